This is an optimization exercise on Yosys and OpenROAD, whose aim is small area, a short achievable clock period and few clock cycles per item, not a production implementation. Function was checked by simulation only, so behaviour that the tests miss may differ from the original. Order is by start time. A run may have started before the one above it ended, and the first run may already hold edits. Not every run is shown, and edits may drop behaviour that the tests do not exercise. No activity file was given, so power comes from the tool's default toggle rates.

==> flow/design.v <==
module bram_18_6_P ( clk, wr_en, wr_addr, rd_addr, wr_din, wr_dout, rd_dout );
  input                   clk;
  input                   wr_en;
  input       [  5 : 0]   wr_addr;
  input       [  5 : 0]   rd_addr;
  input       [ 17 : 0]   wr_din;
  output      [ 17 : 0]   wr_dout;
  output      [ 17 : 0]   rd_dout;
  reg         [ 17 : 0]   ram [63:0];
  reg         [  5 : 0]   reg_wra;
  reg         [  5 : 0]   reg_rda;
  always @ (posedge clk) begin
    if(wr_en) begin
      ram[wr_addr] <= wr_din;
    end
    reg_wra <= wr_addr;
    reg_rda <= rd_addr;
  end
  assign wr_dout = ram[reg_wra];
  assign rd_dout = ram[reg_rda];
endmodule
module modmul163841s (
  input                     clk,
  input                     rst,
  input signed      [34:0]  inZ,
  output reg signed [17:0]  outZ
) ;
  wire signed       [34:0]  mZ;
  wire              [3:0]   mZptoken;
  wire              [3:0]   mZntoken;
  wire              [3:0]   mZpuu;
  wire              [5:0]   mZpu;
  wire              [5:0]   mZnu;
  wire              [13:0]  mZpl_p0;
  wire              [11:0]  mZnl_p00;
  wire              [4:0]   mZnl_p01;
  wire              [11:0]  mZnl_p0;
  wire              [14:0]  mZnl_p1;
  reg               [13:0]  mZpl;
  reg               [14:0]  mZnl;
  reg               [6:0]   mZpnu;
  reg                       mZ33_1;
  wire              [2:0]   mZn2u;
  wire              [4:0]   mZpn2u;
  wire              [14:0]  mZn2l;
  wire              [13:0]  mZp2l_33T;
  wire              [4:0]   mZp3u;
  wire              [13:0]  mZp2l_33F;
  reg               [17:0]  mZp_33T;
  reg               [17:0]  mZn_33T;
  reg               [17:0]  mZp_33F;
  reg               [14:0]  mZn_33F;
  reg                       mZ33_2;
  wire signed       [18:0]  mZpn_33T;
  wire signed       [17:0]  mZpn_33T_pQ;
  wire signed       [17:0]  mZpn_33T_nQ;
  wire                      mZpn_33T_G;
  wire signed       [18:0]  mZpn_33F;
  wire signed       [17:0]  mZpn_33F_nQ;
  wire                      mZpn_33F_G;
  wire signed       [17:0]  outZ_33T;
  wire signed       [17:0]  outZ_33F;
  assign mZ = inZ;
  assign mZptoken = ( { 2'b0, mZ[20:19] } + { 2'b0, mZ[24:23] } ) + ( { 2'b0, mZ[28:27] } + { 2'b0, mZ[32:31] } ) ;
  assign mZntoken = ( { 2'b0, mZ[18:17] } + { 2'b0, mZ[22:21] } ) + ( { 2'b0, mZ[26:25] } + { 2'b0, mZ[30:29] } ) ;
  assign mZpuu    = mZptoken + { 2'b0, mZ[16:15] };
  assign mZpu     = { mZpuu, mZ[14:13] };
  assign mZnu     = { mZntoken, mZ[32], mZ[32] };
  assign mZpl_p0  = { 1'b0, mZ[12:0] } + { 1'b0, mZ[34], mZ[34], 2'b0, mZ[34], mZ[34], 2'b0, mZ[34], mZ[34], 2'b0, mZ[34] };
  assign mZnl_p00 = { 1'b0, mZ[31:21] } + { 4'b0, mZ[32:25] };
  assign mZnl_p01 = { 1'b0, mZ[32:29] } + { 3'b0, mZptoken[3:2] };
  assign mZnl_p0  = mZnl_p00 + { 7'b0, mZnl_p01 };
  assign mZnl_p1  = { mZnl_p0, mZptoken[1:0], 1'b0 } + { 1'b0, mZnl_p0, mZptoken[1:0] };
  always @ ( posedge clk ) begin
    if(rst) begin
      mZpl   <= 'd0;
      mZnl   <= 'd0;
      mZpnu  <= 'd0;
      mZ33_1 <= 'b0;
    end else begin
      mZpl   <= mZpl_p0;
      mZnl   <= mZnl_p1 + mZntoken;
      mZpnu  <= { 1'b0, mZpu } - { 1'b0, mZnu };
      mZ33_1 <= mZ[33];
    end
  end
  assign mZn2u     = { 1'b0, mZpnu[5:4] } + { 2'b0, mZpnu[6] };
  assign mZpn2u    = { 1'b0, mZpnu[3:0] } - { mZn2u, 2'b0 };
  assign mZn2l     = mZnl + { 13'b0, mZpnu[5:4] };
  assign mZp2l_33T = mZpl + { 12'b0, mZpnu[6], mZpnu[6] };
  assign mZp3u     = { 1'b0, mZpn2u[3:0] } + { 2'b0, mZpn2u[4], 2'b0 };
  assign mZp2l_33F = mZp2l_33T + { 13'b0, mZpn2u[4] };
  always @ ( posedge clk ) begin
    if(rst) begin
      mZp_33T <= 'd0;
      mZn_33T <= 'd0;
      mZp_33F <= 'd0;
      mZn_33F <= 'd0;
      mZ33_2  <= 'b0;
    end else begin
      mZp_33T <= { 1'b0, mZpn2u[3:0], 13'b0 } + { 4'b0, mZp2l_33T } ;
      mZn_33T <= { mZpn2u[4], 2'b0, mZn2l } ;
      mZp_33F <= { mZp3u, 13'b0 } + { 4'b0, mZp2l_33F } ;
      mZn_33F <= mZn2l;
      mZ33_2  <= mZ33_1;
    end
  end
  assign mZpn_33T    = { 1'b0, mZp_33T } - { 1'b0, mZn_33T } ;
  assign mZpn_33T_pQ = mZpn_33T + 'sd78644;
  assign mZpn_33T_nQ = mZpn_33T - 'sd85197;
  assign mZpn_33T_G  = (mZpn_33T > 'sd3276);
  assign outZ_33T    = mZpn_33T_G ? mZpn_33T_nQ : mZpn_33T_pQ ;
  assign mZpn_33F    = { 1'b0, mZp_33F } - { 4'b0, mZn_33F } ;
  assign mZpn_33F_nQ = mZpn_33F - 'sd163841;
  assign mZpn_33F_G  = (mZpn_33F > 'sd81920);
  assign outZ_33F    = mZpn_33F_G ? mZpn_33F_nQ : mZpn_33F[17:0] ;
  always @ ( posedge clk ) begin
    outZ <= mZ33_2 ? outZ_33T : outZ_33F;
  end
endmodule
module ntt32_163841 ( clk, rst, start, input_fg, addr, din, dout, valid );
  localparam Q0 = 163841;
  localparam ST_IDLE   = 0;
  localparam ST_NTT    = 1;
  localparam ST_PMUL   = 2;
  localparam ST_RELOAD = 3;
  localparam ST_INTT   = 4;
  localparam ST_CRT    = 5;   
  localparam ST_REDUCE = 6;
  localparam ST_FINISH = 7;
  input                      clk;
  input                      rst;
  input                      start;
  input                      input_fg;
  input             [5 : 0] addr;
  input signed      [17 : 0] din;
  output reg signed [17 : 0] dout;
  output reg                 valid;
  reg            wr_en   [0 : 1];
  reg   [5  : 0] wr_addr [0 : 1];
  reg   [5  : 0] rd_addr [0 : 1];
  reg   [17 : 0] wr_din  [0 : 1];
  wire  [17 : 0] rd_dout [0 : 1];
  wire  [17 : 0] wr_dout [0 : 1];
  wire         bank_index_rd [0 : 1];
  wire         bank_index_wr [0 : 1];
  wire [4 : 0] data_index_rd [0 : 1];
  wire [4 : 0] data_index_wr [0 : 1];
  reg  bank_index_wr_0_shift_1, bank_index_wr_0_shift_2;
  reg  fg_shift_1, fg_shift_2, fg_shift_3;
  reg  [4  : 0] stage_bit;
  wire [4  : 0] w_addr;
  reg                  ntt_state; 
  reg  signed [17: 0] in_a  ;
  reg  signed [17: 0] in_b  ;
  reg  signed [17: 0] in_w  ;
  wire signed [35: 0] bw    ;
  wire signed [17: 0] out_a ;
  wire signed [17: 0] out_b ;
  reg  [2 : 0] state, next_state;
  reg  [3 : 0] stage, stage_wr;
  wire [3 : 0] stage_rdM, stage_wrM;
  reg  [6 : 0] ctr;
  reg  [6 : 0] ctr_shift_7, ctr_shift_8, ctr_shift_9, ctr_shift_1, ctr_shift_2;
  reg          ctr_MSB_masked;
  reg          poly_select;
  reg          ctr_msb_shift_1;
  wire         ctr_half_end, ctr_full_end, ctr_shift_7_end, stage_rd_end, stage_rd_2, stage_wr_end, ntt_end, point_proc_end, reduce_end;
  reg         [5 : 0] w_addr_in;
  wire signed [17: 0] w_dout ;
  reg          bank_index_rd_shift_1, bank_index_rd_shift_2;
  reg [5 : 0] wr_ctr [0 : 1];
  reg [17: 0] din_shift_1, din_shift_2, din_shift_3;
  reg [5 : 0] w_addr_in_shift_1;
  bram_18_6_P bank_0
  (clk, wr_en[0], wr_addr[0], rd_addr[0], wr_din[0], wr_dout[0], rd_dout[0]);
  bram_18_6_P bank_1
  (clk, wr_en[1], wr_addr[1], rd_addr[1], wr_din[1], wr_dout[1], rd_dout[1]);
  addr_gen addr_rd_0 (clk, stage_rdM, {ctr_MSB_masked, ctr[4:0]}, bank_index_rd[0], data_index_rd[0]);
  addr_gen addr_rd_1 (clk, stage_rdM, {1'b1, ctr[4:0]}, bank_index_rd[1], data_index_rd[1]);
  addr_gen addr_wr_0 (clk, stage_wrM, {wr_ctr[0]}, bank_index_wr[0], data_index_wr[0]);
  addr_gen addr_wr_1 (clk, stage_wrM, {wr_ctr[1]}, bank_index_wr[1], data_index_wr[1]);
  w_addr_gen w_addr_gen_0 (clk, stage_bit, ctr[4:0], w_addr);
  bfu_163841 bfu_inst (clk, ntt_state, in_a, in_b, in_w, bw, out_a, out_b);
  w_163841 rom_w_inst (clk, w_addr_in_shift_1, w_dout);
  assign ctr_half_end         = (ctr[4:0] == 31) ? 1 : 0;
  assign ctr_full_end         = (ctr[5:0] == 63) ? 1 : 0;
  assign stage_rd_end         = (stage == 6) ? 1 : 0;
  assign stage_rd_2           = (stage == 2) ? 1 : 0;
  assign ntt_end         = (stage_rd_end && ctr[4 : 0] == 10) ? 1 : 0;
  assign crt_end         = (stage_rd_2 && ctr[4 : 0] == 10) ? 1 : 0;
  assign point_proc_end   = (ctr == 74) ? 1 : 0;
  assign reload_end      = (stage != 0 && ctr[4:0] == 4) ? 1 : 0;
  assign reduce_end      = (ctr == 68);
  always @ ( posedge clk ) begin
    fg_shift_1 <= input_fg;
    fg_shift_2 <= fg_shift_1;
    fg_shift_3 <= fg_shift_2;
  end
  always @ ( posedge clk ) begin
    if (state == ST_FINISH) begin
      if (bank_index_wr_0_shift_2) begin
        dout <= wr_dout[1][17:0];
      end else begin
        dout <= wr_dout[0][17:0];
      end
    end else begin
      dout <= 'sd0;
    end
  end
  always @ ( posedge clk ) begin
    bank_index_wr_0_shift_1 <= bank_index_wr[0];
    bank_index_wr_0_shift_2 <= bank_index_wr_0_shift_1;
  end
  always @ ( posedge clk ) begin
    if (state == ST_NTT || state == ST_INTT) begin
      if (ntt_end) begin
        poly_select <= ~poly_select;
      end else begin
        poly_select <= poly_select;
      end    
    end else if (state == ST_RELOAD) begin
      poly_select <= 1;
    end else begin
      poly_select <= 0;
    end
  end
  always @ ( posedge clk ) begin
    w_addr_in_shift_1 <= w_addr_in;
  end
  always @ ( posedge clk ) begin
    din_shift_1 <= din;
    din_shift_2 <= din_shift_1;
    din_shift_3 <= din_shift_2;
  end
  always @(posedge clk ) begin
    if ( state == ST_NTT || state == ST_INTT ) begin
      if (poly_select ^ bank_index_rd[0]) begin
        rd_addr[0][4:0] <= data_index_rd[1];
        rd_addr[1][4:0] <= data_index_rd[0];
      end else begin
        rd_addr[0][4:0] <= data_index_rd[0];
        rd_addr[1][4:0] <= data_index_rd[1];
      end
    end else begin
      rd_addr[0][4:0] <= data_index_rd[0];
      rd_addr[1][4:0] <= data_index_rd[0];
    end
    if (state == ST_NTT)  begin
      rd_addr[0][5] <= poly_select;
      rd_addr[1][5] <= poly_select;
    end else if (state == ST_PMUL) begin
      rd_addr[0][5] <=  bank_index_rd[0];
      rd_addr[1][5] <= ~bank_index_rd[0];
    end else if (state == ST_RELOAD) begin
      rd_addr[0][5] <= 0;
      rd_addr[1][5] <= 0;
    end else begin
      rd_addr[0][5] <= 1;
      rd_addr[1][5] <= 1;
    end
  end
  always @ ( posedge clk ) begin
    if (state == ST_NTT || state == ST_INTT) begin
      if (stage == 0 && ctr < 11) begin
        wr_en[0] <= 0;
        wr_en[1] <= 0;
      end else begin
        wr_en[0] <= 1;
        wr_en[1] <= 1;
      end
    end else if (state == ST_IDLE) begin
      if (fg_shift_3 ^ bank_index_wr[0]) begin
        wr_en[0] <= 0;
        wr_en[1] <= 1;
      end else begin
        wr_en[0] <= 1;
        wr_en[1] <= 0;
      end
    end else if (state == ST_PMUL) begin
      if (stage == 0 && ctr < 11) begin
        wr_en[0] <= 0;
        wr_en[1] <= 0;
      end else begin
        wr_en[0] <= ~bank_index_wr[0];
        wr_en[1] <=  bank_index_wr[0];
      end
    end else if (state == ST_REDUCE) begin
      if (stage == 0 && ctr < 4) begin
        wr_en[0] <= 0;
        wr_en[1] <= 0;
      end else begin
        wr_en[0] <= ~bank_index_wr[0];
        wr_en[1] <=  bank_index_wr[0];
      end
    end else if (state == ST_CRT) begin
      if (stage == 0 && ctr < 11) begin
        wr_en[0] <= 0;
        wr_en[1] <= 0;
      end else begin
        wr_en[0] <=  bank_index_wr[0];
        wr_en[1] <= ~bank_index_wr[0];
      end
    end else if (state == ST_RELOAD) begin
      if (stage == 0 && ctr < 4) begin
        wr_en[0] <= 0;
        wr_en[1] <= 0;
      end else begin
        wr_en[0] <=  bank_index_wr[0];
        wr_en[1] <= ~bank_index_wr[0];
      end
    end else begin
      wr_en[0] <= 0;
      wr_en[1] <= 0;
    end
  end
  always @(posedge clk ) begin
    if ( state == ST_NTT || state == ST_INTT ) begin
      if (poly_select ^ bank_index_wr[0]) begin
        wr_addr[0][4:0] <= data_index_wr[1];
        wr_addr[1][4:0] <= data_index_wr[0];
      end else begin
        wr_addr[0][4:0] <= data_index_wr[0];
        wr_addr[1][4:0] <= data_index_wr[1];
      end
    end else begin
      wr_addr[0][4:0] <= data_index_wr[0];
      wr_addr[1][4:0] <= data_index_wr[0];
    end  
    if (state == ST_IDLE) begin
      wr_addr[0][5] <= fg_shift_3;
      wr_addr[1][5] <= fg_shift_3;
    end else if(state == ST_NTT || state == ST_INTT) begin
      wr_addr[0][5] <= poly_select;
      wr_addr[1][5] <= poly_select;
    end else if (state == ST_PMUL || state == ST_REDUCE || state == ST_FINISH) begin
      wr_addr[0][5] <= 0;
      wr_addr[1][5] <= 0;
    end else begin
      wr_addr[0][5] <= 1;
      wr_addr[1][5] <= 1;
    end     
  end
  always @ ( posedge clk ) begin
    if (state == ST_IDLE) begin
      wr_din[0][17:0] <= { din_shift_3 };
      wr_din[1][17:0] <= { din_shift_3 };
    end else if (state == ST_NTT || state == ST_INTT) begin
      if (poly_select ^ bank_index_wr[0]) begin
        wr_din[0][17:0] <= out_b;
        wr_din[1][17:0] <= out_a;
      end else begin
        wr_din[0][17:0] <= out_a;
        wr_din[1][17:0] <= out_b;
      end
    end else if (state == ST_RELOAD) begin
      if (bank_index_rd_shift_2) begin
        wr_din[0][17:0] <= rd_dout[1][17:0];
        wr_din[1][17:0] <= rd_dout[1][17:0];
      end else begin
        wr_din[0][17:0] <= rd_dout[0][17:0];
        wr_din[1][17:0] <= rd_dout[0][17:0];
      end
    end else if (state == ST_REDUCE) begin
      if (bank_index_rd_shift_2) begin
        wr_din[0][17:0] <= rd_dout[0][17:0];
        wr_din[1][17:0] <= rd_dout[0][17:0];
      end else begin
        wr_din[0][17:0] <= rd_dout[1][17:0];
        wr_din[1][17:0] <= rd_dout[1][17:0];
      end
    end else begin
      wr_din[0][17:0] <= out_a;
      wr_din[1][17:0] <= out_a;
    end
  end
  always @ ( posedge clk ) begin
    bank_index_rd_shift_1 <= bank_index_rd[0];
    bank_index_rd_shift_2 <= bank_index_rd_shift_1;
  end
  always @ ( posedge clk ) begin
    if (state == ST_INTT) begin
      ntt_state <= 1;
    end else begin
      ntt_state <= 0;
    end
  end
  always @ ( posedge clk ) begin
    if (state == ST_NTT || state == ST_INTT) begin
      if (poly_select ^ bank_index_rd_shift_2) begin
        in_b <= $signed(rd_dout[0]);
      end else begin
        in_b <= $signed(rd_dout[1]);
      end
    end else if (state == ST_CRT) begin
      if (bank_index_rd_shift_2) begin
        in_b <= $signed(rd_dout[0]);
      end else begin
        in_b <= $signed(rd_dout[1]);
      end
    end else begin  
      in_b <= $signed(rd_dout[1]);
    end
    if (state == ST_NTT || state == ST_INTT) begin
      if (poly_select ^ bank_index_rd_shift_2) begin
        in_a <= $signed(rd_dout[1]);
      end else begin
        in_a <= $signed(rd_dout[0]);
      end
    end else begin  
      in_a <= 'sd0;
    end
  end
  always @ ( posedge clk ) begin
    if (state == ST_NTT) begin
      w_addr_in <= {1'b0, w_addr};
    end else begin
      w_addr_in <= 64 - w_addr;
    end
    if (state == ST_PMUL) begin
        in_w <= rd_dout[0];
    end else begin
      in_w <= w_dout;
    end
  end
  always @ ( posedge clk ) begin
    if (state == ST_IDLE || state == ST_FINISH) begin
      wr_ctr[0] <= addr[5:0];
    end else if (state == ST_RELOAD || state == ST_REDUCE) begin
      wr_ctr[0] <= {ctr_shift_1[0], ctr_shift_1[1], ctr_shift_1[2], ctr_shift_1[3], ctr_shift_1[4], ctr_shift_1[5]};
    end else if (state == ST_NTT || state == ST_INTT) begin
      wr_ctr[0] <= {1'b0, ctr_shift_7[4:0]};
    end else begin
      wr_ctr[0] <= ctr_shift_7[5:0];
    end
    wr_ctr[1] <= {1'b1, ctr_shift_7[4:0]};
  end
  always @ (*) begin
    if (state == ST_NTT || state == ST_INTT) begin
      ctr_MSB_masked = 0;
    end else begin
      ctr_MSB_masked = ctr[5];
    end
  end
  always @ ( posedge clk ) begin
    if (state == ST_NTT || state == ST_INTT) begin
      if (ntt_end) begin
        ctr <= 0;
      end else begin
        ctr <= ctr + 1;
      end
    end else if (state == ST_PMUL) begin
      if (point_proc_end) begin
        ctr <= 0;
      end else begin
        ctr <= ctr + 1;
      end
    end else if (state == ST_CRT) begin
      if (crt_end || ctr_full_end) begin
        ctr <= 0;
      end else begin
        ctr <= ctr + 1;
      end
    end else if (state == ST_RELOAD) begin
      if (reload_end) begin
        ctr <= 0;
      end else begin
        ctr <= ctr + 1;
      end
    end else if (state == ST_REDUCE) begin
      if (reduce_end) begin
        ctr <= 0;
      end else begin
        ctr <= ctr + 1;
      end
    end else begin
      ctr <= 0;
    end
    ctr_shift_7 <= ctr - 7;
    ctr_shift_8 <= ctr_shift_7;
    ctr_shift_9 <= ctr_shift_8;
    ctr_shift_1 <= ctr;
    ctr_shift_2 <= ctr_shift_1;
  end
  always @ ( posedge clk ) begin
    if (state == ST_NTT || state == ST_INTT) begin
      if (ntt_end) begin
        stage <= 0;
      end else if (ctr_half_end) begin
        stage <= stage + 1;
      end else begin
        stage <= stage;
      end
    end else if (state == ST_RELOAD) begin
      if (reload_end) begin
        stage <= 0;
      end else if (ctr_full_end) begin
        stage <= stage + 1;
      end else begin
        stage <= stage;
      end
    end else if (state == ST_CRT) begin
      if (crt_end) begin
        stage <= 0;
      end else if (ctr_full_end) begin
        stage <= stage + 1;
      end else begin
        stage <= stage;
      end
    end else begin
      stage <= 0;
    end
    if (state == ST_NTT || state == ST_INTT) begin
      if (ntt_end) begin
        stage_wr <= 0;
      end else if (ctr_shift_7[4:0] == 0 && stage != 0) begin
        stage_wr <= stage_wr + 1;
      end else begin
        stage_wr <= stage_wr;
      end
    end else if (state == ST_RELOAD) begin
      if (reload_end) begin
        stage_wr <= 0;
      end else if (ctr_shift_7[5:0] == 0 && stage != 0) begin
        stage_wr <= stage_wr + 1;
      end else begin
        stage_wr <= stage_wr;
      end
    end else if (state == ST_CRT) begin
      if (crt_end) begin
        stage_wr <= 0;
      end else if (ctr_shift_9[5:0] == 0 && stage != 0) begin
        stage_wr <= stage_wr + 1;
      end else begin
        stage_wr <= stage_wr;
      end
    end else begin
      stage_wr <= 0;
    end        
  end
  assign stage_rdM = (state == ST_NTT || state == ST_INTT) ? stage : 0;
  assign stage_wrM = (state == ST_NTT || state == ST_INTT) ? stage_wr : 0;
  always @ ( posedge clk ) begin
    if (state == ST_NTT || state == ST_INTT) begin
      if (ntt_end) begin
        stage_bit <= 0;
      end else if (ctr_half_end) begin
        stage_bit[0] <= 1'b1;
        stage_bit[4 : 1] <= stage_bit[3 : 0];
      end else begin
        stage_bit <= stage_bit;
      end
    end else begin
      stage_bit <= 'b0;
    end
  end
  always @ (*) begin
      if (state == ST_FINISH) begin
          valid = 1;
      end else begin
          valid = 0;
      end
  end
  always @ ( posedge clk ) begin
    if(rst) begin
            state <= 0;
        end else begin
            state <= next_state;
        end
  end
  always @(*) begin
    case(state)
    ST_IDLE: begin
      if(start)
        next_state = ST_NTT;
      else
        next_state = ST_IDLE;
    end
    ST_NTT: begin
      if(ntt_end && poly_select == 1)
        next_state = ST_PMUL;
      else
        next_state = ST_NTT;
    end
    ST_PMUL: begin
      if (point_proc_end)
        next_state = ST_RELOAD;
      else
        next_state = ST_PMUL;
    end
    ST_RELOAD: begin
      if (reload_end) begin
        next_state = ST_INTT;
      end else begin
        next_state = ST_RELOAD;
      end
    end
    ST_INTT: begin
      if(ntt_end)
        next_state = ST_REDUCE;
      else
        next_state = ST_INTT;
      end
    ST_REDUCE: begin
      if(reduce_end)
        next_state = ST_FINISH;
      else
        next_state = ST_REDUCE;
    end
    ST_FINISH: begin
      if(!start)
        next_state = ST_FINISH;
      else
        next_state = ST_IDLE;
    end
    default: next_state = ST_IDLE;
    endcase
  end
endmodule
module w_addr_gen ( clk, stage_bit, ctr, w_addr );
  input              clk;
  input      [ 4: 0] stage_bit;
  input      [ 4: 0] ctr;
  output reg [ 4: 0] w_addr;
  wire [ 4: 0] w;
  assign w[ 0] = (stage_bit[ 0]) ? ctr[ 0] : 0;
  assign w[ 1] = (stage_bit[ 1]) ? ctr[ 1] : 0;
  assign w[ 2] = (stage_bit[ 2]) ? ctr[ 2] : 0;
  assign w[ 3] = (stage_bit[ 3]) ? ctr[ 3] : 0;
  assign w[ 4] = (stage_bit[ 4]) ? ctr[ 4] : 0;
  always @ ( posedge clk ) begin
    w_addr <= {w[0], w[1], w[2], w[3], w[4]};
  end
endmodule
module addr_gen ( clk, stage, ctr, bank_index, data_index );
  input              clk;
  input      [2 : 0] stage;
  input      [5 : 0] ctr;
  output reg         bank_index;
  output reg [4 : 0] data_index;
  wire       [5 : 0] bs_out;
  barrel_shifter bs ( clk, ctr, stage, bs_out );
    always @( posedge clk ) begin
        bank_index <= ^bs_out;
    end
    always @( posedge clk ) begin
        data_index <= bs_out[5:1];
    end
endmodule
module barrel_shifter ( clk, in, shift, out );
  input              clk;
  input      [5 : 0] in;
  input      [2 : 0] shift;
  output reg [5 : 0] out;
  reg        [5 : 0] in_s [0:3];
  always @ (*) begin
    in_s[0] = in;
  end
  always @ (*) begin
    if(shift[0]) begin
      in_s[1] = { in_s[0][0], in_s[0][5:1] };
    end else begin
      in_s[1] = in_s[0];
    end
  end
  always @ (*) begin
    if(shift[1]) begin
      in_s[2] = { in_s[1][1:0], in_s[1][5:2] };
    end else begin
      in_s[2] = in_s[1];
    end
  end
  always @ (*) begin
    if(shift[2]) begin
      in_s[3] = { in_s[2][3:0], in_s[2][5:4] };
    end else begin
      in_s[3] = in_s[2];
    end
  end
  always @ ( posedge clk ) begin
    out <= in_s[3];
  end
endmodule
module bfu_163841 ( clk, state, in_a, in_b, w, bw, out_a, out_b );
  input                      clk;
  input                      state;
  input      signed [17 : 0] in_a;
  input      signed [17 : 0] in_b;
  input      signed [17 : 0] w;
  output reg signed [34 : 0] bw;
  output reg signed [17 : 0] out_a;
  output reg signed [17 : 0] out_b;
  wire signed       [17 : 0] mod_bw;
  reg signed        [18 : 0] a, b;
  reg signed        [17 : 0] in_a_s1, in_a_s2, in_a_s3, in_a_s4, in_a_s5;
  reg signed        [34 : 0] bwQ_0, bwQ_1, bwQ_2;
  wire signed       [18 : 0] a_add_q, a_sub_q, b_add_q, b_sub_q;
  modmul163841s mod163841s_inst ( clk, 1'b0, bw, mod_bw );
  assign a_add_q = a + 'sd163841;
  assign a_sub_q = a - 'sd163841;
  assign b_add_q = b + 'sd163841;
  assign b_sub_q = b - 'sd163841;
  always @(posedge clk ) begin
    in_a_s1 <= in_a;
    in_a_s2 <= in_a_s1;
    in_a_s3 <= in_a_s2;
    in_a_s4 <= in_a_s3;
    in_a_s5 <= in_a_s4;
  end
  always @ ( posedge clk ) begin
    bw <= in_b * w;
  end
  always @ ( posedge clk ) begin
    a <= in_a_s4 + mod_bw;
    b <= in_a_s4 - mod_bw;
    if (state == 0) begin
      if (a > 'sd81920) begin
        out_a <= a_sub_q;
      end else if (a < -'sd81920) begin
        out_a <= a_add_q;
      end else begin
        out_a <= a;
      end
    end else begin
      if (a[0] == 0) begin
        out_a <= a[18:1];
      end else if (a[18] == 0) begin  
        out_a <= a_sub_q[18:1];
      end else begin                  
        out_a <= a_add_q[18:1];
      end
    end
    if (state == 0) begin
      if (b > 'sd81920) begin
        out_b <= b_sub_q;
      end else if (b < -'sd81920) begin
        out_b <= b_add_q;
      end else begin
        out_b <= b;
      end
    end else begin
      if (b[0] == 0) begin
        out_b <= b[18:1];
      end else if (b[18] == 0) begin  
        out_b <= b_sub_q[18:1];
      end else begin                  
        out_b <= b_add_q[18:1];
      end
    end
  end
endmodule
module w_163841 ( clk, addr, dout );
  input                       clk;
  input             [ 5 : 0]  addr;
  output signed     [17 : 0]  dout;
  wire signed       [17 : 0]  dout_p;
  wire signed       [17 : 0]  dout_n;
  reg               [ 5 : 0]  addr_reg;
  reg signed [17:0] dout_p_r;
  assign dout_p = dout_p_r;
  assign dout_n = -dout_p;
  assign dout   = addr_reg[5] ? dout_n : dout_p;
  always @ ( posedge clk ) begin
    addr_reg <= addr;
  end
  always @ (*) begin
    case (addr_reg[4:0])
      5'd0 : dout_p_r = 'sd1;
      5'd1 : dout_p_r = 'sd8386;
      5'd2 : dout_p_r = 'sd37207;
      5'd3 : dout_p_r = 'sd64638;
      5'd4 : dout_p_r = 'sd68240;
      5'd5 : dout_p_r = -'sd35973;
      5'd6 : dout_p_r = -'sd38297;
      5'd7 : dout_p_r = -'sd30282;
      5'd8 : dout_p_r = 'sd8698;
      5'd9 : dout_p_r = 'sd32183;
      5'd10: dout_p_r = 'sd40511;
      5'd11: dout_p_r = -'sd80988;
      5'd12: dout_p_r = -'sd44423;
      5'd13: dout_p_r = 'sd43156;
      5'd14: dout_p_r = -'sd18553;
      5'd15: dout_p_r = 'sd63492;
      5'd16: dout_p_r = -'sd39338;
      5'd17: dout_p_r = -'sd76535;
      5'd18: dout_p_r = -'sd57313;
      5'd19: dout_p_r = -'sd81165;
      5'd20: dout_p_r = -'sd54176;
      5'd21: dout_p_r = 'sd11157;
      5'd22: dout_p_r = 'sd9391;
      5'd23: dout_p_r = -'sd54595;
      5'd24: dout_p_r = -'sd61916;
      5'd25: dout_p_r = -'sd15447;
      5'd26: dout_p_r = 'sd59689;
      5'd27: dout_p_r = 'sd17699;
      5'd28: dout_p_r = -'sd16132;
      5'd29: dout_p_r = 'sd49714;
      5'd30: dout_p_r = -'sd73741;
      5'd31: dout_p_r = -'sd56092;
      default: dout_p_r = 'sd0;
    endcase
  end
endmodule
==> flow/run.sh <==
#!/bin/bash
# synth_recipe.tcl (not shown) runs the flow's synth.tcl, then flattens the netlist and writes it again
# the make line also repeats each setting of config.mk as NAME=value (left out here)
make -C /OpenROAD-flow-scripts/flow DESIGN_CONFIG=/design/flow/config.mk WORK_HOME=/design/flow/orfs CLKGATE_MAP_FILE= SYNTH_SCRIPT=/design/flow/synth_recipe.tcl finish
==> flow/config.mk <==
export PLATFORM = sky130hd
export DESIGN_NAME = ntt32_163841
export DESIGN_NICKNAME = ntt32_163841
export VERILOG_FILES = /design/flow/design.v
export SDC_FILE = /design/flow/constraint.sdc
export NUM_CORES = 4
export LEC_CHECK = 0
export CAP_MARGIN = 20
export CORE_MARGIN = 2
export CORE_UTILIZATION = 45
export SLEW_MARGIN = 20
==> flow/constraint.sdc <==
create_clock -name core_clock -period 8.0 [get_ports {clk}]
set_input_delay 1.6000 -clock core_clock [delete_from_list [all_inputs] [get_ports {clk}]]
set_output_delay 1.6000 -clock core_clock [all_outputs]
set_load 0.01 [all_outputs]
==> results.yml, run 1 <==
worst_setup_path:
  path_cells: "nand2_1 -> fa_1 -> fa_1 -> fa_1 -> inv_1 -> fa_1 -> fa_1 -> inv_1 -> fa_1 -> inv_1 -> ha_1 -> and2_1 -> a221o_1 -> a21oi_1 -> a2bb2oi_1 -> a31oi_1 -> o41ai_1 -> o21ai_0 -> nand3_1 -> and2_1 -> o21ai_0 -> xor2_1"
  timing.rr.start: "in_b[11]"
  cp_max_fo: 18
  cp.arrival_ns: 8.15
  critPathMostFrequentCell: "fa_1"
  startpoint: "in_b[11]"
  setup.worst_path.end_class: "flop"
  start_kind: "flop"
  slowest_delay_ns: 0.80
  cp.required_ns: 8.76
  worstSetupPathType: "reg -> reg"
  cp_slowest_cell: "dfxtp_1"
global_routing:
  grt_overflow: 0
  grt_pass1_wl_mm: 621.2
  grt_pass1_vias: 87070
  antenna_found_initial: 45
  grt_util_all_layers: 0.2606
  grt_max_degree: 139
power:
  power.switching_uw: 23780
  seqPwrFrac: 0.339
  max-vdd-ir-drop_uv: 1214
  power_density_nw_per_um2: 386.8
  leakagePower_uw: 0.05454
  switching_share: 0.3754
  power.internal_uw: 39570
  combPwrFrac: 0.423
  p_clk_frac: 0.237
sta:
  setup-violations-final: 0
  fin_skew_ns: 0.06405
  worstMarginPinSlew_ns: 1.207
  post-route-period-util: 0.9230
  fin_setup_tns_ns: 0
  hold_violations: 0
  setup_slack_ns: 0.6163
  timing.fmax_mhz: 135.4
  rsz0062_at_grt: "no"
  relSlewSlack: 0.1946
  maxSlewViolCount: 0
  fin_hold_ws_ns: 0.2900
  min_period_ns: 7.384
finish:
  syn2layout_area_growth_pct: 11.49
  nets: 9647
  final_cells: 13610
  drive_gt1_frac: 0.2684
  largest_registers: "bank_0.ram (1152), bank_1.ram (1152), wr_din (36)"
  nFillCells: 26280
  post-route-util: 0.5047
clocking:
  tritoncts_num_sinks: 2943
  cts_buffers: 325
  postCtsHoldBufs: 0
  cts_tree: "yes"
  clk_latency_ns: 0.94
  postCtsSetupRepairBufs: 0
  cts_resized: 0
  root_buffer: "clkbuf_16"
  htreeDepth: 5
  clockBufferDepth: 4
  clk_pin_slew_ns: 0.06
yosys:
  avgSynthCellArea_sq_um: 16.39
  synth_top_family_by_area: "multiplexers"
  synth-seq-area-share: 0.5586
  async_flop_share: 0
  synth_cell_types: 82
  yosys_warnings: 28
  synthesis.nets: 9601
  synth_common_cells: "edfxtp_1 (2312), mux4_2 (1507), dfxtp_1 (631)"
  synth-compound-area-share: 0.03781
  synthXorXnorAreaFrac: 0.01765
  synth_simple_gate_area_frac: 0.04657
  yosys.area.top_type: "edfxtp_1"
  ys_ff_latch: 2943
  synth_edf_count: 2312
  yosys-top-cells-area: "edfxtp_1 (47%), mux4_2 (23%), dfxtp_1 (8.6%)"
  yosys-mux-area-fraction: 0.2399
  post_synth_fa_ha_maj_area_fraction: 0.06976
  synth_area_sq_um: 146900
  synth.most_common_cell: "edfxtp_1"
  synth_top_area_frac: 0.4726
  syn_inst: 8964
  synth_flop_cell: "edfxtp_1"
drt:
  ant_nets: 0
  drt_wl_total_mm: 432.9
  wire_per_inst_um: 31.81
  drc_errors: 0
  detail_route.vias_per_cell: 6.308
  first_pass_iters: 7
  first_iter_violations: 11090
  via_count: 85850
placement:
  io_buffers: 46
  dp_slack_ns: 0.7174
  place_inst: 13010
  dp_hpwl_mm: 271.3
  place.gp.congestion: 0.8856
floorplan:
  dieArea_sq_um: 331000
  core-area_sq_um: 324500
  fp.dieH_um: 575.3
  ios: 47
  die_w_um: 575.3
  start_util: 0.4526
  std_cell_rows: 209
status:
  outcome: "timing/DRC/antenna clean"
run:
  maxCapViolations: 0
hold_path:
  hold_class: "reg -> reg"
  hold_start: "addr_wr_1.bs.out[2]"
[layout make-up]
type,instances,area [sq um],area share
flip-flops and latches,2943,82220,0.5020
multi-input cells,4907,60970,0.3723
clock buffers,419,8977,0.05482
well taps,4325,5411,0.03304
repair buffers,270,2434,0.01486
inverters,563,2113,0.01290
clock inverters,164,1600,0.009771
diodes,20,50.05,0.0003056
[cell usage in the layout (no fill, tap or decap), drive strengths merged, types with 77 or more instances in the layout]
master  netlist  routed
xor2         97      97
mux2i        77      77
nand3        77      77
nor2        450     450
clkbuf      378     419
and2        151     151
clkinv        3     109
inv         560     579
dfxtp       631     631
a21oi       260     260
fa          350     350
ha          259     259
o21ai       234     234
edfxtp     2312    2312
nand2       511     511
mux4       1507    1507
xnor2       199     199
buf         173     224
[layer usage]
layer	share of wire	routed length (um)	vias up	track usage
li1	-	-	35250	-
met1	0.40	172800	45530	0.3705
met2	0.46	197100	4281	0.3963
met3	0.10	45180	770	0.05625
met4	0.041	17700	24	0.09655
met5	0.00039	167	-	0
[power by group through the flow]
stage               clock network (uW)  logic (uW)  registers, uW
floorplan                            0       19300          20700
global placement                     0       26500          21700
detailed placement                   0       26700          21800
CTS                              15200       26900          21500
global route                     15800       29200          21700
finish                           15000       26800          21500
[kinds of logic (layout without fill, tap and decap cells)]
family,count (synthesis),in the layout
flops,2943,2943
mux,1631,1631
simple gates,1491,1491
buf+inv,1114,1416
compound gates,880,880
fa+ha+maj,609,609
xor+xnor,296,296
other cells,0,20
[worst max-delay path: cells and delay by family (launching register included)]
kind / cells / cell delay [ns]
buffers and inverters: 3 / 0.16
AOI/OAI and AO/OA: 7 / 2.02
adders and majority gates: 7 / 3.41
and+or+nand+nor: 4 / 0.69
DFF: 1 / 0.80
xor gates and xnor gates: 1 / 0.16
[stage by stage]
step	total power, uW	instance area (sq um)
6_report	63350	163800
5_1_grt	66790	163700
4_1_cts	63620	163700
3_5_place_dp	48490	153100
3_3_place_gp	48230	153000
2_1_floorplan	39960	146900
[final timing paths]
check,depth (start not counted),to,slack [ns]
setup / recovery,22,bfu_inst.bw[32],0.62
hold / removal,0,addr_wr_1.data_index[1],0.29
setup reg to reg,22,bfu_inst.bw[32],0.62
hold reg to reg,0,addr_wr_1.data_index[1],0.29
Testbench counts, summed over its fixed seeds: cycles 98,120, txns 96.
==> run 2: changes to the inputs <==
==> flow/design.v (replaced) <==
module ntt_bank (
  input             clk,
  input             we,
  input      [4:0]  wa,
  input      [17:0] wd,
  input      [4:0]  ra,
  output     [17:0] rd
);
  reg [17:0] mem [0:31];
  always @(posedge clk) begin
    if (we) mem[wa] <= wd;
  end
  assign rd = mem[ra];
endmodule
module kmul (
  input                     clk,
  input      signed [17:0]  a,
  input      signed [17:0]  b,
  output reg signed [17:0]  x,
  output     signed [18:0]  r2
);
  reg signed [27:0] pl;
  reg signed [26:0] ph;
  always @(posedge clk) begin
    pl <= a * $signed({1'b0, b[8:0]});
    ph <= a * $signed(b[17:9]);
  end
  wire signed [35:0] p  = pl + $signed({ph, 9'd0});
  wire        [14:0] pL = p[14:0];
  wire signed [20:0] pH = p[35:15];
  wire        [17:0] f5 = {pL, 2'b00} + {3'b000, pL};
  wire signed [21:0] r1w = $signed({4'b0000, f5}) - pH;
  reg  signed [19:0] r1;
  always @(posedge clk) r1 <= r1w[19:0];
  wire        [14:0] rL = r1[14:0];
  wire signed [4:0]  rH = r1[19:15];
  wire        [17:0] g5 = {rL, 2'b00} + {3'b000, rL};
  assign r2 = $signed({1'b0, g5}) - rH;
  wire signed [18:0] r2m = r2 - 19'sd163841;
  always @(posedge clk) x <= (r2 > 19'sd81920) ? r2m[17:0] : r2[17:0];
endmodule
module jmul (
  input                     clk,
  input      signed [18:0]  s,
  output reg signed [17:0]  t
);
  wire signed [35:0] se = s;
  reg  signed [35:0] jp;
  always @(posedge clk)
    jp <= (se <<< 16) + (se <<< 13) - (se <<< 8) - (se <<< 6) - (se <<< 2);
  wire        [14:0] pL = jp[14:0];
  wire signed [20:0] pH = jp[35:15];
  wire        [17:0] f5 = {pL, 2'b00} + {3'b000, pL};
  wire signed [21:0] jrw = $signed({4'b0000, f5}) - pH;
  reg  signed [20:0] jr;
  always @(posedge clk) jr <= jrw[20:0];
  wire        [14:0] rl = jr[14:0];
  wire signed [5:0]  rh = jr[20:15];
  reg  signed [17:0] tj;
  always @(*) begin
    case (rh)
      -6'sd12: tj = -18'sd65534;
      -6'sd11: tj = -18'sd32766;
      -6'sd10: tj =  18'sd2;
      -6'sd9 : tj =  18'sd32770;
      -6'sd8 : tj =  18'sd65538;
      -6'sd7 : tj = -18'sd65535;
      -6'sd6 : tj = -18'sd32767;
      -6'sd5 : tj =  18'sd1;
      -6'sd4 : tj =  18'sd32769;
      -6'sd3 : tj =  18'sd65537;
      -6'sd2 : tj = -18'sd65536;
      -6'sd1 : tj = -18'sd32768;
       6'sd0 : tj =  18'sd0;
       6'sd1 : tj =  18'sd32768;
       6'sd2 : tj =  18'sd65536;
       6'sd3 : tj = -18'sd65537;
       6'sd4 : tj = -18'sd32769;
       6'sd5 : tj = -18'sd1;
       6'sd6 : tj =  18'sd32767;
       6'sd7 : tj =  18'sd65535;
       6'sd8 : tj = -18'sd65538;
       6'sd9 : tj = -18'sd32770;
       6'sd10: tj = -18'sd2;
       6'sd11: tj =  18'sd32766;
       6'sd12: tj =  18'sd65534;
       6'sd13: tj = -18'sd65539;
       6'sd14: tj = -18'sd32771;
       6'sd15: tj = -18'sd3;
       6'sd16: tj =  18'sd32765;
      default: tj = 18'sd0;
    endcase
  end
  wire signed [18:0] v  = $signed({4'b0000, rl}) + tj;
  wire signed [18:0] vm = v - 19'sd163841;
  always @(posedge clk) t <= (v > 19'sd81920) ? vm[17:0] : v[17:0];
endmodule
module ntt32_163841 ( clk, rst, start, input_fg, addr, din, dout, valid );
  input                      clk;
  input                      rst;
  input                      start;
  input                      input_fg;
  input             [5 : 0]  addr;
  input  signed     [17 : 0] din;
  output reg signed [17 : 0] dout;
  output                     valid;
  localparam signed [18:0] Q = 19'sd163841;
  localparam signed [17:0] C_OUT = 18'sd9171;    
  localparam ST_IDLE = 2'd0, ST_COMP = 2'd1, ST_VALID = 2'd2;
  localparam [7:0] PW0  = 8'd96;     
  localparam [7:0] IV0  = 8'd128;    
  localparam [7:0] IV1  = 8'd144;    
  localparam [7:0] IV2  = 8'd165;    
  localparam [7:0] IEND = 8'd181;
  localparam [7:0] WLAT = 8'd8;      
  localparam [7:0] DONE = 8'd188;    
  function [15:0] seq;
    input [7:0] c;
    reg       act, pl;
    reg [1:0] md, vd, a2, a1, a0;
    reg [3:0] e, g;
    reg [7:0] cc;
    begin
      act = 1'b1; md = 2'd0; pl = 1'b0; vd = 2'd0;
      a2 = 2'd0; a1 = 2'd0; a0 = 2'd0; e = 4'd0;
      g = c[3:0];
      cc = c - IV2;
      if (c < PW0) begin
        pl = c[4];
        case (c[6:5])
          2'd0:    begin vd = 2'd2; a1 = g[3:2]; a0 = g[1:0]; end
          2'd1:    begin vd = 2'd1; a2 = g[3:2]; a0 = g[1:0]; e = {g[3:2], 2'b00}; end
          default: begin vd = 2'd0; a2 = g[3:2]; a1 = g[1:0]; e = {g[1:0], g[3:2]}; end
        endcase
      end else if (c < IV0) begin
        md = 2'd1; a2 = c[4:3]; a1 = c[2:1]; a0 = {1'b0, c[0]};
      end else if (c < IV1) begin
        md = 2'd2; vd = 2'd0; a2 = g[3:2]; a1 = g[1:0];
      end else if (c < IV1 + 8'd16) begin
        md = 2'd2; vd = 2'd1; a2 = g[3:2]; a0 = g[1:0]; e = {g[1:0], 2'b00};
      end else if (c >= IV2 && c < IEND) begin
        md = 2'd2; vd = 2'd2; a0 = cc[3:2]; a1 = cc[1:0]; e = {cc[1:0], cc[3:2]};
      end else begin
        act = 1'b0;
      end
      seq = {act, md, pl, vd, a2, a1, a0, e};
    end
  endfunction
  function [4:0] laddr;
    input [1:0] md;
    input       pl;
    input [1:0] vd, a2, a1, base, b;
    reg   [1:0] t;
    begin
      t = b - base;
      if (md == 2'd1) laddr = {t[0], a2, a1};
      else case (vd)
        2'd2:    laddr = {pl, t, a1};
        2'd1:    laddr = {pl, a2, t};
        default: laddr = {pl, a2, a1};
      endcase
    end
  endfunction
  function signed [17:0] addmod;
    input signed [18:0] v;
    reg   signed [18:0] r;
    begin
      if (v > 19'sd81920)       r = v - Q;
      else if (v < -19'sd81920) r = v + Q;
      else                      r = v;
      addmod = r[17:0];
    end
  endfunction
  function signed [17:0] tw1;
    input [4:0] ie;
    begin
      case (ie)
        5'd0: tw1 = -18'sd72090;
        5'd1: tw1 = -18'sd76400;
        5'd2: tw1 = -18'sd3604;
        5'd3: tw1 = 18'sd24226;
        5'd4: tw1 = -18'sd12462;
        5'd5: tw1 = -18'sd72798;
        5'd6: tw1 = 18'sd23827;
        5'd7: tw1 = 18'sd53047;
        5'd8: tw1 = -18'sd4077;
        5'd9: tw1 = 18'sd34952;
        5'd10: tw1 = 18'sd6178;
        5'd11: tw1 = 18'sd12661;
        5'd12: tw1 = -18'sd69923;
        5'd13: tw1 = 18'sd68783;
        5'd14: tw1 = 18'sd48168;
        5'd15: tw1 = -18'sd62475;
        5'd16: tw1 = -18'sd72090;
        5'd17: tw1 = 18'sd26550;
        5'd18: tw1 = -18'sd11619;
        5'd19: tw1 = 18'sd48461;
        5'd20: tw1 = 18'sd68266;
        5'd21: tw1 = 18'sd18222;
        5'd22: tw1 = -18'sd53961;
        5'd23: tw1 = 18'sd11896;
        5'd24: tw1 = -18'sd19313;
        5'd25: tw1 = 18'sd79931;
        5'd26: tw1 = 18'sd27835;
        5'd27: tw1 = -18'sd49115;
        5'd28: tw1 = 18'sd17884;
        5'd29: tw1 = 18'sd60709;
        5'd30: tw1 = 18'sd51687;
        5'd31: tw1 = -18'sd76104;
        default: tw1 = 18'sd0;
      endcase
    end
  endfunction
  function signed [17:0] tw2;
    input [4:0] ie;
    begin
      case (ie)
        5'd0: tw2 = -18'sd72090;
        5'd1: tw2 = -18'sd3604;
        5'd2: tw2 = -18'sd12462;
        5'd3: tw2 = 18'sd23827;
        5'd4: tw2 = -18'sd4077;
        5'd5: tw2 = 18'sd6178;
        5'd6: tw2 = -18'sd69923;
        5'd7: tw2 = 18'sd48168;
        5'd8: tw2 = 18'sd47449;
        5'd9: tw2 = -18'sd51687;
        5'd10: tw2 = -18'sd17884;
        5'd11: tw2 = -18'sd27835;
        5'd12: tw2 = 18'sd19313;
        5'd13: tw2 = 18'sd53961;
        5'd14: tw2 = -18'sd68266;
        5'd15: tw2 = 18'sd11619;
        5'd16: tw2 = -18'sd72090;
        5'd17: tw2 = -18'sd11619;
        5'd18: tw2 = 18'sd68266;
        5'd19: tw2 = -18'sd53961;
        5'd20: tw2 = -18'sd19313;
        5'd21: tw2 = 18'sd27835;
        5'd22: tw2 = 18'sd17884;
        5'd23: tw2 = 18'sd51687;
        5'd24: tw2 = -18'sd47449;
        5'd25: tw2 = -18'sd48168;
        5'd26: tw2 = 18'sd69923;
        5'd27: tw2 = -18'sd6178;
        5'd28: tw2 = 18'sd4077;
        5'd29: tw2 = -18'sd23827;
        5'd30: tw2 = 18'sd12462;
        5'd31: tw2 = 18'sd3604;
        default: tw2 = 18'sd0;
      endcase
    end
  endfunction
  function signed [17:0] tw3;
    input [4:0] ie;
    begin
      case (ie)
        5'd0: tw3 = -18'sd72090;
        5'd1: tw3 = 18'sd24226;
        5'd2: tw3 = 18'sd23827;
        5'd3: tw3 = 18'sd34952;
        5'd4: tw3 = -18'sd69923;
        5'd5: tw3 = -18'sd62475;
        5'd6: tw3 = -18'sd51687;
        5'd7: tw3 = 18'sd49115;
        5'd8: tw3 = 18'sd19313;
        5'd9: tw3 = -18'sd18222;
        5'd10: tw3 = 18'sd11619;
        5'd11: tw3 = 18'sd76400;
        5'd12: tw3 = 18'sd12462;
        5'd13: tw3 = -18'sd53047;
        5'd14: tw3 = -18'sd6178;
        5'd15: tw3 = -18'sd68783;
        5'd16: tw3 = -18'sd72090;
        5'd17: tw3 = 18'sd48461;
        5'd18: tw3 = -18'sd53961;
        5'd19: tw3 = 18'sd79931;
        5'd20: tw3 = 18'sd17884;
        5'd21: tw3 = -18'sd76104;
        5'd22: tw3 = -18'sd48168;
        5'd23: tw3 = -18'sd12661;
        5'd24: tw3 = 18'sd4077;
        5'd25: tw3 = 18'sd72798;
        5'd26: tw3 = 18'sd3604;
        5'd27: tw3 = -18'sd26550;
        5'd28: tw3 = -18'sd68266;
        5'd29: tw3 = -18'sd11896;
        5'd30: tw3 = -18'sd27835;
        5'd31: tw3 = -18'sd60709;
        default: tw3 = 18'sd0;
      endcase
    end
  endfunction
  reg [1:0] state;
  reg [7:0] cnt;
  always @(posedge clk) begin
    if (rst) begin
      state <= ST_IDLE;
      cnt   <= 8'd0;
    end else begin
      case (state)
        ST_IDLE:  begin
          cnt <= 8'd0;
          if (start) state <= ST_COMP;
        end
        ST_COMP:  begin
          cnt <= cnt + 8'd1;
          if (cnt == DONE) state <= ST_VALID;
        end
        default:  begin
          cnt <= 8'd0;
          if (start) state <= ST_IDLE;
        end
      endcase
    end
  end
  assign valid = (state == ST_VALID);
  wire comp = (state == ST_COMP);
  wire [15:0] rs = seq(cnt);
  wire        rs_act = rs[15] & comp;
  wire [1:0]  rs_md  = rs[14:13];
  wire        rs_pl  = rs[12];
  wire [1:0]  rs_vd  = rs[11:10];
  wire [1:0]  rs_a2  = rs[9:8];
  wire [1:0]  rs_a1  = rs[7:6];
  wire [1:0]  rs_a0  = rs[5:4];
  wire [3:0]  rs_e   = rs[3:0];
  wire [1:0]  rs_base = rs_a2 + rs_a1 + rs_a0 + {1'b0, rs_pl};
  wire [15:0] ws = seq(cnt - WLAT);
  wire        ws_act = ws[15] & comp & ~rst;
  wire [1:0]  ws_md  = ws[14:13];
  wire        ws_pl  = ws[12];
  wire [1:0]  ws_vd  = ws[11:10];
  wire [1:0]  ws_a2  = ws[9:8];
  wire [1:0]  ws_a1  = ws[7:6];
  wire [1:0]  ws_a0  = ws[5:4];
  wire [1:0]  ws_base = ws_a2 + ws_a1 + ws_a0 + {1'b0, ws_pl};
  reg [4:0] ra [0:3];
  reg [1:0] rbase;
  reg       rpw, rout, rinv;
  reg [3:0] re;
  wire [1:0] addr_bank = addr[5:4] + addr[3:2] + addr[1:0];
  integer i;
  always @(posedge clk) begin
    if (comp) begin
      for (i = 0; i < 4; i = i + 1)
        ra[i] <= laddr(rs_md, rs_pl, rs_vd, rs_a2, rs_a1, rs_base, i[1:0]);
      rbase <= rs_base;
      rpw   <= rs_act & (rs_md == 2'd1);
      rinv  <= (rs_md == 2'd2);
      rout  <= 1'b0;
      re    <= rs_e;
    end else begin
      for (i = 0; i < 4; i = i + 1)
        ra[i] <= {1'b0, addr[5:2]};
      rbase <= addr_bank - 2'd1;     
      rpw   <= 1'b0;
      rinv  <= 1'b0;
      rout  <= 1'b1;
      re    <= 4'd0;
    end
  end
  wire [17:0] rd [0:3];
  reg         bwe [0:3];
  reg  [4:0]  bwa [0:3];
  reg  [17:0] bwd [0:3];
  ntt_bank bank0 (.clk(clk), .we(bwe[0]), .wa(bwa[0]), .wd(bwd[0]), .ra(ra[0]), .rd(rd[0]));
  ntt_bank bank1 (.clk(clk), .we(bwe[1]), .wa(bwa[1]), .wd(bwd[1]), .ra(ra[1]), .rd(rd[1]));
  ntt_bank bank2 (.clk(clk), .we(bwe[2]), .wa(bwa[2]), .wd(bwd[2]), .ra(ra[2]), .rd(rd[2]));
  ntt_bank bank3 (.clk(clk), .we(bwe[3]), .wa(bwa[3]), .wd(bwd[3]), .ra(ra[3]), .rd(rd[3]));
  wire [17:0] xc0 = rd[rbase];
  wire [17:0] xc1 = rd[rbase + 2'd1];
  wire [17:0] xc2 = rd[rbase + 2'd2];
  wire [17:0] xc3 = rd[rbase + 2'd3];
  reg  signed [17:0] x0, x1, x2, x3, w1, w2, w3;
  always @(posedge clk) begin
    x0 <= xc0;
    x1 <= xc1;
    x2 <= xc2;
    x3 <= xc3;
    w1 <= rpw ? xc0 : (rout ? C_OUT : tw1({rinv, re}));
    w2 <= rpw ? xc3 : tw2({rinv, re});
    w3 <= rpw ? 18'sd0 : tw3({rinv, re});
  end
  reg [8:1] pwp;
  always @(posedge clk) pwp <= {pwp[7:1], rpw};
  wire signed [17:0] X1, X2, X3;
  wire signed [18:0] r21, r22, r23;
  kmul m1 (.clk(clk), .a(x1), .b(w1), .x(X1), .r2(r21));
  kmul m2 (.clk(clk), .a(x2), .b(w2), .x(X2), .r2(r22));
  kmul m3 (.clk(clk), .a(x3), .b(w3), .x(X3), .r2(r23));
  reg signed [17:0] x0d1, x0d2, X0;
  reg signed [18:0] s3;
  always @(posedge clk) begin
    x0d1 <= x0;
    x0d2 <= x0d1;
    X0   <= pwp[3] ? 18'sd0 : x0d2;
    s3   <= r21 - r23;
    dout <= X1;
  end
  wire signed [18:0] a02p = X0 + X2;
  wire signed [18:0] a02m = X0 - X2;
  wire signed [18:0] a13p = X1 + X3;
  reg  signed [17:0] s0, s1, s2, s0d, s1d, s2d, s0e, s1e, s2e;
  always @(posedge clk) begin
    s0  <= addmod(a02p);
    s1  <= addmod(a02m);
    s2  <= addmod(a13p);
    s0d <= s0;  s1d <= s1;  s2d <= s2;
    s0e <= s0d; s1e <= s1d; s2e <= s2d;
  end
  wire signed [17:0] t3;
  jmul mj (.clk(clk), .s(s3), .t(t3));
  wire signed [18:0] b0 = s0e + s2e;
  wire signed [18:0] b2 = s0e - s2e;
  wire signed [18:0] b1 = s1e + t3;
  wire signed [18:0] b3 = s1e - t3;
  reg  signed [17:0] y [0:3];
  always @(posedge clk) begin
    y[0] <= pwp[7] ? s2e : addmod(b0);
    y[2] <= pwp[7] ? s0e : addmod(b2);
    y[1] <= addmod(b1);
    y[3] <= addmod(b3);
  end
  reg       wwe [0:3];
  reg [4:0] wwa [0:3];
  reg [1:0] wsel [0:3];
  always @(posedge clk) begin
    for (i = 0; i < 4; i = i + 1) begin
      wwe[i]  <= ws_act & ((ws_md != 2'd1) | ~(i[0] ^ ws_base[0]));
      wwa[i]  <= laddr(ws_md, ws_pl, ws_vd, ws_a2, ws_a1, ws_base, i[1:0]);
      wsel[i] <= (ws_md == 2'd2) ? (ws_base - i[1:0]) : (i[1:0] - ws_base);
    end
  end
  reg        ldv, ld_fg;
  reg [5:0]  ld_addr;
  reg [17:0] din_r;
  always @(posedge clk) begin
    ldv     <= (state == ST_IDLE);
    ld_fg   <= input_fg;
    ld_addr <= addr;
    din_r   <= din;
  end
  wire [1:0] ld_bank = ld_addr[5:4] + ld_addr[3:2] + ld_addr[1:0] + {1'b0, ld_fg};
  always @(*) begin
    for (i = 0; i < 4; i = i + 1) begin
      if (ldv) begin
        bwe[i] = (ld_bank == i[1:0]);
        bwa[i] = {ld_fg, ld_addr[5:2]};
        bwd[i] = din_r;
      end else begin
        bwe[i] = wwe[i];
        bwa[i] = wwa[i];
        bwd[i] = y[wsel[i]];
      end
    end
  end
endmodule
==> results.yml, run 2 <==
clocking:
  clk_latency_ns: 0.98
  cts_tree: "yes"
  postCtsSetupRepairBufs: 0
  postCtsHoldBufs: 0
  cts_resized: 0
  tritoncts_num_sinks: 3228
  clockBufferDepth: 4
  root_buffer: "clkbuf_16"
  clk_pin_slew_ns: 0.06
  cts_buffers: 342
  htreeDepth: 5
drt:
  drt_wl_total_mm: 469.9
  wire_per_inst_um: 23.99
  ant_nets: 0
  first_iter_violations: 10720
  detail_route.vias_per_cell: 5.647
  first_pass_iters: 6
  drc_errors: 0
  via_count: 110600
yosys:
  synth_top_family_by_area: "adder cells"
  post_synth_fa_ha_maj_area_fraction: 0.1603
  synth_top_area_frac: 0.3866
  synth_simple_gate_area_frac: 0.08572
  ys_ff_latch: 3228
  synth_area_sq_um: 179000
  synthesis.nets: 15730
  async_flop_share: 0
  syn_inst: 13930
  yosys.area.top_type: "edfxtp_1"
  yosys-mux-area-fraction: 0.1103
  synth.most_common_cell: "edfxtp_1"
  synth_edf_count: 2304
  synth-compound-area-share: 0.07578
  synth_cell_types: 116
  synth_common_cells: "edfxtp_1 (2304), inv_1 (1410), nand2_1 (979)"
  synth_flop_cell: "edfxtp_1"
  synth-seq-area-share: 0.4899
  avgSynthCellArea_sq_um: 12.85
  yosys-top-cells-area: "edfxtp_1 (39%), dfxtp_1 (10%), mux4_2 (10%)"
  yosys_warnings: 20
  synthXorXnorAreaFrac: 0.03685
finish:
  syn2layout_area_growth_pct: 10.69
  most-common-layout-cells: "edfxtp_1 (2304), inv_1 (1410), nand2_1 (979)"
  nets: 15850
  drive_gt1_frac: 0.1373
  nFillCells: 34070
  final_common_cell: "edfxtp_1"
worst_setup_path:
  r2r_slack_ns: 1.57
  crit_end: "m2.ph[25]"
  timing.rr.start: "w2[9]"
  start_kind: "flop"
  reg2reg_depth: 23
  startpoint: "w2[9]"
  cp.arrival_ns: 7.23
  r2r-end: "m2.ph[25]"
  cp_max_fo: 18
  cp.required_ns: 8.80
  worstSetupPathType: "reg -> reg"
  setup.worst_path.end_class: "flop"
floorplan:
  dieArea_sq_um: 402800
  std_cell_rows: 231
  die_w_um: 634.7
  fp.dieH_um: 634.7
  start_util: 0.4520
  ios: 47
  core-area_sq_um: 396000
global_routing:
  grt_util_all_layers: 0.2324
  grt_pass1_wl_mm: 702.1
  grt_overflow: 0
  grt_max_degree: 116
  antenna_found_initial: 26
  grt_pass1_vias: 108600
sta:
  setup-violations-final: 0
  min_period_ns: 6.433
  post-route-period-util: 0.8041
  relSlewSlack: 0.1464
  fin_skew_ns: 0.09013
  maxSlewViolCount: 0
  worstMarginPinSlew_ns: 1.245
  fin_setup_tns_ns: 0
  rsz0062_at_grt: "no"
  timing.fmax_mhz: 155.5
  fin_hold_ws_ns: 0.3124
  hold_violations: 0
run:
  maxCapViolations: 0
hold_path:
  hold_class: "reg -> reg"
  hold_depth: 0
placement:
  place.gp.congestion: 0.8978
  io_buffers: 46
  dp_hpwl_mm: 329.9
status:
  outcome: "timing/DRC/antenna clean"
-- run 2: cell types whose count changed in the layout (fill, tap and decap cells not counted), sizes merged, moves of 255 or more --
cell	previous run	this run
xnor2	199	526
inv	579	1425
nand2	511	979
dfxtp	631	924
and2	151	530
ha	259	898
o21ai	234	564
fa	350	871
mux4	1507	792
a21oi	260	531
nor2	450	705
-- run 2: cell families after synthesis --
family / after synthesis
DFF: 3228
xor gates and xnor gates: 753
and+or+nand+nor: 3162
buffers and inverters: 1942
AOI/OAI and AO/OA: 2104
adders and majority gates: 1771
muxes: 973
-- run 2: routing by layer --
layer	global-route usage	routed length [um]	up-vias
met2	0.3710	218600	3437
met3	0.03423	31200	664
li1	-	-	50230
met4	0.07197	15770	4
met1	0.3288	204400	56260
met5	0	27	-
-- run 2: final cells by class --
class,count,area [sq um],share of cell area
Sequential cell,3228,87740,0.4429
Multi-Input combinational cell,8763,84860,0.4284
Inverter,1416,5315,0.02683
Tap cell,5242,6559,0.03311
Timing Repair Buffer,305,2551,0.01288
Clock inverter,169,1785,0.009012
Antenna cell,15,37.54,0.0001895
Clock buffer,447,9264,0.04676
-- run 2: worst min path at each step --
| stage | slack [ns] | startpoint | to |
|---|---|---|---|
| detailed placement | 0.31 | s1d[16] | s1e[16] |
| finish | 0.31 | s1d[4] | s1e[4] |
| global route | 0.32 | x0d1[13] | x0d2[13] |
| CTS | 0.31 | s1d[4] | s1e[4] |
| floorplan | 0.31 | pwp[0] | pwp[1] |
| global placement | 0.31 | s0[1] | s0d[1] |
-- run 2: metrics by stage --
stage	util	cell area [sq um]	cells	setup slack (ns)
6_report	0.5003	198100	19590	1.567
5_1_grt	0.5002	198100	19570	1.123
4_1_cts	0.5001	198000	19570	1.600
3_5_place_dp	0.4722	187000	18950	1.609
3_3_place_gp	0.4718	186800	18950	1.734
2_1_floorplan	-	179000	13930	2.063
-- run 2: critical path: stages (launching register included) --
cell and delay [ns]:
dfxtp_1 0.74, nand2_1 0.17, fa_1 0.53, fa_1 0.52
inv_1 0.04, ha_1 0.27, inv_1 0.05, fa_1 0.47
inv_1 0.04, ha_1 0.27, ha_1 0.22, fa_1 0.46
a21o_1 0.18, a21oi_1 0.23, o21bai_1 0.09, a21oi_1 0.23
o21bai_1 0.09, a21oi_1 0.31, o2111ai_1 0.17, a21oi_1 0.31
o21ai_0 0.18, a41o_1 0.30, o41a_1 0.32, xnor2_1 0.13
Testbench counts for the RTL of run 2, summed over its fixed seeds: cycles 37,352, txns 96.
Power of run 2 is not shown: default switching activity piles up to over one toggle a cycle in this logic, so the estimate is an artifact.
==> run 3: changes to the inputs <==
--- a/flow/design.v
+++ b/flow/design.v
@@ -11,5 +11,843 @@
     if (we) mem[wa] <= wd;
   end
-  assign rd = mem[ra];
+  reg [17:0] r;
+  integer k;
+  always @(*) begin
+    r = 18'd0;
+    for (k = 0; k < 32; k = k + 1)
+      r = r | (mem[k] & {18{ra == k[4:0]}});
+  end
+  assign rd = r;
+endmodule
+module bmul (
+  input  [17:0] a,
+  input  [17:0] b,
+  output [35:0] S,
+  output [35:0] C
+);
+  wire one0 = b[0] ^ 1'b0;
+  wire two0 = (b[1] & ~b[0] & ~1'b0) | (~b[1] & b[0] & 1'b0);
+  wire neg0 = b[1];
+  wire pp0_0 = ((one0 & a[0]) | (two0 & 1'b0)) ^ neg0;
+  wire pp0_1 = ((one0 & a[1]) | (two0 & a[0])) ^ neg0;
+  wire pp0_2 = ((one0 & a[2]) | (two0 & a[1])) ^ neg0;
+  wire pp0_3 = ((one0 & a[3]) | (two0 & a[2])) ^ neg0;
+  wire pp0_4 = ((one0 & a[4]) | (two0 & a[3])) ^ neg0;
+  wire pp0_5 = ((one0 & a[5]) | (two0 & a[4])) ^ neg0;
+  wire pp0_6 = ((one0 & a[6]) | (two0 & a[5])) ^ neg0;
+  wire pp0_7 = ((one0 & a[7]) | (two0 & a[6])) ^ neg0;
+  wire pp0_8 = ((one0 & a[8]) | (two0 & a[7])) ^ neg0;
+  wire pp0_9 = ((one0 & a[9]) | (two0 & a[8])) ^ neg0;
+  wire pp0_10 = ((one0 & a[10]) | (two0 & a[9])) ^ neg0;
+  wire pp0_11 = ((one0 & a[11]) | (two0 & a[10])) ^ neg0;
+  wire pp0_12 = ((one0 & a[12]) | (two0 & a[11])) ^ neg0;
+  wire pp0_13 = ((one0 & a[13]) | (two0 & a[12])) ^ neg0;
+  wire pp0_14 = ((one0 & a[14]) | (two0 & a[13])) ^ neg0;
+  wire pp0_15 = ((one0 & a[15]) | (two0 & a[14])) ^ neg0;
+  wire pp0_16 = ((one0 & a[16]) | (two0 & a[15])) ^ neg0;
+  wire pp0_17 = ((one0 & a[17]) | (two0 & a[16])) ^ neg0;
+  wire pp0_18 = ((one0 & a[17]) | (two0 & a[17])) ^ neg0;
+  wire pp0_19 = ((one0 & a[17]) | (two0 & a[17])) ^ neg0;
+  wire one1 = b[2] ^ b[1];
+  wire two1 = (b[3] & ~b[2] & ~b[1]) | (~b[3] & b[2] & b[1]);
+  wire neg1 = b[3];
+  wire pp1_0 = ((one1 & a[0]) | (two1 & 1'b0)) ^ neg1;
+  wire pp1_1 = ((one1 & a[1]) | (two1 & a[0])) ^ neg1;
+  wire pp1_2 = ((one1 & a[2]) | (two1 & a[1])) ^ neg1;
+  wire pp1_3 = ((one1 & a[3]) | (two1 & a[2])) ^ neg1;
+  wire pp1_4 = ((one1 & a[4]) | (two1 & a[3])) ^ neg1;
+  wire pp1_5 = ((one1 & a[5]) | (two1 & a[4])) ^ neg1;
+  wire pp1_6 = ((one1 & a[6]) | (two1 & a[5])) ^ neg1;
+  wire pp1_7 = ((one1 & a[7]) | (two1 & a[6])) ^ neg1;
+  wire pp1_8 = ((one1 & a[8]) | (two1 & a[7])) ^ neg1;
+  wire pp1_9 = ((one1 & a[9]) | (two1 & a[8])) ^ neg1;
+  wire pp1_10 = ((one1 & a[10]) | (two1 & a[9])) ^ neg1;
+  wire pp1_11 = ((one1 & a[11]) | (two1 & a[10])) ^ neg1;
+  wire pp1_12 = ((one1 & a[12]) | (two1 & a[11])) ^ neg1;
+  wire pp1_13 = ((one1 & a[13]) | (two1 & a[12])) ^ neg1;
+  wire pp1_14 = ((one1 & a[14]) | (two1 & a[13])) ^ neg1;
+  wire pp1_15 = ((one1 & a[15]) | (two1 & a[14])) ^ neg1;
+  wire pp1_16 = ((one1 & a[16]) | (two1 & a[15])) ^ neg1;
+  wire pp1_17 = ((one1 & a[17]) | (two1 & a[16])) ^ neg1;
+  wire pp1_18 = ((one1 & a[17]) | (two1 & a[17])) ^ neg1;
+  wire pp1_19 = ((one1 & a[17]) | (two1 & a[17])) ^ neg1;
+  wire one2 = b[4] ^ b[3];
+  wire two2 = (b[5] & ~b[4] & ~b[3]) | (~b[5] & b[4] & b[3]);
+  wire neg2 = b[5];
+  wire pp2_0 = ((one2 & a[0]) | (two2 & 1'b0)) ^ neg2;
+  wire pp2_1 = ((one2 & a[1]) | (two2 & a[0])) ^ neg2;
+  wire pp2_2 = ((one2 & a[2]) | (two2 & a[1])) ^ neg2;
+  wire pp2_3 = ((one2 & a[3]) | (two2 & a[2])) ^ neg2;
+  wire pp2_4 = ((one2 & a[4]) | (two2 & a[3])) ^ neg2;
+  wire pp2_5 = ((one2 & a[5]) | (two2 & a[4])) ^ neg2;
+  wire pp2_6 = ((one2 & a[6]) | (two2 & a[5])) ^ neg2;
+  wire pp2_7 = ((one2 & a[7]) | (two2 & a[6])) ^ neg2;
+  wire pp2_8 = ((one2 & a[8]) | (two2 & a[7])) ^ neg2;
+  wire pp2_9 = ((one2 & a[9]) | (two2 & a[8])) ^ neg2;
+  wire pp2_10 = ((one2 & a[10]) | (two2 & a[9])) ^ neg2;
+  wire pp2_11 = ((one2 & a[11]) | (two2 & a[10])) ^ neg2;
+  wire pp2_12 = ((one2 & a[12]) | (two2 & a[11])) ^ neg2;
+  wire pp2_13 = ((one2 & a[13]) | (two2 & a[12])) ^ neg2;
+  wire pp2_14 = ((one2 & a[14]) | (two2 & a[13])) ^ neg2;
+  wire pp2_15 = ((one2 & a[15]) | (two2 & a[14])) ^ neg2;
+  wire pp2_16 = ((one2 & a[16]) | (two2 & a[15])) ^ neg2;
+  wire pp2_17 = ((one2 & a[17]) | (two2 & a[16])) ^ neg2;
+  wire pp2_18 = ((one2 & a[17]) | (two2 & a[17])) ^ neg2;
+  wire pp2_19 = ((one2 & a[17]) | (two2 & a[17])) ^ neg2;
+  wire one3 = b[6] ^ b[5];
+  wire two3 = (b[7] & ~b[6] & ~b[5]) | (~b[7] & b[6] & b[5]);
+  wire neg3 = b[7];
+  wire pp3_0 = ((one3 & a[0]) | (two3 & 1'b0)) ^ neg3;
+  wire pp3_1 = ((one3 & a[1]) | (two3 & a[0])) ^ neg3;
+  wire pp3_2 = ((one3 & a[2]) | (two3 & a[1])) ^ neg3;
+  wire pp3_3 = ((one3 & a[3]) | (two3 & a[2])) ^ neg3;
+  wire pp3_4 = ((one3 & a[4]) | (two3 & a[3])) ^ neg3;
+  wire pp3_5 = ((one3 & a[5]) | (two3 & a[4])) ^ neg3;
+  wire pp3_6 = ((one3 & a[6]) | (two3 & a[5])) ^ neg3;
+  wire pp3_7 = ((one3 & a[7]) | (two3 & a[6])) ^ neg3;
+  wire pp3_8 = ((one3 & a[8]) | (two3 & a[7])) ^ neg3;
+  wire pp3_9 = ((one3 & a[9]) | (two3 & a[8])) ^ neg3;
+  wire pp3_10 = ((one3 & a[10]) | (two3 & a[9])) ^ neg3;
+  wire pp3_11 = ((one3 & a[11]) | (two3 & a[10])) ^ neg3;
+  wire pp3_12 = ((one3 & a[12]) | (two3 & a[11])) ^ neg3;
+  wire pp3_13 = ((one3 & a[13]) | (two3 & a[12])) ^ neg3;
+  wire pp3_14 = ((one3 & a[14]) | (two3 & a[13])) ^ neg3;
+  wire pp3_15 = ((one3 & a[15]) | (two3 & a[14])) ^ neg3;
+  wire pp3_16 = ((one3 & a[16]) | (two3 & a[15])) ^ neg3;
+  wire pp3_17 = ((one3 & a[17]) | (two3 & a[16])) ^ neg3;
+  wire pp3_18 = ((one3 & a[17]) | (two3 & a[17])) ^ neg3;
+  wire pp3_19 = ((one3 & a[17]) | (two3 & a[17])) ^ neg3;
+  wire one4 = b[8] ^ b[7];
+  wire two4 = (b[9] & ~b[8] & ~b[7]) | (~b[9] & b[8] & b[7]);
+  wire neg4 = b[9];
+  wire pp4_0 = ((one4 & a[0]) | (two4 & 1'b0)) ^ neg4;
+  wire pp4_1 = ((one4 & a[1]) | (two4 & a[0])) ^ neg4;
+  wire pp4_2 = ((one4 & a[2]) | (two4 & a[1])) ^ neg4;
+  wire pp4_3 = ((one4 & a[3]) | (two4 & a[2])) ^ neg4;
+  wire pp4_4 = ((one4 & a[4]) | (two4 & a[3])) ^ neg4;
+  wire pp4_5 = ((one4 & a[5]) | (two4 & a[4])) ^ neg4;
+  wire pp4_6 = ((one4 & a[6]) | (two4 & a[5])) ^ neg4;
+  wire pp4_7 = ((one4 & a[7]) | (two4 & a[6])) ^ neg4;
+  wire pp4_8 = ((one4 & a[8]) | (two4 & a[7])) ^ neg4;
+  wire pp4_9 = ((one4 & a[9]) | (two4 & a[8])) ^ neg4;
+  wire pp4_10 = ((one4 & a[10]) | (two4 & a[9])) ^ neg4;
+  wire pp4_11 = ((one4 & a[11]) | (two4 & a[10])) ^ neg4;
+  wire pp4_12 = ((one4 & a[12]) | (two4 & a[11])) ^ neg4;
+  wire pp4_13 = ((one4 & a[13]) | (two4 & a[12])) ^ neg4;
+  wire pp4_14 = ((one4 & a[14]) | (two4 & a[13])) ^ neg4;
+  wire pp4_15 = ((one4 & a[15]) | (two4 & a[14])) ^ neg4;
+  wire pp4_16 = ((one4 & a[16]) | (two4 & a[15])) ^ neg4;
+  wire pp4_17 = ((one4 & a[17]) | (two4 & a[16])) ^ neg4;
+  wire pp4_18 = ((one4 & a[17]) | (two4 & a[17])) ^ neg4;
+  wire pp4_19 = ((one4 & a[17]) | (two4 & a[17])) ^ neg4;
+  wire one5 = b[10] ^ b[9];
+  wire two5 = (b[11] & ~b[10] & ~b[9]) | (~b[11] & b[10] & b[9]);
+  wire neg5 = b[11];
+  wire pp5_0 = ((one5 & a[0]) | (two5 & 1'b0)) ^ neg5;
+  wire pp5_1 = ((one5 & a[1]) | (two5 & a[0])) ^ neg5;
+  wire pp5_2 = ((one5 & a[2]) | (two5 & a[1])) ^ neg5;
+  wire pp5_3 = ((one5 & a[3]) | (two5 & a[2])) ^ neg5;
+  wire pp5_4 = ((one5 & a[4]) | (two5 & a[3])) ^ neg5;
+  wire pp5_5 = ((one5 & a[5]) | (two5 & a[4])) ^ neg5;
+  wire pp5_6 = ((one5 & a[6]) | (two5 & a[5])) ^ neg5;
+  wire pp5_7 = ((one5 & a[7]) | (two5 & a[6])) ^ neg5;
+  wire pp5_8 = ((one5 & a[8]) | (two5 & a[7])) ^ neg5;
+  wire pp5_9 = ((one5 & a[9]) | (two5 & a[8])) ^ neg5;
+  wire pp5_10 = ((one5 & a[10]) | (two5 & a[9])) ^ neg5;
+  wire pp5_11 = ((one5 & a[11]) | (two5 & a[10])) ^ neg5;
+  wire pp5_12 = ((one5 & a[12]) | (two5 & a[11])) ^ neg5;
+  wire pp5_13 = ((one5 & a[13]) | (two5 & a[12])) ^ neg5;
+  wire pp5_14 = ((one5 & a[14]) | (two5 & a[13])) ^ neg5;
+  wire pp5_15 = ((one5 & a[15]) | (two5 & a[14])) ^ neg5;
+  wire pp5_16 = ((one5 & a[16]) | (two5 & a[15])) ^ neg5;
+  wire pp5_17 = ((one5 & a[17]) | (two5 & a[16])) ^ neg5;
+  wire pp5_18 = ((one5 & a[17]) | (two5 & a[17])) ^ neg5;
+  wire pp5_19 = ((one5 & a[17]) | (two5 & a[17])) ^ neg5;
+  wire one6 = b[12] ^ b[11];
+  wire two6 = (b[13] & ~b[12] & ~b[11]) | (~b[13] & b[12] & b[11]);
+  wire neg6 = b[13];
+  wire pp6_0 = ((one6 & a[0]) | (two6 & 1'b0)) ^ neg6;
+  wire pp6_1 = ((one6 & a[1]) | (two6 & a[0])) ^ neg6;
+  wire pp6_2 = ((one6 & a[2]) | (two6 & a[1])) ^ neg6;
+  wire pp6_3 = ((one6 & a[3]) | (two6 & a[2])) ^ neg6;
+  wire pp6_4 = ((one6 & a[4]) | (two6 & a[3])) ^ neg6;
+  wire pp6_5 = ((one6 & a[5]) | (two6 & a[4])) ^ neg6;
+  wire pp6_6 = ((one6 & a[6]) | (two6 & a[5])) ^ neg6;
+  wire pp6_7 = ((one6 & a[7]) | (two6 & a[6])) ^ neg6;
+  wire pp6_8 = ((one6 & a[8]) | (two6 & a[7])) ^ neg6;
+  wire pp6_9 = ((one6 & a[9]) | (two6 & a[8])) ^ neg6;
+  wire pp6_10 = ((one6 & a[10]) | (two6 & a[9])) ^ neg6;
+  wire pp6_11 = ((one6 & a[11]) | (two6 & a[10])) ^ neg6;
+  wire pp6_12 = ((one6 & a[12]) | (two6 & a[11])) ^ neg6;
+  wire pp6_13 = ((one6 & a[13]) | (two6 & a[12])) ^ neg6;
+  wire pp6_14 = ((one6 & a[14]) | (two6 & a[13])) ^ neg6;
+  wire pp6_15 = ((one6 & a[15]) | (two6 & a[14])) ^ neg6;
+  wire pp6_16 = ((one6 & a[16]) | (two6 & a[15])) ^ neg6;
+  wire pp6_17 = ((one6 & a[17]) | (two6 & a[16])) ^ neg6;
+  wire pp6_18 = ((one6 & a[17]) | (two6 & a[17])) ^ neg6;
+  wire pp6_19 = ((one6 & a[17]) | (two6 & a[17])) ^ neg6;
+  wire one7 = b[14] ^ b[13];
+  wire two7 = (b[15] & ~b[14] & ~b[13]) | (~b[15] & b[14] & b[13]);
+  wire neg7 = b[15];
+  wire pp7_0 = ((one7 & a[0]) | (two7 & 1'b0)) ^ neg7;
+  wire pp7_1 = ((one7 & a[1]) | (two7 & a[0])) ^ neg7;
+  wire pp7_2 = ((one7 & a[2]) | (two7 & a[1])) ^ neg7;
+  wire pp7_3 = ((one7 & a[3]) | (two7 & a[2])) ^ neg7;
+  wire pp7_4 = ((one7 & a[4]) | (two7 & a[3])) ^ neg7;
+  wire pp7_5 = ((one7 & a[5]) | (two7 & a[4])) ^ neg7;
+  wire pp7_6 = ((one7 & a[6]) | (two7 & a[5])) ^ neg7;
+  wire pp7_7 = ((one7 & a[7]) | (two7 & a[6])) ^ neg7;
+  wire pp7_8 = ((one7 & a[8]) | (two7 & a[7])) ^ neg7;
+  wire pp7_9 = ((one7 & a[9]) | (two7 & a[8])) ^ neg7;
+  wire pp7_10 = ((one7 & a[10]) | (two7 & a[9])) ^ neg7;
+  wire pp7_11 = ((one7 & a[11]) | (two7 & a[10])) ^ neg7;
+  wire pp7_12 = ((one7 & a[12]) | (two7 & a[11])) ^ neg7;
+  wire pp7_13 = ((one7 & a[13]) | (two7 & a[12])) ^ neg7;
+  wire pp7_14 = ((one7 & a[14]) | (two7 & a[13])) ^ neg7;
+  wire pp7_15 = ((one7 & a[15]) | (two7 & a[14])) ^ neg7;
+  wire pp7_16 = ((one7 & a[16]) | (two7 & a[15])) ^ neg7;
+  wire pp7_17 = ((one7 & a[17]) | (two7 & a[16])) ^ neg7;
+  wire pp7_18 = ((one7 & a[17]) | (two7 & a[17])) ^ neg7;
+  wire pp7_19 = ((one7 & a[17]) | (two7 & a[17])) ^ neg7;
+  wire one8 = b[16] ^ b[15];
+  wire two8 = (b[17] & ~b[16] & ~b[15]) | (~b[17] & b[16] & b[15]);
+  wire neg8 = b[17];
+  wire pp8_0 = ((one8 & a[0]) | (two8 & 1'b0)) ^ neg8;
+  wire pp8_1 = ((one8 & a[1]) | (two8 & a[0])) ^ neg8;
+  wire pp8_2 = ((one8 & a[2]) | (two8 & a[1])) ^ neg8;
+  wire pp8_3 = ((one8 & a[3]) | (two8 & a[2])) ^ neg8;
+  wire pp8_4 = ((one8 & a[4]) | (two8 & a[3])) ^ neg8;
+  wire pp8_5 = ((one8 & a[5]) | (two8 & a[4])) ^ neg8;
+  wire pp8_6 = ((one8 & a[6]) | (two8 & a[5])) ^ neg8;
+  wire pp8_7 = ((one8 & a[7]) | (two8 & a[6])) ^ neg8;
+  wire pp8_8 = ((one8 & a[8]) | (two8 & a[7])) ^ neg8;
+  wire pp8_9 = ((one8 & a[9]) | (two8 & a[8])) ^ neg8;
+  wire pp8_10 = ((one8 & a[10]) | (two8 & a[9])) ^ neg8;
+  wire pp8_11 = ((one8 & a[11]) | (two8 & a[10])) ^ neg8;
+  wire pp8_12 = ((one8 & a[12]) | (two8 & a[11])) ^ neg8;
+  wire pp8_13 = ((one8 & a[13]) | (two8 & a[12])) ^ neg8;
+  wire pp8_14 = ((one8 & a[14]) | (two8 & a[13])) ^ neg8;
+  wire pp8_15 = ((one8 & a[15]) | (two8 & a[14])) ^ neg8;
+  wire pp8_16 = ((one8 & a[16]) | (two8 & a[15])) ^ neg8;
+  wire pp8_17 = ((one8 & a[17]) | (two8 & a[16])) ^ neg8;
+  wire pp8_18 = ((one8 & a[17]) | (two8 & a[17])) ^ neg8;
+  wire pp8_19 = ((one8 & a[17]) | (two8 & a[17])) ^ neg8;
+  wire s1;
+  wire c2;
+  assign s1 = pp0_16 ^ pp1_14;
+  assign c2 = pp0_16 & pp1_14;
+  wire s3;
+  wire c4;
+  assign s3 = pp0_17 ^ pp1_15;
+  assign c4 = pp0_17 & pp1_15;
+  wire s5;
+  wire c6;
+  assign s5 = pp0_18 ^ pp1_16;
+  assign c6 = pp0_18 & pp1_16;
+  wire s7;
+  wire c8;
+  assign s7 = ~pp0_19 ^ pp1_17 ^ pp2_15;
+  assign c8 = (~pp0_19 & pp1_17) | (~pp0_19 & pp2_15) | (pp1_17 & pp2_15);
+  wire s9;
+  wire c10;
+  assign s9 = pp1_18 ^ pp2_16;
+  assign c10 = pp1_18 & pp2_16;
+  wire s11;
+  wire c12;
+  assign s11 = pp0_10 ^ pp1_8;
+  assign c12 = pp0_10 & pp1_8;
+  wire s13;
+  wire c14;
+  assign s13 = pp0_11 ^ pp1_9;
+  assign c14 = pp0_11 & pp1_9;
+  wire s15;
+  wire c16;
+  assign s15 = pp0_12 ^ pp1_10 ^ pp2_8;
+  assign c16 = (pp0_12 & pp1_10) | (pp0_12 & pp2_8) | (pp1_10 & pp2_8);
+  wire s17;
+  wire c18;
+  assign s17 = pp3_6 ^ pp4_4;
+  assign c18 = pp3_6 & pp4_4;
+  wire s19;
+  wire c20;
+  assign s19 = pp0_13 ^ pp1_11 ^ pp2_9;
+  assign c20 = (pp0_13 & pp1_11) | (pp0_13 & pp2_9) | (pp1_11 & pp2_9);
+  wire s21;
+  wire c22;
+  assign s21 = pp3_7 ^ pp4_5;
+  assign c22 = pp3_7 & pp4_5;
+  wire s23;
+  wire c24;
+  assign s23 = pp0_14 ^ pp1_12 ^ pp2_10;
+  assign c24 = (pp0_14 & pp1_12) | (pp0_14 & pp2_10) | (pp1_12 & pp2_10);
+  wire s25;
+  wire c26;
+  assign s25 = pp3_8 ^ pp4_6 ^ pp5_4;
+  assign c26 = (pp3_8 & pp4_6) | (pp3_8 & pp5_4) | (pp4_6 & pp5_4);
+  wire s27;
+  wire c28;
+  assign s27 = pp6_2 ^ pp7_0;
+  assign c28 = pp6_2 & pp7_0;
+  wire s29;
+  wire c30;
+  assign s29 = pp0_15 ^ pp1_13 ^ pp2_11;
+  assign c30 = (pp0_15 & pp1_13) | (pp0_15 & pp2_11) | (pp1_13 & pp2_11);
+  wire s31;
+  wire c32;
+  assign s31 = pp3_9 ^ pp4_7 ^ pp5_5;
+  assign c32 = (pp3_9 & pp4_7) | (pp3_9 & pp5_5) | (pp4_7 & pp5_5);
+  wire s33;
+  wire c34;
+  assign s33 = pp6_3 ^ pp7_1;
+  assign c34 = pp6_3 & pp7_1;
+  wire s35;
+  wire c36;
+  assign s35 = pp2_12 ^ pp3_10 ^ pp4_8;
+  assign c36 = (pp2_12 & pp3_10) | (pp2_12 & pp4_8) | (pp3_10 & pp4_8);
+  wire s37;
+  wire c38;
+  assign s37 = pp5_6 ^ pp6_4 ^ pp7_2;
+  assign c38 = (pp5_6 & pp6_4) | (pp5_6 & pp7_2) | (pp6_4 & pp7_2);
+  wire s39;
+  wire c40;
+  assign s39 = pp8_0 ^ neg8 ^ s1;
+  assign c40 = (pp8_0 & neg8) | (pp8_0 & s1) | (neg8 & s1);
+  wire s41;
+  wire c42;
+  assign s41 = pp2_13 ^ pp3_11 ^ pp4_9;
+  assign c42 = (pp2_13 & pp3_11) | (pp2_13 & pp4_9) | (pp3_11 & pp4_9);
+  wire s43;
+  wire c44;
+  assign s43 = pp5_7 ^ pp6_5 ^ pp7_3;
+  assign c44 = (pp5_7 & pp6_5) | (pp5_7 & pp7_3) | (pp6_5 & pp7_3);
+  wire s45;
+  wire c46;
+  assign s45 = pp8_1 ^ c2 ^ s3;
+  assign c46 = (pp8_1 & c2) | (pp8_1 & s3) | (c2 & s3);
+  wire s47;
+  wire c48;
+  assign s47 = pp2_14 ^ pp3_12 ^ pp4_10;
+  assign c48 = (pp2_14 & pp3_12) | (pp2_14 & pp4_10) | (pp3_12 & pp4_10);
+  wire s49;
+  wire c50;
+  assign s49 = pp5_8 ^ pp6_6 ^ pp7_4;
+  assign c50 = (pp5_8 & pp6_6) | (pp5_8 & pp7_4) | (pp6_6 & pp7_4);
+  wire s51;
+  wire c52;
+  assign s51 = pp8_2 ^ c4 ^ s5;
+  assign c52 = (pp8_2 & c4) | (pp8_2 & s5) | (c4 & s5);
+  wire s53;
+  wire c54;
+  assign s53 = pp3_13 ^ pp4_11 ^ pp5_9;
+  assign c54 = (pp3_13 & pp4_11) | (pp3_13 & pp5_9) | (pp4_11 & pp5_9);
+  wire s55;
+  wire c56;
+  assign s55 = pp6_7 ^ pp7_5 ^ pp8_3;
+  assign c56 = (pp6_7 & pp7_5) | (pp6_7 & pp8_3) | (pp7_5 & pp8_3);
+  wire s57;
+  wire c58;
+  assign s57 = 1'b1 ^ c6 ^ s7;
+  assign c58 = (1'b1 & c6) | (1'b1 & s7) | (c6 & s7);
+  wire s59;
+  wire c60;
+  assign s59 = pp3_14 ^ pp4_12 ^ pp5_10;
+  assign c60 = (pp3_14 & pp4_12) | (pp3_14 & pp5_10) | (pp4_12 & pp5_10);
+  wire s61;
+  wire c62;
+  assign s61 = pp6_8 ^ pp7_6 ^ pp8_4;
+  assign c62 = (pp6_8 & pp7_6) | (pp6_8 & pp8_4) | (pp7_6 & pp8_4);
+  wire s63;
+  wire c64;
+  assign s63 = 1'b1 ^ c8 ^ s9;
+  assign c64 = (1'b1 & c8) | (1'b1 & s9) | (c8 & s9);
+  wire s65;
+  wire c66;
+  assign s65 = ~pp1_19 ^ pp2_17 ^ pp3_15;
+  assign c66 = (~pp1_19 & pp2_17) | (~pp1_19 & pp3_15) | (pp2_17 & pp3_15);
+  wire s67;
+  wire c68;
+  assign s67 = pp4_13 ^ pp5_11 ^ pp6_9;
+  assign c68 = (pp4_13 & pp5_11) | (pp4_13 & pp6_9) | (pp5_11 & pp6_9);
+  wire s69;
+  wire c70;
+  assign s69 = pp7_7 ^ pp8_5 ^ c10;
+  assign c70 = (pp7_7 & pp8_5) | (pp7_7 & c10) | (pp8_5 & c10);
+  wire s71;
+  wire c72;
+  assign s71 = pp2_18 ^ pp3_16 ^ pp4_14;
+  assign c72 = (pp2_18 & pp3_16) | (pp2_18 & pp4_14) | (pp3_16 & pp4_14);
+  wire s73;
+  wire c74;
+  assign s73 = pp5_12 ^ pp6_10 ^ pp7_8;
+  assign c74 = (pp5_12 & pp6_10) | (pp5_12 & pp7_8) | (pp6_10 & pp7_8);
+  wire s75;
+  wire c76;
+  assign s75 = pp8_6 ^ 1'b1;
+  assign c76 = pp8_6 & 1'b1;
+  wire s77;
+  wire c78;
+  assign s77 = ~pp2_19 ^ pp3_17 ^ pp4_15;
+  assign c78 = (~pp2_19 & pp3_17) | (~pp2_19 & pp4_15) | (pp3_17 & pp4_15);
+  wire s79;
+  wire c80;
+  assign s79 = pp5_13 ^ pp6_11 ^ pp7_9;
+  assign c80 = (pp5_13 & pp6_11) | (pp5_13 & pp7_9) | (pp6_11 & pp7_9);
+  wire s81;
+  wire c82;
+  assign s81 = pp3_18 ^ pp4_16 ^ pp5_14;
+  assign c82 = (pp3_18 & pp4_16) | (pp3_18 & pp5_14) | (pp4_16 & pp5_14);
+  wire s83;
+  wire c84;
+  assign s83 = pp6_12 ^ pp7_10;
+  assign c84 = pp6_12 & pp7_10;
+  wire s85;
+  wire c86;
+  assign s85 = ~pp3_19 ^ pp4_17 ^ pp5_15;
+  assign c86 = (~pp3_19 & pp4_17) | (~pp3_19 & pp5_15) | (pp4_17 & pp5_15);
+  wire s87;
+  wire c88;
+  assign s87 = pp4_18 ^ pp5_16;
+  assign c88 = pp4_18 & pp5_16;
+  wire s89;
+  wire c90;
+  assign s89 = pp0_6 ^ pp1_4;
+  assign c90 = pp0_6 & pp1_4;
+  wire s91;
+  wire c92;
+  assign s91 = pp0_7 ^ pp1_5;
+  assign c92 = pp0_7 & pp1_5;
+  wire s93;
+  wire c94;
+  assign s93 = pp0_8 ^ pp1_6 ^ pp2_4;
+  assign c94 = (pp0_8 & pp1_6) | (pp0_8 & pp2_4) | (pp1_6 & pp2_4);
+  wire s95;
+  wire c96;
+  assign s95 = pp3_2 ^ pp4_0;
+  assign c96 = pp3_2 & pp4_0;
+  wire s97;
+  wire c98;
+  assign s97 = pp0_9 ^ pp1_7 ^ pp2_5;
+  assign c98 = (pp0_9 & pp1_7) | (pp0_9 & pp2_5) | (pp1_7 & pp2_5);
+  wire s99;
+  wire c100;
+  assign s99 = pp3_3 ^ pp4_1;
+  assign c100 = pp3_3 & pp4_1;
+  wire s101;
+  wire c102;
+  assign s101 = pp2_6 ^ pp3_4 ^ pp4_2;
+  assign c102 = (pp2_6 & pp3_4) | (pp2_6 & pp4_2) | (pp3_4 & pp4_2);
+  wire s103;
+  wire c104;
+  assign s103 = pp5_0 ^ neg5 ^ s11;
+  assign c104 = (pp5_0 & neg5) | (pp5_0 & s11) | (neg5 & s11);
+  wire s105;
+  wire c106;
+  assign s105 = pp2_7 ^ pp3_5 ^ pp4_3;
+  assign c106 = (pp2_7 & pp3_5) | (pp2_7 & pp4_3) | (pp3_5 & pp4_3);
+  wire s107;
+  wire c108;
+  assign s107 = pp5_1 ^ c12 ^ s13;
+  assign c108 = (pp5_1 & c12) | (pp5_1 & s13) | (c12 & s13);
+  wire s109;
+  wire c110;
+  assign s109 = pp5_2 ^ pp6_0 ^ neg6;
+  assign c110 = (pp5_2 & pp6_0) | (pp5_2 & neg6) | (pp6_0 & neg6);
+  wire s111;
+  wire c112;
+  assign s111 = c14 ^ s15 ^ s17;
+  assign c112 = (c14 & s15) | (c14 & s17) | (s15 & s17);
+  wire s113;
+  wire c114;
+  assign s113 = pp5_3 ^ pp6_1 ^ c16;
+  assign c114 = (pp5_3 & pp6_1) | (pp5_3 & c16) | (pp6_1 & c16);
+  wire s115;
+  wire c116;
+  assign s115 = c18 ^ s19 ^ s21;
+  assign c116 = (c18 & s19) | (c18 & s21) | (s19 & s21);
+  wire s117;
+  wire c118;
+  assign s117 = neg7 ^ c20 ^ c22;
+  assign c118 = (neg7 & c20) | (neg7 & c22) | (c20 & c22);
+  wire s119;
+  wire c120;
+  assign s119 = s23 ^ s25 ^ s27;
+  assign c120 = (s23 & s25) | (s23 & s27) | (s25 & s27);
+  wire s121;
+  wire c122;
+  assign s121 = c24 ^ c26 ^ c28;
+  assign c122 = (c24 & c26) | (c24 & c28) | (c26 & c28);
+  wire s123;
+  wire c124;
+  assign s123 = s29 ^ s31 ^ s33;
+  assign c124 = (s29 & s31) | (s29 & s33) | (s31 & s33);
+  wire s125;
+  wire c126;
+  assign s125 = c30 ^ c32 ^ c34;
+  assign c126 = (c30 & c32) | (c30 & c34) | (c32 & c34);
+  wire s127;
+  wire c128;
+  assign s127 = s35 ^ s37 ^ s39;
+  assign c128 = (s35 & s37) | (s35 & s39) | (s37 & s39);
+  wire s129;
+  wire c130;
+  assign s129 = c36 ^ c38 ^ c40;
+  assign c130 = (c36 & c38) | (c36 & c40) | (c38 & c40);
+  wire s131;
+  wire c132;
+  assign s131 = s41 ^ s43 ^ s45;
+  assign c132 = (s41 & s43) | (s41 & s45) | (s43 & s45);
+  wire s133;
+  wire c134;
+  assign s133 = c42 ^ c44 ^ c46;
+  assign c134 = (c42 & c44) | (c42 & c46) | (c44 & c46);
+  wire s135;
+  wire c136;
+  assign s135 = s47 ^ s49 ^ s51;
+  assign c136 = (s47 & s49) | (s47 & s51) | (s49 & s51);
+  wire s137;
+  wire c138;
+  assign s137 = c48 ^ c50 ^ c52;
+  assign c138 = (c48 & c50) | (c48 & c52) | (c50 & c52);
+  wire s139;
+  wire c140;
+  assign s139 = s53 ^ s55 ^ s57;
+  assign c140 = (s53 & s55) | (s53 & s57) | (s55 & s57);
+  wire s141;
+  wire c142;
+  assign s141 = c54 ^ c56 ^ c58;
+  assign c142 = (c54 & c56) | (c54 & c58) | (c56 & c58);
+  wire s143;
+  wire c144;
+  assign s143 = s59 ^ s61 ^ s63;
+  assign c144 = (s59 & s61) | (s59 & s63) | (s61 & s63);
+  wire s145;
+  wire c146;
+  assign s145 = c60 ^ c62 ^ c64;
+  assign c146 = (c60 & c62) | (c60 & c64) | (c62 & c64);
+  wire s147;
+  wire c148;
+  assign s147 = s65 ^ s67 ^ s69;
+  assign c148 = (s65 & s67) | (s65 & s69) | (s67 & s69);
+  wire s149;
+  wire c150;
+  assign s149 = c66 ^ c68 ^ c70;
+  assign c150 = (c66 & c68) | (c66 & c70) | (c68 & c70);
+  wire s151;
+  wire c152;
+  assign s151 = s71 ^ s73 ^ s75;
+  assign c152 = (s71 & s73) | (s71 & s75) | (s73 & s75);
+  wire s153;
+  wire c154;
+  assign s153 = pp8_7 ^ c72 ^ c74;
+  assign c154 = (pp8_7 & c72) | (pp8_7 & c74) | (c72 & c74);
+  wire s155;
+  wire c156;
+  assign s155 = c76 ^ s77 ^ s79;
+  assign c156 = (c76 & s77) | (c76 & s79) | (s77 & s79);
+  wire s157;
+  wire c158;
+  assign s157 = pp8_8 ^ 1'b1 ^ c78;
+  assign c158 = (pp8_8 & 1'b1) | (pp8_8 & c78) | (1'b1 & c78);
+  wire s159;
+  wire c160;
+  assign s159 = c80 ^ s81 ^ s83;
+  assign c160 = (c80 & s81) | (c80 & s83) | (s81 & s83);
+  wire s161;
+  wire c162;
+  assign s161 = pp6_13 ^ pp7_11 ^ pp8_9;
+  assign c162 = (pp6_13 & pp7_11) | (pp6_13 & pp8_9) | (pp7_11 & pp8_9);
+  wire s163;
+  wire c164;
+  assign s163 = c82 ^ c84 ^ s85;
+  assign c164 = (c82 & c84) | (c82 & s85) | (c84 & s85);
+  wire s165;
+  wire c166;
+  assign s165 = pp6_14 ^ pp7_12 ^ pp8_10;
+  assign c166 = (pp6_14 & pp7_12) | (pp6_14 & pp8_10) | (pp7_12 & pp8_10);
+  wire s167;
+  wire c168;
+  assign s167 = 1'b1 ^ c86 ^ s87;
+  assign c168 = (1'b1 & c86) | (1'b1 & s87) | (c86 & s87);
+  wire s169;
+  wire c170;
+  assign s169 = ~pp4_19 ^ pp5_17 ^ pp6_15;
+  assign c170 = (~pp4_19 & pp5_17) | (~pp4_19 & pp6_15) | (pp5_17 & pp6_15);
+  wire s171;
+  wire c172;
+  assign s171 = pp7_13 ^ pp8_11 ^ c88;
+  assign c172 = (pp7_13 & pp8_11) | (pp7_13 & c88) | (pp8_11 & c88);
+  wire s173;
+  wire c174;
+  assign s173 = pp5_18 ^ pp6_16 ^ pp7_14;
+  assign c174 = (pp5_18 & pp6_16) | (pp5_18 & pp7_14) | (pp6_16 & pp7_14);
+  wire s175;
+  wire c176;
+  assign s175 = pp8_12 ^ 1'b1;
+  assign c176 = pp8_12 & 1'b1;
+  wire s177;
+  wire c178;
+  assign s177 = ~pp5_19 ^ pp6_17 ^ pp7_15;
+  assign c178 = (~pp5_19 & pp6_17) | (~pp5_19 & pp7_15) | (pp6_17 & pp7_15);
+  wire s179;
+  wire c180;
+  assign s179 = pp6_18 ^ pp7_16;
+  assign c180 = pp6_18 & pp7_16;
+  wire s181;
+  wire c182;
+  assign s181 = pp0_4 ^ pp1_2;
+  assign c182 = pp0_4 & pp1_2;
+  wire s183;
+  wire c184;
+  assign s183 = pp0_5 ^ pp1_3;
+  assign c184 = pp0_5 & pp1_3;
+  wire s185;
+  wire c186;
+  assign s185 = pp2_2 ^ pp3_0 ^ neg3;
+  assign c186 = (pp2_2 & pp3_0) | (pp2_2 & neg3) | (pp3_0 & neg3);
+  wire s187;
+  wire c188;
+  assign s187 = pp2_3 ^ pp3_1 ^ c90;
+  assign c188 = (pp2_3 & pp3_1) | (pp2_3 & c90) | (pp3_1 & c90);
+  wire s189;
+  wire c190;
+  assign s189 = neg4 ^ c92 ^ s93;
+  assign c190 = (neg4 & c92) | (neg4 & s93) | (c92 & s93);
+  wire s191;
+  wire c192;
+  assign s191 = c94 ^ c96 ^ s97;
+  assign c192 = (c94 & c96) | (c94 & s97) | (c96 & s97);
+  wire s193;
+  wire c194;
+  assign s193 = c98 ^ c100 ^ s101;
+  assign c194 = (c98 & c100) | (c98 & s101) | (c100 & s101);
+  wire s195;
+  wire c196;
+  assign s195 = c102 ^ c104 ^ s105;
+  assign c196 = (c102 & c104) | (c102 & s105) | (c104 & s105);
+  wire s197;
+  wire c198;
+  assign s197 = c106 ^ c108 ^ s109;
+  assign c198 = (c106 & c108) | (c106 & s109) | (c108 & s109);
+  wire s199;
+  wire c200;
+  assign s199 = c110 ^ c112 ^ s113;
+  assign c200 = (c110 & c112) | (c110 & s113) | (c112 & s113);
+  wire s201;
+  wire c202;
+  assign s201 = c114 ^ c116 ^ s117;
+  assign c202 = (c114 & c116) | (c114 & s117) | (c116 & s117);
+  wire s203;
+  wire c204;
+  assign s203 = c118 ^ c120 ^ s121;
+  assign c204 = (c118 & c120) | (c118 & s121) | (c120 & s121);
+  wire s205;
+  wire c206;
+  assign s205 = c122 ^ c124 ^ s125;
+  assign c206 = (c122 & c124) | (c122 & s125) | (c124 & s125);
+  wire s207;
+  wire c208;
+  assign s207 = c126 ^ c128 ^ s129;
+  assign c208 = (c126 & c128) | (c126 & s129) | (c128 & s129);
+  wire s209;
+  wire c210;
+  assign s209 = c130 ^ c132 ^ s133;
+  assign c210 = (c130 & c132) | (c130 & s133) | (c132 & s133);
+  wire s211;
+  wire c212;
+  assign s211 = c134 ^ c136 ^ s137;
+  assign c212 = (c134 & c136) | (c134 & s137) | (c136 & s137);
+  wire s213;
+  wire c214;
+  assign s213 = c138 ^ c140 ^ s141;
+  assign c214 = (c138 & c140) | (c138 & s141) | (c140 & s141);
+  wire s215;
+  wire c216;
+  assign s215 = c142 ^ c144 ^ s145;
+  assign c216 = (c142 & c144) | (c142 & s145) | (c144 & s145);
+  wire s217;
+  wire c218;
+  assign s217 = c146 ^ c148 ^ s149;
+  assign c218 = (c146 & c148) | (c146 & s149) | (c148 & s149);
+  wire s219;
+  wire c220;
+  assign s219 = c150 ^ c152 ^ s153;
+  assign c220 = (c150 & c152) | (c150 & s153) | (c152 & s153);
+  wire s221;
+  wire c222;
+  assign s221 = c154 ^ c156 ^ s157;
+  assign c222 = (c154 & c156) | (c154 & s157) | (c156 & s157);
+  wire s223;
+  wire c224;
+  assign s223 = c158 ^ c160 ^ s161;
+  assign c224 = (c158 & c160) | (c158 & s161) | (c160 & s161);
+  wire s225;
+  wire c226;
+  assign s225 = c162 ^ c164 ^ s165;
+  assign c226 = (c162 & c164) | (c162 & s165) | (c164 & s165);
+  wire s227;
+  wire c228;
+  assign s227 = c166 ^ c168 ^ s169;
+  assign c228 = (c166 & c168) | (c166 & s169) | (c168 & s169);
+  wire s229;
+  wire c230;
+  assign s229 = c170 ^ c172 ^ s173;
+  assign c230 = (c170 & c172) | (c170 & s173) | (c172 & s173);
+  wire s231;
+  wire c232;
+  assign s231 = pp8_13 ^ c174 ^ c176;
+  assign c232 = (pp8_13 & c174) | (pp8_13 & c176) | (c174 & c176);
+  wire s233;
+  wire c234;
+  assign s233 = pp8_14 ^ 1'b1 ^ c178;
+  assign c234 = (pp8_14 & 1'b1) | (pp8_14 & c178) | (1'b1 & c178);
+  wire s235;
+  wire c236;
+  assign s235 = ~pp6_19 ^ pp7_17 ^ pp8_15;
+  assign c236 = (~pp6_19 & pp7_17) | (~pp6_19 & pp8_15) | (pp7_17 & pp8_15);
+  wire s237;
+  wire c238;
+  assign s237 = pp7_18 ^ pp8_16;
+  assign c238 = pp7_18 & pp8_16;
+  wire s239;
+  wire c240;
+  assign s239 = pp0_2 ^ pp1_0;
+  assign c240 = pp0_2 & pp1_0;
+  wire s241;
+  wire c242;
+  assign s241 = pp0_3 ^ pp1_1;
+  assign c242 = pp0_3 & pp1_1;
+  wire s243;
+  wire c244;
+  assign s243 = pp2_0 ^ neg2 ^ s181;
+  assign c244 = (pp2_0 & neg2) | (pp2_0 & s181) | (neg2 & s181);
+  wire s245;
+  wire c246;
+  assign s245 = pp2_1 ^ c182 ^ s183;
+  assign c246 = (pp2_1 & c182) | (pp2_1 & s183) | (c182 & s183);
+  wire s247;
+  wire c248;
+  assign s247 = s89 ^ c184 ^ s185;
+  assign c248 = (s89 & c184) | (s89 & s185) | (c184 & s185);
+  wire s249;
+  wire c250;
+  assign s249 = s91 ^ c186 ^ s187;
+  assign c250 = (s91 & c186) | (s91 & s187) | (c186 & s187);
+  wire s251;
+  wire c252;
+  assign s251 = s95 ^ c188 ^ s189;
+  assign c252 = (s95 & c188) | (s95 & s189) | (c188 & s189);
+  wire s253;
+  wire c254;
+  assign s253 = s99 ^ c190 ^ s191;
+  assign c254 = (s99 & c190) | (s99 & s191) | (c190 & s191);
+  wire s255;
+  wire c256;
+  assign s255 = s103 ^ c192 ^ s193;
+  assign c256 = (s103 & c192) | (s103 & s193) | (c192 & s193);
+  wire s257;
+  wire c258;
+  assign s257 = s107 ^ c194 ^ s195;
+  assign c258 = (s107 & c194) | (s107 & s195) | (c194 & s195);
+  wire s259;
+  wire c260;
+  assign s259 = s111 ^ c196 ^ s197;
+  assign c260 = (s111 & c196) | (s111 & s197) | (c196 & s197);
+  wire s261;
+  wire c262;
+  assign s261 = s115 ^ c198 ^ s199;
+  assign c262 = (s115 & c198) | (s115 & s199) | (c198 & s199);
+  wire s263;
+  wire c264;
+  assign s263 = s119 ^ c200 ^ s201;
+  assign c264 = (s119 & c200) | (s119 & s201) | (c200 & s201);
+  wire s265;
+  wire c266;
+  assign s265 = s123 ^ c202 ^ s203;
+  assign c266 = (s123 & c202) | (s123 & s203) | (c202 & s203);
+  wire s267;
+  wire c268;
+  assign s267 = s127 ^ c204 ^ s205;
+  assign c268 = (s127 & c204) | (s127 & s205) | (c204 & s205);
+  wire s269;
+  wire c270;
+  assign s269 = s131 ^ c206 ^ s207;
+  assign c270 = (s131 & c206) | (s131 & s207) | (c206 & s207);
+  wire s271;
+  wire c272;
+  assign s271 = s135 ^ c208 ^ s209;
+  assign c272 = (s135 & c208) | (s135 & s209) | (c208 & s209);
+  wire s273;
+  wire c274;
+  assign s273 = s139 ^ c210 ^ s211;
+  assign c274 = (s139 & c210) | (s139 & s211) | (c210 & s211);
+  wire s275;
+  wire c276;
+  assign s275 = s143 ^ c212 ^ s213;
+  assign c276 = (s143 & c212) | (s143 & s213) | (c212 & s213);
+  wire s277;
+  wire c278;
+  assign s277 = s147 ^ c214 ^ s215;
+  assign c278 = (s147 & c214) | (s147 & s215) | (c214 & s215);
+  wire s279;
+  wire c280;
+  assign s279 = s151 ^ c216 ^ s217;
+  assign c280 = (s151 & c216) | (s151 & s217) | (c216 & s217);
+  wire s281;
+  wire c282;
+  assign s281 = s155 ^ c218 ^ s219;
+  assign c282 = (s155 & c218) | (s155 & s219) | (c218 & s219);
+  wire s283;
+  wire c284;
+  assign s283 = s159 ^ c220 ^ s221;
+  assign c284 = (s159 & c220) | (s159 & s221) | (c220 & s221);
+  wire s285;
+  wire c286;
+  assign s285 = s163 ^ c222 ^ s223;
+  assign c286 = (s163 & c222) | (s163 & s223) | (c222 & s223);
+  wire s287;
+  wire c288;
+  assign s287 = s167 ^ c224 ^ s225;
+  assign c288 = (s167 & c224) | (s167 & s225) | (c224 & s225);
+  wire s289;
+  wire c290;
+  assign s289 = s171 ^ c226 ^ s227;
+  assign c290 = (s171 & c226) | (s171 & s227) | (c226 & s227);
+  wire s291;
+  wire c292;
+  assign s291 = s175 ^ c228 ^ s229;
+  assign c292 = (s175 & c228) | (s175 & s229) | (c228 & s229);
+  wire s293;
+  wire c294;
+  assign s293 = s177 ^ c230 ^ s231;
+  assign c294 = (s177 & c230) | (s177 & s231) | (c230 & s231);
+  wire s295;
+  wire c296;
+  assign s295 = s179 ^ c232 ^ s233;
+  assign c296 = (s179 & c232) | (s179 & s233) | (c232 & s233);
+  wire s297;
+  wire c298;
+  assign s297 = c180 ^ c234 ^ s235;
+  assign c298 = (c180 & c234) | (c180 & s235) | (c234 & s235);
+  wire s299;
+  wire c300;
+  assign s299 = 1'b1 ^ c236 ^ s237;
+  assign c300 = (1'b1 & c236) | (1'b1 & s237) | (c236 & s237);
+  wire s301;
+  wire c302;
+  assign s301 = ~pp7_19 ^ pp8_17 ^ c238;
+  assign c302 = (~pp7_19 & pp8_17) | (~pp7_19 & c238) | (pp8_17 & c238);
+  wire s303;
+  wire c304;
+  assign s303 = pp8_18 ^ 1'b1;
+  assign c304 = pp8_18 & 1'b1;
+  assign S = {~pp8_19, c302, c300, c298, c296, c294, c292, c290, c288, c286, c284, c282, c280, c278, c276, c274, c272, c270, c268, c266, c264, c262, c260, c258, c256, c254, c252, c250, c248, c246, c244, c242, c240, neg1, pp0_1, pp0_0};
+  assign C = {c304, s303, s301, s299, s297, s295, s293, s291, s289, s287, s285, s283, s281, s279, s277, s275, s273, s271, s269, s267, s265, s263, s261, s259, s257, s255, s253, s251, s249, s247, s245, s243, s241, s239, 1'b0, neg0};
+endmodule
+module csa #(parameter W = 8) (
+  input  [W-1:0] x, y, z,
+  output [W-1:0] s, c
+);
+  assign s = x ^ y ^ z;
+  assign c = {((x[W-2:0] & y[W-2:0]) | (x[W-2:0] & z[W-2:0]) | (y[W-2:0] & z[W-2:0])), 1'b0};
 endmodule
 module kmul (
@@ -17,26 +855,119 @@
   input      signed [17:0]  a,
   input      signed [17:0]  b,
-  output reg signed [17:0]  x,
-  output     signed [18:0]  r2
+  output reg signed [18:0]  x,
+  output     signed [17:0]  xc,
+  output     [18:0]         rs,
+  output     [18:0]         rc
 );
-  reg signed [27:0] pl;
-  reg signed [26:0] ph;
+  wire [35:0] ps, pc;
+  bmul bm (.a(a), .b(b), .S(ps), .C(pc));
+  reg  [35:0] cs_s, cs_c;
   always @(posedge clk) begin
-    pl <= a * $signed({1'b0, b[8:0]});
-    ph <= a * $signed(b[17:9]);
+    cs_s <= ps;
+    cs_c <= pc;
   end
-  wire signed [35:0] p  = pl + $signed({ph, 9'd0});
-  wire        [14:0] pL = p[14:0];
-  wire signed [20:0] pH = p[35:15];
-  wire        [17:0] f5 = {pL, 2'b00} + {3'b000, pL};
-  wire signed [21:0] r1w = $signed({4'b0000, f5}) - pH;
-  reg  signed [19:0] r1;
-  always @(posedge clk) r1 <= r1w[19:0];
-  wire        [14:0] rL = r1[14:0];
-  wire signed [4:0]  rH = r1[19:15];
-  wire        [17:0] g5 = {rL, 2'b00} + {3'b000, rL};
-  assign r2 = $signed({1'b0, g5}) - rH;
-  wire signed [18:0] r2m = r2 - 19'sd163841;
-  always @(posedge clk) x <= (r2 > 19'sd81920) ? r2m[17:0] : r2[17:0];
+  wire [20:0] hw = cs_s[35:15] + cs_c[35:15];
+  wire [18:0] o1 = {2'b0, cs_s[14:0], 2'b00};
+  wire [18:0] o2 = {4'd0, cs_s[14:0]};
+  wire [18:0] o3 = {2'b0, cs_c[14:0], 2'b00};
+  wire [18:0] o4 = {4'd0, cs_c[14:0]};
+  wire [18:0] k1s, k1c, k2s, k2c;
+  csa #(19) ka (.x(o1),  .y(o2),  .z(o3),  .s(k1s), .c(k1c));
+  csa #(19) kb (.x(o4),  .y(k1s), .z(k1c), .s(k2s), .c(k2c));
+  reg  [20:0] hr;
+  reg  [18:0] ls, lc;
+  always @(posedge clk) begin
+    hr <= hw;
+    ls <= k2s;
+    lc <= k2c;
+  end
+  wire [21:0] k3s, k3c;
+  csa #(22) kc (.x({3'd0, ls}), .y({3'd0, lc}), .z(~{hr[20], hr}), .s(k3s), .c(k3c));
+  reg  signed [21:0] r1;
+  always @(posedge clk) r1 <= k3s + k3c + 22'd1;
+  wire [18:0] q1 = {2'b00, r1[14:0], 2'b00};
+  wire [18:0] q2 = {4'd0, r1[14:0]};
+  wire [18:0] q3 = ~{{12{r1[21]}}, r1[21:15]};
+  wire [18:0] m1s, m1c, m2s, m2c;
+  csa #(19) kd (.x(q1), .y(q2), .z(q3), .s(m1s), .c(m1c));
+  assign rs = m1s;
+  assign rc = m1c;
+  csa #(19) ke (.x(m1s), .y(m1c), .z(19'd360448), .s(m2s), .c(m2c));
+  wire signed [18:0] r2  = m1s + m1c + 19'd1;
+  wire signed [18:0] r2m = m2s + m2c;       
+  assign xc = (r2 > 19'sd81920) ? r2m[17:0] : r2[17:0];
+  always @(posedge clk) x <= r2;
+endmodule
+module tred (
+  input  signed [20:0] v,
+  output signed [17:0] r
+);
+  wire [5:0] hu = v[20:15];
+  wire signed [17:0] t =
+    ({18{hu == 6'd32}} & 18'h30006) |
+    ({18{hu == 6'd33}} & 18'h38006) |
+    ({18{hu == 6'd34}} & 18'h00006) |
+    ({18{hu == 6'd35}} & 18'h08006) |
+    ({18{hu == 6'd36}} & 18'h10006) |
+    ({18{hu == 6'd37}} & 18'h30005) |
+    ({18{hu == 6'd38}} & 18'h38005) |
+    ({18{hu == 6'd39}} & 18'h00005) |
+    ({18{hu == 6'd40}} & 18'h08005) |
+    ({18{hu == 6'd41}} & 18'h10005) |
+    ({18{hu == 6'd42}} & 18'h30004) |
+    ({18{hu == 6'd43}} & 18'h38004) |
+    ({18{hu == 6'd44}} & 18'h00004) |
+    ({18{hu == 6'd45}} & 18'h08004) |
+    ({18{hu == 6'd46}} & 18'h10004) |
+    ({18{hu == 6'd47}} & 18'h30003) |
+    ({18{hu == 6'd48}} & 18'h38003) |
+    ({18{hu == 6'd49}} & 18'h00003) |
+    ({18{hu == 6'd50}} & 18'h08003) |
+    ({18{hu == 6'd51}} & 18'h10003) |
+    ({18{hu == 6'd52}} & 18'h30002) |
+    ({18{hu == 6'd53}} & 18'h38002) |
+    ({18{hu == 6'd54}} & 18'h00002) |
+    ({18{hu == 6'd55}} & 18'h08002) |
+    ({18{hu == 6'd56}} & 18'h10002) |
+    ({18{hu == 6'd57}} & 18'h30001) |
+    ({18{hu == 6'd58}} & 18'h38001) |
+    ({18{hu == 6'd59}} & 18'h00001) |
+    ({18{hu == 6'd60}} & 18'h08001) |
+    ({18{hu == 6'd61}} & 18'h10001) |
+    ({18{hu == 6'd62}} & 18'h30000) |
+    ({18{hu == 6'd63}} & 18'h38000) |
+    ({18{hu == 6'd1}} & 18'h08000) |
+    ({18{hu == 6'd2}} & 18'h10000) |
+    ({18{hu == 6'd3}} & 18'h2ffff) |
+    ({18{hu == 6'd4}} & 18'h37fff) |
+    ({18{hu == 6'd5}} & 18'h3ffff) |
+    ({18{hu == 6'd6}} & 18'h07fff) |
+    ({18{hu == 6'd7}} & 18'h0ffff) |
+    ({18{hu == 6'd8}} & 18'h2fffe) |
+    ({18{hu == 6'd9}} & 18'h37ffe) |
+    ({18{hu == 6'd10}} & 18'h3fffe) |
+    ({18{hu == 6'd11}} & 18'h07ffe) |
+    ({18{hu == 6'd12}} & 18'h0fffe) |
+    ({18{hu == 6'd13}} & 18'h2fffd) |
+    ({18{hu == 6'd14}} & 18'h37ffd) |
+    ({18{hu == 6'd15}} & 18'h3fffd) |
+    ({18{hu == 6'd16}} & 18'h07ffd) |
+    ({18{hu == 6'd17}} & 18'h0fffd) |
+    ({18{hu == 6'd18}} & 18'h2fffc) |
+    ({18{hu == 6'd19}} & 18'h37ffc) |
+    ({18{hu == 6'd20}} & 18'h3fffc) |
+    ({18{hu == 6'd21}} & 18'h07ffc) |
+    ({18{hu == 6'd22}} & 18'h0fffc) |
+    ({18{hu == 6'd23}} & 18'h2fffb) |
+    ({18{hu == 6'd24}} & 18'h37ffb) |
+    ({18{hu == 6'd25}} & 18'h3fffb) |
+    ({18{hu == 6'd26}} & 18'h07ffb) |
+    ({18{hu == 6'd27}} & 18'h0fffb) |
+    ({18{hu == 6'd28}} & 18'h2fffa) |
+    ({18{hu == 6'd29}} & 18'h37ffa) |
+    ({18{hu == 6'd30}} & 18'h3fffa) |
+    ({18{hu == 6'd31}} & 18'h07ffa);
+  wire signed [18:0] s = $signed({4'b0000, v[14:0]}) + t;
+  assign r = s[17:0];
 endmodule
 module jmul (
@@ -45,54 +976,24 @@
   output reg signed [17:0]  t
 );
-  wire signed [35:0] se = s;
-  reg  signed [35:0] jp;
-  always @(posedge clk)
-    jp <= (se <<< 16) + (se <<< 13) - (se <<< 8) - (se <<< 6) - (se <<< 2);
-  wire        [14:0] pL = jp[14:0];
-  wire signed [20:0] pH = jp[35:15];
-  wire        [17:0] f5 = {pL, 2'b00} + {3'b000, pL};
-  wire signed [21:0] jrw = $signed({4'b0000, f5}) - pH;
+  wire [35:0] se = {{17{s[18]}}, s};
+  wire [35:0] j1s, j1c, j2s, j2c, j3s, j3c;
+  csa #(36) ja (.x(se << 16), .y(se << 13), .z(~(se << 8)), .s(j1s), .c(j1c));
+  csa #(36) jb (.x(~(se << 6)), .y(~(se << 2)), .z(j1s), .s(j2s), .c(j2c));
+  csa #(36) jc (.x(j1c), .y(j2c), .z(j2s), .s(j3s), .c(j3c));
+  reg  [16:0] jl;
+  reg  [20:0] jh;
+  always @(posedge clk) begin
+    jl <= j3s[14:0] + j3c[14:0] + 17'd3;
+    jh <= j3s[35:15] + j3c[35:15];
+  end
+  wire [21:0] u1 = {3'd0, jl, 2'b00};
+  wire [21:0] u2 = {5'd0, jl};
+  wire [21:0] v1s, v1c;
+  csa #(22) jd (.x(u1), .y(u2), .z(~{jh[20], jh}), .s(v1s), .c(v1c));
   reg  signed [20:0] jr;
-  always @(posedge clk) jr <= jrw[20:0];
-  wire        [14:0] rl = jr[14:0];
-  wire signed [5:0]  rh = jr[20:15];
-  reg  signed [17:0] tj;
-  always @(*) begin
-    case (rh)
-      -6'sd12: tj = -18'sd65534;
-      -6'sd11: tj = -18'sd32766;
-      -6'sd10: tj =  18'sd2;
-      -6'sd9 : tj =  18'sd32770;
-      -6'sd8 : tj =  18'sd65538;
-      -6'sd7 : tj = -18'sd65535;
-      -6'sd6 : tj = -18'sd32767;
-      -6'sd5 : tj =  18'sd1;
-      -6'sd4 : tj =  18'sd32769;
-      -6'sd3 : tj =  18'sd65537;
-      -6'sd2 : tj = -18'sd65536;
-      -6'sd1 : tj = -18'sd32768;
-       6'sd0 : tj =  18'sd0;
-       6'sd1 : tj =  18'sd32768;
-       6'sd2 : tj =  18'sd65536;
-       6'sd3 : tj = -18'sd65537;
-       6'sd4 : tj = -18'sd32769;
-       6'sd5 : tj = -18'sd1;
-       6'sd6 : tj =  18'sd32767;
-       6'sd7 : tj =  18'sd65535;
-       6'sd8 : tj = -18'sd65538;
-       6'sd9 : tj = -18'sd32770;
-       6'sd10: tj = -18'sd2;
-       6'sd11: tj =  18'sd32766;
-       6'sd12: tj =  18'sd65534;
-       6'sd13: tj = -18'sd65539;
-       6'sd14: tj = -18'sd32771;
-       6'sd15: tj = -18'sd3;
-       6'sd16: tj =  18'sd32765;
-      default: tj = 18'sd0;
-    endcase
-  end
-  wire signed [18:0] v  = $signed({4'b0000, rl}) + tj;
-  wire signed [18:0] vm = v - 19'sd163841;
-  always @(posedge clk) t <= (v > 19'sd81920) ? vm[17:0] : v[17:0];
+  always @(posedge clk) jr <= v1s + v1c + 22'd1;
+  wire signed [17:0] tr;
+  tred rj (.v(jr), .r(tr));
+  always @(posedge clk) t <= tr;
 endmodule
 module ntt32_163841 ( clk, rst, start, input_fg, addr, din, dout, valid );
@@ -111,8 +1012,8 @@
   localparam [7:0] IV0  = 8'd128;    
   localparam [7:0] IV1  = 8'd144;    
-  localparam [7:0] IV2  = 8'd165;    
-  localparam [7:0] IEND = 8'd181;
-  localparam [7:0] WLAT = 8'd8;      
-  localparam [7:0] DONE = 8'd188;    
+  localparam [7:0] IV2  = 8'd167;    
+  localparam [7:0] IEND = 8'd183;
+  localparam [7:0] WLAT = 8'd10;     
+  localparam [7:0] DONE = 8'd192;    
   function [15:0] seq;
     input [7:0] c;
@@ -162,14 +1063,4 @@
     end
   endfunction
-  function signed [17:0] addmod;
-    input signed [18:0] v;
-    reg   signed [18:0] r;
-    begin
-      if (v > 19'sd81920)       r = v - Q;
-      else if (v < -19'sd81920) r = v + Q;
-      else                      r = v;
-      addmod = r[17:0];
-    end
-  endfunction
   function signed [17:0] tw1;
     input [4:0] ie;
@@ -293,21 +1184,25 @@
   endfunction
   reg [1:0] state;
-  reg [7:0] cnt;
+  reg [7:0] cnt, cntw;    
   always @(posedge clk) begin
     if (rst) begin
       state <= ST_IDLE;
       cnt   <= 8'd0;
+      cntw  <= 8'd0 - WLAT;
     end else begin
       case (state)
         ST_IDLE:  begin
-          cnt <= 8'd0;
+          cnt  <= 8'd0;
+          cntw <= 8'd0 - WLAT;
           if (start) state <= ST_COMP;
         end
         ST_COMP:  begin
-          cnt <= cnt + 8'd1;
+          cnt  <= cnt + 8'd1;
+          cntw <= cntw + 8'd1;
           if (cnt == DONE) state <= ST_VALID;
         end
         default:  begin
-          cnt <= 8'd0;
+          cnt  <= 8'd0;
+          cntw <= 8'd0 - WLAT;
           if (start) state <= ST_IDLE;
         end
@@ -327,5 +1222,5 @@
   wire [3:0]  rs_e   = rs[3:0];
   wire [1:0]  rs_base = rs_a2 + rs_a1 + rs_a0 + {1'b0, rs_pl};
-  wire [15:0] ws = seq(cnt - WLAT);
+  wire [15:0] ws = seq(cntw);
   wire        ws_act = ws[15] & comp & ~rst;
   wire [1:0]  ws_md  = ws[14:13];
@@ -370,56 +1265,76 @@
   ntt_bank bank3 (.clk(clk), .we(bwe[3]), .wa(bwa[3]), .wd(bwd[3]), .ra(ra[3]), .rd(rd[3]));
   wire [17:0] xc0 = rd[rbase];
-  wire [17:0] xc1 = rd[rbase + 2'd1];
-  wire [17:0] xc2 = rd[rbase + 2'd2];
-  wire [17:0] xc3 = rd[rbase + 2'd3];
+  wire [17:0] xm1 = rd[rbase + 2'd1];
+  wire [17:0] xm2 = rd[rbase + 2'd2];
+  wire [17:0] xm3 = rd[rbase + 2'd3];
   reg  signed [17:0] x0, x1, x2, x3, w1, w2, w3;
   always @(posedge clk) begin
     x0 <= xc0;
-    x1 <= xc1;
-    x2 <= xc2;
-    x3 <= xc3;
+    x1 <= xm1;
+    x2 <= xm2;
+    x3 <= xm3;
     w1 <= rpw ? xc0 : (rout ? C_OUT : tw1({rinv, re}));
-    w2 <= rpw ? xc3 : tw2({rinv, re});
+    w2 <= rpw ? xm3 : tw2({rinv, re});
     w3 <= rpw ? 18'sd0 : tw3({rinv, re});
   end
   reg [8:1] pwp;
   always @(posedge clk) pwp <= {pwp[7:1], rpw};
-  wire signed [17:0] X1, X2, X3;
-  wire signed [18:0] r21, r22, r23;
-  kmul m1 (.clk(clk), .a(x1), .b(w1), .x(X1), .r2(r21));
-  kmul m2 (.clk(clk), .a(x2), .b(w2), .x(X2), .r2(r22));
-  kmul m3 (.clk(clk), .a(x3), .b(w3), .x(X3), .r2(r23));
-  reg signed [17:0] x0d1, x0d2, X0;
+  wire signed [18:0] X1, X2, X3;
+  wire signed [17:0] kc1, kc2, kc3;
+  wire        [18:0] rs1, rs2, rs3, rc1, rc2, rc3;
+  kmul m1 (.clk(clk), .a(x1), .b(w1), .x(X1), .xc(kc1), .rs(rs1), .rc(rc1));
+  kmul m2 (.clk(clk), .a(x2), .b(w2), .x(X2), .xc(kc2), .rs(rs2), .rc(rc2));
+  kmul m3 (.clk(clk), .a(x3), .b(w3), .x(X3), .xc(kc3), .rs(rs3), .rc(rc3));
+  wire [19:0] f1s, f1c, f2s, f2c;
+  csa #(20) sa (.x({rs1[18], rs1}), .y({rc1[18], rc1}), .z(~{rs3[18], rs3}), .s(f1s), .c(f1c));
+  csa #(20) sb (.x(f1s), .y(f1c), .z(~{rc3[18], rc3}), .s(f2s), .c(f2c));
+  wire [19:0] s3w = f2s + f2c + 20'd2;
+  reg signed [17:0] x0d1, x0d2, x0d3, X0;
   reg signed [18:0] s3;
   always @(posedge clk) begin
     x0d1 <= x0;
     x0d2 <= x0d1;
-    X0   <= pwp[3] ? 18'sd0 : x0d2;
-    s3   <= r21 - r23;
-    dout <= X1;
-  end
-  wire signed [18:0] a02p = X0 + X2;
-  wire signed [18:0] a02m = X0 - X2;
-  wire signed [18:0] a13p = X1 + X3;
-  reg  signed [17:0] s0, s1, s2, s0d, s1d, s2d, s0e, s1e, s2e;
-  always @(posedge clk) begin
-    s0  <= addmod(a02p);
-    s1  <= addmod(a02m);
-    s2  <= addmod(a13p);
-    s0d <= s0;  s1d <= s1;  s2d <= s2;
-    s0e <= s0d; s1e <= s1d; s2e <= s2d;
+    x0d3 <= x0d2;
+    X0   <= pwp[4] ? 18'sd0 : x0d3;
+    s3   <= s3w[18:0];
+    dout <= kc1;           
+  end
+  wire signed [18:0] X1k = pwp[5] ? 19'sd0 : X1;
+  wire signed [18:0] X2k = pwp[5] ? 19'sd0 : X2;
+  reg  signed [20:0] v0, v2;
+  reg  signed [19:0] s1;
+  always @(posedge clk) begin
+    v0 <= X0 + X1 + X2k + X3;
+    v2 <= X0 + X2 - X1k - X3;
+    s1 <= X0 - X2;
   end
   wire signed [17:0] t3;
   jmul mj (.clk(clk), .s(s3), .t(t3));
-  wire signed [18:0] b0 = s0e + s2e;
-  wire signed [18:0] b2 = s0e - s2e;
-  wire signed [18:0] b1 = s1e + t3;
-  wire signed [18:0] b3 = s1e - t3;
+  wire signed [17:0] v0r, v2r;
+  tred rv0 (.v(v0), .r(v0r));
+  tred rv2 (.v(v2), .r(v2r));
+  reg signed [17:0] y0d, y2d, y0e, y2e;
+  reg signed [19:0] s1d, s1e;
+  always @(posedge clk) begin
+    y0d <= v0r;  y2d <= v2r;  s1d <= s1;
+    y0e <= y0d;  y2e <= y2d;  s1e <= s1d;
+  end
+  reg signed [20:0] v1, v3;
+  reg signed [17:0] y0f, y2f;
+  always @(posedge clk) begin
+    v1  <= s1e + t3;
+    v3  <= s1e - t3;
+    y0f <= y0e;
+    y2f <= y2e;
+  end
+  wire signed [17:0] v1r, v3r;
+  tred rv1 (.v(v1), .r(v1r));
+  tred rv3 (.v(v3), .r(v3r));
   reg  signed [17:0] y [0:3];
   always @(posedge clk) begin
-    y[0] <= pwp[7] ? s2e : addmod(b0);
-    y[2] <= pwp[7] ? s0e : addmod(b2);
-    y[1] <= addmod(b1);
-    y[3] <= addmod(b3);
+    y[0] <= y0f;
+    y[2] <= y2f;
+    y[1] <= v1r;
+    y[3] <= v3r;
   end
   reg       wwe [0:3];
==> results.yml, run 3 <==
status:
  outcome: "timing/DRC/antenna clean"
yosys:
  syn_inst: 16030
  yosys.area.top_type: "edfxtp_1"
  synth_top_area_frac: 0.3852
  yosys_warnings: 20
  synth_area_sq_um: 179600
  avgSynthCellArea_sq_um: 11.21
  synth_edf_count: 2304
  synth.most_common_cell: "edfxtp_1"
  synth_cell_types: 99
  synth_flop_cell: "edfxtp_1"
  synth_common_cells: "edfxtp_1 (2304), inv_1 (1301), dfxtp_1 (1261)"
  ys_ff_latch: 3565
  synth-seq-area-share: 0.5257
  yosys-top-cells-area: "edfxtp_1 (39%), dfxtp_1 (14%), fa_1 (7.9%)"
  async_flop_share: 0
  synthesis.nets: 17390
sta:
  relSlewSlack: 0.2023
  fin_setup_tns_ns: 0
  fin_skew_ns: 0.1066
  worstMarginPinSlew_ns: 1.166
  setup-violations-final: 0
  post-route-period-util: 0.6318
  rsz0062_at_grt: "no"
  maxSlewViolCount: 0
  hold_violations: 0
  min_period_ns: 5.055
  timing.fmax_mhz: 197.8
drt:
  first_iter_violations: 17280
  detail_route.vias_per_cell: 6.042
  via_count: 129200
  drc_errors: 0
  wire_per_inst_um: 27.64
  drt_wl_total_mm: 591.2
  ant_nets: 0
  first_pass_iters: 10
worst_setup_path:
  critPathMostFrequentCell: "fa_1"
  cp.required_ns: 8.87
  cp_slowest_cell: "dfxtp_2"
  cp_max_fo: 37
  r2r_slack_ns: 2.95
  worstSetupPathType: "reg -> reg"
  slowest_delay_ns: 0.77
  timing.rr.start: "w2[2]"
  crit_family: "adder cells"
  cp.arrival_ns: 5.92
  setup.worst_path.end_class: "flop"
  path_buf_inv: 3
  reg2reg_depth: 12
  start_kind: "flop"
  cp_num_cells: 12
  r2r-end: "m2.cs_c[20]"
  path_cells: "inv_1 -> nor2_2 -> a21oi_1 -> o22ai_1 -> a21oi_1 -> fa_1 -> inv_1 -> ha_1 -> fa_1 -> fa_1 -> inv_1 -> fa_1"
clocking:
  cts_tree: "yes"
  tritoncts_num_sinks: 3565
  postCtsSetupRepairBufs: 0
  htreeDepth: 5
  cts_buffers: 365
  postCtsHoldBufs: 0
  clk_latency_ns: 1.00
  clockBufferDepth: 4
  clk_pin_slew_ns: 0.06
  cts_resized: 0
  root_buffer: "clkbuf_16"
finish:
  nFillCells: 35110
  most-common-layout-cells: "edfxtp_1 (2304), inv_1 (1301), dfxtp_1 (1227)"
  nets: 17180
  post-route-util: 0.5006
  final_cells: 21390
  drive_gt1_frac: 0.08725
  syn2layout_area_growth_pct: 11.00
  final_common_cell: "edfxtp_1"
floorplan:
  std_cell_rows: 232
  dieArea_sq_um: 404200
  core-area_sq_um: 398300
  fp.dieH_um: 635.8
  die_w_um: 635.8
  ios: 47
  start_util: 0.4510
global_routing:
  grt_max_degree: 99
  grt_util_all_layers: 0.2842
  grt_pass1_wl_mm: 848.4
  antenna_found_initial: 29
  grt_overflow: 0
  grt_pass1_vias: 120500
hold_path:
  hold_class: "reg -> reg"
  hold_end: "y2e[15]"
  hold_start: "y2d[15]"
  hold_depth: 0
placement:
  place.gp.congestion: 0.9275
  place_inst: 20710
  io_buffers: 46
  dp_hpwl_mm: 396.2
run:
  maxCapViolations: 0
[run 3: cell types whose count changed after synthesis, moves of 226 or more]
cell / previous run / this run
and2_1: 527 / 53
a22oi_1: 14 / 1066
mux4_2: 792 / 74
o21ai_0: 543 / 837
clkbuf_1: 404 / 841
and3_1: 54 / 280
ha_1: 898 / 624
nor2_1: 703 / 1182
dfxtp_1: 924 / 1261
a21oi_1: 524 / 1004
[run 3: stage by stage]
stage / setup WS, ns / instance area (sq um) / hold WS [ns]
after global placement: 2.125 / 187100 / 0.3102
after global routing: 2.649 / 199300 / 0.3116
final: 2.945 / 199400 / 0.3157
after floorplan: 3.598 / 179600 / 0.3096
after CTS: 2.108 / 199300 / 0.3105
after detailed placement: 2.123 / 187200 / 0.3121
[run 3: per-layer routing]
layer  track usage  up-vias  wire, um
met5             0        -        52
met4        0.1279        8     30850
met3       0.04763     1150     56970
met2        0.4400     6629    263300
met1        0.3928    63590    240000
li1              -    57870         -
[run 3: area by class of cell]
type	instances	area (sq um)	share of cell area
flip-flops and latches	3565	94490	0.4740
multi-input cells	10130	77800	0.3902
clock buffers	473	10050	0.05041
well taps	5265	6588	0.03304
inverters	1327	4981	0.02498
repair buffers	429	3339	0.01675
clock inverters	195	2083	0.01045
diodes	13	32.53	0.0001632
[run 3: logic make-up after synthesis]
family,Yosys count,synth area share
AOI/OAI and AO/OA,4316,0.1572
DFF,3565,0.5257
and+or+nand+nor,3551,0.09191
buffers and inverters,2337,0.04915
adders and majority gates,1431,0.1281
xor gates and xnor gates,528,0.02579
muxes,299,0.02212
[run 3: worst max path at each step]
| stage | from | end | slack, ns |
|---|---|---|---|
| 2_1_floorplan | s3[9] | mj.jh[20] | 3.60 |
| 3_3_place_gp | w2[2] | m2.cs_c[20] | 2.13 |
| 3_5_place_dp | w2[2] | m2.cs_c[20] | 2.12 |
| 4_1_cts | w2[2] | m2.cs_c[20] | 2.11 |
| 5_1_grt | s3[9] | mj.jh[20] | 2.65 |
| 6_report | w2[2] | m2.cs_c[20] | 2.95 |
Testbench counts for the RTL of run 3, summed over its fixed seeds: cycles 37,736, txns 96.
Power of run 3 is not shown: the default activity estimate is doubtful for this run.
==> run 4: changes to the inputs <==
--- a/flow/design.v
+++ b/flow/design.v
@@ -853,4 +853,5 @@
 module kmul (
   input                     clk,
+  input                     hold,      
   input      signed [17:0]  a,
   input      signed [17:0]  b,
@@ -897,12 +898,12 @@
   wire signed [18:0] r2m = m2s + m2c;       
   assign xc = (r2 > 19'sd81920) ? r2m[17:0] : r2[17:0];
-  always @(posedge clk) x <= r2;
+  always @(posedge clk) if (!hold) x <= r2;
 endmodule
-module tred (
-  input  signed [20:0] v,
-  output signed [17:0] r
+module tval (
+  input  [5:0]         h,
+  output signed [17:0] t
 );
-  wire [5:0] hu = v[20:15];
-  wire signed [17:0] t =
+  wire [5:0] hu = h;
+  assign t =
     ({18{hu == 6'd32}} & 18'h30006) |
     ({18{hu == 6'd33}} & 18'h38006) |
@@ -968,4 +969,11 @@
     ({18{hu == 6'd30}} & 18'h3fffa) |
     ({18{hu == 6'd31}} & 18'h07ffa);
+endmodule
+module tred (
+  input  signed [20:0] v,
+  output signed [17:0] r
+);
+  wire signed [17:0] t;
+  tval tv (.h(v[20:15]), .t(t));
   wire signed [18:0] s = $signed({4'b0000, v[14:0]}) + t;
   assign r = s[17:0];
@@ -974,5 +982,6 @@
   input                     clk,
   input      signed [18:0]  s,
-  output reg signed [17:0]  t
+  output     [14:0]         tl,
+  output     signed [17:0]  th
 );
   wire [35:0] se = {{17{s[18]}}, s};
@@ -993,7 +1002,6 @@
   reg  signed [20:0] jr;
   always @(posedge clk) jr <= v1s + v1c + 22'd1;
-  wire signed [17:0] tr;
-  tred rj (.v(jr), .r(tr));
-  always @(posedge clk) t <= tr;
+  assign tl = jr[14:0];
+  tval tj (.h(jr[20:15]), .t(th));
 endmodule
 module ntt32_163841 ( clk, rst, start, input_fg, addr, din, dout, valid );
@@ -1010,10 +1018,9 @@
   localparam ST_IDLE = 2'd0, ST_COMP = 2'd1, ST_VALID = 2'd2;
   localparam [7:0] PW0  = 8'd96;     
-  localparam [7:0] IV0  = 8'd128;    
-  localparam [7:0] IV1  = 8'd144;    
-  localparam [7:0] IV2  = 8'd167;    
-  localparam [7:0] IEND = 8'd183;
-  localparam [7:0] WLAT = 8'd10;     
-  localparam [7:0] DONE = 8'd192;    
+  localparam [7:0] IV1  = 8'd128;    
+  localparam [7:0] IV2  = 8'd150;    
+  localparam [7:0] IEND = 8'd166;
+  localparam [7:0] WLAT = 8'd9;      
+  localparam [7:0] DONE = 8'd174;    
   function [15:0] seq;
     input [7:0] c;
@@ -1034,8 +1041,6 @@
           default: begin vd = 2'd0; a2 = g[3:2]; a1 = g[1:0]; e = {g[1:0], g[3:2]}; end
         endcase
-      end else if (c < IV0) begin
-        md = 2'd1; a2 = c[4:3]; a1 = c[2:1]; a0 = {1'b0, c[0]};
       end else if (c < IV1) begin
-        md = 2'd2; vd = 2'd0; a2 = g[3:2]; a1 = g[1:0];
+        md = 2'd1; a2 = c[4:3]; a1 = c[2:1]; a0 = {1'b0, c[0]};
       end else if (c < IV1 + 8'd16) begin
         md = 2'd2; vd = 2'd1; a2 = g[3:2]; a0 = g[1:0]; e = {g[1:0], 2'b00};
@@ -1223,15 +1228,16 @@
   wire [1:0]  rs_base = rs_a2 + rs_a1 + rs_a0 + {1'b0, rs_pl};
   wire [15:0] ws = seq(cntw);
-  wire        ws_act = ws[15] & comp & ~rst;
-  wire [1:0]  ws_md  = ws[14:13];
+  wire        ws_pw  = (ws[14:13] == 2'd1);
+  wire        ws_act = ws[15] & comp & ~rst & ~(ws_pw & ~ws[4]);
+  wire [1:0]  ws_md  = ws_pw ? 2'd2 : ws[14:13];
   wire        ws_pl  = ws[12];
   wire [1:0]  ws_vd  = ws[11:10];
   wire [1:0]  ws_a2  = ws[9:8];
   wire [1:0]  ws_a1  = ws[7:6];
-  wire [1:0]  ws_a0  = ws[5:4];
+  wire [1:0]  ws_a0  = ws_pw ? 2'd0 : ws[5:4];
   wire [1:0]  ws_base = ws_a2 + ws_a1 + ws_a0 + {1'b0, ws_pl};
   reg [4:0] ra [0:3];
   reg [1:0] rbase;
-  reg       rpw, rout, rinv;
+  reg       rpw, rpwb, rout, rinv;
   reg [3:0] re;
   wire [1:0] addr_bank = addr[5:4] + addr[3:2] + addr[1:0];
@@ -1243,4 +1249,5 @@
       rbase <= rs_base;
       rpw   <= rs_act & (rs_md == 2'd1);
+      rpwb  <= rs_act & (rs_md == 2'd1) & rs_a0[0];
       rinv  <= (rs_md == 2'd2);
       rout  <= 1'b0;
@@ -1251,4 +1258,5 @@
       rbase <= addr_bank - 2'd1;     
       rpw   <= 1'b0;
+      rpwb  <= 1'b0;
       rinv  <= 1'b0;
       rout  <= 1'b1;
@@ -1276,19 +1284,20 @@
     w1 <= rpw ? xc0 : (rout ? C_OUT : tw1({rinv, re}));
     w2 <= rpw ? xm3 : tw2({rinv, re});
-    w3 <= rpw ? 18'sd0 : tw3({rinv, re});
+    w3 <= rpw ? (rpwb ? xm2 : 18'sd0) : tw3({rinv, re});
   end
-  reg [8:1] pwp;
-  always @(posedge clk) pwp <= {pwp[7:1], rpw};
+  reg [4:1] pwbp;
+  always @(posedge clk) pwbp <= {pwbp[3:1], rpwb};
   wire signed [18:0] X1, X2, X3;
   wire signed [17:0] kc1, kc2, kc3;
   wire        [18:0] rs1, rs2, rs3, rc1, rc2, rc3;
-  kmul m1 (.clk(clk), .a(x1), .b(w1), .x(X1), .xc(kc1), .rs(rs1), .rc(rc1));
-  kmul m2 (.clk(clk), .a(x2), .b(w2), .x(X2), .xc(kc2), .rs(rs2), .rc(rc2));
-  kmul m3 (.clk(clk), .a(x3), .b(w3), .x(X3), .xc(kc3), .rs(rs3), .rc(rc3));
+  kmul m1 (.clk(clk), .hold(1'b0), .a(x1), .b(w1), .x(X1), .xc(kc1), .rs(rs1), .rc(rc1));
+  kmul m2 (.clk(clk), .hold(pwbp[4]), .a(x2), .b(w2), .x(X2), .xc(kc2), .rs(rs2), .rc(rc2));
+  kmul m3 (.clk(clk), .hold(1'b0), .a(x3), .b(w3), .x(X3), .xc(kc3), .rs(rs3), .rc(rc3));
   wire [19:0] f1s, f1c, f2s, f2c;
   csa #(20) sa (.x({rs1[18], rs1}), .y({rc1[18], rc1}), .z(~{rs3[18], rs3}), .s(f1s), .c(f1c));
   csa #(20) sb (.x(f1s), .y(f1c), .z(~{rc3[18], rc3}), .s(f2s), .c(f2c));
   wire [19:0] s3w = f2s + f2c + 20'd2;
-  reg signed [17:0] x0d1, x0d2, x0d3, X0;
+  reg signed [17:0] x0d1, x0d2, x0d3;
+  reg signed [18:0] X0;
   reg signed [18:0] s3;
   always @(posedge clk) begin
@@ -1296,35 +1305,33 @@
     x0d2 <= x0d1;
     x0d3 <= x0d2;
-    X0   <= pwp[4] ? 18'sd0 : x0d3;
+    X0   <= pwbp[4] ? X1 : x0d3;    
     s3   <= s3w[18:0];
     dout <= kc1;           
   end
-  wire signed [18:0] X1k = pwp[5] ? 19'sd0 : X1;
-  wire signed [18:0] X2k = pwp[5] ? 19'sd0 : X2;
   reg  signed [20:0] v0, v2;
   reg  signed [19:0] s1;
   always @(posedge clk) begin
-    v0 <= X0 + X1 + X2k + X3;
-    v2 <= X0 + X2 - X1k - X3;
+    v0 <= X0 + X1 + X2 + X3;
+    v2 <= X0 + X2 - X1 - X3;
     s1 <= X0 - X2;
   end
-  wire signed [17:0] t3;
-  jmul mj (.clk(clk), .s(s3), .t(t3));
+  wire        [14:0] t3l;
+  wire signed [17:0] t3h;
+  jmul mj (.clk(clk), .s(s3), .tl(t3l), .th(t3h));
   wire signed [17:0] v0r, v2r;
   tred rv0 (.v(v0), .r(v0r));
   tred rv2 (.v(v2), .r(v2r));
-  reg signed [17:0] y0d, y2d, y0e, y2e;
-  reg signed [19:0] s1d, s1e;
+  reg signed [17:0] y0d, y2d;
+  reg signed [19:0] s1d;
   always @(posedge clk) begin
     y0d <= v0r;  y2d <= v2r;  s1d <= s1;
-    y0e <= y0d;  y2e <= y2d;  s1e <= s1d;
   end
   reg signed [20:0] v1, v3;
   reg signed [17:0] y0f, y2f;
   always @(posedge clk) begin
-    v1  <= s1e + t3;
-    v3  <= s1e - t3;
-    y0f <= y0e;
-    y2f <= y2e;
+    v1  <= s1d + $signed({1'b0, t3l}) + t3h;
+    v3  <= s1d - $signed({1'b0, t3l}) - t3h;
+    y0f <= y0d;
+    y2f <= y2d;
   end
   wire signed [17:0] v1r, v3r;
--- a/flow/config.mk
+++ b/flow/config.mk
@@ -9,3 +9,4 @@
 export CORE_MARGIN = 2
 export CORE_UTILIZATION = 45
+export SETUP_SLACK_MARGIN = 3.3
 export SLEW_MARGIN = 20
==> results.yml, run 4 <==
clocking:
  cts_tree: "yes"
  tritoncts_num_sinks: 3505
  htreeDepth: 5
  clk_pin_slew_ns: 0.06
  clk_latency_ns: 1.01
  postCtsHoldBufs: 0
  root_buffer: "clkbuf_16"
  clockBufferDepth: 4
  cts_buffers: 370
worst_setup_path:
  cp_max_fo: 26
  path_cells: "buf_4 -> nor3b_2 -> buf_4 -> and2_1 -> a22oi_1 -> nand4_1 -> or4_1 -> mux2i_1 -> mux2i_1 -> a22o_1"
  cp.arrival_ns: 5.71
  path_buf_inv: 2
  cp.required_ns: 8.89
  cp_slowest_cell: "and2_1"
  crit_family: "simple AND/OR/NAND/NOR gates"
  startpoint: "ra[2][1]"
  slowest_delay_ns: 0.80
  start_kind: "flop"
  r2r_slack_ns: 3.18
  timing.rr.start: "ra[2][1]"
  worstSetupPathType: "reg -> reg"
  setup.worst_path.end_class: "flop"
floorplan:
  die_w_um: 636.3
  fp.dieH_um: 636.3
  ios: 47
  start_util: 0.4514
  dieArea_sq_um: 404900
  core-area_sq_um: 398600
  std_cell_rows: 232
finish:
  nets: 17310
  final_cells: 21510
  syn2layout_area_growth_pct: 11.30
  most-common-layout-cells: "edfxtp_1 (2323), inv_1 (1365), dfxtp_1 (1131)"
  drive_gt1_frac: 0.09823
  nFillCells: 35050
  final_common_cell: "edfxtp_1"
yosys:
  synth_edf_count: 2323
  avgSynthCellArea_sq_um: 11.18
  yosys_warnings: 20
  syn_inst: 16090
  async_flop_share: 0
  synth_common_cells: "edfxtp_1 (2323), inv_1 (1368), dfxtp_1 (1182)"
  synth-seq-area-share: 0.5193
  synth_top_area_frac: 0.3877
  synthesis.nets: 17480
  yosys-top-cells-area: "edfxtp_1 (39%), dfxtp_1 (13%), fa_1 (8.2%)"
  yosys.area.top_type: "edfxtp_1"
  ys_ff_latch: 3505
  synth.most_common_cell: "edfxtp_1"
  synth_area_sq_um: 179900
  synth_flop_cell: "edfxtp_1"
  synth_cell_types: 100
drt:
  first_pass_iters: 6
  ant_nets: 0
  detail_route.vias_per_cell: 6.142
  first_iter_violations: 18390
  drt_wl_total_mm: 609.5
  wire_per_inst_um: 28.34
  drc_errors: 0
  via_count: 132100
placement:
  place.gp.congestion: 0.9411
  dp_hpwl_mm: 405.2
  io_buffers: 46
  place_inst: 20780
  dp_slack_ns: 2.598
global_routing:
  grt_max_degree: 91
  grt.busiest_layer: "met2"
  grt_overflow: 0
  grt.met1_usage: 0.4078
  grt_util_all_layers: 0.2916
  grtUsageMet3: 0.05623
  met2_usage: 0.4460
  antenna_found_initial: 44
  grt_pass1_wl_mm: 867.6
  grt_pass1_vias: 121700
sta:
  maxSlewViolCount: 0
  post-route-period-util: 0.6024
  fin_setup_tns_ns: 0
  rsz0062_at_grt: "yes"
  min_period_ns: 4.819
  fin_skew_ns: 0.09349
  setup_slack_ns: 3.181
  relSlewSlack: 0.2022
  timing.fmax_mhz: 207.5
  setup-violations-final: 0
  hold_violations: 0
  worstMarginPinSlew_ns: 1.194
run:
  maxCapViolations: 0
hold_path:
  hold_class: "reg -> reg"
  hold_start: "x0[4]"
status:
  outcome: "timing/DRC/antenna clean"
## run 4: cell count changes after synthesis, sizes merged, moves of 37 or more
cell and change:
a22oi -180, nor2 -73, inv +67, nand2 -145
buf +37, and2 +40, nand3 +184, a2111oi +61
and3 +173, dfxtp -79
## run 4: final cells by class
| type | instances | area (sq um) | area share |
|---|---|---|---|
| Clock inverter | 179 | 1793 | 0.008954 |
| Tap cell | 5265 | 6588 | 0.03290 |
| Timing Repair Buffer | 509 | 3986 | 0.01991 |
| Clock buffer | 500 | 10290 | 0.05138 |
| Timing Repair inverter | 1 | 5.005 | 0.00002499 |
| Inverter | 1393 | 5249 | 0.02621 |
| Antenna cell | 14 | 35.03 | 0.0001750 |
| Multi-Input combinational cell | 10140 | 78780 | 0.3934 |
| Sequential cell | 3505 | 93520 | 0.4670 |
## run 4: final timing paths
path / endpoint / cells past startpoint
setup / recovery: w1[14] / 10
hold / removal: x0d1[4] / 0
setup reg to reg: w1[14] / 10
hold reg to reg: x0d1[4] / 0
## run 4: repair_timing
item                                    CTS  global route
pin swaps                                 1             9
endpoints found under the setup margin   48           147
setup buffers                             2            31
resized for setup                        25            65
cloned                                    1             0
## run 4: cells by family after synthesis
family                   Yosys count  synth area share
AO/OA/AOI/OAI                   4135            0.1497
flip-flops                      3505            0.5193
XOR/XNOR                         519           0.02527
multiplexers                     318           0.02344
buffers and inverters           2447           0.05192
AND/OR/NAND/NOR                 3712           0.09960
adder cells (fa/ha/maj)         1456            0.1308
## run 4: stage by stage
stage	instance area [sq um]	utilization	hold slack [ns]
2_1_floorplan	179900	-	0.3096
3_3_place_gp	187500	0.4703	0.3109
3_5_place_dp	187500	0.4705	0.3121
4_1_cts	199700	0.5010	0.3172
5_1_grt	200200	0.5024	0.3235
6_report	200200	0.5024	0.3171
## run 4: routing by layer
metal	wire length [um]	vias to the layer above
li1	-	58160
met1	244300	65410
met2	268800	7327
met3	67880	1173
met4	28360	20
met5	134	-
## run 4: worst reg2reg max path, cell delays in order, from the launching register on
cell	delay [ns]
dfxtp_1	0.30
buf_4	0.34
nor3b_2	0.68
buf_4	0.46
and2_1	0.83
a22oi_1	0.22
nand4_1	0.15
or4_1	0.53
mux2i_1	0.20
mux2i_1	0.74
a22o_1	0.27
Testbench counts for the RTL of run 4, summed over its fixed seeds: cycles 36,008, txns 96.
Power of run 4 is not shown: the default activity estimate is doubtful for this run.
==> run 5: changes to the inputs <==
--- a/flow/design.v
+++ b/flow/design.v
@@ -868,21 +868,12 @@
     cs_c <= pc;
   end
-  wire [20:0] hw = cs_s[35:15] + cs_c[35:15];
-  wire [18:0] o1 = {2'b0, cs_s[14:0], 2'b00};
-  wire [18:0] o2 = {4'd0, cs_s[14:0]};
-  wire [18:0] o3 = {2'b0, cs_c[14:0], 2'b00};
-  wire [18:0] o4 = {4'd0, cs_c[14:0]};
-  wire [18:0] k1s, k1c, k2s, k2c;
-  csa #(19) ka (.x(o1),  .y(o2),  .z(o3),  .s(k1s), .c(k1c));
-  csa #(19) kb (.x(o4),  .y(k1s), .z(k1c), .s(k2s), .c(k2c));
+  reg  [15:0] lr;
   reg  [20:0] hr;
-  reg  [18:0] ls, lc;
   always @(posedge clk) begin
-    hr <= hw;
-    ls <= k2s;
-    lc <= k2c;
+    lr <= cs_s[14:0] + cs_c[14:0];
+    hr <= cs_s[35:15] + cs_c[35:15];
   end
   wire [21:0] k3s, k3c;
-  csa #(22) kc (.x({3'd0, ls}), .y({3'd0, lc}), .z(~{hr[20], hr}), .s(k3s), .c(k3c));
+  csa #(22) kc (.x({4'd0, lr, 2'b00}), .y({6'd0, lr}), .z(~{hr[20], hr}), .s(k3s), .c(k3c));
   reg  signed [21:0] r1;
   always @(posedge clk) r1 <= k3s + k3c + 22'd1;
@@ -897,91 +888,15 @@
   wire signed [18:0] r2  = m1s + m1c + 19'd1;
   wire signed [18:0] r2m = m2s + m2c;       
-  assign xc = (r2 > 19'sd81920) ? r2m[17:0] : r2[17:0];
+  wire [18:0] m3s, m3c;
+  csa #(19) kf (.x(m1s), .y(m1c), .z(19'd442368), .s(m3s), .c(m3c));
+  wire [18:0] dcmp = m3s + m3c;
+  assign xc = dcmp[18] ? r2[17:0] : r2m[17:0];
   always @(posedge clk) if (!hold) x <= r2;
 endmodule
-module tval (
-  input  [5:0]         h,
-  output signed [17:0] t
-);
-  wire [5:0] hu = h;
-  assign t =
-    ({18{hu == 6'd32}} & 18'h30006) |
-    ({18{hu == 6'd33}} & 18'h38006) |
-    ({18{hu == 6'd34}} & 18'h00006) |
-    ({18{hu == 6'd35}} & 18'h08006) |
-    ({18{hu == 6'd36}} & 18'h10006) |
-    ({18{hu == 6'd37}} & 18'h30005) |
-    ({18{hu == 6'd38}} & 18'h38005) |
-    ({18{hu == 6'd39}} & 18'h00005) |
-    ({18{hu == 6'd40}} & 18'h08005) |
-    ({18{hu == 6'd41}} & 18'h10005) |
-    ({18{hu == 6'd42}} & 18'h30004) |
-    ({18{hu == 6'd43}} & 18'h38004) |
-    ({18{hu == 6'd44}} & 18'h00004) |
-    ({18{hu == 6'd45}} & 18'h08004) |
-    ({18{hu == 6'd46}} & 18'h10004) |
-    ({18{hu == 6'd47}} & 18'h30003) |
-    ({18{hu == 6'd48}} & 18'h38003) |
-    ({18{hu == 6'd49}} & 18'h00003) |
-    ({18{hu == 6'd50}} & 18'h08003) |
-    ({18{hu == 6'd51}} & 18'h10003) |
-    ({18{hu == 6'd52}} & 18'h30002) |
-    ({18{hu == 6'd53}} & 18'h38002) |
-    ({18{hu == 6'd54}} & 18'h00002) |
-    ({18{hu == 6'd55}} & 18'h08002) |
-    ({18{hu == 6'd56}} & 18'h10002) |
-    ({18{hu == 6'd57}} & 18'h30001) |
-    ({18{hu == 6'd58}} & 18'h38001) |
-    ({18{hu == 6'd59}} & 18'h00001) |
-    ({18{hu == 6'd60}} & 18'h08001) |
-    ({18{hu == 6'd61}} & 18'h10001) |
-    ({18{hu == 6'd62}} & 18'h30000) |
-    ({18{hu == 6'd63}} & 18'h38000) |
-    ({18{hu == 6'd1}} & 18'h08000) |
-    ({18{hu == 6'd2}} & 18'h10000) |
-    ({18{hu == 6'd3}} & 18'h2ffff) |
-    ({18{hu == 6'd4}} & 18'h37fff) |
-    ({18{hu == 6'd5}} & 18'h3ffff) |
-    ({18{hu == 6'd6}} & 18'h07fff) |
-    ({18{hu == 6'd7}} & 18'h0ffff) |
-    ({18{hu == 6'd8}} & 18'h2fffe) |
-    ({18{hu == 6'd9}} & 18'h37ffe) |
-    ({18{hu == 6'd10}} & 18'h3fffe) |
-    ({18{hu == 6'd11}} & 18'h07ffe) |
-    ({18{hu == 6'd12}} & 18'h0fffe) |
-    ({18{hu == 6'd13}} & 18'h2fffd) |
-    ({18{hu == 6'd14}} & 18'h37ffd) |
-    ({18{hu == 6'd15}} & 18'h3fffd) |
-    ({18{hu == 6'd16}} & 18'h07ffd) |
-    ({18{hu == 6'd17}} & 18'h0fffd) |
-    ({18{hu == 6'd18}} & 18'h2fffc) |
-    ({18{hu == 6'd19}} & 18'h37ffc) |
-    ({18{hu == 6'd20}} & 18'h3fffc) |
-    ({18{hu == 6'd21}} & 18'h07ffc) |
-    ({18{hu == 6'd22}} & 18'h0fffc) |
-    ({18{hu == 6'd23}} & 18'h2fffb) |
-    ({18{hu == 6'd24}} & 18'h37ffb) |
-    ({18{hu == 6'd25}} & 18'h3fffb) |
-    ({18{hu == 6'd26}} & 18'h07ffb) |
-    ({18{hu == 6'd27}} & 18'h0fffb) |
-    ({18{hu == 6'd28}} & 18'h2fffa) |
-    ({18{hu == 6'd29}} & 18'h37ffa) |
-    ({18{hu == 6'd30}} & 18'h3fffa) |
-    ({18{hu == 6'd31}} & 18'h07ffa);
-endmodule
-module tred (
-  input  signed [20:0] v,
-  output signed [17:0] r
-);
-  wire signed [17:0] t;
-  tval tv (.h(v[20:15]), .t(t));
-  wire signed [18:0] s = $signed({4'b0000, v[14:0]}) + t;
-  assign r = s[17:0];
-endmodule
 module jmul (
   input                     clk,
   input      signed [18:0]  s,
-  output     [14:0]         tl,
-  output     signed [17:0]  th
+  output reg [16:0]         jl,
+  output reg [20:0]         jh
 );
   wire [35:0] se = {{17{s[18]}}, s};
@@ -990,18 +905,18 @@
   csa #(36) jb (.x(~(se << 6)), .y(~(se << 2)), .z(j1s), .s(j2s), .c(j2c));
   csa #(36) jc (.x(j1c), .y(j2c), .z(j2s), .s(j3s), .c(j3c));
-  reg  [16:0] jl;
-  reg  [20:0] jh;
   always @(posedge clk) begin
     jl <= j3s[14:0] + j3c[14:0] + 17'd3;
     jh <= j3s[35:15] + j3c[35:15];
   end
-  wire [21:0] u1 = {3'd0, jl, 2'b00};
-  wire [21:0] u2 = {5'd0, jl};
-  wire [21:0] v1s, v1c;
-  csa #(22) jd (.x(u1), .y(u2), .z(~{jh[20], jh}), .s(v1s), .c(v1c));
-  reg  signed [20:0] jr;
-  always @(posedge clk) jr <= v1s + v1c + 22'd1;
-  assign tl = jr[14:0];
-  tval tj (.h(jr[20:15]), .t(th));
+endmodule
+module kred5 (
+  input  [21:0] v,
+  output [17:0] r
+);
+  wire [17:0] l  = {{3{v[14]}}, v[14:0]};
+  wire [17:0] hn = ~{{11{v[21]}}, v[21:15]};        
+  wire [17:0] cs, cc;
+  csa #(18) c0 (.x({l[15:0], 2'b00}), .y(l), .z(hn), .s(cs), .c(cc));
+  assign r = cs + cc + {17'd0, ~v[14]};
 endmodule
 module ntt32_163841 ( clk, rst, start, input_fg, addr, din, dout, valid );
@@ -1015,12 +930,12 @@
   output                     valid;
   localparam signed [18:0] Q = 19'sd163841;
-  localparam signed [17:0] C_OUT = 18'sd9171;    
+  localparam signed [17:0] C_OUT = 18'sd55847;   
   localparam ST_IDLE = 2'd0, ST_COMP = 2'd1, ST_VALID = 2'd2;
   localparam [7:0] PW0  = 8'd96;     
   localparam [7:0] IV1  = 8'd128;    
-  localparam [7:0] IV2  = 8'd150;    
-  localparam [7:0] IEND = 8'd166;
-  localparam [7:0] WLAT = 8'd9;      
-  localparam [7:0] DONE = 8'd174;    
+  localparam [7:0] IV2  = 8'd149;    
+  localparam [7:0] IEND = 8'd165;
+  localparam [7:0] WLAT = 8'd8;      
+  localparam [7:0] DONE = 8'd172;    
   function [15:0] seq;
     input [7:0] c;
@@ -1194,10 +1109,10 @@
       state <= ST_IDLE;
       cnt   <= 8'd0;
-      cntw  <= 8'd0 - WLAT;
+      cntw  <= 8'd1 - WLAT;
     end else begin
       case (state)
         ST_IDLE:  begin
-          cnt  <= 8'd0;
-          cntw <= 8'd0 - WLAT;
+          cnt  <= start ? 8'd1 : 8'd0;
+          cntw <= start ? 8'd2 - WLAT : 8'd1 - WLAT;
           if (start) state <= ST_COMP;
         end
@@ -1209,5 +1124,5 @@
         default:  begin
           cnt  <= 8'd0;
-          cntw <= 8'd0 - WLAT;
+          cntw <= 8'd1 - WLAT;
           if (start) state <= ST_IDLE;
         end
@@ -1217,6 +1132,12 @@
   assign valid = (state == ST_VALID);
   wire comp = (state == ST_COMP);
-  wire [15:0] rs = seq(cnt);
-  wire        rs_act = rs[15] & comp;
+  wire iss  = comp | ((state == ST_IDLE) & start);    
+  reg  [15:0] rs;
+  always @(posedge clk) begin
+    if (rst | ~(comp | start)) rs <= seq(8'd0);
+    else if (~comp)            rs <= seq(8'd1);
+    else                       rs <= seq(cnt + 8'd1);
+  end
+  wire        rs_act = rs[15] & iss;
   wire [1:0]  rs_md  = rs[14:13];
   wire        rs_pl  = rs[12];
@@ -1227,5 +1148,6 @@
   wire [3:0]  rs_e   = rs[3:0];
   wire [1:0]  rs_base = rs_a2 + rs_a1 + rs_a0 + {1'b0, rs_pl};
-  wire [15:0] ws = seq(cntw);
+  reg  [15:0] ws;
+  always @(posedge clk) ws <= seq(cntw);
   wire        ws_pw  = (ws[14:13] == 2'd1);
   wire        ws_act = ws[15] & comp & ~rst & ~(ws_pw & ~ws[4]);
@@ -1244,5 +1166,5 @@
   integer i;
   always @(posedge clk) begin
-    if (comp) begin
+    if (iss) begin
       for (i = 0; i < 4; i = i + 1)
         ra[i] <= laddr(rs_md, rs_pl, rs_vd, rs_a2, rs_a1, rs_base, i[1:0]);
@@ -1309,5 +1231,5 @@
     dout <= kc1;           
   end
-  reg  signed [20:0] v0, v2;
+  reg  signed [21:0] v0, v2;
   reg  signed [19:0] s1;
   always @(posedge clk) begin
@@ -1316,32 +1238,35 @@
     s1 <= X0 - X2;
   end
-  wire        [14:0] t3l;
-  wire signed [17:0] t3h;
-  jmul mj (.clk(clk), .s(s3), .tl(t3l), .th(t3h));
-  wire signed [17:0] v0r, v2r;
-  tred rv0 (.v(v0), .r(v0r));
-  tred rv2 (.v(v2), .r(v2r));
-  reg signed [17:0] y0d, y2d;
-  reg signed [19:0] s1d;
-  always @(posedge clk) begin
-    y0d <= v0r;  y2d <= v2r;  s1d <= s1;
-  end
-  reg signed [20:0] v1, v3;
-  reg signed [17:0] y0f, y2f;
+  wire        [16:0] jl;
+  wire        [20:0] jh;
+  jmul mj (.clk(clk), .s(s3), .jl(jl), .jh(jh));
+  wire [17:0] k0, k2;
+  kred5 r0 (.v(v0), .r(k0));
+  kred5 r2 (.v(v2), .r(k2));
+  wire [21:0] t1 = {3'd0, jl, 2'b00};
+  wire [21:0] t2 = {5'd0, jl};
+  wire [21:0] t4 = {{2{s1[19]}}, s1};
+  wire [21:0] pa_s, pa_c, pb_s, pb_c, ma_s, ma_c, mb_s, mb_c;
+  csa #(22) cp1 (.x(t1), .y(t2), .z(~{jh[20], jh}), .s(pa_s), .c(pa_c));
+  csa #(22) cp2 (.x(pa_s), .y(pa_c), .z(t4), .s(pb_s), .c(pb_c));
+  csa #(22) cm1 (.x(~t1), .y(~t2), .z({jh[20], jh}), .s(ma_s), .c(ma_c));
+  csa #(22) cm2 (.x(ma_s), .y(ma_c), .z(t4), .s(mb_s), .c(mb_c));
+  reg  [21:0] v1, v3;
+  reg  [17:0] y0e, y2e;
   always @(posedge clk) begin
-    v1  <= s1d + $signed({1'b0, t3l}) + t3h;
-    v3  <= s1d - $signed({1'b0, t3l}) - t3h;
-    y0f <= y0d;
-    y2f <= y2d;
-  end
-  wire signed [17:0] v1r, v3r;
-  tred rv1 (.v(v1), .r(v1r));
-  tred rv3 (.v(v3), .r(v3r));
+    v1  <= pb_s + pb_c + 22'd1;
+    v3  <= mb_s + mb_c + 22'd2;
+    y0e <= k0;
+    y2e <= k2;
+  end
+  wire [17:0] k1, k3;
+  kred5 r1 (.v(v1), .r(k1));
+  kred5 r3 (.v(v3), .r(k3));
   reg  signed [17:0] y [0:3];
   always @(posedge clk) begin
-    y[0] <= y0f;
-    y[2] <= y2f;
-    y[1] <= v1r;
-    y[3] <= v3r;
+    y[0] <= y0e;
+    y[2] <= y2e;
+    y[1] <= k1;
+    y[3] <= k3;
   end
   reg       wwe [0:3];
==> results.yml, run 5 <==
status:
  outcome: "timing/DRC/antenna clean"
finish:
  drive_gt1_frac: 0.1020
  syn2layout_area_growth_pct: 11.04
  nets: 17240
  most-common-layout-cells: "edfxtp_1 (2323), inv_1 (1401), dfxtp_1 (1033)"
  final_common_cell: "edfxtp_1"
worst_setup_path:
  cp_max_fo: 10
  path_cells: "fa_1 -> ha_1 -> xnor2_1 -> xnor2_1 -> xnor2_1 -> a31oi_1 -> nor2_1 -> nand2_1 -> nor2_2 -> buf_4"
  r2r_slack_ns: 3.10
  worstSetupPathType: "reg -> reg"
  start_kind: "flop"
  cp.required_ns: 8.69
  cp.arrival_ns: 5.59
  crit_family: "simple AND/OR/NAND/NOR gates"
  path_buf_inv: 1
  critPathMostFrequentCell: "xnor2_1"
  setup.worst_path.end_class: "flop"
  cp_slowest_cell: "nor2_2"
  slowest_delay_ns: 1.08
floorplan:
  ios: 47
  core-area_sq_um: 395400
  die_w_um: 633.6
  std_cell_rows: 231
  fp.dieH_um: 633.6
  dieArea_sq_um: 401500
  start_util: 0.4512
drt:
  drt_wl_total_mm: 626.2
  wl_met1_mm: 254.4
  first_pass_iters: 6
  wire_per_inst_um: 29.34
  detail_route.vias_per_cell: 6.148
  drc_errors: 0
  top_layer_used: "met5"
  ant_nets: 0
  wl_met3_mm: 66.29
  first_iter_violations: 18260
  via_count: 131200
  routed-wl-met2_mm: 272.8
yosys:
  synth_top_area_frac: 0.3910
  async_flop_share: 0
  synth_cell_types: 97
  synthesis.nets: 17370
  synth_edf_count: 2323
  synth.most_common_cell: "edfxtp_1"
  synth_common_cells: "edfxtp_1 (2323), inv_1 (1406), dfxtp_1 (1083)"
  avgSynthCellArea_sq_um: 11.20
  yosys.area.top_type: "edfxtp_1"
  syn_inst: 15930
  synth_flop_cell: "edfxtp_1"
  yosys-top-cells-area: "edfxtp_1 (39%), dfxtp_1 (12%), fa_1 (8.1%)"
  synth-seq-area-share: 0.5126
  ys_ff_latch: 3406
  yosys_warnings: 20
  synth_area_sq_um: 178400
global_routing:
  grt_pass1_vias: 122800
  grt_max_degree: 99
  antenna_found_initial: 45
  grt_pass1_wl_mm: 892.9
  grt_util_all_layers: 0.3056
  grt_overflow: 0
clocking:
  clockBufferDepth: 4
  postCtsHoldBufs: 0
  htreeDepth: 5
  clk_pin_slew_ns: 0.06
  cts_buffers: 358
  clk_latency_ns: 1.05
  cts_tree: "yes"
  tritoncts_num_sinks: 3406
  root_buffer: "clkbuf_16"
sta:
  worstMarginPinSlew_ns: 1.269
  fin_skew_ns: 0.1275
  hold_violations: 0
  rsz0062_at_grt: "yes"
  relSlewSlack: 0.1534
  maxSlewViolCount: 0
  setup-violations-final: 0
  timing.fmax_mhz: 204.2
  fin_setup_tns_ns: 0
  post-route-period-util: 0.6121
  min_period_ns: 4.897
placement:
  place.gp.congestion: 0.9336
  dp_hpwl_mm: 422.1
  io_buffers: 46
hold_path:
  hold_class: "reg -> reg"
run:
  maxCapViolations: 0
-- run 5: layout make-up --
type                       count  area [sq um]
tap                         5242          6559
clock inverter               207          1891
timing repair buffer         529          4139
sequential                  3406         91530
fill                       35080        197300
multi-input combinational  10070         78770
antenna                        7         17.52
clock buffer                 450          9778
timing repair inverter         1         5.005
inverter                    1434          5394
-- run 5: worst reg2reg max path, cell delays in order, from the launching register on --
cell	delay (ns)
dfxtp_1	0.45
fa_1	0.44
ha_1	0.20
xnor2_1	0.13
xnor2_1	0.48
xnor2_1	0.18
a31oi_1	0.13
nor2_1	0.57
nand2_1	0.46
nor2_2	1.08
buf_4	0.42
-- run 5: worst paths after layout --
path	start	to	depth (start not counted)
worst min register to register	y0e[10]	y[0][10]	0
worst max register to register	ld_fg	bank1.mem[6][10]	10
worst min-delay path	y0e[10]	y[0][10]	0
worst max-delay path	ld_fg	bank1.mem[6][10]	10
-- run 5: cells by family (layout without fill, tap and decap cells) --
logic type      Yosys count  in the layout  synth area share
compound gates         4065           4065            0.1494
other cells               0              7                 0
fa+ha+maj              1503           1503            0.1346
simple gates           3611           3611           0.09807
buf+inv                2455           2621           0.05299
mux                     355            355           0.02606
xor+xnor                536            536           0.02632
flops                  3406           3406            0.5126
-- run 5: metal layers --
layer | track usage | vias to the layer above
met4 | 0.1291 | 22
met5 | 0 | -
met3 | 0.05674 | 1241
li1 | - | 57750
met2 | 0.4638 | 7389
met1 | 0.4297 | 64830
-- run 5: timing repair --
action / in CTS / in global routing
gates cloned: 0 / 1
setup endpoints to repair: 61 / 138
resized for setup: 17 / 43
endpoints found under the hold margin: 0 / 0
setup buffers: 9 / 4
pin swaps: 14 / 14
-- run 5: per-stage QoR --
step / worst slack, ns / cell area [sq um] / utilization / hold WS (ns) / instances
floorplan: 3.423 / 178400 / - / 0.3096 / 15930
global placement: 2.836 / 185900 / 0.4703 / 0.3105 / 20660
detailed placement: 2.799 / 186000 / 0.4704 / 0.3121 / 20670
CTS: 3.250 / 197800 / 0.5003 / 0.3135 / 21330
global route: 3.110 / 198100 / 0.5009 / 0.3221 / 21340
finish: 3.103 / 198100 / 0.5010 / 0.2970 / 21350
Testbench counts for the RTL of run 5, summed over its fixed seeds: cycles 35,720, txns 96.
Power of run 5 is not shown: the default activity estimate is doubtful for this run.
==> run 6: changes to the inputs <==
--- a/flow/config.mk
+++ b/flow/config.mk
@@ -8,5 +8,5 @@
 export CAP_MARGIN = 20
 export CORE_MARGIN = 2
-export CORE_UTILIZATION = 45
+export CORE_UTILIZATION = 60
 export SETUP_SLACK_MARGIN = 3.3
 export SLEW_MARGIN = 20
==> results.yml, run 6 <==
worst_setup_path:
  crit_family: "simple AND/OR/NAND/NOR gates"
  timing.rr.start: "ra[0][0]"
  cp.arrival_ns: 5.56
  slowest_delay_ns: 0.77
  reg2reg_depth: 10
  start_kind: "flop"
  cp_max_fo: 32
  r2r_slack_ns: 3.25
  cp_slowest_cell: "nor2_1"
  path_buf_inv: 2
  startpoint: "ra[0][0]"
  cp.required_ns: 8.81
  r2r-end: "w1[1]"
  setup.worst_path.end_class: "flop"
  path_cells: "buf_4 -> or3b_2 -> nor2_1 -> buf_4 -> a22oi_1 -> nand4_1 -> or4_1 -> mux2i_1 -> mux2i_1 -> o22a_1"
  crit_end: "w1[1]"
  cp_num_cells: 10
  worstSetupPathType: "reg -> reg"
floorplan:
  start_util: 0.6021
  die_w_um: 549.3
  fp.dieH_um: 549.3
  std_cell_rows: 200
  ios: 47
  dieArea_sq_um: 301700
  core-area_sq_um: 296300
yosys:
  syn_inst: 15930
  async_flop_share: 0
  synth_top_area_frac: 0.3910
  synth_area_sq_um: 178400
  yosys_warnings: 20
  synth-seq-area-share: 0.5126
  synthesis.nets: 17370
  avgSynthCellArea_sq_um: 11.20
  ys_ff_latch: 3406
  synth_common_cells: "edfxtp_1 (2323), inv_1 (1406), dfxtp_1 (1083)"
  yosys.area.top_type: "edfxtp_1"
  synth.most_common_cell: "edfxtp_1"
  synth_edf_count: 2323
  synth_flop_cell: "edfxtp_1"
  yosys-top-cells-area: "edfxtp_1 (39%), dfxtp_1 (12%), fa_1 (8.1%)"
  synth_cell_types: 97
finish:
  syn2layout_area_growth_pct: 10.09
  most-common-layout-cells: "edfxtp_1 (2323), inv_1 (1401), dfxtp_1 (1029)"
  final_cells: 19950
  final_common_cell: "edfxtp_1"
  nFillCells: 22210
  post-route-util: 0.6628
  nets: 17130
  drive_gt1_frac: 0.09607
sta:
  fin_setup_tns_ns: 0
  setup-violations-final: 0
  setup_slack_ns: 3.250
  fin_skew_ns: 0.1035
  maxSlewViolCount: 0
  rsz0062_at_grt: "yes"
  min_period_ns: 4.750
  post-route-period-util: 0.5937
  relSlewSlack: 0.1417
  hold_violations: 0
  worstMarginPinSlew_ns: 1.286
  timing.fmax_mhz: 210.5
status:
  outcome: "timing/DRC/antenna clean"
placement:
  dp_slack_ns: 2.892
  dp_hpwl_mm: 422.9
  place.gp.congestion: 0.9673
  place_inst: 19260
  io_buffers: 46
drt:
  drc_errors: 0
  first_pass_iters: 10
  detail_route.vias_per_cell: 6.780
  drt_wl_total_mm: 628.0
  first_iter_violations: 21090
  via_count: 135300
  ant_nets: 0
  wire_per_inst_um: 31.48
hold_path:
  hold_class: "reg -> reg"
  hold_start: "x0d2[0]"
  hold_depth: 0
global_routing:
  grt_pass1_vias: 128800
  grt_pass1_wl_mm: 897.7
  grt_overflow: 0
  grt_util_all_layers: 0.4091
  antenna_found_initial: 54
  grt_max_degree: 91
clocking:
  tritoncts_num_sinks: 3406
  postCtsHoldBufs: 0
  root_buffer: "clkbuf_16"
  cts_buffers: 354
  cts_tree: "yes"
  htreeDepth: 5
  clockBufferDepth: 4
  clk_latency_ns: 1.00
  clk_pin_slew_ns: 0.07
run:
  maxCapViolations: 0
run 6: cell counts after synthesis:
No cell type changed its count.
run 6: cells by family after synthesis:
kind of cell,count (synthesis),synth area share
compound gates,4065,0.1494
xor+xnor,536,0.02632
flops,3406,0.5126
buf+inv,2455,0.05299
mux,355,0.02606
fa+ha+maj,1503,0.1346
simple gates,3611,0.09807
run 6: layout make-up:
cell class	instances	area, sq um	area share
Sequential cell	3406	91540	0.4661
Multi-Input combinational cell	10070	79230	0.4034
Clock buffer	499	10220	0.05206
Inverter	1434	5398	0.02749
Tap cell	3939	4928	0.02510
Timing Repair Buffer	423	3364	0.01713
Clock inverter	153	1630	0.008302
Antenna cell	24	60.06	0.0003058
Timing Repair inverter	3	15.01	0.00007645
run 6: how the worst min path moves through the flow:
stage                          end
after floorplan            pwbp[2]
after global placement     pwbp[4]
after detailed placement   pwbp[3]
after CTS                 y[2][12]
after global routing       x0d3[1]
final                      x0d3[0]
run 6: metrics by stage:
stage	cell area [sq um]	hold slack, ns
2_1_floorplan	178400	0.3096
3_3_place_gp	183900	0.3110
3_5_place_dp	184000	0.3121
4_1_cts	196000	0.3236
5_1_grt	196300	0.3308
6_report	196400	0.3193
run 6: timing repair:
action | 4_1_cts | 5_1_grt
setup endpoints to repair | 66 | 91
gates resized for setup | 19 | 39
pin swaps | 8 | 13
cloned | 1 | 2
setup buffers | 8 | 5
run 6: per-layer routing:
metal	global-route usage	wire length, um
met1	0.5526	233400
met4	0.2309	42790
met2	0.6103	272900
met3	0.09580	78540
met5	0	411
Power of run 6 is not shown: the default activity estimate is doubtful for this run.
==> run 7: changes to the inputs <==
--- a/flow/config.mk
+++ b/flow/config.mk
@@ -8,5 +8,5 @@
 export CAP_MARGIN = 20
 export CORE_MARGIN = 2
-export CORE_UTILIZATION = 60
-export SETUP_SLACK_MARGIN = 3.3
+export CORE_UTILIZATION = 45
+export SETUP_SLACK_MARGIN = 3.8
 export SLEW_MARGIN = 20
==> results.yml, run 7 <==
yosys:
  synth_top_area_frac: 0.3910
  yosys_warnings: 20
  synth.most_common_cell: "edfxtp_1"
  ys_ff_latch: 3406
  synthesis.nets: 17370
  synth_edf_count: 2323
  synth_flop_cell: "edfxtp_1"
  avgSynthCellArea_sq_um: 11.20
  synth_cell_types: 97
  async_flop_share: 0
  synth_area_sq_um: 178400
  yosys.area.top_type: "edfxtp_1"
  syn_inst: 15930
  synth_common_cells: "edfxtp_1 (2323), inv_1 (1406), dfxtp_1 (1083)"
  synth-seq-area-share: 0.5126
  yosys-top-cells-area: "edfxtp_1 (39%), dfxtp_1 (12%), fa_1 (8.1%)"
run:
  maxCapViolations: 0
drt:
  wl_met1_mm: 249.0
  routed-wl-met2_mm: 271.2
  top_layer_used: "met5"
  first_iter_violations: 17780
  wire_per_inst_um: 29.02
  ant_nets: 0
  wl_met3_mm: 70.12
  detail_route.vias_per_cell: 6.155
  via_count: 132000
  drt_wl_total_mm: 622.3
  first_pass_iters: 6
  drc_errors: 0
floorplan:
  dieArea_sq_um: 401500
  std_cell_rows: 231
  fp.dieH_um: 633.6
  die_w_um: 633.6
  ios: 47
  start_util: 0.4512
  core-area_sq_um: 395400
global_routing:
  grt_util_all_layers: 0.3012
  grt_max_degree: 91
  antenna_found_initial: 40
  grt_overflow: 0
  grt_pass1_wl_mm: 880.5
  grt_pass1_vias: 122100
clocking:
  cts_buffers: 364
  clk_pin_slew_ns: 0.06
  root_buffer: "clkbuf_16"
  htreeDepth: 5
  clk_latency_ns: 1.01
  postCtsHoldBufs: 0
  cts_tree: "yes"
  tritoncts_num_sinks: 3406
  clockBufferDepth: 4
worst_setup_path:
  worstSetupPathType: "reg -> reg"
  cp.arrival_ns: 5.40
  cp.required_ns: 8.88
  reg2reg_depth: 17
  setup.worst_path.end_class: "flop"
  cp_max_fo: 3
  start_kind: "flop"
sta:
  fin_skew_ns: 0.1099
  worstMarginPinSlew_ns: 1.222
  relSlewSlack: 0.1836
  setup_slack_ns: 3.477
  maxSlewViolCount: 0
  fin_setup_tns_ns: 0
  hold_violations: 0
  fin_hold_ws_ns: 0.3221
  min_period_ns: 4.523
  setup-violations-final: 0
  post-route-period-util: 0.5653
  rsz0062_at_grt: "yes"
  timing.fmax_mhz: 221.1
hold_path:
  hold_depth: 0
  hold_class: "reg -> reg"
placement:
  io_buffers: 46
  dp_hpwl_mm: 415.8
  place.gp.congestion: 0.9273
  dp_slack_ns: 2.528
finish:
  post-route-util: 0.5069
  most-common-layout-cells: "edfxtp_1 (2323), inv_1 (1383), dfxtp_1 (1017)"
  nFillCells: 34690
  syn2layout_area_growth_pct: 12.35
  nets: 17340
  drive_gt1_frac: 0.1160
  final_common_cell: "edfxtp_1"
status:
  outcome: "timing/DRC/antenna clean"
==> run 7: cell types whose count changed in the layout (fill, tap and decap cells not counted), moves of 17 or more <==
cell        delta
buf_4        +128
nor2_2        +77
nor2_4        -62
clkbuf_8      -39
clkinvlp_4    +34
a2111oi_0     -26
buf_12        +25
buf_6         +23
inv_1         -18
clkinv_1      +17
or4_1         -17
or4_4         +17
==> run 7: what timing repair did <==
action / CTS / global route
setup buffers: 28 / 75
cloned: 5 / 3
pin swaps: 19 / 26
setup endpoints to repair: 602 / 426
resized for setup: 158 / 170
==> run 7: path summary, 6_finish.rpt <==
kind	startpoint	end	slack, ns
worst max-delay path	m3.r1[0]	s3[18]	3.48
worst min-delay path	x0d1[9]	x0d2[9]	0.32
worst max register to register	m3.r1[0]	s3[18]	3.48
worst min register to register	x0d1[9]	x0d2[9]	0.32
==> run 7: cells by family (layout without fill, tap and decap cells) <==
family          Yosys count  after routing  synth area share
fa+ha+maj              1503           1503            0.1346
buf+inv                2455           2715           0.05299
other cells               0             14                 0
xor+xnor                536            536           0.02632
mux                     355            355           0.02606
flops                  3406           3406            0.5126
simple gates           3611           3612           0.09807
compound gates         4065           4065            0.1494
==> run 7: area by class of cell <==
cell class	count	area, sq um	share of cell area
Timing Repair Buffer	617	5450	0.02719
Timing Repair inverter	5	25.02	0.0001249
Clock inverter	213	2233	0.01114
Multi-Input combinational cell	10070	79430	0.3963
Tap cell	5242	6559	0.03272
Inverter	1434	5493	0.02741
Sequential cell	3406	91590	0.4570
Clock buffer	446	9618	0.04799
Antenna cell	14	35.03	0.0001748
==> run 7: critical path: stages (launching register included) <==
cell,delay (ns)
dfxtp_2,0.33
inv_2,0.04
fa_1,0.51
inv_2,0.05
fa_1,0.49
fa_1,0.50
inv_1,0.05
ha_1,0.27
ha_2,0.19
fa_2,0.35
a21oi_2,0.16
o21ai_2,0.08
o41a_1,0.34
a41o_1,0.27
o41ai_4,0.33
o2111ai_1,0.14
a21oi_1,0.22
xnor2_1,0.13
==> run 7: per-stage QoR <==
| step | instances | instance area, sq um |
|---|---|---|
| 3_3_place_gp | 20660 | 186100 |
| 3_5_place_dp | 20660 | 186100 |
| 2_1_floorplan | 15930 | 178500 |
| 5_1_grt | 21440 | 200400 |
| 4_1_cts | 21350 | 198800 |
| 6_report | 21450 | 200400 |
==> run 7: routing by layer <==
layer / vias to the layer above / global-route usage
met5: - / 0
met2: 7540 / 0.4527
met1: 65290 / 0.4215
li1: 57950 / -
met4: 18 / 0.1328
met3: 1203 / 0.06124
Power of run 7 is not shown: the default activity estimate is doubtful for this run.
==> run 8: changes to the inputs <==
--- a/flow/design.v
+++ b/flow/design.v
@@ -857,7 +857,5 @@
   input      signed [17:0]  b,
   output reg signed [18:0]  x,
-  output     signed [17:0]  xc,
-  output     [18:0]         rs,
-  output     [18:0]         rc
+  output     signed [17:0]  xc
 );
   wire [35:0] ps, pc;
@@ -883,6 +881,4 @@
   wire [18:0] m1s, m1c, m2s, m2c;
   csa #(19) kd (.x(q1), .y(q2), .z(q3), .s(m1s), .c(m1c));
-  assign rs = m1s;
-  assign rc = m1c;
   csa #(19) ke (.x(m1s), .y(m1c), .z(19'd360448), .s(m2s), .c(m2c));
   wire signed [18:0] r2  = m1s + m1c + 19'd1;
@@ -934,8 +930,8 @@
   localparam [7:0] PW0  = 8'd96;     
   localparam [7:0] IV1  = 8'd128;    
-  localparam [7:0] IV2  = 8'd149;    
-  localparam [7:0] IEND = 8'd165;
-  localparam [7:0] WLAT = 8'd8;      
-  localparam [7:0] DONE = 8'd172;    
+  localparam [7:0] IV2  = 8'd150;    
+  localparam [7:0] IEND = 8'd166;
+  localparam [7:0] WLAT = 8'd9;      
+  localparam [7:0] DONE = 8'd174;    
   function [15:0] seq;
     input [7:0] c;
@@ -1212,15 +1208,9 @@
   wire signed [18:0] X1, X2, X3;
   wire signed [17:0] kc1, kc2, kc3;
-  wire        [18:0] rs1, rs2, rs3, rc1, rc2, rc3;
-  kmul m1 (.clk(clk), .hold(1'b0), .a(x1), .b(w1), .x(X1), .xc(kc1), .rs(rs1), .rc(rc1));
-  kmul m2 (.clk(clk), .hold(pwbp[4]), .a(x2), .b(w2), .x(X2), .xc(kc2), .rs(rs2), .rc(rc2));
-  kmul m3 (.clk(clk), .hold(1'b0), .a(x3), .b(w3), .x(X3), .xc(kc3), .rs(rs3), .rc(rc3));
-  wire [19:0] f1s, f1c, f2s, f2c;
-  csa #(20) sa (.x({rs1[18], rs1}), .y({rc1[18], rc1}), .z(~{rs3[18], rs3}), .s(f1s), .c(f1c));
-  csa #(20) sb (.x(f1s), .y(f1c), .z(~{rc3[18], rc3}), .s(f2s), .c(f2c));
-  wire [19:0] s3w = f2s + f2c + 20'd2;
+  kmul m1 (.clk(clk), .hold(1'b0), .a(x1), .b(w1), .x(X1), .xc(kc1));
+  kmul m2 (.clk(clk), .hold(pwbp[4]), .a(x2), .b(w2), .x(X2), .xc(kc2));
+  kmul m3 (.clk(clk), .hold(1'b0), .a(x3), .b(w3), .x(X3), .xc(kc3));
   reg signed [17:0] x0d1, x0d2, x0d3;
   reg signed [18:0] X0;
-  reg signed [18:0] s3;
   always @(posedge clk) begin
     x0d1 <= x0;
@@ -1228,23 +1218,31 @@
     x0d3 <= x0d2;
     X0   <= pwbp[4] ? X1 : x0d3;    
-    s3   <= s3w[18:0];
     dout <= kc1;           
   end
   reg  signed [21:0] v0, v2;
   reg  signed [19:0] s1;
+  reg  signed [18:0] s3;
   always @(posedge clk) begin
     v0 <= X0 + X1 + X2 + X3;
     v2 <= X0 + X2 - X1 - X3;
     s1 <= X0 - X2;
+    s3 <= X1 - X3;
   end
-  wire        [16:0] jl;
-  wire        [20:0] jh;
-  jmul mj (.clk(clk), .s(s3), .jl(jl), .jh(jh));
   wire [17:0] k0, k2;
   kred5 r0 (.v(v0), .r(k0));
   kred5 r2 (.v(v2), .r(k2));
+  wire        [16:0] jl;
+  wire        [20:0] jh;
+  jmul mj (.clk(clk), .s(s3), .jl(jl), .jh(jh));
+  reg  [17:0] y0d, y2d;
+  reg  signed [19:0] s1d;
+  always @(posedge clk) begin
+    y0d <= k0;
+    y2d <= k2;
+    s1d <= s1;
+  end
   wire [21:0] t1 = {3'd0, jl, 2'b00};
   wire [21:0] t2 = {5'd0, jl};
-  wire [21:0] t4 = {{2{s1[19]}}, s1};
+  wire [21:0] t4 = {{2{s1d[19]}}, s1d};
   wire [21:0] pa_s, pa_c, pb_s, pb_c, ma_s, ma_c, mb_s, mb_c;
   csa #(22) cp1 (.x(t1), .y(t2), .z(~{jh[20], jh}), .s(pa_s), .c(pa_c));
@@ -1257,6 +1255,6 @@
     v1  <= pb_s + pb_c + 22'd1;
     v3  <= mb_s + mb_c + 22'd2;
-    y0e <= k0;
-    y2e <= k2;
+    y0e <= y0d;
+    y2e <= y2d;
   end
   wire [17:0] k1, k3;
==> results.yml, run 8 <==
status:
  outcome: "timing/DRC/antenna clean"
clocking:
  cts_buffers: 369
  cts_tree: "yes"
  htreeDepth: 5
  root_buffer: "clkbuf_16"
  clk_pin_slew_ns: 0.06
  clk_latency_ns: 1.02
  postCtsHoldBufs: 0
  clockBufferDepth: 4
  tritoncts_num_sinks: 3462
sta:
  maxSlewViolCount: 0
  worstMarginPinSlew_ns: 1.429
  setup-violations-final: 0
  hold_violations: 0
  relSlewSlack: 0.04766
  fin_skew_ns: 0.1036
  rsz0062_at_grt: "yes"
  fin_setup_tns_ns: 0
  min_period_ns: 4.320
  post-route-period-util: 0.5399
  timing.fmax_mhz: 231.5
yosys:
  synth-seq-area-share: 0.5226
  synth_top_area_frac: 0.3939
  synthesis.nets: 17010
  synth_common_cells: "edfxtp_1 (2323), inv_1 (1309), dfxtp_1 (1139)"
  synth.most_common_cell: "edfxtp_1"
  yosys.area.top_type: "edfxtp_1"
  avgSynthCellArea_sq_um: 11.35
  syn_inst: 15610
  synth_area_sq_um: 177100
  synth_flop_cell: "edfxtp_1"
  synth_cell_types: 104
  ys_ff_latch: 3462
  yosys-top-cells-area: "edfxtp_1 (39%), dfxtp_1 (13%), fa_1 (7.8%)"
  yosys_warnings: 20
  async_flop_share: 0
  synth_edf_count: 2323
worst_setup_path:
  start_kind: "flop"
  setup.worst_path.end_class: "flop"
  timing.rr.start: "ra[0][3]"
  reg2reg_depth: 10
  cp.arrival_ns: 5.13
  r2r-end: "w1[6]"
  cp_max_fo: 36
  cp.required_ns: 8.81
  worstSetupPathType: "reg -> reg"
  r2r_slack_ns: 3.68
placement:
  place.gp.congestion: 0.9390
  dp_hpwl_mm: 409.6
  io_buffers: 46
floorplan:
  std_cell_rows: 230
  start_util: 0.4515
  dieArea_sq_um: 398600
  die_w_um: 631.3
  core-area_sq_um: 392200
  fp.dieH_um: 631.3
  ios: 47
drt:
  drc_errors: 0
  detail_route.vias_per_cell: 6.123
  drt_wl_total_mm: 613.4
  first_pass_iters: 8
  first_iter_violations: 17380
  ant_nets: 0
  via_count: 129500
  wire_per_inst_um: 29.00
finish:
  nFillCells: 33990
  syn2layout_area_growth_pct: 12.73
  nets: 16990
  most-common-layout-cells: "edfxtp_1 (2323), inv_1 (1293), dfxtp_1 (1072)"
  final_common_cell: "edfxtp_1"
  drive_gt1_frac: 0.1126
global_routing:
  antenna_found_initial: 38
  grt_max_degree: 99
  grt_util_all_layers: 0.2993
  grt_overflow: 0
  grt_pass1_vias: 120300
  grt_pass1_wl_mm: 869.1
hold_path:
  hold_end: "s1d[1]"
  hold_start: "s1[1]"
  hold_depth: 0
  hold_class: "reg -> reg"
run:
  maxCapViolations: 0
run 8: cell types whose count changed in the layout (fill, tap and decap cells not counted), moves of 42 or more:
| cell | previous run | this run |
|---|---|---|
| buf_12 | 30 | 77 |
| a22o_1 | 57 | 15 |
| nand2_1 | 791 | 858 |
| inv_1 | 1383 | 1293 |
| o21ai_2 | 58 | 7 |
| nor2_1 | 874 | 812 |
| nand3_1 | 428 | 298 |
| nor2_4 | 52 | 99 |
| nor2_2 | 149 | 95 |
| dfxtp_1 | 1017 | 1072 |
| buf_4 | 498 | 431 |
| a22oi_1 | 788 | 922 |
run 8: worst max-delay path by stage:
stage               start           endpoint  slack (ns)  depth (start not counted)
6_report         ra[0][3]              w1[6]        3.68                         10
2_1_floorplan    m1.r1[0]           dout[10]        3.83                         16
3_3_place_gp        start               flop        2.86                         11
5_1_grt        ld_addr[4]  bank0.mem[19][14]        3.70                         10
3_5_place_dp        w1[6]        m1.cs_c[22]        2.85                         11
4_1_cts        ld_addr[4]   bank2.mem[1][13]        3.67                          9
run 8: cell type report:
class                      instances  area [sq um]  share of cell area
multi-input combinational       9828         77320              0.3873
inverter                        1339          5137             0.02573
sequential                      3462         92710              0.4644
timing repair inverter             5         25.02           0.0001253
clock buffer                     472         10080             0.05048
tap                             5220          6531             0.03272
timing repair buffer             583          5634             0.02822
antenna                           32         80.08           0.0004011
clock inverter                   207          2125             0.01064
run 8: stage by stage:
stage | hold slack [ns] | area, sq um | util | cells | worst slack, ns
final | 0.3085 | 199600 | 0.5090 | 21150 | 3.680
after global routing | 0.3177 | 199600 | 0.5089 | 21140 | 3.704
after CTS | 0.3086 | 198000 | 0.5047 | 21040 | 3.669
after detailed placement | 0.3121 | 184200 | 0.4697 | 20280 | 2.851
after global placement | 0.3108 | 184200 | 0.4696 | 20280 | 2.865
after floorplan | 0.3096 | 177100 | - | 15610 | 3.826
run 8: cell families (layout without fill, tap and decap cells):
family	after synthesis	in the layout	synth area share
mux	313	313	0.02348
fa+ha+maj	1471	1471	0.1318
xor+xnor	536	536	0.02655
compound gates	4032	4032	0.1505
buf+inv	2319	2606	0.05052
other cells	0	32	0
simple gates	3475	3476	0.09450
flops	3462	3462	0.5226
run 8: per-layer routing:
metal  global-route usage  part of all wire  up-vias
met4               0.1314             0.051       20
met1               0.4121              0.40    63980
met3              0.06128              0.11     1247
met5                    0           0.00041        -
li1                     -                 -    56810
met2               0.4579              0.44     7446
run 8: critical path: stages, from the launching register on:
cell     delay [ns]
dfxtp_1        0.31
buf_4          0.40
or3b_2         0.56
nor2_1         0.84
buf_4          0.37
a22oi_1        0.12
nand3_1        0.15
or4_1          0.27
mux2i_1        0.13
mux2i_1        0.52
a22o_1         0.46
run 8: repair_timing:
action                                 in CTS  in global routing
setup buffers                              75                 73
setup endpoints to repair                1033                894
cloned                                      2                  4
endpoints found under the hold margin       0                  0
pin swaps                                  53                 57
gates resized for setup                   126                168
Testbench counts for the RTL of run 8, summed over its fixed seeds: cycles 35,912, txns 96.
Power of run 8 is not shown: the default activity estimate is doubtful for this run.
==> run 9: changes to the inputs <==
--- a/flow/config.mk
+++ b/flow/config.mk
@@ -9,4 +9,4 @@
 export CORE_MARGIN = 2
 export CORE_UTILIZATION = 45
-export SETUP_SLACK_MARGIN = 3.8
+export SETUP_SLACK_MARGIN = 4.3
 export SLEW_MARGIN = 20
==> results.yml, run 9 <==
yosys:
  synth-seq-area-share: 0.5226
  ys_ff_latch: 3462
  synth_common_cells: "edfxtp_1 (2323), inv_1 (1309), dfxtp_1 (1139)"
  yosys.area.top_type: "edfxtp_1"
  avgSynthCellArea_sq_um: 11.35
  synth_flop_cell: "edfxtp_1"
  synthesis.nets: 17010
  async_flop_share: 0
  syn_inst: 15610
  synth_top_area_frac: 0.3939
  yosys-top-cells-area: "edfxtp_1 (39%), dfxtp_1 (13%), fa_1 (7.8%)"
  synth_edf_count: 2323
  yosys_warnings: 20
  synth.most_common_cell: "edfxtp_1"
  synth_cell_types: 104
  synth_area_sq_um: 177100
clocking:
  clk_latency_ns: 1.00
  tritoncts_num_sinks: 3462
  root_buffer: "clkbuf_16"
  cts_tree: "yes"
  clockBufferDepth: 4
  cts_buffers: 363
  htreeDepth: 5
  clk_pin_slew_ns: 0.07
placement:
  place.gp.congestion: 0.9121
  place_area_sq_um: 184500
  io_buffers: 46
  dp_slack_ns: 2.781
  place_inst: 20310
  dp_hpwl_mm: 405.9
worst_setup_path:
  worstSetupPathType: "reg -> reg"
  cp.arrival_ns: 4.89
  cp_max_fo: 3
  path_buf_inv: 4
  start_kind: "flop"
  path_cells: "buf_4 -> fa_1 -> inv_1 -> fa_1 -> inv_2 -> fa_1 -> ha_2 -> or4_4 -> o221ai_4 -> o22ai_4 -> o21ai_4 -> buf_6 -> o21ai_4 -> o21a_1 -> nor2_2 -> xnor2_1"
  setup.worst_path.end_class: "flop"
  cp_slowest_cell: "or4_4"
  critPathMostFrequentCell: "fa_1"
  slowest_delay_ns: 0.55
  crit_family: "adder cells"
  cp.required_ns: 8.86
global_routing:
  grt_max_degree: 82
  grt_util_all_layers: 0.3039
  grt_overflow: 0
  grt_pass1_wl_mm: 884.7
  antenna_found_initial: 32
  grt_pass1_vias: 122500
drt:
  top_layer_used: "met5"
  ant_nets: 0
  first_pass_iters: 8
  drt_wl_total_mm: 636.1
  first_iter_violations: 19080
  wl_met1_mm: 244.7
  via_count: 132500
  routed-wl-met2_mm: 277.0
  drc_errors: 0
  wl_met3_mm: 79.24
  detail_route.vias_per_cell: 6.168
  wire_per_inst_um: 29.61
sta:
  fin_skew_ns: 0.1056
  post-route-period-util: 0.5037
  min_period_ns: 4.030
  timing.fmax_mhz: 248.2
  setup_slack_ns: 3.970
  hold_violations: 0
  rsz0062_at_grt: "yes"
  fin_setup_tns_ns: 0
  relSlewSlack: 0.2428
  worstMarginPinSlew_ns: 1.128
  setup-violations-final: 0
  maxSlewViolCount: 0
finish:
  most-common-layout-cells: "edfxtp_1 (2323), inv_1 (1225), dfxtp_1 (1026)"
  multi_input_area_sq_um: 79540
  final_common_cell: "edfxtp_1"
  syn2layout_area_growth_pct: 16.94
  nets: 17350
  final_cells: 21490
  final_cell_area_sq_um: 207100
  drive_gt1_frac: 0.1624
  nFillCells: 33470
  regArea_sq_um: 92880
hold_path:
  hold_class: "reg -> reg"
floorplan:
  start_util: 0.4515
  core-area_sq_um: 392200
  fp.dieH_um: 631.3
  std_cell_rows: 230
  die_w_um: 631.3
  ios: 47
  dieArea_sq_um: 398600
status:
  outcome: "timing/DRC/antenna clean"
run:
  maxCapViolations: 0
run 9: routing by layer:
metal  vias to the layer above  GRT usage
li1                      57570          -
met2                      8131     0.4643
met4                         6     0.1304
met1                     65360     0.4195
met5                         -          0
met3                      1474    0.06316
run 9: layout make-up:
| class | instances | share of cell area |
|---|---|---|
| sequential | 3462 | 0.4485 |
| multi-input combinational | 9832 | 0.3840 |
| timing repair buffer | 946 | 0.05311 |
| clock buffer | 488 | 0.04834 |
| tap | 5220 | 0.03154 |
| inverter | 1339 | 0.02566 |
| clock inverter | 181 | 0.008537 |
| antenna | 14 | 0.0001692 |
| timing repair inverter | 5 | 0.0001571 |
run 9: timing repair:
action | in CTS | in global routing
gates resized for setup | 728 | 607
pin swaps | 173 | 213
hold buffers | 0 | 0
buffers inserted | 303 | 121
setup endpoints to repair | 2229 | 1287
endpoints found under the hold margin | 0 | 0
gates cloned | 32 | 41
run 9: per-stage QoR:
stage,hold WS [ns],util
finish,0.3193,0.5280
global placement,0.3110,0.4703
detailed placement,0.3121,0.4704
CTS,0.3185,0.5175
floorplan,0.3096,-
global route,0.3249,0.5279
run 9: cells by family after synthesis:
logic type	synth area share
multiplexers	0.02348
AND/OR/NAND/NOR	0.09450
adder cells (fa/ha/maj)	0.1318
flip-flops	0.5226
buffers and inverters	0.05052
XOR/XNOR	0.02655
AO/OA/AOI/OAI	0.1505
run 9: worst paths after layout:
kind | to | startpoint | depth (start not counted) | slack (ns)
max | mj.jh[18] | s3[9] | 16 | 3.97
min | s1d[2] | s1[2] | 0 | 0.32
max reg2reg | mj.jh[18] | s3[9] | 16 | 3.97
min reg2reg | s1d[2] | s1[2] | 0 | 0.32
Power of run 9 is not shown: the default activity estimate is doubtful for this run.
==> run 10: changes to the inputs <==
--- a/flow/config.mk
+++ b/flow/config.mk
@@ -8,5 +8,7 @@
 export CAP_MARGIN = 20
 export CORE_MARGIN = 2
-export CORE_UTILIZATION = 45
-export SETUP_SLACK_MARGIN = 4.3
+export CORE_UTILIZATION = 60
+export CTS_BUF_LIST = sky130_fd_sc_hd__clkbuf_8
+export CTS_CLUSTER_SIZE = 30
+export SETUP_SLACK_MARGIN = 3.8
 export SLEW_MARGIN = 20
==> results.yml, run 10 <==
worst_setup_path:
  start_kind: "flop"
  setup.worst_path.end_class: "flop"
  cp_max_fo: 15
  slowest_delay_ns: 0.84
  crit_family: "simple AND/OR/NAND/NOR gates"
  cp.required_ns: 9.08
  cp_slowest_cell: "nor2_1"
  worstSetupPathType: "reg -> reg"
  path_buf_inv: 2
  r2r_slack_ns: 3.57
  cp.arrival_ns: 5.51
  path_cells: "buf_4 -> nand2b_1 -> nor2_1 -> buf_4 -> a22oi_1 -> nand4_1 -> or4_1 -> mux2i_1 -> mux2i_1 -> a22o_1"
run:
  maxCapViolations: 0
global_routing:
  grt_util_all_layers: 0.4070
  grt_max_degree: 91
  grt_overflow: 0
  grt_pass1_vias: 129400
  antenna_found_initial: 33
  grt_pass1_wl_mm: 887.3
finish:
  drive_gt1_frac: 0.1234
  regArea_sq_um: 92700
  nFillCells: 21820
  nets: 17180
  syn2layout_area_growth_pct: 11.10
  multi_input_area_sq_um: 77410
  final_common_cell: "edfxtp_1"
  most-common-layout-cells: "edfxtp_1 (2323), inv_1 (1457), dfxtp_1 (1071)"
sta:
  min_period_ns: 4.428
  fin_setup_tns_ns: 0
  timing.fmax_mhz: 225.8
  relSlewSlack: 0.1667
  worstMarginPinSlew_ns: 1.245
  post-route-period-util: 0.5535
  fin_skew_ns: 0.1251
  maxSlewViolCount: 0
  rsz0062_at_grt: "yes"
  hold_violations: 0
  setup-violations-final: 0
clocking:
  clk_pin_slew_ns: 0.06
  clockBufferDepth: 4
  cts_tree: "yes"
  postCtsHoldBufs: 0
  tritoncts_num_sinks: 3462
  root_buffer: "clkbuf_8"
  cts_buffers: 562
  htreeDepth: 6
  clk_latency_ns: 1.23
status:
  outcome: "timing/DRC/antenna clean"
hold_path:
  hold_class: "reg -> reg"
yosys:
  synth_common_cells: "edfxtp_1 (2323), inv_1 (1309), dfxtp_1 (1139)"
  yosys.area.top_type: "edfxtp_1"
  yosys-top-cells-area: "edfxtp_1 (39%), dfxtp_1 (13%), fa_1 (7.8%)"
  synth_edf_count: 2323
  syn_inst: 15610
  synth_top_area_frac: 0.3939
  yosys_warnings: 20
  synth_cell_types: 104
  avgSynthCellArea_sq_um: 11.35
  synth_area_sq_um: 177100
  synth.most_common_cell: "edfxtp_1"
  synth-seq-area-share: 0.5226
  ys_ff_latch: 3462
  synth_flop_cell: "edfxtp_1"
  synthesis.nets: 17010
  async_flop_share: 0
drt:
  first_iter_violations: 21460
  drt_wl_total_mm: 627.2
  via_count: 135100
  first_pass_iters: 27
  detail_route.vias_per_cell: 6.702
  ant_nets: 0
  wire_per_inst_um: 31.11
  drc_errors: 0
placement:
  place.gp.congestion: 0.9737
  io_buffers: 46
  dp_hpwl_mm: 419.3
floorplan:
  std_cell_rows: 199
  start_util: 0.6028
  dieArea_sq_um: 299500
  ios: 47
  die_w_um: 547.3
  core-area_sq_um: 293800
  fp.dieH_um: 547.3
run 10: changes by cell type in the layout (fill, tap and decap cells not counted), sizes merged, moves of 2 or more:
cell | previous run | this run
and2 | 80 | 77
buf | 837 | 527
bufbuf | 24 | 0
bufinv | 24 | 18
clkbuf | 527 | 617
clkinv | 131 | 175
clkinvlp | 58 | 48
inv | 1312 | 1504
nor2 | 1008 | 1006
run 10: layout make-up:
class	instances	share of cell area
timing repair inverter	4	0.0001145
timing repair buffer	580	0.02823
clock buffer	611	0.04274
tap	3919	0.02492
sequential	3462	0.4712
antenna	15	0.0001908
inverter	1339	0.02624
clock inverter	402	0.01295
multi-input combinational	9827	0.3935
run 10: cell families (layout without fill, tap and decap cells):
group	Yosys count	in the layout	synth area share
adders and majority gates	1471	1471	0.1318
AOI/OAI and AO/OA	4032	4032	0.1505
and+or+nand+nor	3475	3475	0.09450
muxes	313	313	0.02348
other	0	15	0
buffers and inverters	2319	2936	0.05052
DFF	3462	3462	0.5226
xor gates and xnor gates	536	536	0.02655
run 10: stage by stage:
stage	area, sq um	setup WS (ns)	std cells	hold WS (ns)	util
floorplan	177100	3.826	15610	0.3096	-
global placement	182400	2.645	18950	0.3102	0.6207
detailed placement	182400	2.598	18950	0.3121	0.6208
CTS	194400	3.801	20010	0.3075	0.6615
global route	196700	3.643	20150	0.3146	0.6696
finish	196800	3.572	20160	0.3108	0.6697
run 10: metal layers:
layer,track usage,up-vias,part of all wire
met2,0.6055,9986,0.43
li1,-,57230,-
met3,0.1098,2000,0.14
met4,0.2217,8,0.065
met5,0,-,0.000094
met1,0.5451,65870,0.36
run 10: worst paths after layout:
path,startpoint,to,cells past startpoint
setup reg to reg,ra[1][4],w1[10],10
hold reg to reg,s1[16],s1d[16],0
setup / recovery,ra[1][4],w1[10],10
hold / removal,s1[16],s1d[16],0
run 10: timing repair:
item / 4_1_cts / 5_1_grt
gates cloned: 3 / 6
pin swaps: 25 / 67
setup endpoints to repair: 465 / 756
buffers inserted: 46 / 125
gates resized for setup: 146 / 177
Power of run 10 is not shown: the default activity estimate is doubtful for this run.
==> run 11: changes to the inputs <==
--- a/flow/design.v
+++ b/flow/design.v
@@ -892,16 +892,14 @@
 module jmul (
   input                     clk,
-  input      signed [18:0]  s,
+  input      signed [21:0]  t,
   output reg [16:0]         jl,
   output reg [20:0]         jh
 );
-  wire [35:0] se = {{17{s[18]}}, s};
-  wire [35:0] j1s, j1c, j2s, j2c, j3s, j3c;
-  csa #(36) ja (.x(se << 16), .y(se << 13), .z(~(se << 8)), .s(j1s), .c(j1c));
-  csa #(36) jb (.x(~(se << 6)), .y(~(se << 2)), .z(j1s), .s(j2s), .c(j2c));
-  csa #(36) jc (.x(j1c), .y(j2c), .z(j2s), .s(j3s), .c(j3c));
+  wire [35:0] te = {{14{t[21]}}, t};
+  wire [35:0] j1s, j1c;
+  csa #(36) ja (.x(te << 13), .y(~(te << 5)), .z(~(te << 2)), .s(j1s), .c(j1c));
   always @(posedge clk) begin
-    jl <= j3s[14:0] + j3c[14:0] + 17'd3;
-    jh <= j3s[35:15] + j3c[35:15];
+    jl <= j1s[14:0] + j1c[14:0] + 17'd2;
+    jh <= j1s[35:15] + j1c[35:15];
   end
 endmodule
@@ -1222,10 +1220,15 @@
   reg  signed [21:0] v0, v2;
   reg  signed [19:0] s1;
-  reg  signed [18:0] s3;
+  wire [21:0] x1e = {{3{X1[18]}}, X1};
+  wire [21:0] x3e = {{3{X3[18]}}, X3};
+  wire [21:0] n1s, n1c, n2s, n2c;
+  csa #(22) c91 (.x(x1e << 3), .y(x1e), .z(~(x3e << 3)), .s(n1s), .c(n1c));
+  csa #(22) c92 (.x(n1s), .y(n1c), .z(~x3e), .s(n2s), .c(n2c));
+  reg  signed [21:0] s9;
   always @(posedge clk) begin
     v0 <= X0 + X1 + X2 + X3;
     v2 <= X0 + X2 - X1 - X3;
     s1 <= X0 - X2;
-    s3 <= X1 - X3;
+    s9 <= n2s + n2c + 22'd2;
   end
   wire [17:0] k0, k2;
@@ -1234,5 +1237,5 @@
   wire        [16:0] jl;
   wire        [20:0] jh;
-  jmul mj (.clk(clk), .s(s3), .jl(jl), .jh(jh));
+  jmul mj (.clk(clk), .t(s9), .jl(jl), .jh(jh));
   reg  [17:0] y0d, y2d;
   reg  signed [19:0] s1d;
@@ -1279,18 +1282,20 @@
   end
   reg        ldv, ld_fg;
-  reg [5:0]  ld_addr;
+  reg [3:0]  ld_be;       
+  reg [3:0]  ld_wa;       
   reg [17:0] din_r;
+  wire [1:0] in_bank = addr[5:4] + addr[3:2] + addr[1:0] + {1'b0, input_fg};
   always @(posedge clk) begin
-    ldv     <= (state == ST_IDLE);
-    ld_fg   <= input_fg;
-    ld_addr <= addr;
-    din_r   <= din;
+    ldv   <= (state == ST_IDLE);
+    ld_fg <= input_fg;
+    ld_wa <= addr[5:2];
+    ld_be <= 4'd1 << in_bank;
+    din_r <= din;
   end
-  wire [1:0] ld_bank = ld_addr[5:4] + ld_addr[3:2] + ld_addr[1:0] + {1'b0, ld_fg};
   always @(*) begin
     for (i = 0; i < 4; i = i + 1) begin
       if (ldv) begin
-        bwe[i] = (ld_bank == i[1:0]);
-        bwa[i] = {ld_fg, ld_addr[5:2]};
+        bwe[i] = ld_be[i];
+        bwa[i] = {ld_fg, ld_wa};
         bwd[i] = din_r;
       end else begin
--- a/flow/config.mk
+++ b/flow/config.mk
@@ -8,7 +8,5 @@
 export CAP_MARGIN = 20
 export CORE_MARGIN = 2
-export CORE_UTILIZATION = 60
-export CTS_BUF_LIST = sky130_fd_sc_hd__clkbuf_8
-export CTS_CLUSTER_SIZE = 30
-export SETUP_SLACK_MARGIN = 3.8
+export CORE_UTILIZATION = 45
+export SETUP_SLACK_MARGIN = 4.3
 export SLEW_MARGIN = 20
==> results.yml, run 11 <==
drt:
  routed-wl-met2_mm: 276.7
  drt_wl_total_mm: 635.8
  first_iter_violations: 17760
  detail_route.vias_per_cell: 6.167
  ant_nets: 0
  wire_per_inst_um: 29.48
  first_pass_iters: 8
  wl_met3_mm: 71.84
  drc_errors: 0
  wl_met1_mm: 251.0
  top_layer_used: "met5"
  via_count: 133000
yosys:
  syn_inst: 15800
  synth_common_cells: "edfxtp_1 (2323), inv_1 (1353), dfxtp_1 (1144)"
  synth_area_sq_um: 177700
  synth_top_area_frac: 0.3925
  synth_edf_count: 2323
  avgSynthCellArea_sq_um: 11.25
  synthesis.nets: 17200
  synth_flop_cell: "edfxtp_1"
  async_flop_share: 0
  ys_ff_latch: 3467
  synth-seq-area-share: 0.5214
  synth.most_common_cell: "edfxtp_1"
  yosys-top-cells-area: "edfxtp_1 (39%), dfxtp_1 (13%), fa_1 (7.9%)"
  yosys.area.top_type: "edfxtp_1"
  synth_cell_types: 88
  yosys_warnings: 20
finish:
  most-common-layout-cells: "edfxtp_1 (2323), inv_1 (1284), dfxtp_1 (1051)"
  syn2layout_area_growth_pct: 16.28
  nets: 17420
  drive_gt1_frac: 0.1562
  final_common_cell: "edfxtp_1"
worst_setup_path:
  slowest_delay_ns: 0.51
  path_cells: "inv_2 -> fa_1 -> inv_2 -> ha_4 -> ha_4 -> fa_2 -> a21oi_2 -> nor2b_2 -> o31a_1 -> o211ai_1 -> o21ai_2 -> o31ai_2 -> mux2_4 -> a21oi_4 -> buf_12 -> buf_12 -> mux2_4"
  worstSetupPathType: "reg -> reg"
  cp_slowest_cell: "fa_1"
  cp.arrival_ns: 4.80
  start_kind: "flop"
  setup.worst_path.end_class: "flop"
  cp.required_ns: 8.81
  cp_max_fo: 8
clocking:
  cts_buffers: 368
  tritoncts_num_sinks: 3467
  clk_latency_ns: 1.01
  htreeDepth: 5
  clk_pin_slew_ns: 0.06
  cts_tree: "yes"
  clockBufferDepth: 4
  root_buffer: "clkbuf_16"
sta:
  setup-violations-final: 0
  maxSlewViolCount: 0
  setup_slack_ns: 4.011
  timing.fmax_mhz: 250.7
  worstMarginPinSlew_ns: 1.172
  fin_skew_ns: 0.09599
  rsz0062_at_grt: "yes"
  post-route-period-util: 0.4986
  fin_setup_tns_ns: 0
  hold_violations: 0
  min_period_ns: 3.989
  relSlewSlack: 0.2167
floorplan:
  ios: 47
  start_util: 0.4524
  fp.dieH_um: 632.4
  core-area_sq_um: 392800
  dieArea_sq_um: 400000
  die_w_um: 632.4
  std_cell_rows: 230
placement:
  io_buffers: 46
  place.gp.congestion: 0.9189
  dp_slack_ns: 2.493
  dp_hpwl_mm: 408.0
global_routing:
  antenna_found_initial: 40
  grt_util_all_layers: 0.3040
  grt_pass1_vias: 122600
  grt_max_degree: 79
  grt_overflow: 0
  grt_pass1_wl_mm: 884.5
status:
  outcome: "timing/DRC/antenna clean"
run:
  maxCapViolations: 0
hold_path:
  hold_class: "reg -> reg"
[run 11: area by class of cell]
class / count / area [sq um]
fillers: 33610 / 186200
flip-flops and latches: 3467 / 92940
multi-input cells: 9930 / 80210
clock buffers: 487 / 10140
repair buffers: 868 / 9047
well taps: 5220 / 6531
inverters: 1380 / 5475
clock inverters: 189 / 2217
diodes: 21 / 52.55
repair inverters: 6 / 40.04
[run 11: repair_timing]
item,CTS,global route
gates cloned,22,37
hold buffers,0,0
pin swaps,101,173
setup endpoints to repair,371,392
buffers inserted,194,143
gates resized for setup,668,569
[run 11: path summary, 6_finish.rpt]
kind	from	endpoint	slack, ns	depth (start not counted)
worst min register to register	y2d[1]	y2e[1]	0.32	0
worst max-delay path	m1.r1[2]	dout[8]	4.01	17
worst min-delay path	y2d[1]	y2e[1]	0.32	0
worst max register to register	m1.r1[2]	dout[8]	4.01	17
[run 11: kinds of logic after synthesis]
logic type | after synthesis | synth area share
AOI/OAI and AO/OA | 4018 | 0.1475
adders and majority gates | 1466 | 0.1314
and+or+nand+nor | 3595 | 0.09875
xor gates and xnor gates | 531 | 0.02617
buffers and inverters | 2408 | 0.05120
muxes | 317 | 0.02362
DFF | 3467 | 0.5214
[run 11: critical path: cells and delay by family, from the launching register on]
family / cells / cell delay [ns]
DFF: 1 / 0.32
buffers and inverters: 4 / 0.37
AOI/OAI and AO/OA: 6 / 1.17
and+or+nand+nor: 1 / 0.06
muxes: 2 / 0.64
adders and majority gates: 4 / 1.28
[run 11: routing by layer]
metal | vias up | GRT usage
met4 | 8 | 0.1440
li1 | 58010 | -
met5 | - | 0
met2 | 7710 | 0.4589
met1 | 65790 | 0.4182
met3 | 1477 | 0.06431
[run 11: stage by stage]
stage               area, sq um  cells  hold WS, ns    util
global route             206600  21560       0.3276  0.5260
finish                   206600  21570       0.3213  0.5261
global placement         185500  20470       0.3107  0.4721
CTS                      202500  21370       0.3172  0.5154
floorplan                177900  15800       0.3096       -
detailed placement       185500  20480       0.3121  0.4722
Testbench counts for the RTL of run 11, summed over its fixed seeds: cycles 35,912, txns 96.
Power of run 11 is not shown: the default activity estimate is doubtful for this run.
==> run 12: changes to the inputs <==
--- a/flow/design.v
+++ b/flow/design.v
@@ -876,16 +876,21 @@
   reg  signed [21:0] r1;
   always @(posedge clk) r1 <= k3s + k3c + 22'd1;
-  wire [18:0] q1 = {2'b00, r1[14:0], 2'b00};
-  wire [18:0] q2 = {4'd0, r1[14:0]};
-  wire [18:0] q3 = ~{{12{r1[21]}}, r1[21:15]};
-  wire [18:0] m1s, m1c, m2s, m2c;
-  csa #(19) kd (.x(q1), .y(q2), .z(q3), .s(m1s), .c(m1c));
-  csa #(19) ke (.x(m1s), .y(m1c), .z(19'd360448), .s(m2s), .c(m2c));
-  wire signed [18:0] r2  = m1s + m1c + 19'd1;
-  wire signed [18:0] r2m = m2s + m2c;       
-  wire [18:0] m3s, m3c;
-  csa #(19) kf (.x(m1s), .y(m1c), .z(19'd442368), .s(m3s), .c(m3c));
-  wire [18:0] dcmp = m3s + m3c;
-  assign xc = dcmp[18] ? r2[17:0] : r2m[17:0];
+  wire [18:0] l19 = {{4{r1[14]}}, r1[14:0]};
+  wire [18:0] q1 = {l19[16:0], 2'b00};
+  wire [18:0] q3 = ~{{12{r1[21]}}, r1[21:15]};      
+  wire [18:0] m1s, m1c, m2s, m2c, m3s, m3c;
+  csa #(19) kd (.x(q1), .y(l19), .z(q3), .s(m1s), .c(m1c));
+  csa #(19) ke (.x(m1s), .y(m1c), .z(19'd360447), .s(m2s), .c(m2c));   
+  csa #(19) kf (.x(m1s), .y(m1c), .z(19'd163841), .s(m3s), .c(m3c));   
+  wire [18:0] ci = {18'd0, ~r1[14]};                  
+  wire signed [18:0] r2  = m1s + m1c + ci;
+  wire signed [18:0] r2m = m2s + m2c + ci;            
+  wire signed [18:0] r2p = m3s + m3c + ci;            
+  wire signed [7:0] hh = $signed(r1[21:15]) + $signed({7'd0, r1[14]});
+  wire signed [7:0] fl = 8'sd5 * $signed({6'd0, r1[1:0]});
+  wire signed [7:0] fm = 8'sd5 * $signed({5'd0, r1[2:0]});
+  wire hi = (r1[14:2] == 13'h0fff) & ((fl - hh) > 8'sd20);
+  wire lo = (r1[14:3] == 12'h800)  & (fm < hh);
+  assign xc = hi ? r2m[17:0] : (lo ? r2p[17:0] : r2[17:0]);
   always @(posedge clk) if (!hold) x <= r2;
 endmodule
==> results.yml, run 12 <==
floorplan:
  fp.dieH_um: 633.2
  ios: 47
  start_util: 0.4509
  die_w_um: 633.2
  dieArea_sq_um: 400900
  std_cell_rows: 231
  core-area_sq_um: 395100
placement:
  place_inst: 20460
  dp_hpwl_mm: 406.1
  place.gp.congestion: 0.9342
  io_buffers: 46
worst_setup_path:
  cp.required_ns: 8.86
  start_kind: "flop"
  cp_slowest_cell: "fa_1"
  setup.worst_path.end_class: "flop"
  cp_max_fo: 3
  slowest_delay_ns: 0.53
  cp.arrival_ns: 4.94
  path_buf_inv: 2
  worstSetupPathType: "reg -> reg"
  path_cells: "inv_6 -> fa_1 -> inv_1 -> fa_1 -> ha_4 -> ha_4 -> a211o_1 -> a211oi_2 -> o211a_1 -> nor3_1 -> o31a_1 -> or4_4 -> a31o_2 -> a21oi_2 -> xnor2_1"
  crit_family: "adder cells"
global_routing:
  antenna_found_initial: 43
  grt_pass1_vias: 121800
  grt_util_all_layers: 0.2987
  grt_overflow: 0
  grt_pass1_wl_mm: 872.5
  grt_max_degree: 79
finish:
  syn2layout_area_growth_pct: 15.56
  most-common-layout-cells: "edfxtp_1 (2323), inv_1 (1271), dfxtp_1 (1025)"
  drive_gt1_frac: 0.1496
  final_common_cell: "edfxtp_1"
  nets: 17380
  final_cells: 21500
yosys:
  synth_common_cells: "edfxtp_1 (2323), inv_1 (1362), dfxtp_1 (1144)"
  yosys_warnings: 20
  synth_top_area_frac: 0.3916
  avgSynthCellArea_sq_um: 11.29
  yosys-mux-area-fraction: 0.02019
  synth_top_family_by_area: "compound AO/OA/AOI/OAI gates"
  synth_cell_types: 90
  synthesis.nets: 17230
  ys_ff_latch: 3467
  synthXorXnorAreaFrac: 0.02744
  synth_flop_cell: "edfxtp_1"
  synth-compound-area-share: 0.1532
  synth_simple_gate_area_frac: 0.09332
  syn_inst: 15780
  synth_edf_count: 2323
  async_flop_share: 0
  post_synth_fa_ha_maj_area_fraction: 0.1346
  yosys-top-cells-area: "edfxtp_1 (39%), dfxtp_1 (13%), fa_1 (7.9%)"
  synth-seq-area-share: 0.5202
  yosys.area.top_type: "edfxtp_1"
  synth.most_common_cell: "edfxtp_1"
  synth_area_sq_um: 178100
drt:
  first_iter_violations: 17780
  wire_per_inst_um: 29.02
  drt_wl_total_mm: 624.1
  first_pass_iters: 6
  drc_errors: 0
  via_count: 132300
  ant_nets: 0
  detail_route.vias_per_cell: 6.151
clocking:
  clockBufferDepth: 4
  clk_pin_slew_ns: 0.06
  cts_buffers: 365
  root_buffer: "clkbuf_16"
  clk_latency_ns: 0.99
  htreeDepth: 5
  postCtsHoldBufs: 0
  tritoncts_num_sinks: 3467
  cts_tree: "yes"
sta:
  relSlewSlack: 0.1949
  hold_violations: 0
  worstMarginPinSlew_ns: 1.203
  timing.fmax_mhz: 244.9
  fin_skew_ns: 0.08871
  maxSlewViolCount: 0
  rsz0062_at_grt: "yes"
  setup-violations-final: 0
  min_period_ns: 4.083
  fin_setup_tns_ns: 0
  post-route-period-util: 0.5103
run:
  maxCapViolations: 0
status:
  outcome: "timing/DRC/antenna clean"
hold_path:
  hold_class: "reg -> reg"
run 12: path summary, 6_finish.rpt:
kind              slack, ns       to  depth (start not counted)     from
hold / removal         0.32  x0d3[5]                          0  x0d2[5]
setup / recovery       3.92   s9[21]                         15  m1.x[3]
hold reg to reg        0.32  x0d3[5]                          0  x0d2[5]
setup reg to reg       3.92   s9[21]                         15  m1.x[3]
run 12: metal layers:
| metal | GRT usage | part of all wire | up-vias |
|---|---|---|---|
| li1 | - | - | 57890 |
| met1 | 0.4120 | 0.40 | 65320 |
| met2 | 0.4600 | 0.44 | 7632 |
| met3 | 0.05612 | 0.11 | 1416 |
| met4 | 0.1306 | 0.054 | 20 |
| met5 | 0 | 0.00022 | - |
run 12: cells by family (layout without fill, tap and decap cells):
logic type,count (synthesis),count (layout)
AO/OA/AOI/OAI,4154,4154
flip-flops,3467,3467
AND/OR/NAND/NOR,3434,3435
buffers and inverters,2389,2853
adder cells (fa/ha/maj),1514,1514
XOR/XNOR,558,558
multiplexers,266,266
other,0,14
run 12: per-stage QoR:
step	utilization	setup slack, ns	hold WS [ns]	cell area (sq um)
floorplan	-	4.043	0.3096	178200
global placement	0.4701	2.838	0.3101	185700
detailed placement	0.4703	2.845	0.3121	185800
CTS	0.5108	3.900	0.3201	201800
global route	0.5210	3.762	0.3222	205800
finish	0.5210	3.917	0.3194	205900
run 12: cell type report:
type | instances | area (sq um)
Antenna cell | 14 | 35.03
Clock buffer | 479 | 9952
Clock inverter | 200 | 2168
Fill cell | 33990 | 189200
Inverter | 1390 | 5527
Multi-Input combinational cell | 9927 | 80550
Sequential cell | 3467 | 92990
Tap cell | 5242 | 6559
Timing Repair Buffer | 779 | 8046
Timing Repair inverter | 5 | 32.53
run 12: repair_timing:
item,4_1_cts,5_1_grt
resized for setup,615,609
setup endpoints to repair,619,701
pin swaps,97,197
cloned,15,27
setup buffers,164,145
Testbench counts for the RTL of run 12, summed over its fixed seeds: cycles 35,912, txns 96.
Power of run 12 is not shown: the default activity estimate is doubtful for this run.
==> run 13: changes to the inputs <==
--- a/flow/config.mk
+++ b/flow/config.mk
@@ -9,4 +9,4 @@
 export CORE_MARGIN = 2
 export CORE_UTILIZATION = 45
-export SETUP_SLACK_MARGIN = 4.3
+export SETUP_SLACK_MARGIN = 4.6
 export SLEW_MARGIN = 20
==> results.yml, run 13 <==
status:
  outcome: "timing/DRC/antenna clean"
worst_setup_path:
  worstSetupPathType: "reg -> reg"
  cp_slowest_cell: "fa_1"
  r2r_slack_ns: 3.91
  cp_max_fo: 3
  reg2reg_depth: 14
  start_kind: "flop"
  timing.rr.start: "mj.jl[4]"
  cp.arrival_ns: 4.91
  setup.worst_path.end_class: "flop"
  cp.required_ns: 8.82
  crit_family: "compound AO/OA/AOI/OAI gates"
  cp_num_cells: 14
  path_cells: "inv_4 -> fa_1 -> fa_1 -> ha_4 -> ha_4 -> o21a_1 -> o21a_1 -> o211ai_1 -> a31oi_1 -> o311a_1 -> o21a_1 -> or2_4 -> a221o_1 -> xnor2_1"
  slowest_delay_ns: 0.59
  path_buf_inv: 1
  startpoint: "mj.jl[4]"
  critPathMostFrequentCell: "o21a_1"
clocking:
  htreeDepth: 5
  cts_tree: "yes"
  tritoncts_num_sinks: 3467
  clk_pin_slew_ns: 0.07
  clockBufferDepth: 4
  cts_buffers: 366
  clk_latency_ns: 1.00
  root_buffer: "clkbuf_16"
floorplan:
  die_w_um: 633.2
  core-area_sq_um: 395100
  ios: 47
  start_util: 0.4509
  fp.dieH_um: 633.2
  std_cell_rows: 231
  dieArea_sq_um: 400900
finish:
  final_common_cell: "edfxtp_1"
  nFillCells: 32610
  syn2layout_area_growth_pct: 21.40
  drive_gt1_frac: 0.2222
  most-common-layout-cells: "edfxtp_1 (2323), inv_1 (1177), dfxtp_1 (990)"
  nets: 17830
yosys:
  synth_top_area_frac: 0.3916
  yosys_warnings: 20
  avgSynthCellArea_sq_um: 11.29
  yosys-top-cells-area: "edfxtp_1 (39%), dfxtp_1 (13%), fa_1 (7.9%)"
  synth_edf_count: 2323
  synth_cell_types: 90
  synth_flop_cell: "edfxtp_1"
  ys_ff_latch: 3467
  async_flop_share: 0
  synth-seq-area-share: 0.5202
  syn_inst: 15780
  synthesis.nets: 17230
  synth.most_common_cell: "edfxtp_1"
  yosys.area.top_type: "edfxtp_1"
  synth_common_cells: "edfxtp_1 (2323), inv_1 (1362), dfxtp_1 (1144)"
  synth_area_sq_um: 178100
placement:
  io_buffers: 46
  place.gp.congestion: 0.9308
  dp_hpwl_mm: 408.5
hold_path:
  hold_class: "reg -> reg"
  hold_start: "pwbp[3]"
  hold_depth: 0
drt:
  wire_per_inst_um: 30.12
  first_pass_iters: 7
  first_iter_violations: 18950
  drt_wl_total_mm: 660.9
  via_count: 137100
  detail_route.vias_per_cell: 6.247
  ant_nets: 0
  drc_errors: 0
sta:
  timing.fmax_mhz: 244.6
  fin_skew_ns: 0.1126
  setup-violations-final: 0
  rsz0062_at_grt: "yes"
  worstMarginPinSlew_ns: 1.203
  hold_violations: 0
  min_period_ns: 4.088
  relSlewSlack: 0.1962
  fin_setup_tns_ns: 0
  maxSlewViolCount: 0
  post-route-period-util: 0.5110
global_routing:
  grt_overflow: 0
  grt_pass1_wl_mm: 910.0
  grt_util_all_layers: 0.3131
  grt_pass1_vias: 125900
  grt_max_degree: 75
  antenna_found_initial: 40
run:
  maxCapViolations: 0
-- run 13: cell count changes in the layout (fill, tap and decap cells not counted), sizes merged, moves of 2 or more --
cell / before / now
nand2: 719 / 721
dlygate4sd2: 0 / 19
inv: 1350 / 1355
and2: 112 / 116
diode: 14 / 11
clkbuf: 506 / 492
clkinv: 141 / 165
clkdlybuf4s50: 45 / 26
bufbuf: 10 / 59
bufinv: 32 / 27
clkinvlp: 72 / 58
buf: 696 / 1085
-- run 13: what timing repair did --
| action | 4_1_cts | 5_1_grt |
|---|---|---|
| hold buffers | 0 | 0 |
| setup endpoints to repair | 712 | 530 |
| setup buffers | 419 | 248 |
| pin swaps | 359 | 515 |
| resized for setup | 1650 | 1026 |
| hold endpoints to repair | 0 | 0 |
| gates cloned | 85 | 33 |
-- run 13: path summary, 6_finish.rpt --
| path | end |
|---|---|
| max | v3[21] |
| min | pwbp[4] |
| max reg2reg | v3[21] |
| min reg2reg | pwbp[4] |
-- run 13: logic make-up (layout without fill, tap and decap cells) --
group,after synthesis,count (layout),synth area share
xor gates and xnor gates,558,558,0.02744
buffers and inverters,2389,3286,0.05102
other,0,11,0
and+or+nand+nor,3434,3443,0.09332
muxes,266,266,0.02019
adders and majority gates,1514,1514,0.1346
DFF,3467,3467,0.5202
AOI/OAI and AO/OA,4154,4154,0.1532
-- run 13: stage by stage --
step                      setup WS (ns)  hold slack (ns)    util  cells  instance area (sq um)
after global routing              3.804           0.2789  0.5473  21930                 216200
final                             3.912           0.2821  0.5473  21940                 216300
after global placement            2.729           0.3108  0.4708  20470                 186000
after detailed placement          2.810           0.3121  0.4709  20470                 186100
after floorplan                   4.072           0.3096       -  15780                 178900
after CTS                         3.871           0.2911  0.5306  21650                 209600
-- run 13: cell type report --
cell class,count,area [sq um],area share
antenna,11,27.53,0.0001273
clock buffer,466,9958,0.04605
clock inverter,206,2146,0.009923
inverter,1390,5654,0.02615
multi-input combinational,9935,84690,0.3916
sequential,3467,93110,0.4306
tap,5242,6559,0.03033
timing repair buffer,1215,14030,0.06489
timing repair inverter,9,71.32,0.0003298
-- run 13: layer usage --
metal  wire [um]  up-vias  GRT usage
li1            -    58830          -
met1      250800    67550     0.4181
met2      287500     8609     0.4783
met3       80200     2048    0.07559
met4       42100       28     0.1524
met5         280        -  0.0004831
Power of run 13 is not shown: the default activity estimate is doubtful for this run.
==> run 14: changes to the inputs <==
--- a/flow/design.v
+++ b/flow/design.v
@@ -933,8 +933,8 @@
   localparam [7:0] PW0  = 8'd96;     
   localparam [7:0] IV1  = 8'd128;    
-  localparam [7:0] IV2  = 8'd150;    
-  localparam [7:0] IEND = 8'd166;
-  localparam [7:0] WLAT = 8'd9;      
-  localparam [7:0] DONE = 8'd174;    
+  localparam [7:0] IV2  = 8'd151;    
+  localparam [7:0] IEND = 8'd167;
+  localparam [7:0] WLAT = 8'd10;     
+  localparam [7:0] DONE = 8'd176;    
   function [15:0] seq;
     input [7:0] c;
@@ -1223,17 +1223,18 @@
     dout <= kc1;           
   end
-  reg  signed [21:0] v0, v2;
+  reg  signed [19:0] a0p, a0m, a1p, a1m;
+  always @(posedge clk) begin
+    a0p <= X0 + X2;
+    a0m <= X0 - X2;
+    a1p <= X1 + X3;
+    a1m <= X1 - X3;
+  end
+  reg  signed [21:0] v0, v2, s9;
   reg  signed [19:0] s1;
-  wire [21:0] x1e = {{3{X1[18]}}, X1};
-  wire [21:0] x3e = {{3{X3[18]}}, X3};
-  wire [21:0] n1s, n1c, n2s, n2c;
-  csa #(22) c91 (.x(x1e << 3), .y(x1e), .z(~(x3e << 3)), .s(n1s), .c(n1c));
-  csa #(22) c92 (.x(n1s), .y(n1c), .z(~x3e), .s(n2s), .c(n2c));
-  reg  signed [21:0] s9;
   always @(posedge clk) begin
-    v0 <= X0 + X1 + X2 + X3;
-    v2 <= X0 + X2 - X1 - X3;
-    s1 <= X0 - X2;
-    s9 <= n2s + n2c + 22'd2;
+    v0 <= a0p + a1p;
+    v2 <= a0p - a1p;
+    s9 <= (a1m <<< 3) + a1m;
+    s1 <= a0m;
   end
   wire [17:0] k0, k2;
==> results.yml, run 14 <==
sta:
  post-route-period-util: 0.5016
  maxSlewViolCount: 0
  hold_violations: 0
  timing.fmax_mhz: 249.2
  setup-violations-final: 0
  worstMarginPinSlew_ns: 1.214
  rsz0062_at_grt: "yes"
  fin_setup_tns_ns: 0
  min_period_ns: 4.013
  relSlewSlack: 0.1889
  fin_skew_ns: 0.09114
hold_path:
  hold_depth: 0
  hold_start: "y0d[10]"
  hold_end: "y0e[10]"
  hold_class: "reg -> reg"
global_routing:
  grt_pass1_vias: 124100
  grt_max_degree: 79
  antenna_found_initial: 41
  grt_util_all_layers: 0.3041
  grt_overflow: 0
  grt_pass1_wl_mm: 884.7
drt:
  drt_wl_total_mm: 634.8
  ant_nets: 0
  first_iter_violations: 18810
  wire_per_inst_um: 28.85
  detail_route.vias_per_cell: 6.145
  via_count: 135200
  drc_errors: 0
  first_pass_iters: 6
yosys:
  yosys_warnings: 20
  avgSynthCellArea_sq_um: 11.18
  synth_flop_cell: "edfxtp_1"
  synth.most_common_cell: "edfxtp_1"
  synth_common_cells: "edfxtp_1 (2323), inv_1 (1370), a22oi_1 (1259)"
  async_flop_share: 0
  ys_ff_latch: 3542
  yosys-top-cells-area: "edfxtp_1 (39%), dfxtp_1 (14%), fa_1 (6.7%)"
  synth-seq-area-share: 0.5314
  synth_cell_types: 98
  yosys.area.top_type: "edfxtp_1"
  synth_top_area_frac: 0.3936
  synth_edf_count: 2323
  syn_inst: 15850
  synthesis.nets: 17210
  synth_area_sq_um: 177200
worst_setup_path:
  cp.required_ns: 8.91
  timing.rr.start: "m1.r1[19]"
  r2r-end: "dout[16]"
  setup.worst_path.end_class: "flop"
  worstSetupPathType: "reg -> reg"
  r2r_slack_ns: 3.99
  reg2reg_depth: 14
  cp_max_fo: 3
  start_kind: "flop"
  cp.arrival_ns: 4.92
finish:
  most-common-layout-cells: "edfxtp_1 (2323), a22oi_1 (1246), inv_1 (1213)"
  nFillCells: 32640
  drive_gt1_frac: 0.2003
  final_common_cell: "edfxtp_1"
  regArea_sq_um: 94530
  syn2layout_area_growth_pct: 20.10
  multi_input_area_sq_um: 80870
  nets: 17830
clocking:
  cts_tree: "yes"
  root_buffer: "clkbuf_16"
  clk_latency_ns: 1.03
  cts_buffers: 368
  htreeDepth: 5
  clockBufferDepth: 4
  clk_pin_slew_ns: 0.06
  tritoncts_num_sinks: 3542
placement:
  dp_hpwl_mm: 389.2
  io_buffers: 46
  place.gp.congestion: 0.8990
floorplan:
  die_w_um: 631.5
  fp.dieH_um: 631.5
  start_util: 0.4518
  dieArea_sq_um: 398800
  core-area_sq_um: 392200
  std_cell_rows: 230
  ios: 47
run:
  maxCapViolations: 0
status:
  outcome: "timing/DRC/antenna clean"
[run 14: cell types whose count changed after synthesis, sizes merged, moves of 56 or more]
| cell | previous run | this run |
|---|---|---|
| dfxtp | 1144 | 1219 |
| o21ai | 777 | 862 |
| nor2 | 1072 | 1128 |
| and3 | 445 | 37 |
| or4 | 70 | 11 |
| and2 | 112 | 45 |
| fa | 704 | 593 |
| a21oi | 970 | 1035 |
| a2111oi | 141 | 12 |
| a22oi | 1019 | 1259 |
| nand3 | 325 | 213 |
| nand2 | 719 | 1055 |
[run 14: routing by layer]
layer / up-vias / global-route usage / routed length [um]
met4: 24 / 0.1247 / 32300
met5: - / 0.004348 / 162
met1: 66360 / 0.4155 / 244800
met3: 1693 / 0.07306 / 78580
met2: 8389 / 0.4638 / 278900
li1: 58750 / - / -
[run 14: repair_timing]
| action | in CTS | in global routing |
|---|---|---|
| buffers inserted | 450 | 197 |
| setup endpoints to repair | 1434 | 1097 |
| gates resized for setup | 1220 | 728 |
| pin swaps | 296 | 393 |
| hold buffers | 0 | 0 |
| gates cloned | 75 | 21 |
[run 14: through the flow]
step / instances / area, sq um / setup WS [ns] / hold slack [ns] / utilization
6_report: 22000 / 212800 / 3.987 / 0.3160 / 0.5426
5_1_grt: 21990 / 212800 / 3.798 / 0.3150 / 0.5425
4_1_cts: 21760 / 207700 / 3.970 / 0.3066 / 0.5295
3_5_place_dp: 20570 / 185500 / 2.901 / 0.3121 / 0.4730
3_3_place_gp: 20570 / 185500 / 2.987 / 0.3111 / 0.4728
2_1_floorplan: 15850 / 178000 / 4.162 / 0.3096 / -
[run 14: kinds of logic (layout without fill, tap and decap cells)]
kind of cell	after synthesis	count (layout)	share of synthesized area
flip-flops	3542	3542	0.5314
XOR/XNOR	606	606	0.02995
multiplexers	268	268	0.02051
other	0	23	0
AND/OR/NAND/NOR	3281	3289	0.08303
adder cells (fa/ha/maj)	1438	1438	0.1252
buffers and inverters	2342	3247	0.04975
AO/OA/AOI/OAI	4370	4370	0.1602
[run 14: critical path, cell delays in order, from the launching register on]
cell and delay (ns):
dfxtp_4 0.37, fa_1 0.58, inv_2 0.06, ha_4 0.16, fa_1 0.48, or2_1 0.24, a21o_1 0.20, o211a_1 0.14
or4_4 0.43, a31o_1 0.24, a21oi_2 0.17, nor2b_1 0.07, or4_1 0.41, a32oi_2 0.21, mux2_4 0.17
[run 14: how the worst max path moves through the flow]
stage | from | cells after the start | to
2_1_floorplan | m1.r1[0] | 15 | dout[16]
3_3_place_gp | start | 12 | flop
3_5_place_dp | start | 12 | flop
4_1_cts | m1.r1[19] | 14 | dout[16]
5_1_grt | m1.r1[4] | 15 | dout[16]
6_report | m1.r1[19] | 14 | dout[16]
[run 14: final cells by class]
class	count	area share
flip-flops and latches	3542	0.4442
repair buffers	1171	0.06134
inverters	1402	0.02667
repair inverters	8	0.0002940
clock inverters	204	0.009736
diodes	23	0.0002704
multi-input cells	9971	0.3800
well taps	5220	0.03069
clock buffers	462	0.04682
Testbench counts for the RTL of run 14, summed over its fixed seeds: cycles 36,104, txns 96.
Power of run 14 is not shown: the default activity estimate is doubtful for this run.

port drivers added, routing unchanged:
In the flow no input, the clock included, has a driving cell. The finished layouts below were timed again as built, in two steps. Step 1, drivers: a clkbuf_16 drives clk and a buf_2 each remaining input, both assumed. Step 2 also shifts input and output timing later by t, the mid clock arrival at the registers, as if the neighbouring blocks saw the same clock. Slacks: no drivers / after step 1 / after step 2; pairs: no drivers / after step 1.
| run | shift t [ns] | slack for setup (ns) | clock arrival spread, ns | worst register clock-pin slew, ns | cell pins on the clock port's net |
|---|---|---|---|---|---|
| run 1 | 1.007 | 0.616 / 0.616 / 0.616 | 0.069 / 0.068 | 0.07 / 0.07 | 1 |
| run 2 | 1.034 | 1.567 / 1.567 / 1.567 | 0.109 / 0.109 | 0.07 / 0.07 | 1 |
| run 3 | 1.066 | 2.945 / 2.945 / 2.945 | 0.111 / 0.111 | 0.07 / 0.07 | 1 |
| run 4 | 1.062 | 3.181 / 3.181 / 3.181 | 0.108 / 0.108 | 0.07 / 0.07 | 1 |
| run 5 | 1.097 | 3.103 / 3.103 / 2.734 | 0.134 / 0.134 | 0.08 / 0.08 | 1 |
| run 6 | 1.059 | 3.250 / 3.250 / 2.776 | 0.108 / 0.108 | 0.07 / 0.07 | 1 |
| run 7 | 1.075 | 3.477 / 3.477 / 2.912 | 0.124 / 0.123 | 0.07 / 0.07 | 1 |
| run 8 | 1.079 | 3.680 / 3.680 / 3.117 | 0.104 / 0.104 | 0.07 / 0.07 | 1 |
| run 9 | 1.052 | 3.970 / 3.970 / 3.352 | 0.113 / 0.113 | 0.08 / 0.08 | 1 |
| run 10 | 1.280 | 3.572 / 3.572 / 2.545 | 0.125 / 0.125 | 0.08 / 0.08 | 1 |
| run 11 | 1.071 | 4.011 / 4.011 / 3.247 | 0.104 / 0.104 | 0.07 / 0.07 | 1 |
| run 12 | 1.055 | 3.917 / 3.917 / 3.241 | 0.095 / 0.095 | 0.07 / 0.07 | 1 |
| run 13 | 1.058 | 3.912 / 3.912 / 3.494 | 0.122 / 0.122 | 0.09 / 0.09 | 1 |
| run 14 | 1.094 | 3.987 / 3.987 / 3.547 | 0.103 / 0.103 | 0.07 / 0.07 | 1 |
After both steps every run listed still meets setup and hold. For run 10, which loses most, drivers alone change the setup slack by 0.000 ns; drivers and shift together by -1.027 ns.
